Source: an optimization exercise on an open RTL-to-GDS flow (aim: small area). Production flows keep margins and buffers that such runs may drop. RTL that was checked went through simulation tests only; none was proved equivalent to the original. The runs stand in the order in which they began. Some may have run side by side, so a run need not build on the results above it, and the first need not be the original design. Some runs may be left out. An edit can pass the tests and still lose a function that they never use. Function not checked in runs 3, 4 and 6: the RTL went through the layout flow alone. In runs 9 to 17 the design's own scripts or RTL, not TritonCTS, make the clock network. The flow treats the clock pin as an ideal source. Dropping or thinning the clock tree relies on that and would not hold on a real chip. Power and IR drop assume default switching activity.

### flow/config.mk
export PLATFORM = sky130hd
export DESIGN_NAME = uy
export DESIGN_NICKNAME = uy
export VERILOG_FILES = /design/flow/design.v
export SDC_FILE = /design/flow/constraint.sdc
export NUM_CORES = 4
export LEC_CHECK = 0
export CAP_MARGIN = 20
export CORE_MARGIN = 2
export CORE_UTILIZATION = 40
export SLEW_MARGIN = 20
### flow/constraint.sdc
create_clock -name core_clock -period 10.0 [get_ports {clk}]
set_input_delay 2.0000 -clock core_clock [delete_from_list [all_inputs] [get_ports {clk}]]
set_output_delay 2.0000 -clock core_clock [all_outputs]
set_load 0.01 [all_outputs]
### flow/design.v
module uy(counter1,counter2,counter3,counter4,counter5,counter6,counter7,counter8,control,control2,control3,control4,display,display2,display3,display4,clk,reset,s1,s2,s3,s4,s5,s6,s7,s8,s9);
input clk,reset,s1,s2,s3,s4,s5,s6,s7,s8,s9;
output reg [3:0]control;
output reg [3:0]control2;
output reg [3:0]control3;
output reg [3:0]control4;
output reg [7:0]display;
output reg [7:0]display2;
output reg [7:0]display3;
output reg [7:0]display4;
output reg [3:0]counter1;
output reg [3:0]counter2;
output reg [3:0]counter3;
output reg [3:0]counter4;
output reg [3:0]counter5;
output reg [4:0]counter6;
output reg [4:0]counter7;
output reg [4:0]counter8;
localparam integer DIV = 10;
reg clkms,flag1,flag2,flag3,flag4;
integer temp1;
wire tick;
assign tick = (temp1 == DIV-1) && (clkms == 1'b0);
always@(posedge clk)
begin
if(reset==1'b1)
begin
temp1<=0;
clkms<=1'b0;
end
else if(temp1 == DIV-1)
begin
clkms<=~clkms;
temp1<=0;
end
else
temp1<=temp1+1;
end
always@(posedge clk)
begin
if(reset==1'b1)
begin
counter1=4'd0;
counter2=4'd0;
counter3=4'd0;
counter4=4'd0;
counter5=4'd0;
counter6=5'd0;
counter7=5'd0;
counter8=5'd0;
flag1=1'b0;
flag2=1'b0;
flag3=1'b0;
flag4=1'b0;
control=4'b1111;
control2=4'b1111;
control3=4'b1111;
control4=4'b1111;
display=8'b00000000;
display2=8'b00000000;
display3=8'b00000000;
display4=8'b00000000;
end
else if(tick)
begin
if(s1==1'b1)
begin
begin
counter1=counter1+1;
counter2=counter2+1;
counter3=counter3+1;
counter4=counter4+1;
counter5=counter5+1;
counter6=counter6+1;
counter7=counter7+1;
counter8=counter8+1;
end
if(counter1==4'b0001 && s2==1'b1)
begin
flag1=1'b1;
flag2=1'b0;
flag3=1'b0;
flag4=1'b0;
counter2=4'b0000;
counter3=4'b0000;
counter4=4'b0000;
end
else if(counter2==4'b0001 && s3==1'b1)
begin
flag1=1'b0;
flag2=1'b1;
flag3=1'b0;
flag4=1'b0;
counter3=4'b0000;
counter1=4'b0000;
counter4=4'b0000;
end
else if(counter3==4'b0001 && s4==1'b1)
begin
counter1=4'b0000;
counter4=4'b0000;
counter2=4'b0000;
flag1=1'b0;
flag2=1'b0;
flag3=1'b1;
flag4=1'b0;
end
else if(counter4==4'b0001 && s5==1'b1)
begin
counter1=4'b0000;
counter2=4'b0000;
counter3=4'b0000;
flag1=1'b0;
flag2=1'b0;
flag3=1'b0;
flag4=1'b1;
end
else if(counter1 > 4'b0100)
begin
flag1=1'b0;
flag2=1'b0;
flag3=1'b0;
flag4=1'b0;
counter1=4'b0000;
counter2=4'b0000;
counter3=4'b0000;
counter4=4'b0000;
end
else if(s6==1'b1 && counter5 < 4'b1010)
begin
case(counter5)
4'd0: begin
control=4'b0111;
display=8'b11111100;
end
4'd1:begin
control=4'b0111;
display=8'b01100000;
end
4'd2:begin
control=4'b1011;
display=8'b11011010;
end
4'd3:begin
control=4'b1101;
display=8'b11110010;
end
4'd4:begin
control=4'b1110;
display=8'b01100110;
end
4'd5: begin
control=4'b1110;
display=8'b01100110;
end
4'd6:begin
control=4'b1101;
display=8'b11110010;
end
4'd7:begin
control=4'b1011;
display=8'b11011010;
end
4'd8:begin
control=4'b0111;
display=8'b01100000;
end
endcase
end
else if(s7==1'b1 && counter6 < 5'b10010)
begin
case(counter6)
5'd0:begin
control=4'b0111;
display=8'b00000010;
end
5'd1:begin
control=4'b0111;
display=8'b00000010;
end
5'd2:begin
control=4'b1011;
display=8'b00000010;
end
5'd3:begin
control=4'b1101;
display=8'b00000010;
end
5'd4:begin
control=4'b1110;
display=8'b00000010;
end
5'd5:begin
control=4'b1111;
control2=4'b0111;
display2=8'b00000010;
end
5'd6:begin
control=4'b1111;
control2=4'b1011;
display2=8'b00000010;
end
5'd7:begin
control=4'b1111;
control2=4'b1101;
display2=8'b00000010;
end
5'd8:begin
control=4'b1111;
control2=4'b1110;
display2=8'b00000010;
end
5'd9:begin
control=4'b1111;
control2=4'b1111;
control3=4'b0111;
display3=8'b00000010;
end
5'd10:begin
control=4'b1111;
control2=4'b1111;
control3=4'b1011;
display3=8'b00000010;
end
5'd11:begin
control=4'b1111;
control2=4'b1111;
control3=4'b1101;
display3=8'b00000010;
end
5'd12:begin
control=4'b1111;
control2=4'b1111;
control3=4'b1110;
display3=8'b00000010;
end
5'd13:begin
control=4'b1111;
control2=4'b1111;
control3=4'b1111;
control4=4'b0111;
display4=8'b00000010;
end
5'd14:begin
control=4'b1111;
control2=4'b1111;
control3=4'b1111;
control4=4'b1011;
display4=8'b00000010;
end
5'd15:begin
control=4'b1111;
control2=4'b1111;
control3=4'b1111;
control4=4'b1101;
display4=8'b00000010;
end
5'd16:begin
control=4'b1111;
control2=4'b1111;
control3=4'b1111;
control4=4'b1110;
display4=8'b00000010;
end
5'd17:begin
control=4'b1111;
control2=4'b1111;
control3=4'b1111;
control4=4'b1111;
display4=8'b00000010;
counter6=5'd0;
end
endcase
end
else if(s8==1'b1 && counter7 < 5'b10010)
begin
case(counter7)
5'd0:begin
control=4'b0111;
display=8'b11000110;
end
5'd1:begin
control=4'b0111;
display=8'b11000110;
end
5'd2:begin
control=4'b1011;
display=8'b00111010;
end
5'd3:begin
control=4'b1101;
display=8'b11000110;
end
5'd4:begin
control=4'b1110;
display=8'b00111010;
end
5'd5:begin
control=4'b1111;
control2=4'b0111;
display2=8'b11000110;
end
5'd6:begin
control=4'b1111;
control2=4'b1011;
display2=8'b00111010;
end
5'd7:begin
control=4'b1111;
control2=4'b1101;
display2=8'b11000110;
end
5'd8:begin
control=4'b1111;
control2=4'b1110;
display2=8'b00111010;
end
5'd9:begin
control=4'b1111;
control2=4'b1111;
control3=4'b0111;
display3=8'b11000110;
end
5'd10:begin
control=4'b1111;
control2=4'b1111;
control3=4'b1011;
display3=8'b00111010;
end
5'd11:begin
control=4'b1111;
control2=4'b1111;
control3=4'b1101;
display3=8'b11000110;
end
5'd12:begin
control=4'b1111;
control2=4'b1111;
control3=4'b1110;
display3=8'b00111010;
end
5'd13:begin
control=4'b1111;
control2=4'b1111;
control3=4'b1111;
control4=4'b0111;
display4=8'b11000110;
end
5'd14:begin
control=4'b1111;
control2=4'b1111;
control3=4'b1111;
control4=4'b1011;
display4=8'b00111010;
end
5'd15:begin
control=4'b1111;
control2=4'b1111;
control3=4'b1111;
control4=4'b1101;
display4=8'b11000110;
end
5'd16:begin
control=4'b1111;
control2=4'b1111;
control3=4'b1111;
control4=4'b1110;
display4=8'b00111010;
end
5'd17:begin
control=4'b1111;
control2=4'b1111;
control3=4'b1111;
control4=4'b1111;
display4=8'b00000010;
counter6=5'd0;
end
endcase
end
else if(s9==1'b1 && counter8 < 5'b10011)
begin
case(counter7)
5'd0:begin
control=4'b0111;
display=8'b00001000;
end
5'd1:begin
control=4'b0111;
display=8'b00001000;
end
5'd2:begin
control=4'b0111;
display=8'b00000100;
end
5'd3:begin
control=4'b0111;
display=8'b10000000;
end
5'd4:begin
control=4'b0111;
display=8'b01000000;
end
5'd5:begin
control=4'b0111;
display=8'b00100000;
end
5'd6:begin
control=4'b1011;
display=8'b00000100;
end
5'd7:begin
control=4'b1011;
display=8'b10000000;
end
5'd8:begin
control=4'b1011;
display=8'b01000000;
end
5'd9:begin
control=4'b1101;
display=8'b00100000;
end
5'd10:begin
control=4'b1101;
display=8'b00000100;
end
5'd11:begin
control=4'b1101;
display=8'b10000000;
end
5'd12:begin
control=4'b1101;
display=8'b01000000;
end
5'd13:begin
control=4'b1101;
display=8'b00100000;
end
5'd14:begin
control=4'b1110;
display=8'b00100000;
end
5'd15:begin
control=4'b1110;
display=8'b00000100;
end
5'd16:begin
control=4'b1110;
display=8'b10000000;
end
5'd17:begin
control=4'b1110;
display=8'b01000000;
end
5'd18:begin
control=4'b1110;
display=8'b00100000;
counter8=4'd0;
end
endcase
end
if(flag1==1'b1 && s1==1'b1 && flag2==1'b0)
begin
control=4'b0111;
case(counter1)
4'd0:display=8'b11101110;
4'd1:display=8'b11111110;
4'd2:display=8'b10011100;
4'd3:display=8'b10011100;
4'd4:display=8'b11111100;
4'd5:display=8'b10011100;
4'd6:display=8'b10001110;
4'd7:display=8'b01101110;
4'd8:display=8'b01100000;
4'd9:display=8'b11111010;
endcase
end
else if(flag2==1'b1 && s1==1'b1 && flag1==1'b0)
begin
control=4'b1011;
case(counter2)
4'd0:display=8'b11101110;
4'd1:display=8'b11111110;
4'd2:display=8'b10011100;
4'd3:display=8'b10011100;
4'd4:display=8'b11111100;
4'd5:display=8'b10011100;
4'd6:display=8'b10001110;
4'd7:display=8'b01101110;
4'd8:display=8'b01100000;
4'd9:display=8'b11111010;
endcase
end
else if(flag3==1'b1 && s1==1'b1 && flag2==1'b0 )
begin
control=4'b1101;
case(counter3)
4'd0:display=8'b11101110;
4'd1:display=8'b11111110;
4'd2:display=8'b10011100;
4'd3:display=8'b10011100;
4'd4:display=8'b11111100;
4'd5:display=8'b10011100;
4'd6:display=8'b10001110;
4'd7:display=8'b01101110;
4'd8:display=8'b01100000;
4'd9:display=8'b11111010;
endcase
end
else if(flag4==1'b1 && s1==1'b1 && flag3==1'b0 )
begin
control=4'b1110;
case(counter4)
4'd0:display=8'b11101110;
4'd1:display=8'b11111110;
4'd2:display=8'b10011100;
4'd3:display=8'b10011100;
4'd4:display=8'b11111100;
4'd5:display=8'b10011100;
4'd6:display=8'b10001110;
4'd7:display=8'b01101110;
4'd8:display=8'b01100000;
4'd9:display=8'b11111010;
endcase
end
end
end
end
endmodule
### flow/run.sh
#!/bin/bash
# synth_recipe.tcl (not shown) runs the flow's synth.tcl, then flattens the netlist and writes it again
# the make line also repeats each setting of config.mk as NAME=value (left out here)
make -C /OpenROAD-flow-scripts/flow DESIGN_CONFIG=/design/flow/config.mk WORK_HOME=/design/flow/orfs CLKGATE_MAP_FILE= SYNTH_SCRIPT=/design/flow/synth_recipe.tcl finish
==> results_dict.tcl, run 1 <==
set metrics [dict create \
    criticalPathCategory "in2reg" \
    critPathLaunchType "input port" \
    die_w_um 148 \
    clock-skew-final_ps 14.2 \
    final_common_cell "nor2_1" \
    tritoncts "yes" \
    grt_pass1_wl_um 41500 \
    ys_seq_area_frac 0.254 \
    outcome "timing/DRC/antenna clean" \
    area_growth_pct 14.7 \
    fin_area_um2 9510 \
    avgSynthCellArea_um2 7.37 \
    hold_start "display2[1]" \
    final_cell_mix "nor2_1 (132), dfxtp_1 (105), nand2_1 (98)" \
    power_density_nw_per_um2 89.0 \
    drc 0 \
    setup_tns_ps 0 \
    grt_max_degree 44 \
    cp_max_fo 14 \
    r2r-start "counter4[0]" \
    place_area_um2 9200 \
    nets 1193 \
    cts_buffers 9 \
    start_util 0.408 \
    min_path_cells 2 \
    required_ps 10260 \
    final_max_slew_viol_count 0 \
    first_pass_iters 5 \
    ir_drop_v 0.0000805 \
    vias 8483 \
    netlist_instances 1125 \
    synthDistinctLibCells 96 \
    dp_hpwl_um 18600 \
    cts_sinks 105 \
    cp.arrival_ps 5420 \
    grt_pass1_vias 7620 \
    antenna_found_initial 0 \
    core_um2 20300 \
    cts_setup_buffers 0 \
    cpPeakStageDelay_ps 610 \
    fin_crit_sh 0.517 \
    stdcell_count 1431 \
    clock_latency_ps 370 \
    track_usage 0.232 \
    initialDrtViolationCount 852 \
    p_leak_uw 0.00317 \
    yosys_warnings 1 \
    critPathSlowestCell "nand4_1" \
    r2r_cells 10 \
    synth_seq_cells 105 \
    path_clk_slew_ps 70 \
    gr-usage-met3 0.0358 \
    rows 52 \
    cts-resized-gates 0 \
    multi_input_area_um2 5680 \
    rsz0062_at_grt "false" \
    grt_use_met2 0.376 \
    drt-total-wl_um 25400 \
    cp_cell_sequence "clkdlybuf4s50_1, and2_1, a22oi_4, nand4_1, nor2_1, nand3_1, nor3b_2, nor2b_1, a211o_1" \
    hold_viol_final 0 \
    worst_pin_slew_ps 984 \
    fin_crit_ps 5170 \
    clk_path_buf_depth 2 \
    grt.overflow.total 0 \
    fillerInstances 2085 \
    r2r_end "control4[1]" \
    critPathTopFamily "simple AND/OR/NAND/NOR gates" \
    syn_area_um2 8290 \
    synth-main-ff-cell "dfxtp_1" \
    top_usage_layer "met2" \
    drive_gt1_frac 0.0603 \
    port_buffers 90 \
    die_h_um 148 \
    min_to "display2[1]" \
    ctsHoldBuffers 0 \
    r2r_slack_ps 5620 \
    vias_per_cell 5.93 \
    crit_buf_inv 1 \
    use_met1 0.323 \
    n_antenna_cell 0 \
    max-slew-margin-rel 0.339 \
    ios 94 \
    dp_cells 1415 \
    worst_setup_path_end_kind "register" \
    drtAntennaViolNets 0 \
    fmax_ghz 0.194 \
    setup_violations 0 \
    root_buffer "clkbuf_16" \
    routedWlPerCell_um 17.8 \
    min_path_type "reg2reg" \
    async_reset_ff_frac 0 \
    synth_edf_count 0 \
    h-tree-depth 3 \
    seqCellArea_um2 2100 \
    cap_violations 0 \
    gp_congestion 0.900 \
    dieArea_um2 21900 \
]
-- logic make-up after synthesis --
logic type      Yosys count  synth area share
other cells               1          0.000452
flops                   105             0.254
compound gates          333             0.279
mux                      16            0.0220
fa+ha+maj                26            0.0393
buf+inv                 116            0.0637
simple gates            481             0.291
xor+xnor                 47            0.0515
-- synthesized netlist by cell type (all sizes together), types with 6 or more instances --
master	instances	share of area
a211o	12	0.013
or3	23	0.017
o211ai	9	0.0082
nor2	133	0.061
o21ai	62	0.038
a31oi	16	0.013
o221ai	6	0.0063
nor2b	21	0.016
clkbuf	40	0.018
buf	39	0.029
mux2i	10	0.013
a22oi	13	0.013
nand2b	11	0.0083
nor3	47	0.031
nor4b	6	0.0063
and3	16	0.012
nand4	18	0.014
a211oi	8	0.0078
and2	16	0.012
ha	26	0.039
o21bai	6	0.0054
xnor2	25	0.027
nand2	101	0.047
xor2	22	0.024
dfxtp	105	0.25
nor3b	6	0.0054
or2	9	0.0071
nor4	11	0.0091
a21oi	96	0.058
inv	37	0.017
nand3	47	0.028
o32ai	10	0.011
o31a	6	0.0063
o22ai	6	0.0045
-- worst register-to-register path, cell delays in order (launching register included) --
cell,delay [ps]
dfxtp_1,630
ha_1,460
nor3_1,100
a41o_4,290
a22oi_4,410
nand4_1,620
nor2_1,550
nand3_1,270
nor3b_2,560
nor2b_1,110
a211o_1,280
-- worst max-delay path by stage --
stage,from,endpoint,slack [ps],depth (start not counted)
6_report,s5,control4[1],4830,9
3_5_place_dp,s5,control4[3],4180,9
5_1_grt,s5,control4[0],4680,9
4_1_cts,s5,control4[3],4560,9
2_1_floorplan,s2,control[0],5850,11
3_3_place_gp,s5,control4[0],4280,9
-- power breakdown --
part / switching (µW) / internal (µW)
sequential: 1.61 / 419
combinational: 42.6 / 19.9
clock: 186 / 177
-- layout make-up --
| class | count | area share |
|---|---|---|
| multi-input cells | 906 | 0.598 |
| clock inverters | 7 | 0.00737 |
| flip-flops and latches | 105 | 0.221 |
| inverters | 37 | 0.0146 |
| repair buffers | 97 | 0.0998 |
| clock buffers | 9 | 0.0237 |
| well taps | 270 | 0.0355 |
-- metal layers --
layer,share of wire,routed length [µm],vias up
met5,0,0,-
met4,0.019,486,0
met3,0.056,1420,25
met2,0.46,11700,282
met1,0.46,11800,3988
li1,-,-,4188
-- through the flow --
step / setup slack (ps) / power, µW / hold WS [ps] / utilization
3_3_place_gp: 4280 / 491 / 439 / 0.453
4_1_cts: 4560 / 856 / 448 / 0.468
5_1_grt: 4680 / 882 / 487 / 0.468
6_report: 4830 / 846 / 445 / 0.468
2_1_floorplan: 5850 / 474 / 432 / -
3_5_place_dp: 4180 / 491 / 437 / 0.453
-- flip-flops by register name, indices dropped and copies added, names as in the netlist --
signal	flops
display3	3
counter4	4
flag3	1
counter2	4
display	8
flag4	1
control2	4
counter6	5
counter3	4
display4	3
control	4
counter5	4
control4	4
counter8	5
flag1	1
temp1	32
clkms	1
control3	4
flag2	1
display2	3
counter1	4
counter7	5
==> inputs of run 2 (changes only) <==
==> flow/design.v (replaced) <==
module uy(counter1,counter2,counter3,counter4,counter5,counter6,counter7,counter8,control,control2,control3,control4,display,display2,display3,display4,clk,reset,s1,s2,s3,s4,s5,s6,s7,s8,s9);
input clk,reset,s1,s2,s3,s4,s5,s6,s7,s8,s9;
output [3:0] control;
output [3:0] control2;
output [3:0] control3;
output [3:0] control4;
output [7:0] display;
output [7:0] display2;
output [7:0] display3;
output [7:0] display4;
output [3:0] counter1;
output [3:0] counter2;
output [3:0] counter3;
output [3:0] counter4;
output [3:0] counter5;
output [4:0] counter6;
output [4:0] counter7;
output [4:0] counter8;
reg [4:0] t;
wire tick = (t == 5'd9);
always @(posedge clk)
  if (reset || t == 5'd19) t <= 5'd0;
  else t <= t + 5'd1;
reg [2:0] k;
reg [2:0] f;
reg [4:0] c6, c7, c8;
reg [3:0] ctl1, ctl2, ctl3, ctl4;
reg [7:0] d1;
reg [7:0] d2, d3, d4;
wire [2:0] k1 = k + 3'd1;
assign counter1 = {1'b0, (f == 3'd1) ? k1 : k};
assign counter2 = {1'b0, (f == 3'd2) ? k1 : k};
assign counter3 = {1'b0, (f == 3'd3) ? k1 : k};
assign counter4 = {1'b0, (f == 3'd4) ? k1 : k};
assign counter5 = c7[3:0];
assign counter6 = c6;
assign counter7 = c7;
assign counter8 = c8;
assign control = ctl1;
assign control2 = ctl2;
assign control3 = ctl3;
assign control4 = ctl4;
assign display = d1;
assign display2 = d2;
assign display3 = d3;
assign display4 = d4;
wire en = tick & s1;
wire [4:0] n6 = c6 + 5'd1;
wire [4:0] n7 = c7 + 5'd1;
wire [4:0] n8 = c8 + 5'd1;
wire kz = (k == 3'd0);
reg [2:0] nk, nf;
reg [4:0] m6, m8;
reg [3:0] nc1, nc2, nc3, nc4;
reg [7:0] nd1, nd2, nd3, nd4;
reg rest;
always @* begin
  nk = k1; nf = f; m6 = n6; m8 = n8;
  nc1 = ctl1; nc2 = ctl2; nc3 = ctl3; nc4 = ctl4;
  nd1 = d1; nd2 = d2; nd3 = d3; nd4 = d4;
  rest = 1'b0;
  if (kz && f != 3'd1 && s2) begin nk = 3'd0; nf = 3'd1; end
  else if (kz && f != 3'd2 && s3) begin nk = 3'd0; nf = 3'd2; end
  else if (kz && f != 3'd3 && s4) begin nk = 3'd0; nf = 3'd3; end
  else if (kz && f != 3'd4 && s5) begin nk = 3'd0; nf = 3'd4; end
  else if (k == 3'd4 || (k == 3'd3 && f == 3'd1)) begin nk = 3'd0; nf = 3'd0; end
  else if (s6 && n7[3:0] < 4'd10) begin
    case (n7[3:0])
      4'd0: begin nc1 = 4'b0111; nd1 = 8'b11111100; end
      4'd1: begin nc1 = 4'b0111; nd1 = 8'b01100000; end
      4'd2: begin nc1 = 4'b1011; nd1 = 8'b11011010; end
      4'd3: begin nc1 = 4'b1101; nd1 = 8'b11110010; end
      4'd4: begin nc1 = 4'b1110; nd1 = 8'b01100110; end
      4'd5: begin nc1 = 4'b1110; nd1 = 8'b01100110; end
      4'd6: begin nc1 = 4'b1101; nd1 = 8'b11110010; end
      4'd7: begin nc1 = 4'b1011; nd1 = 8'b11011010; end
      4'd8: begin nc1 = 4'b0111; nd1 = 8'b01100000; end
      default: ;
    endcase
  end
  else if (s7 && n6 < 5'd18) begin
    if (n6 < 5'd5) begin
      nd1 = 8'b00000010;
      case (n6[2:0])
        3'd0, 3'd1: nc1 = 4'b0111;
        3'd2: nc1 = 4'b1011;
        3'd3: nc1 = 4'b1101;
        default: nc1 = 4'b1110;
      endcase
    end else begin
      nc1 = 4'b1111;
      if (n6 < 5'd9) begin
        nd2 = 8'b00000010;
        case (n6)
          5'd5: nc2 = 4'b0111;
          5'd6: nc2 = 4'b1011;
          5'd7: nc2 = 4'b1101;
          default: nc2 = 4'b1110;
        endcase
      end else begin
        nc2 = 4'b1111;
        if (n6 < 5'd13) begin
          nd3 = 8'b00000010;
          case (n6)
            5'd9: nc3 = 4'b0111;
            5'd10: nc3 = 4'b1011;
            5'd11: nc3 = 4'b1101;
            default: nc3 = 4'b1110;
          endcase
        end else begin
          nc3 = 4'b1111;
          nd4 = 8'b00000010;
          case (n6)
            5'd13: nc4 = 4'b0111;
            5'd14: nc4 = 4'b1011;
            5'd15: nc4 = 4'b1101;
            5'd16: nc4 = 4'b1110;
            default: begin nc4 = 4'b1111; m6 = 5'd0; end
          endcase
        end
      end
    end
  end
  else if (s8 && n7 < 5'd18) begin
    if (n7 < 5'd5) begin
      nd1 = (n7 == 5'd2 || n7 == 5'd4) ? 8'b00111010 : 8'b11000110;
      case (n7[2:0])
        3'd0, 3'd1: nc1 = 4'b0111;
        3'd2: nc1 = 4'b1011;
        3'd3: nc1 = 4'b1101;
        default: nc1 = 4'b1110;
      endcase
    end else begin
      nc1 = 4'b1111;
      if (n7 < 5'd9) begin
        nd2 = n7[0] ? 8'b11000110 : 8'b00111010;
        case (n7)
          5'd5: nc2 = 4'b0111;
          5'd6: nc2 = 4'b1011;
          5'd7: nc2 = 4'b1101;
          default: nc2 = 4'b1110;
        endcase
      end else begin
        nc2 = 4'b1111;
        if (n7 < 5'd13) begin
          nd3 = n7[0] ? 8'b11000110 : 8'b00111010;
          case (n7)
            5'd9: nc3 = 4'b0111;
            5'd10: nc3 = 4'b1011;
            5'd11: nc3 = 4'b1101;
            default: nc3 = 4'b1110;
          endcase
        end else begin
          nc3 = 4'b1111;
          case (n7)
            5'd13: begin nc4 = 4'b0111; nd4 = 8'b11000110; end
            5'd14: begin nc4 = 4'b1011; nd4 = 8'b00111010; end
            5'd15: begin nc4 = 4'b1101; nd4 = 8'b11000110; end
            5'd16: begin nc4 = 4'b1110; nd4 = 8'b00111010; end
            default: begin nc4 = 4'b1111; nd4 = 8'b00000010; m6 = 5'd0; end
          endcase
        end
      end
    end
  end
  else if (s9 && n8 < 5'd19) begin
    case (n7)
      5'd0: begin nc1 = 4'b0111; nd1 = 8'b00001000; end
      5'd1: begin nc1 = 4'b0111; nd1 = 8'b00001000; end
      5'd2: begin nc1 = 4'b0111; nd1 = 8'b00000100; end
      5'd3: begin nc1 = 4'b0111; nd1 = 8'b10000000; end
      5'd4: begin nc1 = 4'b0111; nd1 = 8'b01000000; end
      5'd5: begin nc1 = 4'b0111; nd1 = 8'b00100000; end
      5'd6: begin nc1 = 4'b1011; nd1 = 8'b00000100; end
      5'd7: begin nc1 = 4'b1011; nd1 = 8'b10000000; end
      5'd8: begin nc1 = 4'b1011; nd1 = 8'b01000000; end
      5'd9: begin nc1 = 4'b1101; nd1 = 8'b00100000; end
      5'd10: begin nc1 = 4'b1101; nd1 = 8'b00000100; end
      5'd11: begin nc1 = 4'b1101; nd1 = 8'b10000000; end
      5'd12: begin nc1 = 4'b1101; nd1 = 8'b01000000; end
      5'd13: begin nc1 = 4'b1101; nd1 = 8'b00100000; end
      5'd14: begin nc1 = 4'b1110; nd1 = 8'b00100000; end
      5'd15: begin nc1 = 4'b1110; nd1 = 8'b00000100; end
      5'd16: begin nc1 = 4'b1110; nd1 = 8'b10000000; end
      5'd17: begin nc1 = 4'b1110; nd1 = 8'b01000000; end
      5'd18: begin nc1 = 4'b1110; nd1 = 8'b00100000; m8 = 5'd0; end
      default: ;
    endcase
  end
  case (nf)
    3'd1: nc1 = 4'b0111;
    3'd2: nc1 = 4'b1011;
    3'd3: nc1 = 4'b1101;
    3'd4: nc1 = 4'b1110;
    default: ;
  endcase
  if (nf != 3'd0)
    case (nk)
      3'd0: nd1 = 8'b11111110;
      3'd1, 3'd2, 3'd4: nd1 = 8'b10011100;
      default: nd1 = 8'b11111100;
    endcase
end
always @(posedge clk) begin
  if (reset) begin
    k <= 3'd0; f <= 3'd0; c6 <= 5'd0; c7 <= 5'd0; c8 <= 5'd0;
    ctl1 <= 4'b1111; ctl2 <= 4'b1111; ctl3 <= 4'b1111; ctl4 <= 4'b1111;
    d1 <= 8'd0; d2 <= 8'd0; d3 <= 8'd0; d4 <= 8'd0;
  end else if (en) begin
    k <= nk; f <= nf; c6 <= m6; c7 <= n7; c8 <= m8;
    ctl1 <= nc1; ctl2 <= nc2; ctl3 <= nc3; ctl4 <= nc4;
    d1 <= nd1; d2 <= nd2; d3 <= nd3; d4 <= nd4;
  end
end
endmodule
==> run 2 against run 1 <==
Against the previous run: design area down 34%; non-clock buffer count down 1; sequential power down 45%; die area down 37%; worst setup slack better by 560 ps; synthesized cell count down 36%; global-route usage up 2.2 points; combinational power down 33%; core utilization up 2.8 points; sequential cell count down 47; wire length down 30%; largest cell class unchanged; highest routed layer is now met5.
==> results_dict.tcl, run 2 <==
set metrics [dict create \
    fin_crit_ps 4610 \
    vias 5637 \
    drc 0 \
    cp_max_fo 12 \
    grt.overflow.total 0 \
    tritoncts "yes" \
    hold_viol_final 0 \
    critPathLaunchType "input port" \
    h-tree-depth 3 \
    fin_crit_sh 0.461 \
    grt_max_degree 49 \
    syn_area_um2 5170 \
    synth_top_area_frac 0.224 \
    grt_pass1_vias 5327 \
    power_density_nw_per_um2 97.8 \
    final_common_cell "clkdlybuf4s50_1" \
    setup_violations 0 \
    cts_buffers 9 \
    worst_hold_slack_ps 453 \
    path_clk_slew_ps 50 \
    netlist_instances 718 \
    largest-register "d1" \
    start_util 0.410 \
    yosys_warnings 1 \
    first_pass_iters 6 \
    port_buffers 85 \
    cts_sinks 58 \
    p_leak_uw 0.00241 \
    clock_latency_ps 330 \
    cts-resized-gates 0 \
    ios 94 \
    required_ps 10280 \
    largest_reg_flops 7 \
    yosysMostFrequentCell "nand2_1" \
    clk_path_buf_depth 2 \
    max-slew-margin-rel 0.338 \
    dp_hpwl_um 12900 \
    dieArea_um2 13900 \
    rows 41 \
    outcome "timing/DRC/antenna clean" \
    final_core_util 0.497 \
    gp_congestion 0.989 \
    die_h_um 118 \
    drive_gt1_frac 0.0631 \
    antenna_found_initial 0 \
    ys_top_cells_by_count "nand2_1 (73), nor2_1 (72), dfxtp_1 (58)" \
    synth-main-ff-cell "dfxtp_1" \
    avgSynthCellArea_um2 7.21 \
    track_usage 0.254 \
    cp.arrival_ps 4890 \
    cts_setup_buffers 0 \
    p_total_uw 613 \
    ys_seq_area_frac 0.224 \
    n_antenna_cell 0 \
    initialDrtViolationCount 611 \
    clock-skew-final_ps 4.85 \
    critPathSlowestCell "a222oi_1" \
    drt-total-wl_um 17700 \
    critPathTopFamily "compound AO/OA/AOI/OAI gates" \
    ir_drop_v 0.0000814 \
    synthDistinctLibCells 79 \
    ctsHoldBuffers 0 \
    final.setup.worst_slack_ps 5390 \
    final_cell_mix "clkdlybuf4s50_1 (84), nand2_1 (73), nor2_1 (72)" \
    synth_edf_count 0 \
    nets 783 \
    area_growth_pct 21.1 \
    grt_pass1_wl_um 28500 \
    drtAntennaViolNets 0 \
    rsz0062_at_grt "false" \
    criticalPathCategory "in2reg" \
    fmax_ghz 0.217 \
    setup_tns_ps 0 \
    crit_buf_inv 1 \
    synth_seq_cells 58 \
    yosys-top-cells-area "dfxtp_1 (22%), nand2_1 (5.3%), nor2_1 (5.2%), a21oi_1 (4.6%), o21ai_0 (4.3%)" \
    root_buffer "clkbuf_16" \
    r2r_slack_ps 5980 \
    final_max_slew_viol_count 0 \
    core_um2 12600 \
    routedWlPerCell_um 19.0 \
    die_w_um 118 \
    cpPeakStageDelay_ps 760 \
    min_path_type "reg2reg" \
    worst_pin_slew_ps 989 \
    worst_setup_path_end_kind "register" \
    cap_violations 0 \
    async_reset_ff_frac 0 \
    dpl_worst_slack_ps 5110 \
    synth_top_area_cell "dfxtp_1" \
    cp_cell_sequence "clkdlybuf4s50_1, and3b_1, a222oi_1, o211ai_2, nor3_4, nand4b_4, or2_4, a311oi_1, a211o_1" \
    vias_per_cell 6.04 \
]
-- run 2: cell count changes after synthesis, sizes merged, moves of 13 or more --
cell / delta
xor2: -15
o21ai: -15
inv: -14
nor2: -61
nand3: -19
dfxtp: -47
nor3: -26
nand2: -28
xnor2: -13
a21oi: -48
nor2b: -15
or3: -19
-- run 2: kinds of logic after synthesis --
logic type | synth area share
DFF | 0.224
and+or+nand+nor | 0.279
other | 0.000725
buffers and inverters | 0.0936
adders and majority gates | 0.0387
muxes | 0.0355
xor gates and xnor gates | 0.0322
AOI/OAI and AO/OA | 0.296
-- run 2: cell type report --
| class | instances | area [µm²] |
|---|---|---|
| Clock buffer | 11 | 243 |
| Multi-Input combinational cell | 568 | 3560 |
| Timing Repair Buffer | 96 | 928 |
| Tap cell | 172 | 215 |
| Fill cell | 1289 | 6350 |
| Sequential cell | 58 | 1160 |
| Inverter | 23 | 86.3 |
| Clock inverter | 5 | 77.6 |
-- run 2: where the power goes --
group | internal, µW | switching [µW]
clock network | 224 | 114
logic | 13.7 | 27.9
registers | 232 | 1.04
-- run 2: final timing paths --
kind | to | start | cells after the start
max | ctl4[0] | s4 | 9
max reg2reg | ctl1[2] | c7[1] | 10
min | d2[1] | d2[1] | 2
min reg2reg | d2[1] | d2[1] | 2
-- run 2: layer usage --
| metal | up-vias | wire [µm] | GRT usage |
|---|---|---|---|
| met5 | - | 40 | 0.0221 |
| met4 | 2 | 542 | 0.0919 |
| met3 | 38 | 1140 | 0.0562 |
| met2 | 218 | 8320 | 0.418 |
| met1 | 2683 | 7680 | 0.323 |
| li1 | 2696 | - | - |
-- run 2: metrics by stage --
| stage | cell area (µm²) | instances |
|---|---|---|
| global placement | 5950 | 917 |
| CTS | 6270 | 933 |
| finish | 6270 | 933 |
| floorplan | 5200 | 725 |
| global route | 6270 | 933 |
| detailed placement | 5950 | 917 |
-- run 2: tightest hold or removal path: cells and delay by family (launching register included) --
family,cells,cell delay (ps)
compound gates,1,50
buf+inv,1,50
flops,1,300
==> inputs of run 3 (changes only) <==
==> flow/design.v (replaced) <==
module uy(counter1,counter2,counter3,counter4,counter5,counter6,counter7,counter8,control,control2,control3,control4,display,display2,display3,display4,clk,reset,s1,s2,s3,s4,s5,s6,s7,s8,s9);
input clk,reset,s1,s2,s3,s4,s5,s6,s7,s8,s9;
output [3:0] control;
output [3:0] control2;
output [3:0] control3;
output [3:0] control4;
output [7:0] display;
output [7:0] display2;
output [7:0] display3;
output [7:0] display4;
output [3:0] counter1;
output [3:0] counter2;
output [3:0] counter3;
output [3:0] counter4;
output [3:0] counter5;
output [4:0] counter6;
output [4:0] counter7;
output [4:0] counter8;
function [4:0] inc5(input [4:0] x);
  inc5 = x ^ {&x[3:0], &x[2:0], &x[1:0], x[0], 1'b1};
endfunction
reg [4:0] t;
wire tick = (t == 5'd9);
always @(posedge clk)
  if (reset || t == 5'd19) t <= 5'd0;
  else t <= inc5(t);
reg [2:0] k, f;
reg [4:0] c6, c7, c8;
wire [2:0] k1 = {k[2]^(k[1]&k[0]), k[1]^k[0], ~k[0]};
assign counter1 = {1'b0, (f == 3'd1) ? k1 : k};
assign counter2 = {1'b0, (f == 3'd2) ? k1 : k};
assign counter3 = {1'b0, (f == 3'd3) ? k1 : k};
assign counter4 = {1'b0, (f == 3'd4) ? k1 : k};
assign counter5 = c7[3:0];
assign counter6 = c6;
assign counter7 = c7;
assign counter8 = c8;
reg [2:0] ctl1, nc1;
reg [2:0] ctl2, ctl3, ctl4, nc2, nc3, nc4;
reg [3:0] d1, nd1;
reg [1:0] d2, d3, d4, nd2, nd3, nd4;
assign control[0] = (ctl1 == 3'd0) | (ctl1 == 3'd1) | (ctl1 == 3'd2) | (ctl1 == 3'd3);
assign control[1] = (ctl1 == 3'd0) | (ctl1 == 3'd1) | (ctl1 == 3'd2) | (ctl1 == 3'd4);
assign control[2] = (ctl1 == 3'd0) | (ctl1 == 3'd1) | (ctl1 == 3'd3) | (ctl1 == 3'd4);
assign control[3] = (ctl1 == 3'd0) | (ctl1 == 3'd2) | (ctl1 == 3'd3) | (ctl1 == 3'd4);
assign display[0] = 1'b0;
assign display[1] = (d1 == 4'd3) | (d1 == 4'd4) | (d1 == 4'd5) | (d1 == 4'd6) | (d1 == 4'd7) | (d1 == 4'd8) | (d1 == 4'd14);
assign display[2] = (d1 == 4'd1) | (d1 == 4'd5) | (d1 == 4'd7) | (d1 == 4'd10) | (d1 == 4'd14) | (d1 == 4'd15);
assign display[3] = (d1 == 4'd1) | (d1 == 4'd3) | (d1 == 4'd8) | (d1 == 4'd9) | (d1 == 4'd14) | (d1 == 4'd15);
assign display[4] = (d1 == 4'd1) | (d1 == 4'd3) | (d1 == 4'd4) | (d1 == 4'd8) | (d1 == 4'd14) | (d1 == 4'd15);
assign display[5] = (d1 == 4'd1) | (d1 == 4'd2) | (d1 == 4'd4) | (d1 == 4'd5) | (d1 == 4'd8) | (d1 == 4'd13) | (d1 == 4'd14);
assign display[6] = (d1 == 4'd1) | (d1 == 4'd2) | (d1 == 4'd3) | (d1 == 4'd4) | (d1 == 4'd5) | (d1 == 4'd7) | (d1 == 4'd12) | (d1 == 4'd14);
assign display[7] = (d1 == 4'd1) | (d1 == 4'd3) | (d1 == 4'd4) | (d1 == 4'd7) | (d1 == 4'd11) | (d1 == 4'd14) | (d1 == 4'd15);
assign control2[0] = (ctl2 == 3'd0) | (ctl2 == 3'd1) | (ctl2 == 3'd2) | (ctl2 == 3'd3);
assign control2[1] = (ctl2 == 3'd0) | (ctl2 == 3'd1) | (ctl2 == 3'd2) | (ctl2 == 3'd4);
assign control2[2] = (ctl2 == 3'd0) | (ctl2 == 3'd1) | (ctl2 == 3'd3) | (ctl2 == 3'd4);
assign control2[3] = (ctl2 == 3'd0) | (ctl2 == 3'd2) | (ctl2 == 3'd3) | (ctl2 == 3'd4);
assign display2[0] = 1'b0;
assign display2[1] = (d2 == 2'd1) | (d2 == 2'd2) | (d2 == 2'd3);
assign display2[2] = (d2 == 2'd2);
assign display2[3] = (d2 == 2'd3);
assign display2[4] = (d2 == 2'd3);
assign display2[5] = (d2 == 2'd3);
assign display2[6] = (d2 == 2'd2);
assign display2[7] = (d2 == 2'd2);
assign control3[0] = (ctl3 == 3'd0) | (ctl3 == 3'd1) | (ctl3 == 3'd2) | (ctl3 == 3'd3);
assign control3[1] = (ctl3 == 3'd0) | (ctl3 == 3'd1) | (ctl3 == 3'd2) | (ctl3 == 3'd4);
assign control3[2] = (ctl3 == 3'd0) | (ctl3 == 3'd1) | (ctl3 == 3'd3) | (ctl3 == 3'd4);
assign control3[3] = (ctl3 == 3'd0) | (ctl3 == 3'd2) | (ctl3 == 3'd3) | (ctl3 == 3'd4);
assign display3[0] = 1'b0;
assign display3[1] = (d3 == 2'd1) | (d3 == 2'd2) | (d3 == 2'd3);
assign display3[2] = (d3 == 2'd2);
assign display3[3] = (d3 == 2'd3);
assign display3[4] = (d3 == 2'd3);
assign display3[5] = (d3 == 2'd3);
assign display3[6] = (d3 == 2'd2);
assign display3[7] = (d3 == 2'd2);
assign control4[0] = (ctl4 == 3'd0) | (ctl4 == 3'd1) | (ctl4 == 3'd2) | (ctl4 == 3'd3);
assign control4[1] = (ctl4 == 3'd0) | (ctl4 == 3'd1) | (ctl4 == 3'd2) | (ctl4 == 3'd4);
assign control4[2] = (ctl4 == 3'd0) | (ctl4 == 3'd1) | (ctl4 == 3'd3) | (ctl4 == 3'd4);
assign control4[3] = (ctl4 == 3'd0) | (ctl4 == 3'd2) | (ctl4 == 3'd3) | (ctl4 == 3'd4);
assign display4[0] = 1'b0;
assign display4[1] = (d4 == 2'd1) | (d4 == 2'd2) | (d4 == 2'd3);
assign display4[2] = (d4 == 2'd2);
assign display4[3] = (d4 == 2'd3);
assign display4[4] = (d4 == 2'd3);
assign display4[5] = (d4 == 2'd3);
assign display4[6] = (d4 == 2'd2);
assign display4[7] = (d4 == 2'd2);
wire en = tick & s1;
wire kz = (k == 3'd0);
reg [2:0] nk, nf;
reg [4:0] m6, m8;
always @* begin
  nk = k1; nf = f; m6 = inc5(c6); m8 = inc5(c8);
  nc1 = ctl1; nc2 = ctl2; nc3 = ctl3; nc4 = ctl4;
  nd1 = d1; nd2 = d2; nd3 = d3; nd4 = d4;
  if (kz && f != 3'd1 && s2) begin nk = 3'd0; nf = 3'd1; end
  else if (kz && f != 3'd2 && s3) begin nk = 3'd0; nf = 3'd2; end
  else if (kz && f != 3'd3 && s4) begin nk = 3'd0; nf = 3'd3; end
  else if (kz && f != 3'd4 && s5) begin nk = 3'd0; nf = 3'd4; end
  else if (k == 3'd4 || (k == 3'd3 && f == 3'd1)) begin nk = 3'd0; nf = 3'd0; end
  else if (s6 && (c7[3:0] <= 4'd8 || c7[3:0] == 4'd15)) begin
    case (c7[3:0])
      4'd15: begin nc1 = 3'd1; nd1 = 4'd1; end
      4'd0: begin nc1 = 3'd1; nd1 = 4'd2; end
      4'd1: begin nc1 = 3'd2; nd1 = 4'd3; end
      4'd2: begin nc1 = 3'd3; nd1 = 4'd4; end
      4'd3: begin nc1 = 3'd4; nd1 = 4'd5; end
      4'd4: begin nc1 = 3'd4; nd1 = 4'd5; end
      4'd5: begin nc1 = 3'd3; nd1 = 4'd4; end
      4'd6: begin nc1 = 3'd2; nd1 = 4'd3; end
      4'd7: begin nc1 = 3'd1; nd1 = 4'd2; end
      default: ;
    endcase
  end
  else if (s7 && (c6 <= 5'd16 || c6 == 5'd31)) begin
    if (c6 <= 5'd3 || c6 == 5'd31) begin
      nd1 = 4'd6;
      case (c6[1:0])
        2'd3, 2'd0: nc1 = 3'd1;
        2'd1: nc1 = 3'd2;
        2'd2: nc1 = 3'd3;
        default: nc1 = 3'd4;
      endcase
      if (c6 == 5'd3) nc1 = 3'd4;
    end else begin
      nc1 = 3'd0;
      if (c6 <= 5'd7) begin
        nd2 = 2'd1;
        case (c6[1:0])
          2'd0: nc2 = 3'd1;
          2'd1: nc2 = 3'd2;
          2'd2: nc2 = 3'd3;
          default: nc2 = 3'd4;
        endcase
      end else begin
        nc2 = 3'd0;
        if (c6 <= 5'd11) begin
          nd3 = 2'd1;
          case (c6[1:0])
            2'd0: nc3 = 3'd1;
            2'd1: nc3 = 3'd2;
            2'd2: nc3 = 3'd3;
            default: nc3 = 3'd4;
          endcase
        end else begin
          nc3 = 3'd0;
          nd4 = 2'd1;
          if (c6 == 5'd16) begin nc4 = 3'd0; m6 = 5'd0; end
          else case (c6[1:0])
            2'd0: nc4 = 3'd1;
            2'd1: nc4 = 3'd2;
            2'd2: nc4 = 3'd3;
            default: nc4 = 3'd4;
          endcase
        end
      end
    end
  end
  else if (s8 && (c7 <= 5'd16 || c7 == 5'd31)) begin
    if (c7 <= 5'd3 || c7 == 5'd31) begin
      nd1 = (c7 == 5'd1 || c7 == 5'd3) ? 4'd8 : 4'd7;
      case (c7[1:0])
        2'd3, 2'd0: nc1 = 3'd1;
        2'd1: nc1 = 3'd2;
        2'd2: nc1 = 3'd3;
        default: nc1 = 3'd4;
      endcase
      if (c7 == 5'd3) nc1 = 3'd4;
    end else begin
      nc1 = 3'd0;
      if (c7 <= 5'd7) begin
        nd2 = c7[0] ? 2'd3 : 2'd2;
        case (c7[1:0])
          2'd0: nc2 = 3'd1;
          2'd1: nc2 = 3'd2;
          2'd2: nc2 = 3'd3;
          default: nc2 = 3'd4;
        endcase
      end else begin
        nc2 = 3'd0;
        if (c7 <= 5'd11) begin
          nd3 = c7[0] ? 2'd3 : 2'd2;
          case (c7[1:0])
            2'd0: nc3 = 3'd1;
            2'd1: nc3 = 3'd2;
            2'd2: nc3 = 3'd3;
            default: nc3 = 3'd4;
          endcase
        end else begin
          nc3 = 3'd0;
          if (c7 == 5'd16) begin nc4 = 3'd0; nd4 = 2'd1; m6 = 5'd0; end
          else begin
            nd4 = c7[0] ? 2'd3 : 2'd2;
            case (c7[1:0])
              2'd0: nc4 = 3'd1;
              2'd1: nc4 = 3'd2;
              2'd2: nc4 = 3'd3;
              default: nc4 = 3'd4;
            endcase
          end
        end
      end
    end
  end
  else if (s9 && (c8 <= 5'd17 || c8 == 5'd31)) begin
    case (c7)
      5'd31: begin nc1 = 3'd1; nd1 = 4'd9; end
      5'd0: begin nc1 = 3'd1; nd1 = 4'd9; end
      5'd1: begin nc1 = 3'd1; nd1 = 4'd10; end
      5'd2: begin nc1 = 3'd1; nd1 = 4'd11; end
      5'd3: begin nc1 = 3'd1; nd1 = 4'd12; end
      5'd4: begin nc1 = 3'd1; nd1 = 4'd13; end
      5'd5: begin nc1 = 3'd2; nd1 = 4'd10; end
      5'd6: begin nc1 = 3'd2; nd1 = 4'd11; end
      5'd7: begin nc1 = 3'd2; nd1 = 4'd12; end
      5'd8: begin nc1 = 3'd3; nd1 = 4'd13; end
      5'd9: begin nc1 = 3'd3; nd1 = 4'd10; end
      5'd10: begin nc1 = 3'd3; nd1 = 4'd11; end
      5'd11: begin nc1 = 3'd3; nd1 = 4'd12; end
      5'd12: begin nc1 = 3'd3; nd1 = 4'd13; end
      5'd13: begin nc1 = 3'd4; nd1 = 4'd13; end
      5'd14: begin nc1 = 3'd4; nd1 = 4'd10; end
      5'd15: begin nc1 = 3'd4; nd1 = 4'd11; end
      5'd16: begin nc1 = 3'd4; nd1 = 4'd12; end
      5'd17: begin nc1 = 3'd4; nd1 = 4'd13; m8 = 5'd0; end
      default: ;
    endcase
  end
  case (nf)
    3'd1: nc1 = 3'd1;
    3'd2: nc1 = 3'd2;
    3'd3: nc1 = 3'd3;
    3'd4: nc1 = 3'd4;
    default: ;
  endcase
  if (nf != 3'd0)
    case (nk)
      3'd0: nd1 = 4'd14;
      3'd1, 3'd2, 3'd4: nd1 = 4'd15;
      default: nd1 = 4'd1;
    endcase
end
always @(posedge clk) begin
  if (reset) begin
    k <= 3'd0; f <= 3'd0; c6 <= 5'd0; c7 <= 5'd0; c8 <= 5'd0;
    ctl1 <= 3'd0; ctl2 <= 3'd0; ctl3 <= 3'd0; ctl4 <= 3'd0;
    d1 <= 4'd0; d2 <= 2'd0; d3 <= 2'd0; d4 <= 2'd0;
  end else if (en) begin
    k <= nk; f <= nf; c6 <= m6; c7 <= inc5(c7); c8 <= m8;
    ctl1 <= nc1; ctl2 <= nc2; ctl3 <= nc3; ctl4 <= nc4;
    d1 <= nd1; d2 <= nd2; d3 <= nd3; d4 <= nd4;
  end
end
endmodule
==> flow/flow/run.sh (new file) <==
#!/bin/bash
# Standard ORFS layout, with small port buffers and a small clock tree.
set -euo pipefail
export BUFFER_PORTS_ARGS="-buffer_cell sky130_fd_sc_hd__buf_1"
export CTS_ARGS="-sink_clustering_enable -repair_clock_nets -dont_use_dummy_load -sink_clustering_size 8 -buf_list sky130_fd_sc_hd__clkbuf_4 -root_buf sky130_fd_sc_hd__clkbuf_8"
bash standard.sh > make_flow.log 2>&1
==> flow/standard.sh (new file) <==
#!/bin/bash
# synth_recipe.tcl (not shown) runs the flow's synth.tcl, then flattens the netlist and writes it again
# the make line also repeats each setting of config.mk as NAME=value (left out here)
make -C /OpenROAD-flow-scripts/flow DESIGN_CONFIG=/design/flow/config.mk WORK_HOME=/design/flow/orfs CLKGATE_MAP_FILE= SYNTH_SCRIPT=/design/flow/synth_recipe.tcl "${@:-finish}"
removed: flow/run.sh
==> run 3 against run 2 <==
Against the previous run: still clean on timing, DRC and antenna; wire length shrank 39%; via count shrank 26%; clock power shrank 68%; core utilization shrank 5.7 points; critical path depth shrank 1; hold slack gained 4.9 ps; sequential power shrank 17%; total power shrank 46%; first-iteration DRC count shrank 54%.
==> results_dict.tcl, run 3 <==
set metrics [dict create \
    worst_setup_path_end_kind "register" \
    synth.area.mux_share 0.0466 \
    ys_top_cells_by_count "nor2_1 (57), a21oi_1 (48), dfxtp_1 (48)" \
    port_buffers 85 \
    cts_setup_buffers 0 \
    required_ps 10210 \
    tritoncts "yes" \
    synth_edf_count 0 \
    clk_path_buf_depth 2 \
    cap_violations 0 \
    cts-resized-gates 0 \
    worst_pin_slew_ps 978 \
    yosys.area_share.simple 0.270 \
    synth_compound_area_frac 0.261 \
    synth_top_family_by_area "simple AND/OR/NAND/NOR gates" \
    clock-skew-final_ps 24.8 \
    r2r-start "c7[0]" \
    dieArea_um2 11300 \
    n_antenna_cell 0 \
    final_max_slew_viol_count 0 \
    routedWlPerCell_um 14.4 \
    drt-total-wl_um 10800 \
    cts_buffers 5 \
    async_reset_ff_frac 0 \
    antenna_found_initial 0 \
    track_usage 0.183 \
    synth_top_area_cell "dfxtp_1" \
    min_path_type "reg2reg" \
    fin_crit_ps 3950 \
    first_pass_iters 4 \
    r2r_cells 10 \
    synth-main-ff-cell "dfxtp_1" \
    fmax_ghz 0.253 \
    grt_max_degree 47 \
    synth_seq_cells 48 \
    root_buffer "clkbuf_8" \
    h-tree-depth 2 \
    dp_hpwl_um 7970 \
    critPathSlowestCell "or3_1" \
    syn_area_um2 4190 \
    start_util 0.410 \
    die_w_um 106 \
    nets 652 \
    grt_pass1_wl_um 17400 \
    initialDrtViolationCount 284 \
    hold_viol_final 0 \
    r2r_slack_ps 6360 \
    rows 37 \
    netlist_instances 568 \
    r2r_end "c6[4]" \
    hold_start "t[0]" \
    vias_per_cell 5.54 \
    drive_gt1_frac 0.0522 \
    final_common_cell "buf_1" \
    fillerInstances 1069 \
    rsz0062_at_grt "false" \
    max-slew-margin-rel 0.348 \
    outcome "timing/DRC/antenna clean" \
    synthDistinctLibCells 62 \
    p_leak_uw 0.00153 \
    yosys-top-cells-area "dfxtp_1 (23%), ha_1 (7.8%), a21oi_1 (5.7%), nor2_1 (5.1%), buf_4 (4.3%)" \
    setup_tns_ps 0 \
    cp.arrival_ps 4160 \
    grt.overflow.total 0 \
    power_density_nw_per_um2 73.4 \
    core_um2 10200 \
    min_path_cells 1 \
    fin_crit_sh 0.395 \
    cts_sinks 48 \
    ir_drop_v 0.0000465 \
    min_to "t[0]" \
    vias 4150 \
    clock_latency_ps 310 \
    final_cell_mix "buf_1 (84), nor2_1 (57), a21oi_1 (48), dfxtp_1 (48), nand2_1 (47)" \
    ys_seq_area_frac 0.229 \
    ios 94 \
    cp_cell_sequence "buf_1, and3b_1, a32o_2, or3_1, a2111o_4, nor3_4, nor2_1, a311oi_1" \
    yosysMostFrequentCell "nor2_1" \
    synth_fa_ha_area_frac 0.0776 \
    critPathLaunchType "input port" \
    area_growth_pct 7.35 \
    gp_congestion 0.869 \
    synth_top_area_frac 0.229 \
    ctsHoldBuffers 0 \
    criticalPathCategory "in2reg" \
    grt_pass1_vias 3549 \
    synth_xor_area_frac 0.0167 \
    avgSynthCellArea_um2 7.38 \
    cp_max_fo 10 \
    drtAntennaViolNets 0 \
    setup_violations 0 \
    yosys_warnings 1 \
    drc 0 \
    cpPeakStageDelay_ps 500 \
    path_clk_slew_ps 100 \
    die_h_um 106 \
    worst_hold_slack_ps 458 \
]
[run 3: cell families (layout without fill, tap and decap cells)]
logic type               Yosys count  in the layout
AO/OA/AOI/OAI                    168            168
XOR/XNOR                           8              8
adder cells (fa/ha/maj)           26             26
buffers and inverters             82            120
flip-flops                        48             48
multiplexers                      19             19
other                              1              8
AND/OR/NAND/NOR                  216            216
[run 3: worst max path at each step]
stage / startpoint / end / depth (start not counted)
floorplan: s3 / d4[0] / 8
global placement: s3 / d4[0] / 8
detailed placement: s3 / ctl4[2] / 8
CTS: s3 / ctl4[2] / 8
global route: f[2] / counter4[2] / 4
finish: s3 / ctl4[2] / 8
[run 3: cell type report]
type,instances,area [µm²],share of cell area
Multi-Input combinational cell,445,2850,0.633
Tap cell,136,170,0.0378
Inverter,25,93.8,0.0209
Sequential cell,48,961,0.214
Clock buffer,5,68.8,0.0153
Timing Repair Buffer,90,358,0.0796
[run 3: worst max-delay path: cells and delay by family]
kind / cells / cell delay (ps)
buf+inv: 1 / 70
simple gates: 4 / 1140
compound gates: 3 / 970
[run 3: report_power, final]
part | leakage (µW) | internal (µW) | switching, µW
registers | 0.000387 | 192 | 0.967
clock network | 0.0000359 | 45.4 | 63.7
logic | 0.00110 | 8.54 | 19.4
[run 3: per-layer routing]
| layer | vias up | track usage | wire (µm) |
|---|---|---|---|
| met3 | 12 | 0.0233 | 497 |
| met2 | 120 | 0.296 | 4960 |
| met5 | - | 0 | 0 |
| met4 | 0 | 0.0376 | 81 |
| met1 | 1915 | 0.261 | 5250 |
| li1 | 2103 | - | - |
[run 3: through the flow]
step                std cells  utilization  setup WS (ps)  total power [µW]  area (µm²)
floorplan                 575            -           6020               220        4220
global placement          744        0.433           5810               225        4430
detailed placement        744        0.433           5740               225        4430
CTS                       749        0.440           6060               334        4500
global route              749        0.440           5910               344        4500
finish                    749        0.440           6050               330        4500
==> inputs of run 4 (changes only) <==
==> flow/flow/run.sh (replaced) <==
#!/bin/bash
# Standard ORFS layout, with small port buffers and a small clock tree.
set -euo pipefail
export BUFFER_PORTS_ARGS="-buffer_cell sky130_fd_sc_hd__buf_1"
export CTS_ARGS="-sink_clustering_enable -repair_clock_nets -dont_use_dummy_load -buf_list sky130_fd_sc_hd__clkbuf_8 -root_buf sky130_fd_sc_hd__clkbuf_8"
bash standard.sh > make_flow.log 2>&1
==> run 4 against run 3 <==
Against the previous run: core utilization unchanged; die area unchanged; cell count unchanged; via count unchanged; hold slack unchanged; register-to-register slack about the same; maximum frequency unchanged; wire length unchanged; count of clock-buffer cells in the layout unchanged.
==> results_dict.tcl, run 4 <==
set metrics [dict create \
    outcome "timing/DRC/antenna clean" \
    fin_crit_sh 0.395 \
    clock_latency_ps 310 \
    routedWlPerCell_um 14.4 \
    grt_pass1_vias 3549 \
    ctsHoldBuffers 0 \
    cts_buffers 5 \
    criticalPathCategory "in2reg" \
    worst_setup_path_end_kind "register" \
    fin_crit_ps 3950 \
    grt.overflow.total 0 \
    ys_seq_area_frac 0.229 \
    r2r_cells 10 \
    setup_tns_ps 0 \
    syn_area_um2 4190 \
    seqCellArea_um2 961 \
    dp_hpwl_um 7970 \
    swShare 0.255 \
    cp.arrival_ps 4160 \
    critPathLaunchType "input port" \
    rsz0062_at_grt "false" \
    rows 37 \
    area_growth_pct 7.35 \
    grt_pass1_wl_um 17400 \
    h-tree-depth 2 \
    synth_fa_ha_area_frac 0.0776 \
    start_util 0.410 \
    fmax_ghz 0.253 \
    yosysMostFrequentCell "nor2_1" \
    r2r_slack_ps 6360 \
    cap_violations 0 \
    core_um2 10200 \
    port_buffers 85 \
    multi_input_area_um2 2850 \
    hold_start "t[0]" \
    vias 4150 \
    p_sw_uw 84.1 \
    synth_edf_count 0 \
    final_common_cell "buf_1" \
    ir_drop_v 0.0000465 \
    drtAntennaViolNets 0 \
    min_path_type "reg2reg" \
    synth_top_area_frac 0.229 \
    drc 0 \
    power_density_nw_per_um2 73.4 \
    cts_setup_buffers 0 \
    p_int_uw 246 \
    gp_congestion 0.869 \
    power_frac_seq 0.585 \
    synth_seq_cells 48 \
    dieArea_um2 11300 \
    initialDrtViolationCount 284 \
    drt-total-wl_um 10800 \
    async_reset_ff_frac 0 \
    synth_compound_area_frac 0.261 \
    yosys.area_share.simple 0.270 \
    die_h_um 106 \
    drive_gt1_frac 0.0522 \
    r2r-start "c7[0]" \
    clk_path_buf_depth 2 \
    n_antenna_cell 0 \
    vias_per_cell 5.54 \
    track_usage 0.183 \
    nets 652 \
    yosys-top-cells-area "dfxtp_1 (23%), ha_1 (7.8%), a21oi_1 (5.7%), nor2_1 (5.1%), buf_4 (4.3%)" \
    required_ps 10210 \
    worst_pin_slew_ps 978 \
    final_max_slew_viol_count 0 \
    ios 94 \
    avgSynthCellArea_um2 7.38 \
    r2r_end "c6[4]" \
    power_frac_clock 0.330 \
    min_path_cells 1 \
    synth_top_area_cell "dfxtp_1" \
    synthDistinctLibCells 62 \
    fillerInstances 1069 \
    cp_max_fo 10 \
    grt_max_degree 47 \
    first_pass_iters 4 \
    tritoncts "yes" \
    synth.area.mux_share 0.0466 \
    cts-resized-gates 0 \
    place_area_um2 4430 \
    power_frac_comb 0.085 \
    hold_viol_final 0 \
    final_cell_mix "buf_1 (84), nor2_1 (57), a21oi_1 (48), dfxtp_1 (48), nand2_1 (47)" \
    path_clk_slew_ps 100 \
    yosys_warnings 1 \
    ys_top_cells_by_count "nor2_1 (57), a21oi_1 (48), dfxtp_1 (48)" \
    setup_violations 0 \
    fin_area_um2 4500 \
    crit_path_start "s3" \
    p_leak_uw 0.00153 \
    synth-main-ff-cell "dfxtp_1" \
    cts_sinks 48 \
    max-slew-margin-rel 0.348 \
    synth_top_family_by_area "simple AND/OR/NAND/NOR gates" \
    antenna_found_initial 0 \
    netlist_instances 568 \
    die_w_um 106 \
    synth_xor_area_frac 0.0167 \
    root_buffer "clkbuf_8" \
    min_to "t[0]" \
    clock-skew-final_ps 24.8 \
]
run 4: layout make-up:
class,instances,area share
multi-input combinational,445,0.633
tap,136,0.0378
timing repair buffer,90,0.0796
inverter,25,0.0209
clock buffer,5,0.0153
sequential,48,0.214
run 4: how the worst max path moves through the flow:
stage	end	slack, ps	depth (start not counted)
after global routing	counter4[2]	5910	4
after detailed placement	ctl4[2]	5740	8
final	ctl4[2]	6050	8
after global placement	d4[0]	5810	8
after CTS	ctl4[2]	6060	8
after floorplan	d4[0]	6020	8
run 4: cells by family after synthesis:
kind of cell / after synthesis
mux: 19
other cells: 1
buf+inv: 82
xor+xnor: 8
flops: 48
compound gates: 168
fa+ha+maj: 26
simple gates: 216
run 4: worst max-delay path: stages:
cell      delay, ps
buf_1            70
and3b_1         180
a32o_2          280
or3_1           500
a2111o_4        450
nor3_4          380
nor2_1           80
a311oi_1        240
run 4: through the flow:
step / total power (µW) / cells / setup slack [ps] / hold WS, ps / utilization
2_1_floorplan: 220 / 575 / 6020 / 421 / -
3_3_place_gp: 225 / 744 / 5810 / 432 / 0.433
3_5_place_dp: 225 / 744 / 5740 / 443 / 0.433
4_1_cts: 334 / 749 / 6060 / 464 / 0.440
5_1_grt: 344 / 749 / 5910 / 494 / 0.440
6_report: 330 / 749 / 6050 / 458 / 0.440
run 4: layer usage:
layer | wire length (µm) | GRT usage | up-vias
li1 | - | - | 2103
met5 | 0 | 0 | -
met1 | 5250 | 0.261 | 1915
met2 | 4960 | 0.296 | 120
met4 | 81 | 0.0376 | 0
met3 | 497 | 0.0233 | 12
run 4: power by group through the flow:
stage	clock, µW	combinational, µW	sequential, µW
final	109	27.9	193
after CTS	113	27.8	193
after detailed placement	0	27.7	198
after global routing	120	31.4	193
after floorplan	0	22.5	197
after global placement	0	27.3	197
==> inputs of run 5 (changes only) <==
==> flow/design.v (replaced) <==
module uy(counter1,counter2,counter3,counter4,counter5,counter6,counter7,counter8,control,control2,control3,control4,display,display2,display3,display4,clk,reset,s1,s2,s3,s4,s5,s6,s7,s8,s9);
input clk,reset,s1,s2,s3,s4,s5,s6,s7,s8,s9;
output [3:0] control;
output [3:0] control2;
output [3:0] control3;
output [3:0] control4;
output [7:0] display;
output [7:0] display2;
output [7:0] display3;
output [7:0] display4;
output [3:0] counter1;
output [3:0] counter2;
output [3:0] counter3;
output [3:0] counter4;
output [3:0] counter5;
output [4:0] counter6;
output [4:0] counter7;
output [4:0] counter8;
reg [4:0] t;
wire tick = (t == 5'd9);
always @(posedge clk)
  if (reset || t == 5'd19) t <= 5'd0;
  else t <= t + 5'd1;
wire en = tick & s1;
reg [2:0] k, f;
reg [4:0] c6, c7, c8;
wire f1 = (f == 3'd1), f2 = (f == 3'd2), f3 = (f == 3'd3), f4 = (f == 3'd4);
wire k01 = k[0] & k[1];
assign counter1 = {1'b0, k[2] ^ (f1 & k01), k[1] ^ (f1 & k[0]), k[0] ^ f1};
assign counter2 = {1'b0, k[2] ^ (f2 & k01), k[1] ^ (f2 & k[0]), k[0] ^ f2};
assign counter3 = {1'b0, k[2] ^ (f3 & k01), k[1] ^ (f3 & k[0]), k[0] ^ f3};
assign counter4 = {1'b0, k[2] ^ (f4 & k01), k[1] ^ (f4 & k[0]), k[0] ^ f4};
assign counter5 = c7[3:0];
assign counter6 = c6;
assign counter7 = c7;
assign counter8 = c8;
reg [2:0] ctl1, nc1;
reg [2:0] ctl2, ctl3, ctl4, nc2, nc3, nc4;
reg [3:0] d1, nd1;
reg [1:0] d2, d3, d4, nd2, nd3, nd4;
assign control[0] = (ctl1 == 3'd4) | (ctl1 == 3'd0) | (ctl1 == 3'd1) | (ctl1 == 3'd2);
assign control[1] = (ctl1 == 3'd4) | (ctl1 == 3'd0) | (ctl1 == 3'd1) | (ctl1 == 3'd3);
assign control[2] = (ctl1 == 3'd4) | (ctl1 == 3'd0) | (ctl1 == 3'd2) | (ctl1 == 3'd3);
assign control[3] = (ctl1 == 3'd4) | (ctl1 == 3'd1) | (ctl1 == 3'd2) | (ctl1 == 3'd3);
assign display[0] = 1'b0;
assign display[1] = (d1 == 4'd3) | (d1 == 4'd4) | (d1 == 4'd5) | (d1 == 4'd6) | (d1 == 4'd7) | (d1 == 4'd8) | (d1 == 4'd14);
assign display[2] = (d1 == 4'd1) | (d1 == 4'd5) | (d1 == 4'd7) | (d1 == 4'd10) | (d1 == 4'd14) | (d1 == 4'd15);
assign display[3] = (d1 == 4'd1) | (d1 == 4'd3) | (d1 == 4'd8) | (d1 == 4'd9) | (d1 == 4'd14) | (d1 == 4'd15);
assign display[4] = (d1 == 4'd1) | (d1 == 4'd3) | (d1 == 4'd4) | (d1 == 4'd8) | (d1 == 4'd14) | (d1 == 4'd15);
assign display[5] = (d1 == 4'd1) | (d1 == 4'd2) | (d1 == 4'd4) | (d1 == 4'd5) | (d1 == 4'd8) | (d1 == 4'd13) | (d1 == 4'd14);
assign display[6] = (d1 == 4'd1) | (d1 == 4'd2) | (d1 == 4'd3) | (d1 == 4'd4) | (d1 == 4'd5) | (d1 == 4'd7) | (d1 == 4'd12) | (d1 == 4'd14);
assign display[7] = (d1 == 4'd1) | (d1 == 4'd3) | (d1 == 4'd4) | (d1 == 4'd7) | (d1 == 4'd11) | (d1 == 4'd14) | (d1 == 4'd15);
assign control2[0] = (ctl2 == 3'd4) | (ctl2 == 3'd0) | (ctl2 == 3'd1) | (ctl2 == 3'd2);
assign control2[1] = (ctl2 == 3'd4) | (ctl2 == 3'd0) | (ctl2 == 3'd1) | (ctl2 == 3'd3);
assign control2[2] = (ctl2 == 3'd4) | (ctl2 == 3'd0) | (ctl2 == 3'd2) | (ctl2 == 3'd3);
assign control2[3] = (ctl2 == 3'd4) | (ctl2 == 3'd1) | (ctl2 == 3'd2) | (ctl2 == 3'd3);
assign display2[0] = 1'b0;
assign display2[1] = (d2 == 2'd1) | (d2 == 2'd2) | (d2 == 2'd3);
assign display2[2] = (d2 == 2'd2);
assign display2[3] = (d2 == 2'd3);
assign display2[4] = (d2 == 2'd3);
assign display2[5] = (d2 == 2'd3);
assign display2[6] = (d2 == 2'd2);
assign display2[7] = (d2 == 2'd2);
assign control3[0] = (ctl3 == 3'd4) | (ctl3 == 3'd0) | (ctl3 == 3'd1) | (ctl3 == 3'd2);
assign control3[1] = (ctl3 == 3'd4) | (ctl3 == 3'd0) | (ctl3 == 3'd1) | (ctl3 == 3'd3);
assign control3[2] = (ctl3 == 3'd4) | (ctl3 == 3'd0) | (ctl3 == 3'd2) | (ctl3 == 3'd3);
assign control3[3] = (ctl3 == 3'd4) | (ctl3 == 3'd1) | (ctl3 == 3'd2) | (ctl3 == 3'd3);
assign display3[0] = 1'b0;
assign display3[1] = (d3 == 2'd1) | (d3 == 2'd2) | (d3 == 2'd3);
assign display3[2] = (d3 == 2'd2);
assign display3[3] = (d3 == 2'd3);
assign display3[4] = (d3 == 2'd3);
assign display3[5] = (d3 == 2'd3);
assign display3[6] = (d3 == 2'd2);
assign display3[7] = (d3 == 2'd2);
assign control4[0] = (ctl4 == 3'd4) | (ctl4 == 3'd0) | (ctl4 == 3'd1) | (ctl4 == 3'd2);
assign control4[1] = (ctl4 == 3'd4) | (ctl4 == 3'd0) | (ctl4 == 3'd1) | (ctl4 == 3'd3);
assign control4[2] = (ctl4 == 3'd4) | (ctl4 == 3'd0) | (ctl4 == 3'd2) | (ctl4 == 3'd3);
assign control4[3] = (ctl4 == 3'd4) | (ctl4 == 3'd1) | (ctl4 == 3'd2) | (ctl4 == 3'd3);
assign display4[0] = 1'b0;
assign display4[1] = (d4 == 2'd1) | (d4 == 2'd2) | (d4 == 2'd3);
assign display4[2] = (d4 == 2'd2);
assign display4[3] = (d4 == 2'd3);
assign display4[4] = (d4 == 2'd3);
assign display4[5] = (d4 == 2'd3);
assign display4[6] = (d4 == 2'd2);
assign display4[7] = (d4 == 2'd2);
wire kz = (k == 3'd0);
wire fa = kz & s2 & !f1;
wire fb = kz & s3 & !f2 & !fa;
wire fc = kz & s4 & !f3 & !fa & !fb;
wire fd = kz & s5 & !f4 & !fa & !fb & !fc;
wire fe = k[2] | (k01 & f1);
wire fl = fa | fb | fc | fd | fe;
function [4:0] carry5(input [4:0] q, input e);
  carry5 = {e & q[3] & q[2] & q[1] & q[0], e & q[2] & q[1] & q[0], e & q[1] & q[0], e & q[0], e};
endfunction
wire [4:0] ca7 = carry5(c7, en);
wire [4:0] ca6 = carry5(c6, en);
wire [4:0] ca8 = carry5(c8, en);
wire [2:0] cak = {en & k[1] & k[0], en & k[0], en};
reg clr6, clr8;
always @(posedge clk) begin
  if (reset) c7 <= 5'd0; else c7 <= c7 ^ ca7[4:0];
  if (reset || clr6) c6 <= 5'd0; else c6 <= c6 ^ ca6[4:0];
  if (reset || clr8) c8 <= 5'd0; else c8 <= c8 ^ ca8[4:0];
  if (reset || (en && fl)) k <= 3'd0; else k <= k ^ cak[2:0];
  if (reset) f <= 3'd0;
  else if (en && fl) f <= fa ? 3'd1 : fb ? 3'd2 : fc ? 3'd3 : fd ? 3'd4 : 3'd0;
end
wire [2:0] nk = fl ? 3'd0 : k + 3'd1;
wire [2:0] nf = fa ? 3'd1 : fb ? 3'd2 : fc ? 3'd3 : fd ? 3'd4 : fe ? 3'd0 : f;
always @* begin
  clr6 = 1'b0; clr8 = 1'b0;
  nc1 = ctl1; nc2 = ctl2; nc3 = ctl3; nc4 = ctl4;
  nd1 = d1; nd2 = d2; nd3 = d3; nd4 = d4;
  if (fl) ;
  else if (s6 && (c7[3:0] <= 4'd8 || c7[3:0] == 4'd15)) begin
    case (c7[3:0])
      4'd15: begin nc1 = 3'd0; nd1 = 4'd1; end
      4'd0: begin nc1 = 3'd0; nd1 = 4'd2; end
      4'd1: begin nc1 = 3'd1; nd1 = 4'd3; end
      4'd2: begin nc1 = 3'd2; nd1 = 4'd4; end
      4'd3: begin nc1 = 3'd3; nd1 = 4'd5; end
      4'd4: begin nc1 = 3'd3; nd1 = 4'd5; end
      4'd5: begin nc1 = 3'd2; nd1 = 4'd4; end
      4'd6: begin nc1 = 3'd1; nd1 = 4'd3; end
      4'd7: begin nc1 = 3'd0; nd1 = 4'd2; end
      default: ;
    endcase
  end
  else if (s7 && (c6 <= 5'd16 || c6 == 5'd31)) begin
    if (c6 <= 5'd3 || c6 == 5'd31) begin
      nd1 = 4'd6;
      case (c6[1:0])
        2'd3, 2'd0: nc1 = 3'd0;
        2'd1: nc1 = 3'd1;
        2'd2: nc1 = 3'd2;
        default: nc1 = 3'd3;
      endcase
      if (c6 == 5'd3) nc1 = 3'd3;
    end else begin
      nc1 = 3'd4;
      if (c6 <= 5'd7) begin
        nd2 = 2'd1;
        case (c6[1:0])
          2'd0: nc2 = 3'd0;
          2'd1: nc2 = 3'd1;
          2'd2: nc2 = 3'd2;
          default: nc2 = 3'd3;
        endcase
      end else begin
        nc2 = 3'd4;
        if (c6 <= 5'd11) begin
          nd3 = 2'd1;
          case (c6[1:0])
            2'd0: nc3 = 3'd0;
            2'd1: nc3 = 3'd1;
            2'd2: nc3 = 3'd2;
            default: nc3 = 3'd3;
          endcase
        end else begin
          nc3 = 3'd4;
          nd4 = 2'd1;
          if (c6 == 5'd16) begin nc4 = 3'd4; clr6 = en; end
          else case (c6[1:0])
            2'd0: nc4 = 3'd0;
            2'd1: nc4 = 3'd1;
            2'd2: nc4 = 3'd2;
            default: nc4 = 3'd3;
          endcase
        end
      end
    end
  end
  else if (s8 && (c7 <= 5'd16 || c7 == 5'd31)) begin
    if (c7 <= 5'd3 || c7 == 5'd31) begin
      nd1 = (c7 == 5'd1 || c7 == 5'd3) ? 4'd8 : 4'd7;
      case (c7[1:0])
        2'd3, 2'd0: nc1 = 3'd0;
        2'd1: nc1 = 3'd1;
        2'd2: nc1 = 3'd2;
        default: nc1 = 3'd3;
      endcase
      if (c7 == 5'd3) nc1 = 3'd3;
    end else begin
      nc1 = 3'd4;
      if (c7 <= 5'd7) begin
        nd2 = c7[0] ? 2'd3 : 2'd2;
        case (c7[1:0])
          2'd0: nc2 = 3'd0;
          2'd1: nc2 = 3'd1;
          2'd2: nc2 = 3'd2;
          default: nc2 = 3'd3;
        endcase
      end else begin
        nc2 = 3'd4;
        if (c7 <= 5'd11) begin
          nd3 = c7[0] ? 2'd3 : 2'd2;
          case (c7[1:0])
            2'd0: nc3 = 3'd0;
            2'd1: nc3 = 3'd1;
            2'd2: nc3 = 3'd2;
            default: nc3 = 3'd3;
          endcase
        end else begin
          nc3 = 3'd4;
          if (c7 == 5'd16) begin nc4 = 3'd4; nd4 = 2'd1; clr6 = en; end
          else begin
            nd4 = c7[0] ? 2'd3 : 2'd2;
            case (c7[1:0])
              2'd0: nc4 = 3'd0;
              2'd1: nc4 = 3'd1;
              2'd2: nc4 = 3'd2;
              default: nc4 = 3'd3;
            endcase
          end
        end
      end
    end
  end
  else if (s9 && (c8 <= 5'd17 || c8 == 5'd31)) begin
    case (c7)
      5'd31: begin nc1 = 3'd0; nd1 = 4'd9; end
      5'd0: begin nc1 = 3'd0; nd1 = 4'd9; end
      5'd1: begin nc1 = 3'd0; nd1 = 4'd10; end
      5'd2: begin nc1 = 3'd0; nd1 = 4'd11; end
      5'd3: begin nc1 = 3'd0; nd1 = 4'd12; end
      5'd4: begin nc1 = 3'd0; nd1 = 4'd13; end
      5'd5: begin nc1 = 3'd1; nd1 = 4'd10; end
      5'd6: begin nc1 = 3'd1; nd1 = 4'd11; end
      5'd7: begin nc1 = 3'd1; nd1 = 4'd12; end
      5'd8: begin nc1 = 3'd2; nd1 = 4'd13; end
      5'd9: begin nc1 = 3'd2; nd1 = 4'd10; end
      5'd10: begin nc1 = 3'd2; nd1 = 4'd11; end
      5'd11: begin nc1 = 3'd2; nd1 = 4'd12; end
      5'd12: begin nc1 = 3'd2; nd1 = 4'd13; end
      5'd13: begin nc1 = 3'd3; nd1 = 4'd13; end
      5'd14: begin nc1 = 3'd3; nd1 = 4'd10; end
      5'd15: begin nc1 = 3'd3; nd1 = 4'd11; end
      5'd16: begin nc1 = 3'd3; nd1 = 4'd12; end
      5'd17: begin nc1 = 3'd3; nd1 = 4'd13; clr8 = en; end
      default: ;
    endcase
  end
  case (nf)
    3'd1: nc1 = 3'd0;
    3'd2: nc1 = 3'd1;
    3'd3: nc1 = 3'd2;
    3'd4: nc1 = 3'd3;
    default: ;
  endcase
  if (nf != 3'd0)
    case (nk)
      3'd0: nd1 = 4'd14;
      3'd1, 3'd2, 3'd4: nd1 = 4'd15;
      default: nd1 = 4'd1;
    endcase
end
always @(posedge clk) begin
  if (reset) begin
    ctl1 <= 3'd4; ctl2 <= 3'd4; ctl3 <= 3'd4; ctl4 <= 3'd4;
    d1 <= 4'd0; d2 <= 2'd0; d3 <= 2'd0; d4 <= 2'd0;
  end else if (en) begin
    ctl1 <= nc1; ctl2 <= nc2; ctl3 <= nc3; ctl4 <= nc4;
    d1 <= nd1; d2 <= nd2; d3 <= nd3; d4 <= nd4;
  end
end
endmodule
==> flow/flow/run.sh (replaced) <==
#!/bin/bash
# The standard ORFS layout (standard.sh) with:
#  - synthesis mapped by an area-oriented ABC script (flow/synth.tcl, flow/area.abc),
#  - port buffers of the smallest buffer cell,
#  - a clock tree of small buffers and no dummy loads.
set -euo pipefail
W=$PWD
export FLOW_ABC_SCRIPT=$W/flow/area.abc
export FLOW_SYNTH_TCL=$W/synth_recipe.tcl
export BUFFER_PORTS_ARGS="-buffer_cell sky130_fd_sc_hd__buf_1"
export CTS_ARGS="-sink_clustering_enable -repair_clock_nets -dont_use_dummy_load -buf_list sky130_fd_sc_hd__clkbuf_8 -root_buf sky130_fd_sc_hd__clkbuf_8"
sed "s#SYNTH_SCRIPT=[^ ]*#SYNTH_SCRIPT=$W/flow/synth.tcl#" standard.sh > standard_own.sh
bash standard_own.sh > make_flow.log 2>&1
==> flow/flow/area.abc (new file) <==
strash
&get -n
&deepsyn -T 20
&put
amap
topo
==> flow/flow/synth.tcl (new file) <==
# The standard synthesis (synth_recipe.tcl), with two changes to the technology mapping:
# no half/full adder extraction, and an area-oriented ABC script (area.abc).
proc extract_fa {args} { puts "extract_fa skipped" }
proc abc {args} {
  set i [lsearch -exact $args -script]
  if {$i >= 0} { lset args [expr {$i + 1}] $::env(FLOW_ABC_SCRIPT) }
  yosys abc {*}$args
}
source $::env(FLOW_SYNTH_TCL)
==> run 5 against run 4 <==
Against the previous run: still clean on timing, DRC and antenna; clock skew is 4.0 ps higher; synthesized cell count is 26% lower; total power is 3.5% lower; die area is 30% lower; non-clock buffer count is 4 lower; maximum frequency is 21% lower; hold slack better by 2.4 ps; sequential power hardly changed; wire length is 30% lower; sequential cell count stayed put; count of clock-buffer cells in the layout stayed put; clock power is 4% lower; critical path type unchanged; largest cell class unchanged.
==> results_dict.tcl, run 5 <==
set metrics [dict create \
    nets 508 \
    drive_gt1_frac 0.0121 \
    top_usage_layer "met2" \
    max-slew-margin-rel 0.498 \
    root_buffer "clkbuf_8" \
    hold_start "t[4]" \
    min_path_type "reg2reg" \
    start_util 0.407 \
    r2r-start "c7[2]" \
    vias_per_cell 5.20 \
    first_pass_iters 5 \
    syn_area_um2 2900 \
    cts_setup_buffers 0 \
    gp_congestion 0.890 \
    grt_use_met2 0.325 \
    ios 94 \
    critPathSlowestCell "nor3_1" \
    netlist_instances 421 \
    cp_cell_sequence "buf_1, clkinv_1, a31oi_1, clkinv_1, nor2_1, o221a_1, a31oi_1, nor3_1, clkinv_1, nor2_1, clkinv_1, nor2_1, clkinv_1, nor2_1, clkinv_1, o22ai_1" \
    synthDistinctLibCells 38 \
    place_area_um2 3200 \
    port_buffers 85 \
    cap_violations 0 \
    rows 31 \
    die_h_um 89.2 \
    r2r_cells 16 \
    min_path_cells 2 \
    area_growth_pct 12.6 \
    core_um2 7140 \
    grt_pass1_wl_um 11700 \
    fin_crit_ps 5020 \
    drt-total-wl_um 7530 \
    setup_violations 0 \
    r2r_end "ctl4[0]" \
    drc 0 \
    cts-resized-gates 0 \
    crit_path_frequent_cell "clkinv_1" \
    ys_top_cells_by_count "nor2_1 (74), clkinv_1 (72), dfxtp_1 (48)" \
    final_cell_mix "buf_1 (85), nor2_1 (74), clkinv_1 (72)" \
    fin_area_um2 3270 \
    path_clk_slew_ps 100 \
    min_to "t[4]" \
    worst_pin_slew_ps 748 \
    synth_seq_cells 48 \
    die_w_um 89.2 \
    n_antenna_cell 0 \
    required_ps 10240 \
    track_usage 0.186 \
    routedWlPerCell_um 12.7 \
    grt_pass1_vias 2589 \
    outcome "timing/DRC/antenna clean" \
    synth_edf_count 0 \
    cts_sinks 48 \
    rsz0062_at_grt "false" \
    setup_tns_ps 0 \
    critPathLaunchType "input port" \
    vias 3088 \
    final_common_cell "buf_1" \
    ctsHoldBuffers 0 \
    gr-usage-met3 0.0360 \
    synth_top_area_frac 0.331 \
    dieArea_um2 7950 \
    avgSynthCellArea_um2 6.89 \
    drtAntennaViolNets 0 \
    r2r_slack_ps 6000 \
    grt.overflow.total 0 \
    yosys_warnings 1 \
    criticalPathCategory "in2reg" \
    tritoncts "yes" \
    synth_top_area_cell "dfxtp_1" \
    async_reset_ff_frac 0 \
    initialDrtViolationCount 139 \
    cpPeakStageDelay_ps 590 \
    power_density_nw_per_um2 97.5 \
    cp_max_fo 7 \
    yosys-top-cells-area "dfxtp_1 (33%), nor2_1 (9.6%), clkinv_1 (9.3%), buf_4 (6.2%), nand2_1 (5.8%)" \
    p_leak_uw 0.00117 \
    hold_viol_final 0 \
    ir_drop_v 0.0000639 \
    dp_hpwl_um 5890 \
    fin_crit_sh 0.502 \
    worst_setup_path_end_kind "register" \
    final_core_util 0.458 \
    antenna_found_initial 0 \
    grt_max_degree 18 \
    clk_path_buf_depth 2 \
    clock-skew-final_ps 28.8 \
    h-tree-depth 2 \
    final_max_slew_viol_count 0 \
    fmax_ghz 0.199 \
    use_met1 0.234 \
    cp.arrival_ps 5260 \
    synth-main-ff-cell "dfxtp_1" \
    ys_seq_area_frac 0.331 \
    yosysMostFrequentCell "nor2_1" \
    cts_buffers 5 \
    clock_latency_ps 310 \
]
## run 5: cell count changes in the layout (fill, tap and decap cells not counted), sizes merged, moves of 14 or more
cell / change
clkinv: +72
a21oi: -37
ha: -26
inv: -25
nor2: +16
o21a: +16
mux2i: -15
nand2b: -14
## run 5: worst max-delay path: cells and delay by family
kind	cells	cell delay, ps
AND/OR/NAND/NOR	5	1330
buffers and inverters	7	1090
AO/OA/AOI/OAI	4	820
## run 5: worst max-delay path by stage
stage          start  slack, ps       to  depth (start not counted)
2_1_floorplan     s7       5540  ctl4[0]                         15
4_1_cts           s7       5040  ctl4[0]                         16
5_1_grt           s7       4390  ctl4[0]                         16
3_3_place_gp      s7       4990  ctl4[0]                         16
3_5_place_dp      s7       4740  ctl4[0]                         16
6_report          s7       4980  ctl4[0]                         16
## run 5: layout make-up
type / count / area, µm²
flip-flops and latches: 48 / 961
repair buffers: 86 / 327
inverters: 72 / 270
well taps: 99 / 124
multi-input cells: 284 / 1520
clock buffers: 5 / 68.8
fillers: 765 / 3870
## run 5: power by group
group / total [µW] / leakage [µW] / internal, µW / switching [µW]
combinational: 20.6 / 0.000743 / 5.73 / 14.8
clock: 105 / 0.0000359 / 45.2 / 60.0
sequential: 193 / 0.000387 / 192 / 0.727
total: 319 / 0.00117 / 243 / 75.6
## run 5: cells by family (layout without fill, tap and decap cells)
logic type | count (synthesis) | in the layout | share of synthesized area
AOI/OAI and AO/OA | 122 | 122 | 0.290
buffers and inverters | 96 | 163 | 0.155
DFF | 48 | 48 | 0.331
other | 1 | 8 | 0.00129
and+or+nand+nor | 154 | 154 | 0.223
## run 5: per-stage QoR
stage	hold slack (ps)	power (µW)	std cells	worst slack [ps]
floorplan	430	212	428	5540
global placement	444	217	589	4990
detailed placement	452	217	589	4740
CTS	465	321	594	5040
global route	490	331	594	4390
finish	461	319	594	4980
## run 5: per-layer routing
layer	up-vias	wire (µm)
met3	10	478
met2	98	3520
met5	-	0
met4	0	82
li1	1593	-
met1	1387	3450
==> inputs of run 6 (changes only) <==
==> flow/design.v (replaced) <==
module uy(counter1,counter2,counter3,counter4,counter5,counter6,counter7,counter8,control,control2,control3,control4,display,display2,display3,display4,clk,reset,s1,s2,s3,s4,s5,s6,s7,s8,s9);
input clk,reset,s1,s2,s3,s4,s5,s6,s7,s8,s9;
output [3:0] control;
output [3:0] control2;
output [3:0] control3;
output [3:0] control4;
output [7:0] display;
output [7:0] display2;
output [7:0] display3;
output [7:0] display4;
output [3:0] counter1;
output [3:0] counter2;
output [3:0] counter3;
output [3:0] counter4;
output [3:0] counter5;
output [4:0] counter6;
output [4:0] counter7;
output [4:0] counter8;
reg [4:0] t;
wire tick = (t == 5'd9);
always @(posedge clk)
  if (reset || t == 5'd19) t <= 5'd0;
  else t <= t + 5'd1;
wire en = tick & s1;
reg [2:0] k;
reg [3:0] g;
reg [4:0] c6, c7, c8;
wire k01 = k[0] & k[1];
assign counter1 = {1'b0, k[2] ^ (g[0] & k01), k[1] ^ (g[0] & k[0]), k[0] ^ g[0]};
assign counter2 = {1'b0, k[2] ^ (g[1] & k01), k[1] ^ (g[1] & k[0]), k[0] ^ g[1]};
assign counter3 = {1'b0, k[2] ^ (g[2] & k01), k[1] ^ (g[2] & k[0]), k[0] ^ g[2]};
assign counter4 = {1'b0, k[2] ^ (g[3] & k01), k[1] ^ (g[3] & k[0]), k[0] ^ g[3]};
assign counter5 = c7[3:0];
assign counter6 = c6;
assign counter7 = c7;
assign counter8 = c8;
reg [2:0] ctl1, ctl2, ctl3, ctl4;
assign control  = ctl1[2] ? 4'b1111 : ~(4'b1000 >> ctl1[1:0]);
assign control2 = ctl2[2] ? 4'b1111 : ~(4'b1000 >> ctl2[1:0]);
assign control3 = ctl3[2] ? 4'b1111 : ~(4'b1000 >> ctl3[1:0]);
assign control4 = ctl4[2] ? 4'b1111 : ~(4'b1000 >> ctl4[1:0]);
reg [1:0] d2, d3, d4;
assign display2 = {{2{d2 == 2'd2}}, {3{d2 == 2'd3}}, d2 == 2'd2, d2 != 2'd0, 1'b0};
assign display3 = {{2{d3 == 2'd2}}, {3{d3 == 2'd3}}, d3 == 2'd2, d3 != 2'd0, 1'b0};
assign display4 = {{2{d4 == 2'd2}}, {3{d4 == 2'd3}}, d4 == 2'd2, d4 != 2'd0, 1'b0};
reg [3:0] d1;
assign display[0] = 1'b0;
assign display[1] = (d1 == 4'd1) | (d1 == 4'd2) | (d1 == 4'd3) | (d1 == 4'd9) | (d1 == 4'd10) | (d1 == 4'd11) | (d1 == 4'd12);
assign display[2] = (d1 == 4'd2) | (d1 == 4'd4) | (d1 == 4'd11) | (d1 == 4'd12) | (d1 == 4'd13) | (d1 == 4'd14);
assign display[3] = (d1 == 4'd3) | (d1 == 4'd9) | (d1 == 4'd12) | (d1 == 4'd13) | (d1 == 4'd14) | (d1 == 4'd15);
assign display[4] = (d1 == 4'd3) | (d1 == 4'd9) | (d1 == 4'd10) | (d1 == 4'd12) | (d1 == 4'd13) | (d1 == 4'd14);
assign display[5] = (d1 == 4'd3) | (d1 == 4'd7) | (d1 == 4'd8) | (d1 == 4'd10) | (d1 == 4'd11) | (d1 == 4'd12) | (d1 == 4'd14);
assign display[6] = (d1 == 4'd2) | (d1 == 4'd6) | (d1 == 4'd8) | (d1 == 4'd9) | (d1 == 4'd10) | (d1 == 4'd11) | (d1 == 4'd12) | (d1 == 4'd14);
assign display[7] = (d1 == 4'd2) | (d1 == 4'd5) | (d1 == 4'd9) | (d1 == 4'd10) | (d1 == 4'd12) | (d1 == 4'd13) | (d1 == 4'd14);
wire kz = (k == 3'd0);
wire fa = kz & s2 & !g[0];
wire fb = kz & s3 & !g[1] & !fa;
wire fc = kz & s4 & !g[2] & !fa & !fb;
wire fd = kz & s5 & !g[3] & !fa & !fb & !fc;
wire fe = k[2] | (k01 & g[0]);
wire fl = fa | fb | fc | fd | fe;
wire fsel = !fl & s6 & (c7[3:0] <= 4'd8 || c7[3:0] == 4'd15);
wire gsel = !fl & !fsel & s7 & (c6 <= 5'd16 || c6 == 5'd31);
wire hsel = !fl & !fsel & !gsel & s8 & (c7 <= 5'd16 || c7 == 5'd31);
wire isel = !fl & !fsel & !gsel & !hsel & s9 & (c8 <= 5'd17 || c8 == 5'd31);
wire gh = gsel | hsel;
wire [4:0] cs = gsel ? c6 : c7;
wire r1 = (cs[4:2] == 3'd0) || (cs == 5'd31);
wire r2 = (cs[4:2] == 3'd1);
wire r3 = (cs[4:2] == 3'd2);
wire r4 = (cs[4:2] == 3'd3);
wire r5 = (cs == 5'd16);
wire [1:0] ghd = gsel ? 2'd1 : {1'b1, c7[0]};
wire [1:0] ghpos = cs[4] ? 2'd0 : cs[1:0];
wire [1:0] fidx = c7[1:0] ^ {2{c7[2]}};
wire fwr = fsel & (c7[3:0] != 4'd8);
wire iwr = isel & (c7 <= 5'd17 || c7 == 5'd31);
wire [1:0] ipos = (c7 <= 5'd4 || c7 == 5'd31) ? 2'd0 : (c7 <= 5'd7) ? 2'd1 : (c7 <= 5'd12) ? 2'd2 : 2'd3;
wire [1:0] iidx = (c7 >= 5'd13 && c7 != 5'd31) ? {~c7[1], c7[0]} : c7[1:0] - 2'd1;
wire i08 = (c7 == 5'd31) || (c7 == 5'd0);
wire [3:0] ng = fl ? {fd, fc, fb, fa} : g;
wire gon = |ng;
wire [1:0] gpos = {ng[3] | ng[2], ng[3] | ng[1]};
reg [2:0] nc1;
reg [3:0] nd1;
always @* begin
  nc1 = ctl1; nd1 = d1;
  if (fwr) begin
    if (c7[3:0] == 4'd15) begin nc1 = 3'd0; nd1 = 4'd14; end
    else begin nc1 = {1'b0, fidx}; nd1 = {2'b10, fidx}; end
  end
  if (gh) begin
    if (r1) begin
      nc1 = {1'b0, ghpos};
      nd1 = gsel ? 4'd1 : (c7[0] & !c7[4]) ? 4'd3 : 4'd2;
    end else nc1 = 3'b100;
  end
  if (iwr) begin
    nc1 = {1'b0, ipos};
    nd1 = i08 ? 4'd15 : {2'b01, iidx};
  end
  if (gon) begin
    nc1 = {1'b0, gpos};
    nd1 = fl ? 4'd12 : (k == 3'd2) ? 4'd14 : 4'd13;
  end
end
always @(posedge clk) begin
  if (reset) begin
    k <= 3'd0; g <= 4'd0; c6 <= 5'd0; c7 <= 5'd0; c8 <= 5'd0;
    ctl1 <= 3'b100; ctl2 <= 3'b100; ctl3 <= 3'b100; ctl4 <= 3'b100;
    d1 <= 4'd0; d2 <= 2'd0; d3 <= 2'd0; d4 <= 2'd0;
  end else if (en) begin
    if (fl) begin k <= 3'd0; g <= {fd, fc, fb, fa}; end
    else k <= k + 3'd1;
    c7 <= c7 + 5'd1;
    c6 <= (gh && r5) ? 5'd0 : c6 + 5'd1;
    c8 <= (iwr && c7 == 5'd17) ? 5'd0 : c8 + 5'd1;
    ctl1 <= nc1; d1 <= nd1;
    if (gh && r2) begin ctl2 <= {1'b0, cs[1:0]}; d2 <= ghd; end
    else if (gh && (r3 || r4 || r5)) ctl2 <= 3'b100;
    if (gh && r3) begin ctl3 <= {1'b0, cs[1:0]}; d3 <= ghd; end
    else if (gh && (r4 || r5)) ctl3 <= 3'b100;
    if (gh && r4) begin ctl4 <= {1'b0, cs[1:0]}; d4 <= ghd; end
    else if (gh && r5) begin ctl4 <= 3'b100; d4 <= 2'd1; end
  end
end
endmodule
==> flow/flow/run.sh (replaced) <==
#!/bin/bash
# The standard ORFS layout (standard.sh) with:
#  - synthesis mapped by an area-oriented ABC script (flow/synth.tcl, flow/area.abc),
#  - port buffers of the smallest buffer cell,
#  - a clock tree of small buffers and no dummy loads,
#  - one tie cell for all constant outputs.
set -euo pipefail
W=$PWD
export FLOW_ABC_SCRIPT=$W/flow/area.abc
export FLOW_SYNTH_TCL=$W/synth_recipe.tcl
export BUFFER_PORTS_ARGS="-buffer_cell sky130_fd_sc_hd__buf_1"
export SKIP_REPAIR_TIE_FANOUT=1
export CTS_ARGS="-sink_clustering_enable -repair_clock_nets -dont_use_dummy_load -buf_list sky130_fd_sc_hd__clkbuf_8 -root_buf sky130_fd_sc_hd__clkbuf_8"
sed "s#SYNTH_SCRIPT=[^ ]*#SYNTH_SCRIPT=$W/flow/synth.tcl#" standard.sh > standard_own.sh
bash standard_own.sh > make_flow.log 2>&1
==> run 6 against run 5 <==
Against the previous run: die area fell by 0.82%; via count decreased by 1.9%; critical endpoint is now ctl3[1]; critical path depth grew 4; still clean; largest cell class unchanged; largest power group unchanged; cell count shrank 0.51%.
==> results_dict.tcl, run 6 <==
set metrics [dict create \
    outcome "timing/DRC/antenna clean" \
    ir_drop_v 0.0000520 \
    clk_path_buf_depth 2 \
    r2r-start "k[1]" \
    p_leak_uw 0.00106 \
    final_max_slew_viol_count 0 \
    yosysMostFrequentCell "nor2_1" \
    tritoncts "yes" \
    worst_pin_slew_ps 889 \
    grt_max_degree 19 \
    synth_top_area_cell "dfxtp_1" \
    h-tree-depth 2 \
    root_buffer "clkbuf_8" \
    avgSynthCellArea_um2 6.72 \
    gp_congestion 0.879 \
    hold_start "t[4]" \
    ctsHoldBuffers 0 \
    crit_path_start "s2" \
    synthDistinctLibCells 36 \
    seqCellArea_um2 981 \
    n_antenna_cell 0 \
    r2r_slack_ps 5600 \
    rows 30 \
    clock-skew-final_ps 26.5 \
    multi_input_area_um2 1450 \
    gr-usage-met3 0.0364 \
    required_ps 10200 \
    vias 3029 \
    cp_max_fo 8 \
    ys_top_cells_by_count "nor2_1 (94), clkinv_1 (72), dfxtp_1 (49)" \
    setup_tns_ps 0 \
    synth-main-ff-cell "dfxtp_1" \
    top_usage_layer "met2" \
    worst_setup_path_end_kind "register" \
    fin_crit_ps 5720 \
    critPathLaunchType "input port" \
    crit_path_frequent_cell "clkinv_1" \
    netlist_instances 428 \
    stdcell_count 591 \
    syn_area_um2 2880 \
    yosys-top-cells-area "dfxtp_1 (34%), nor2_1 (12%), clkinv_1 (9.4%), buf_4 (6.3%), o21ai_0 (4.7%)" \
    nets 508 \
    cts_buffers 5 \
    fmax_ghz 0.175 \
    cap_violations 0 \
    fillerInstances 751 \
    grt.overflow.total 0 \
    worst_hold_slack_ps 464 \
    fin_crit_sh 0.572 \
    ys_seq_area_frac 0.341 \
    final_common_cell "nor2_1" \
    criticalPathCategory "in2reg" \
    port_buffers 85 \
    synth_top_area_frac 0.341 \
    drt-total-wl_um 7520 \
    rsz0062_at_grt "false" \
    grt_use_met2 0.296 \
    drive_gt1_frac 0.0121 \
    dp_hpwl_um 6010 \
    ios 94 \
    path_clk_slew_ps 100 \
    cts-resized-gates 0 \
    max-slew-margin-rel 0.407 \
    cts_sinks 49 \
    die_h_um 88.8 \
    area_growth_pct 11.7 \
    min_path_type "reg2reg" \
    cp_cell_sequence "buf_1, clkinv_1, o21ai_0, nand3b_1, nand2_1, nor3_1, nand2_1, nor2_1, clkinv_1, a31oi_1, a21oi_1, nand3_1, clkinv_1, nand2_1, nor2_1, nor2_1, clkinv_1, nor2_1, clkinv_1, a221oi_1" \
    cts_setup_buffers 0 \
    core_um2 6870 \
    drtAntennaViolNets 0 \
    start_util 0.419 \
    final_core_util 0.468 \
    die_w_um 88.8 \
    routedWlPerCell_um 12.7 \
    initialDrtViolationCount 159 \
    cp.arrival_ps 5920 \
    hold_viol_final 0 \
    critPathSlowestCell "nor3_1" \
    dp_cells 586 \
    grt_pass1_vias 2510 \
    track_usage 0.193 \
    power_density_nw_per_um2 105 \
    antenna_found_initial 0 \
    clock_latency_ps 310 \
    yosys_warnings 1 \
    async_reset_ff_frac 0 \
    vias_per_cell 5.13 \
    final_cell_mix "nor2_1 (94), buf_1 (85), clkinv_1 (72)" \
    first_pass_iters 6 \
    use_met1 0.280 \
    dieArea_um2 7890 \
    drc 0 \
    cpPeakStageDelay_ps 450 \
    synth_edf_count 0 \
    setup_violations 0 \
    synth_seq_cells 49 \
    grt_pass1_wl_um 12000 \
]
-- run 6: changes by cell type in the layout (fill, tap and decap cells not counted), sizes merged, moves of 4 or more --
cell / change
a211oi: +4
conb: -7
o21a: -16
nor2: +20
nand2: -10
o22ai: -4
nand3: +16
-- run 6: metal layers --
| metal | share of wire | vias to the layer above |
|---|---|---|
| met5 | 0 | - |
| li1 | - | 1588 |
| met2 | 0.43 | 91 |
| met1 | 0.50 | 1342 |
| met3 | 0.054 | 8 |
| met4 | 0.011 | 0 |
-- run 6: through the flow --
stage / setup WS (ps) / total power, µW / area (µm²)
2_1_floorplan: 4820 / 228 / 2880
3_3_place_gp: 4250 / 237 / 3140
3_5_place_dp: 4030 / 237 / 3140
4_1_cts: 4320 / 340 / 3210
5_1_grt: 3720 / 352 / 3210
6_report: 4280 / 337 / 3210
-- run 6: cells by family after synthesis --
| group | share of synthesized area |
|---|---|
| buffers and inverters | 0.157 |
| and+or+nand+nor | 0.263 |
| DFF | 0.341 |
| AOI/OAI and AO/OA | 0.239 |
| other | 0.00130 |
-- run 6: path summary, 6_finish.rpt --
kind | end | cells past startpoint
worst max register to register | ctl3[1] | 19
worst min-delay path | t[4] | 2
worst min register to register | t[4] | 2
worst max-delay path | ctl3[1] | 20
-- run 6: final cells by class --
cell class	instances	share of cell area
sequential	49	0.305
clock buffer	5	0.0214
timing repair buffer	86	0.102
inverter	72	0.0841
tap	96	0.0374
multi-input combinational	283	0.450
-- run 6: report_power, final --
group	total [µW]	internal, µW	switching [µW]
clock	105	45.2	59.4
combinational	34.0	10.0	23.9
sequential	198	197	1.66
-- run 6: worst max-delay path: cells and delay by family --
kind            cells  cell delay [ps]
simple gates       10             2150
compound gates      4              990
buf+inv             6              780
==> inputs of run 7 (changes only) <==
--- a/flow/design.v
+++ b/flow/design.v
@@ -17,19 +17,21 @@
 output [4:0] counter7;
 output [4:0] counter8;
 reg [4:0] t;
-wire tick = (t == 5'd9);
+wire tick = t[3] & !t[2] & !t[1] & t[0];    
 always @(posedge clk)
-  if (reset || t == 5'd19) t <= 5'd0;
+  if (reset || (t[4] & t[1] & t[0])) t <= 5'd0;    
   else t <= t + 5'd1;
 wire en = tick & s1;
 reg [2:0] k;
-reg [3:0] g;
+reg fon;           
+reg [1:0] fpos;    
+wire [3:0] g = fon ? (4'b0001 << fpos) : 4'b0000;
 reg [4:0] c6, c7, c8;
 wire k01 = k[0] & k[1];
-assign counter1 = {1'b0, k[2] ^ (g[0] & k01), k[1] ^ (g[0] & k[0]), k[0] ^ g[0]};
-assign counter2 = {1'b0, k[2] ^ (g[1] & k01), k[1] ^ (g[1] & k[0]), k[0] ^ g[1]};
-assign counter3 = {1'b0, k[2] ^ (g[2] & k01), k[1] ^ (g[2] & k[0]), k[0] ^ g[2]};
-assign counter4 = {1'b0, k[2] ^ (g[3] & k01), k[1] ^ (g[3] & k[0]), k[0] ^ g[3]};
+assign counter1 = {1'b0, k[2] | (g[0] & k01), k[1] ^ (g[0] & k[0]), k[0] ^ g[0]};
+assign counter2 = {1'b0, k[2] | (g[1] & k01), k[1] ^ (g[1] & k[0]), k[0] ^ g[1]};
+assign counter3 = {1'b0, k[2] | (g[2] & k01), k[1] ^ (g[2] & k[0]), k[0] ^ g[2]};
+assign counter4 = {1'b0, k[2] | (g[3] & k01), k[1] ^ (g[3] & k[0]), k[0] ^ g[3]};
 assign counter5 = c7[3:0];
 assign counter6 = c6;
 assign counter7 = c7;
@@ -78,9 +80,9 @@
 wire [1:0] ipos = (c7 <= 5'd4 || c7 == 5'd31) ? 2'd0 : (c7 <= 5'd7) ? 2'd1 : (c7 <= 5'd12) ? 2'd2 : 2'd3;
 wire [1:0] iidx = (c7 >= 5'd13 && c7 != 5'd31) ? {~c7[1], c7[0]} : c7[1:0] - 2'd1;
 wire i08 = (c7 == 5'd31) || (c7 == 5'd0);
-wire [3:0] ng = fl ? {fd, fc, fb, fa} : g;
-wire gon = |ng;
-wire [1:0] gpos = {ng[3] | ng[2], ng[3] | ng[1]};
+wire [1:0] npos = {fc | fd, fb | fd};
+wire gon = fl ? (fa | fb | fc | fd) : fon;
+wire [1:0] gpos = fl ? npos : fpos;
 reg [2:0] nc1;
 reg [3:0] nd1;
 always @* begin
@@ -101,17 +103,17 @@
   end
   if (gon) begin
     nc1 = {1'b0, gpos};
-    nd1 = fl ? 4'd12 : (k == 3'd2) ? 4'd14 : 4'd13;
+    nd1 = fl ? 4'd12 : (k[1] & !k[0]) ? 4'd14 : 4'd13;
   end
 end
 always @(posedge clk) begin
   if (reset) begin
-    k <= 3'd0; g <= 4'd0; c6 <= 5'd0; c7 <= 5'd0; c8 <= 5'd0;
+    k <= 3'd0; fon <= 1'b0; fpos <= 2'd0; c6 <= 5'd0; c7 <= 5'd0; c8 <= 5'd0;
     ctl1 <= 3'b100; ctl2 <= 3'b100; ctl3 <= 3'b100; ctl4 <= 3'b100;
     d1 <= 4'd0; d2 <= 2'd0; d3 <= 2'd0; d4 <= 2'd0;
   end else if (en) begin
-    if (fl) begin k <= 3'd0; g <= {fd, fc, fb, fa}; end
-    else k <= k + 3'd1;
+    if (fl) begin k <= 3'd0; fon <= fa | fb | fc | fd; fpos <= npos; end
+    else k <= {k01, k[1] ^ k[0], !k[0]};    
     c7 <= c7 + 5'd1;
     c6 <= (gh && r5) ? 5'd0 : c6 + 5'd1;
     c8 <= (iwr && c7 == 5'd17) ? 5'd0 : c8 + 5'd1;
--- a/flow/flow/run.sh
+++ b/flow/flow/run.sh
@@ -1,12 +1,16 @@
 #!/bin/bash
 # The standard ORFS layout (standard.sh) with:
-#  - synthesis mapped by an area-oriented ABC script (flow/synth.tcl, flow/area.abc),
+#  - synthesis mapped by an area-oriented ABC script, best of several seeds
+#    (flow/synth.tcl, flow/area.abc),
 #  - port buffers of the smallest buffer cell,
 #  - a clock tree of small buffers and no dummy loads,
 #  - one tie cell for all constant outputs.
 set -euo pipefail
 W=$PWD
+mkdir -p $W/abc
 export FLOW_ABC_SCRIPT=$W/flow/area.abc
+export FLOW_ABC_DIR=$W/abc
+export FLOW_ABC_SEEDS="0 1 2"
 export FLOW_SYNTH_TCL=$W/synth_recipe.tcl
 export BUFFER_PORTS_ARGS="-buffer_cell sky130_fd_sc_hd__buf_1"
 export SKIP_REPAIR_TIE_FANOUT=1
==> flow/flow/area.abc (replaced) <==
strash
&get -n
&deepsyn -T 20 -S @SEED@
&put
amap
topo
==> flow/flow/synth.tcl (replaced) <==
# The standard synthesis (synth_recipe.tcl), with two changes to the technology mapping:
# no half/full adder extraction, and an area-oriented ABC script (area.abc: &deepsyn, then
# amap), run with several random seeds, keeping the smallest result.
proc extract_fa {args} { puts "extract_fa skipped" }
proc abc {args} {
  set i [lsearch -exact $args -script]
  set template [read [open $::env(FLOW_ABC_SCRIPT)]]
  yosys design -save pre_abc
  set best_area 1e30
  set best_seed -1
  foreach seed $::env(FLOW_ABC_SEEDS) {
    yosys design -load pre_abc
    set script $::env(FLOW_ABC_DIR)/area_seed$seed.abc
    set f [open $script w]
    puts -nonewline $f [string map [list @SEED@ $seed] $template]
    close $f
    set a $args
    lset a [expr {$i + 1}] $script
    yosys abc {*}$a
    yosys tee -q -o $::env(FLOW_ABC_DIR)/area_seed$seed.txt stat -liberty [lindex $::env(LIB_FILES) 0]
    set f [open $::env(FLOW_ABC_DIR)/area_seed$seed.txt r]
    set txt [read $f]
    close $f
    regexp {Chip area for module[^:]*:\s*([0-9.]+)} $txt -> area
    puts "ABC seed $seed: area $area"
    if {$area < $best_area} {
      set best_area $area
      set best_seed $seed
      yosys design -save best_abc
    }
  }
  puts "ABC best seed $best_seed: area $best_area"
  yosys design -load best_abc
}
source $::env(FLOW_SYNTH_TCL)
==> run 7 against run 6 <==
Against the previous run: still clean on timing, DRC and antenna; clock power about the same; maximum frequency up 12%; cell count down 7.4%; sequential power about the same; synthesized cell count down 6.5%; non-clock buffer count up 1; wire length down 7.2%; clock skew down 9.5 ps; hold slack better by 9.0 ps; largest cell class unchanged.
==> results_dict.tcl, run 7 <==
set metrics [dict create \
    grt.overflow.total 0 \
    clock-skew-final_ps 17.0 \
    final_cell_mix "buf_1 (85), nor2_1 (79), clkinv_1 (62)" \
    rsz0062_at_grt "false" \
    crit_path_frequent_cell "nor2_1" \
    nets 480 \
    cts_buffers 5 \
    max-slew-margin-rel 0.553 \
    track_usage 0.186 \
    antenna_found_initial 0 \
    r2r-start "fon" \
    tritoncts "yes" \
    final_max_slew_viol_count 0 \
    vias_per_cell 5.24 \
    n_antenna_cell 0 \
    synth_seq_cells 48 \
    synthDistinctLibCells 32 \
    cts-resized-gates 0 \
    r2r_cells 17 \
    avgSynthCellArea_um2 6.86 \
    ys_top_cells_by_count "nor2_1 (79), clkinv_1 (62), dfxtp_1 (48)" \
    r2r_end "d1[0]" \
    h-tree-depth 2 \
    dp_hpwl_um 5500 \
    final_common_cell "buf_1" \
    ys_seq_area_frac 0.350 \
    synth.area.mux_share 0 \
    start_util 0.408 \
    core_um2 6720 \
    fin_crit_ps 5100 \
    power_density_nw_per_um2 111 \
    grt_max_degree 17 \
    crit_path_end "d1[0]" \
    grt_pass1_vias 2504 \
    critPathLaunchType "input port" \
    fin_crit_sh 0.510 \
    yosysMostFrequentCell "nor2_1" \
    port_buffers 85 \
    ctsHoldBuffers 0 \
    initialDrtViolationCount 153 \
    drt-total-wl_um 6980 \
    ios 94 \
    grt_pass1_wl_um 11300 \
    synth_top_area_frac 0.350 \
    area_growth_pct 11.5 \
    vias 2866 \
    root_buffer "clkbuf_8" \
    cpPeakStageDelay_ps 440 \
    cts_setup_buffers 0 \
    criticalPathCategory "in2reg" \
    hold_viol_final 0 \
    min_path_type "reg2reg" \
    setup_tns_ps 0 \
    yosys-top-cells-area "dfxtp_1 (35%), nor2_1 (11%), clkinv_1 (8.5%), buf_4 (6.8%), o21ai_0 (5.7%)" \
    drive_gt1_frac 0.0150 \
    gp_congestion 0.933 \
    yosys.area_share.simple 0.257 \
    synth_fa_ha_area_frac 0 \
    worst_setup_path_end_kind "register" \
    crit_buf_inv 3 \
    drc 0 \
    dieArea_um2 7540 \
    setup_violations 0 \
    critPathSlowestCell "nor2_1" \
    cp_max_fo 8 \
    clock_latency_ps 310 \
    worst_pin_slew_ps 665 \
    fmax_ghz 0.196 \
    critPathTopFamily "simple AND/OR/NAND/NOR gates" \
    synth_top_area_cell "dfxtp_1" \
    ir_drop_v 0.0000798 \
    routedWlPerCell_um 12.8 \
    cts_sinks 48 \
    r2r_slack_ps 5820 \
    clk_path_buf_depth 2 \
    die_w_um 86.8 \
    crit_path_start "s5" \
    synth-main-ff-cell "dfxtp_1" \
    syn_area_um2 2740 \
    first_pass_iters 4 \
    rows 30 \
    p_leak_uw 0.000936 \
    cp.depth 17 \
    synth_xor_area_frac 0 \
    synth_top_family_by_area "simple AND/OR/NAND/NOR gates" \
    outcome "timing/DRC/antenna clean" \
    async_reset_ff_frac 0 \
    drtAntennaViolNets 0 \
    path_clk_slew_ps 80 \
    cp.arrival_ps 5330 \
    synth_edf_count 0 \
    yosys_warnings 1 \
    synth_compound_area_frac 0.238 \
    required_ps 10230 \
    cap_violations 0 \
    cp_cell_sequence "buf_1, a21oi_1, nor2_1, o21a_1, or2_0, nor2_1, o21ai_0, nor2_1, clkinv_1, o22ai_1, clkinv_1, o22ai_1, nor2_1, nor2_1, nor3_1, or4_1, o21ai_0" \
    final_core_util 0.455 \
    die_h_um 86.8 \
    netlist_instances 400 \
    fillerInstances 725 \
]
==> run 7: cell types whose count changed after synthesis, moves of 6 or more <==
| cell | previous run | this run |
|---|---|---|
| or3_1 | 4 | 10 |
| o22ai_1 | 9 | 22 |
| a21oi_1 | 14 | 20 |
| clkinv_1 | 72 | 62 |
| nand2_1 | 35 | 18 |
| nor2_1 | 94 | 79 |
| nor3_1 | 13 | 19 |
| nand3_1 | 20 | 14 |
==> run 7: power by group <==
| group | switching [µW] | internal (µW) | total [µW] | leakage [µW] |
|---|---|---|---|---|
| Clock | 58.7 | 45.2 | 104 | 0.0000359 |
| Sequential | 4.95 | 196 | 201 | 0.000388 |
| Combinational | 22.0 | 10.8 | 32.8 | 0.000512 |
| Total | 85.6 | 252 | 338 | 0.000936 |
==> run 7: per-stage QoR <==
stage	hold WS [ps]	worst slack [ps]	total power [µW]	instances	cell area, µm²
global route	489	4520	352	547	3060
global placement	438	4880	238	542	2990
floorplan	423	5320	229	400	2740
CTS	470	4950	341	547	3060
detailed placement	451	4670	238	542	2990
finish	474	4900	338	547	3060
==> run 7: worst min-delay path by stage <==
stage | from | endpoint | slack [ps] | depth (start not counted)
6_report | t[0] | t[0] | 470 | 1
5_1_grt | t[0] | t[0] | 490 | 1
4_1_cts | t[0] | t[0] | 470 | 1
3_5_place_dp | t[0] | t[0] | 450 | 1
3_3_place_gp | t[0] | t[0] | 440 | 1
2_1_floorplan | t[0] | t[0] | 420 | 1
==> run 7: worst reg2reg max path, cell delays in order (launching register included) <==
cell      delay (ps)
dfxtp_1          360
clkinv_1         130
nor3_1           300
clkinv_1         200
o21a_1           190
or2_0            330
nor2_1           250
o21ai_0          190
nor2_1           440
clkinv_1         280
o22ai_1          280
clkinv_1         130
o22ai_1          300
nor2_1           110
nor2_1           130
nor3_1            50
or4_1            390
o21ai_0           80
==> run 7: logic make-up (layout without fill, tap and decap cells) <==
family / Yosys count / after routing
and+or+nand+nor: 158 / 158
buffers and inverters: 87 / 154
DFF: 48 / 48
AOI/OAI and AO/OA: 106 / 106
other: 1 / 1
==> run 7: cell type report <==
class	instances	area, µm²	area share
repair buffers	87	334	0.109
multi-input cells	265	1360	0.445
inverters	62	233	0.0761
clock buffers	5	68.8	0.0225
well taps	80	100	0.0327
flip-flops and latches	48	961	0.314
==> run 7: routing by layer <==
metal	vias to the layer above	track usage	routed length (µm)	share of wire
li1	1510	-	-	-
met1	1266	0.248	3350	0.48
met2	82	0.305	3130	0.45
met3	8	0.0381	409	0.059
met4	0	0.0469	88	0.013
met5	-	0	0	0
==> inputs of run 8 (changes only) <==
==> flow/flow/run.sh (replaced) <==
#!/bin/bash
# The standard ORFS layout (standard.sh) with:
#  - synthesis mapped by an area-oriented ABC script, best of several seeds
#    (flow/synth.tcl, flow/area.abc),
#  - port buffers of the smallest buffer cell,
#  - in place of clock tree synthesis, the clock port drives three clock buffers directly,
#    each feeding one cluster of the flip-flops (flow/manual_cts.tcl),
#  - one tie cell for all constant outputs.
set -euo pipefail
W=$PWD
mkdir -p $W/abc
export FLOW_ABC_SCRIPT=$W/flow/area.abc
export FLOW_ABC_DIR=$W/abc
export FLOW_ABC_SEEDS="0 1 2"
export FLOW_SYNTH_TCL=$W/synth_recipe.tcl
export BUFFER_PORTS_ARGS="-buffer_cell sky130_fd_sc_hd__buf_1"
export SKIP_REPAIR_TIE_FANOUT=1
export PRE_CTS_TCL=$W/flow/manual_cts.tcl
export FLOW_CTS_N=3
export FLOW_CTS_BUF=sky130_fd_sc_hd__clkbuf_8
export FLOW_CTS_CLOCK=clk
sed "s#SYNTH_SCRIPT=[^ ]*#SYNTH_SCRIPT=$W/flow/synth.tcl#" standard.sh > standard_own.sh
bash standard_own.sh > make_flow.log 2>&1
==> flow/flow/manual_cts.tcl (new file) <==
# Clock buffering in place of clock_tree_synthesis: the clock port drives FLOW_CTS_N buffers
# (FLOW_CTS_BUF) directly, each feeding one cluster of the clock sinks (k-means on location).
proc clock_tree_synthesis {args} {
  set block [ord::get_db_block]
  set db [ord::get_db]
  set n $::env(FLOW_CTS_N)
  set master [$db findMaster $::env(FLOW_CTS_BUF)]
  set clk_net [$block findNet $::env(FLOW_CTS_CLOCK)]
  set sinks {}
  foreach it [$clk_net getITerms] {
    {
      set inst [$it getInst]
      set bb [$inst getBBox]
      lappend sinks [list $it [expr {([$bb xMin] + [$bb xMax]) / 2.0}] [expr {([$bb yMin] + [$bb yMax]) / 2.0}]]
    }
  }
  set m [llength $sinks]
  # k-means, seeded by sinks spread along the sorted x order
  set sorted [lsort -real -index 1 $sinks]
  set cent {}
  for {set c 0} {$c < $n} {incr c} {
    set s [lindex $sorted [expr {int(($c + 0.5) * $m / $n)}]]
    lappend cent [list [lindex $s 1] [lindex $s 2]]
  }
  for {set iter 0} {$iter < 50} {incr iter} {
    set assign {}
    foreach s $sinks {
      set best 0; set bd 1e30
      for {set c 0} {$c < $n} {incr c} {
        set dx [expr {[lindex $s 1] - [lindex $cent $c 0]}]
        set dy [expr {[lindex $s 2] - [lindex $cent $c 1]}]
        set d [expr {abs($dx) + abs($dy)}]
        if {$d < $bd} { set bd $d; set best $c }
      }
      lappend assign $best
    }
    set newc {}
    for {set c 0} {$c < $n} {incr c} {
      set sx 0.0; set sy 0.0; set k 0
      foreach s $sinks a $assign { if {$a == $c} { set sx [expr {$sx + [lindex $s 1]}]; set sy [expr {$sy + [lindex $s 2]}]; incr k } }
      if {$k > 0} { lappend newc [list [expr {$sx / $k}] [expr {$sy / $k}]] } else { lappend newc [lindex $cent $c] }
    }
    set cent $newc
  }
  for {set c 0} {$c < $n} {incr c} {
    set inst [odb::dbInst_create $block $master "clkbuf_manual_$c"]
    set net [odb::dbNet_create $block "clknet_manual_$c"]
    $net setSigType CLOCK
    [$inst findITerm A] connect $clk_net
    [$inst findITerm X] connect $net
    set k 0
    foreach s $sinks a $assign {
      if {$a == $c} { set it [lindex $s 0]; $it disconnect; $it connect $net; incr k }
    }
    $inst setLocation [expr {int([lindex $cent $c 0])}] [expr {int([lindex $cent $c 1])}]
    $inst setPlacementStatus PLACED
    puts "manual clock buffer $c: $k sinks at [lindex $cent $c]"
  }
  set_propagated_clock [all_clocks]
}
==> run 8 against run 7 <==
Against the previous run: the run now fails in clock tree synthesis (4_1_cts); area after synthesis did not move; synthesized cell count did not move.
==> results_dict.tcl, run 8 <==
set metrics [dict create \
    outcome "stopped before the end" \
    stop_stage "clock tree synthesis (4_1_cts)" \
    tool.error "Error: cts.tcl, 36 invalid command name \"" \
    synth_top_area_cell "dfxtp_1" \
    start_util 0.408 \
    ys_seq_area_frac 0.350 \
    port_buffers 85 \
    ys_top_cells_by_count "nor2_1 (79), clkinv_1 (62), dfxtp_1 (48)" \
    synth-main-ff-cell "dfxtp_1" \
    avgSynthCellArea_um2 6.86 \
    die_w_um 86.8 \
    gp_congestion 0.933 \
    yosysMostFrequentCell "nor2_1" \
    rows 30 \
    async_reset_ff_frac 0 \
    netlist_instances 400 \
    dpl_worst_slack_ps 4670 \
    synthDistinctLibCells 32 \
    synth_top_area_frac 0.350 \
    ios 94 \
    syn_area_um2 2740 \
    synth_edf_count 0 \
    yosys_warnings 1 \
    yosys-top-cells-area "dfxtp_1 (35%), nor2_1 (11%), clkinv_1 (8.5%), buf_4 (6.8%), o21ai_0 (5.7%)" \
    synth_seq_cells 48 \
    die_h_um 86.8 \
    dp_hpwl_um 5500 \
]
-- run 8: cell counts after synthesis --
No cell type changed its count.
-- run 8: worst max-delay path by stage --
stage                     endpoint  slack [ps]  cells after the start
after floorplan              d1[0]        5320                     16
after global placement       d1[0]        4880                     17
after detailed placement     d1[0]        4670                     17
-- run 8: power groups by stage --
| stage | Clock, µW | Sequential (µW) | Combinational (µW) |
|---|---|---|---|
| after detailed placement | 0 | 206 | 32.4 |
| after global placement | 0 | 206 | 32.2 |
| after floorplan | 0 | 205 | 24.3 |
-- run 8: cells by family after synthesis --
group | synth area share
AO/OA/AOI/OAI | 0.238
buffers and inverters | 0.153
flip-flops | 0.350
other | 0.00137
AND/OR/NAND/NOR | 0.257
-- run 8: stage by stage --
stage	power (µW)	area (µm²)	utilization	instances	hold slack, ps
2_1_floorplan	229	2740	-	400	423
3_3_place_gp	238	2990	0.445	542	438
3_5_place_dp	238	2990	0.445	542	451
==> inputs of run 9 (changes only) <==
--- a/flow/flow/manual_cts.tcl
+++ b/flow/flow/manual_cts.tcl
@@ -8,11 +8,8 @@
   set clk_net [$block findNet $::env(FLOW_CTS_CLOCK)]
   set sinks {}
   foreach it [$clk_net getITerms] {
-    {
-      set inst [$it getInst]
-      set bb [$inst getBBox]
-      lappend sinks [list $it [expr {([$bb xMin] + [$bb xMax]) / 2.0}] [expr {([$bb yMin] + [$bb yMax]) / 2.0}]]
-    }
+    set bb [[$it getInst] getBBox]
+    lappend sinks [list $it [expr {([$bb xMin] + [$bb xMax]) / 2.0}] [expr {([$bb yMin] + [$bb yMax]) / 2.0}]]
   }
   set m [llength $sinks]
   # k-means, seeded by sinks spread along the sorted x order
==> run 9 against run 8 <==
Against the previous run: now clean on timing, DRC and antenna; synthesized cell count is the same; area after synthesis stayed put.
==> results_dict.tcl, run 9 <==
set metrics [dict create \
    rsz0062_at_grt "false" \
    drc 0 \
    min_to "t[0]" \
    synth_edf_count 0 \
    core_um2 6720 \
    final_cell_mix "buf_1 (85), nor2_1 (79), clkinv_1 (62)" \
    synthDistinctLibCells 32 \
    yosysMostFrequentCell "nor2_1" \
    yosys-top-cells-area "dfxtp_1 (35%), nor2_1 (11%), clkinv_1 (8.5%), buf_4 (6.8%), o21ai_0 (5.7%)" \
    die_w_um 86.8 \
    power_density_nw_per_um2 102 \
    critPathLaunchType "input port" \
    r2r_slack_ps 5780 \
    async_reset_ff_frac 0 \
    r2r_cells 17 \
    routedWlPerCell_um 12.7 \
    cpPeakStageDelay_ps 440 \
    port_buffers 85 \
    drtAntennaViolNets 0 \
    n_antenna_cell 0 \
    synth_top_family_by_area "simple AND/OR/NAND/NOR gates" \
    cap_violations 0 \
    track_usage 0.175 \
    ys_seq_area_frac 0.350 \
    synth.area.mux_share 0 \
    critPathSlowestCell "nor2_1" \
    grt_pass1_vias 2493 \
    crit_path_frequent_cell "nor2_1" \
    yosys.area_share.simple 0.257 \
    synth_xor_area_frac 0 \
    ios 94 \
    ctsHoldBuffers 0 \
    max-slew-margin-rel 0.555 \
    synth_compound_area_frac 0.238 \
    netlist_instances 400 \
    grt_max_degree 19 \
    clock-skew-final_ps 11.9 \
    grt_pass1_wl_um 11200 \
    synth_fa_ha_area_frac 0 \
    p_leak_uw 0.000922 \
    setup_tns_ps 0 \
    min_path_cells 1 \
    drt-total-wl_um 6900 \
    drive_gt1_frac 0.0108 \
    nets 478 \
    dp_hpwl_um 5500 \
    fin_crit_ps 5270 \
    area_growth_pct 10.5 \
    place_area_um2 2990 \
    synth_seq_cells 48 \
    gp_congestion 0.933 \
    cp.arrival_ps 5360 \
    grt.overflow.total 0 \
    path_clk_slew_ps 90 \
    outcome "timing/DRC/antenna clean" \
    fmax_ghz 0.190 \
    yosys_warnings 1 \
    initialDrtViolationCount 147 \
    final_common_cell "buf_1" \
    r2r-start "fon" \
    required_ps 10090 \
    cts_setup_buffers 0 \
    rows 30 \
    worst_setup_path_end_kind "register" \
    criticalPathCategory "in2reg" \
    clock_latency_ps 160 \
    ys_top_cells_by_count "nor2_1 (79), clkinv_1 (62), dfxtp_1 (48)" \
    die_h_um 86.8 \
    first_pass_iters 5 \
    cp_max_fo 8 \
    cts-resized-gates 0 \
    setup_violations 0 \
    hold_start "t[0]" \
    worst_pin_slew_ps 660 \
    syn_area_um2 2740 \
    antenna_found_initial 0 \
    dieArea_um2 7540 \
    synth-main-ff-cell "dfxtp_1" \
    synth_top_area_frac 0.350 \
    ir_drop_v 0.0000639 \
    r2r_end "d1[0]" \
    cp_cell_sequence "buf_1, a21oi_1, nor2_1, o21a_1, or2_0, nor2_1, o21ai_0, nor2_1, clkinv_1, o22ai_1, clkinv_1, o22ai_1, nor2_1, nor2_1, nor3_1, or4_1, o21ai_0" \
    min_path_type "reg2reg" \
    avgSynthCellArea_um2 6.86 \
    final_max_slew_viol_count 0 \
    fin_area_um2 3030 \
    vias 2852 \
    hold_viol_final 0 \
    start_util 0.408 \
    vias_per_cell 5.23 \
    synth_top_area_cell "dfxtp_1" \
    fillerInstances 723 \
    fin_crit_sh 0.527 \
]
==> run 9: cell counts after synthesis <==
Identical to the previous run, type by type.
==> run 9: worst max path at each step <==
| stage | from | end | slack (ps) | cells past startpoint |
|---|---|---|---|---|
| 2_1_floorplan | s5 | d1[0] | 5320 | 16 |
| 3_3_place_gp | s5 | d1[0] | 4880 | 17 |
| 3_5_place_dp | s5 | d1[0] | 4670 | 17 |
| 4_1_cts | s5 | d1[0] | 4810 | 17 |
| 5_1_grt | s5 | d1[0] | 4370 | 17 |
| 6_report | s5 | d1[0] | 4730 | 17 |
==> run 9: where the power goes <==
part	total, µW	switching [µW]	internal [µW]
Clock	74.9	47.1	27.8
Combinational	32.7	21.9	10.8
Sequential	201	4.99	196
Total	309	73.9	235
==> run 9: cells by family (layout without fill, tap and decap cells) <==
group                  Yosys count  in the layout
other                            1              1
buffers and inverters           87            152
AOI/OAI and AO/OA              106            106
DFF                             48             48
and+or+nand+nor                158            158
==> run 9: worst max-delay path, delay by kind of cell <==
kind,cells,cell delay (ps)
compound gates,6,1070
buf+inv,3,500
simple gates,8,1790
==> run 9: metrics by stage <==
stage	cells	power (µW)	setup slack, ps	hold slack [ps]	util
final	545	309	4730	477	0.451
after global placement	542	238	4880	438	0.445
after floorplan	400	229	5320	423	-
after global routing	545	324	4370	492	0.451
after CTS	545	312	4810	475	0.451
after detailed placement	542	238	4670	451	0.445
==> run 9: final cells by class <==
| type | instances | area (µm²) | area share |
|---|---|---|---|
| plain buffers | 3 | 41.3 | 0.0136 |
| inverters | 62 | 233 | 0.0768 |
| multi-input cells | 265 | 1360 | 0.449 |
| flip-flops and latches | 48 | 961 | 0.317 |
| well taps | 80 | 100 | 0.0330 |
| repair buffers | 87 | 334 | 0.110 |
==> run 9: per-layer routing <==
metal	vias up	GRT usage	share of wire
met4	0	0.0142	0.0067
li1	1507	-	-
met1	1265	0.249	0.49
met2	76	0.301	0.45
met3	4	0.0162	0.055
met5	-	0	0
==> inputs of run 10 (changes only) <==
--- a/flow/design.v
+++ b/flow/design.v
@@ -26,7 +26,9 @@
 reg fon;           
 reg [1:0] fpos;    
 wire [3:0] g = fon ? (4'b0001 << fpos) : 4'b0000;
-reg [4:0] c6, c7, c8;
+reg [4:0] c6, c7;
+reg c8b;
+wire [4:0] c8 = c8b ? c7 + 5'd14 : c7;
 wire k01 = k[0] & k[1];
 assign counter1 = {1'b0, k[2] | (g[0] & k01), k[1] ^ (g[0] & k[0]), k[0] ^ g[0]};
 assign counter2 = {1'b0, k[2] | (g[1] & k01), k[1] ^ (g[1] & k[0]), k[0] ^ g[1]};
@@ -108,7 +110,7 @@
 end
 always @(posedge clk) begin
   if (reset) begin
-    k <= 3'd0; fon <= 1'b0; fpos <= 2'd0; c6 <= 5'd0; c7 <= 5'd0; c8 <= 5'd0;
+    k <= 3'd0; fon <= 1'b0; fpos <= 2'd0; c6 <= 5'd0; c7 <= 5'd0; c8b <= 1'b0;
     ctl1 <= 3'b100; ctl2 <= 3'b100; ctl3 <= 3'b100; ctl4 <= 3'b100;
     d1 <= 4'd0; d2 <= 2'd0; d3 <= 2'd0; d4 <= 2'd0;
   end else if (en) begin
@@ -116,7 +118,7 @@
     else k <= {k01, k[1] ^ k[0], !k[0]};    
     c7 <= c7 + 5'd1;
     c6 <= (gh && r5) ? 5'd0 : c6 + 5'd1;
-    c8 <= (iwr && c7 == 5'd17) ? 5'd0 : c8 + 5'd1;
+    if (iwr && c7 == 5'd17) c8b <= 1'b1;
     ctl1 <= nc1; d1 <= nd1;
     if (gh && r2) begin ctl2 <= {1'b0, cs[1:0]}; d2 <= ghd; end
     else if (gh && (r3 || r4 || r5)) ctl2 <= 3'b100;
==> run 10 against run 9 <==
Against the previous run: total power rose by 2.2%; first-iteration DRC count fell by 18%; clock power fell by 5.7%; sequential share of layout area fell by 1.5 points; die area fell by 3.4%; sequential power fell by 6%; cell count fell by 3.5%; critical path depth rose by 1; wire length fell by 5.9%; area after synthesis fell by 3.6%; clock skew rose by 5.6 ps; combinational power rose by 75%; critical path type unchanged; largest cell class unchanged; highest routed layer unchanged.
==> results_dict.tcl, run 10 <==
set metrics [dict create \
    grt_pass1_wl_um 10600 \
    min_to "t[1]" \
    outcome "timing/DRC/antenna clean" \
    fin_crit_ps 5410 \
    final_common_cell "buf_1" \
    hold_start "t[1]" \
    setup_tns_ps 0 \
    dp_hpwl_um 5100 \
    first_pass_iters 4 \
    yosysMostFrequentCell "nor2_1" \
    clock_latency_ps 150 \
    cp.arrival_ps 5490 \
    place_area_um2 2870 \
    max-slew-margin-rel 0.517 \
    vias_per_cell 5.19 \
    synth_top_area_cell "dfxtp_1" \
    ios 94 \
    drt-total-wl_um 6490 \
    start_util 0.414 \
    r2r_cells 19 \
    synth-main-ff-cell "dfxtp_1" \
    drtAntennaViolNets 0 \
    gp_congestion 0.942 \
    routedWlPerCell_um 12.3 \
    fin_area_um2 2910 \
    nets 462 \
    rsz0062_at_grt "false" \
    drive_gt1_frac 0.00891 \
    p_leak_uw 0.000917 \
    area_growth_pct 10.2 \
    path_clk_slew_ps 100 \
    port_buffers 85 \
    initialDrtViolationCount 121 \
    criticalPathCategory "in2reg" \
    min_path_cells 1 \
    r2r_slack_ps 5650 \
    fin_crit_sh 0.541 \
    synthDistinctLibCells 33 \
    critPathLaunchType "input port" \
    async_reset_ff_frac 0 \
    min_path_type "reg2reg" \
    fmax_ghz 0.185 \
    final_cell_mix "buf_1 (85), nor2_1 (71), clkinv_1 (60)" \
    synth_edf_count 0 \
    yosys_warnings 1 \
    grt.overflow.total 0 \
    cap_violations 0 \
    n_antenna_cell 0 \
    grt_pass1_vias 2256 \
    avgSynthCellArea_um2 6.85 \
    rows 29 \
    setup_violations 0 \
    ys_seq_area_frac 0.333 \
    cts_setup_buffers 0 \
    die_h_um 85.3 \
    r2r_end "ctl1[0]" \
    power_density_nw_per_um2 108 \
    grt_max_degree 25 \
    hold_viol_final 0 \
    netlist_instances 386 \
    cp_max_fo 10 \
    core_um2 6390 \
    synth_seq_cells 44 \
    ys_top_cells_by_count "nor2_1 (71), clkinv_1 (60), dfxtp_1 (44)" \
    worst_setup_path_end_kind "register" \
    r2r-start "fpos[0]" \
    die_w_um 85.3 \
    antenna_found_initial 0 \
    clock-skew-final_ps 17.5 \
    cts-resized-gates 0 \
    yosys-top-cells-area "dfxtp_1 (33%), nor2_1 (10%), clkinv_1 (8.5%), buf_4 (7.4%), o21ai_0 (7.0%)" \
    ir_drop_v 0.0000775 \
    ctsHoldBuffers 0 \
    drc 0 \
    worst_pin_slew_ps 719 \
    syn_area_um2 2650 \
    synth_top_area_frac 0.333 \
    required_ps 10070 \
    worst_hold_slack_ps 460 \
    dieArea_um2 7280 \
    track_usage 0.168 \
    final_max_slew_viol_count 0 \
    vias 2730 \
    fillerInstances 683 \
]
[run 10: cell types whose count changed in the layout (fill, tap and decap cells not counted), moves of 4 or more]
| cell | change |
|---|---|
| nor3_1 | -9 |
| o21ai_0 | +6 |
| a221oi_1 | +4 |
| dfxtp_1 | -4 |
| a2111oi_0 | +4 |
| o22ai_1 | -9 |
| nor2_1 | -8 |
[run 10: worst max path at each step]
stage	slack, ps	end	start
global route	4160	ctl1[0]	s2
floorplan	5130	ctl1[0]	s2
CTS	4630	ctl1[0]	s2
detailed placement	4480	ctl1[0]	s2
global placement	4720	ctl1[0]	s2
finish	4590	ctl1[0]	s2
[run 10: power breakdown]
part           leakage [µW]  internal [µW]  total, µW  switching [µW]
sequential         0.000356            182        188            5.91
clock             0.0000216           27.7       70.6            43.0
combinational      0.000540           18.8       57.3            38.6
total              0.000917            228        316            87.4
[run 10: logic make-up (layout without fill, tap and decap cells)]
group / count (synthesis) / after routing / share of synthesized area
buffers and inverters: 86 / 149 / 0.159
AND/OR/NAND/NOR: 142 / 142 / 0.238
other: 1 / 1 / 0.00142
AO/OA/AOI/OAI: 113 / 113 / 0.269
flip-flops: 44 / 44 / 0.333
[run 10: metal layers]
layer	vias up	GRT usage	part of all wire
li1	1458	-	-
met1	1193	0.271	0.51
met2	72	0.252	0.42
met3	7	0.00973	0.056
met4	0	0.0202	0.012
met5	-	0	0
[run 10: area by class of cell]
type | instances | area [µm²] | area share
Multi-Input combinational cell | 256 | 1340 | 0.461
Sequential cell | 44 | 881 | 0.302
Timing Repair Buffer | 86 | 327 | 0.112
Inverter | 60 | 225 | 0.0773
Tap cell | 77 | 96.3 | 0.0331
Buffer | 3 | 41.3 | 0.0142
[run 10: critical path, cell delays in order]
cell and delay [ps]:
buf_1 70, nor2b_1 130, nor2_1 160, nor2_1 60, nor2_1 190, nand3_1 180, o21bai_1 230, nor2_1 490
clkinv_1 240, or2_0 260, o21ai_0 130, o21ai_0 160, o21ai_0 380, clkinv_1 110, o21ai_0 250, o221a_1 240
nor2_1 40, a211oi_1 170
[run 10: stage by stage]
stage / setup slack [ps] / util / power (µW) / std cells
6_report: 4590 / 0.456 / 316 / 526
3_3_place_gp: 4720 / 0.450 / 248 / 523
5_1_grt: 4160 / 0.456 / 334 / 526
2_1_floorplan: 5130 / - / 234 / 386
3_5_place_dp: 4480 / 0.450 / 249 / 523
4_1_cts: 4630 / 0.456 / 318 / 526
==> inputs of run 11 (changes only) <==
--- a/flow/flow/run.sh
+++ b/flow/flow/run.sh
@@ -11,7 +11,7 @@
 mkdir -p $W/abc
 export FLOW_ABC_SCRIPT=$W/flow/area.abc
 export FLOW_ABC_DIR=$W/abc
-export FLOW_ABC_SEEDS="0 1 2"
+export FLOW_ABC_SEEDS="1 0"
 export FLOW_SYNTH_TCL=$W/synth_recipe.tcl
 export BUFFER_PORTS_ARGS="-buffer_cell sky130_fd_sc_hd__buf_1"
 export SKIP_REPAIR_TIE_FANOUT=1
==> flow/flow/area.abc (replaced) <==
strash
&get -n
&deepsyn -T 20 -S @SEED@
&eslim -T 180 -D 10
&put
amap
topo
--- a/flow/flow/synth.tcl
+++ b/flow/flow/synth.tcl
@@ -1,5 +1,6 @@
 # The standard synthesis (synth_recipe.tcl), with two changes to the technology mapping:
-# no half/full adder extraction, and an area-oriented ABC script (area.abc: &deepsyn, then
+# no half/full adder extraction, and an area-oriented ABC script (area.abc: &deepsyn and
+# &eslim, then
 # amap), run with several random seeds, keeping the smallest result.
 proc extract_fa {args} { puts "extract_fa skipped" }
 proc abc {args} {
==> run 11 against run 10 <==
Against the previous run: die area shrank 1.5%; core utilization shrank 0.15 points; design area shrank 1.5%; worst setup slack lost 960 ps; via count grew 1.7%; maximum frequency shrank 15%; global-route usage grew 1.0 points; still clean; critical path depth grew 7; combinational power grew 52%; total power grew 14%; first-iteration DRC count grew 57%.
==> results_dict.tcl, run 11 <==
set metrics [dict create \
    outcome "timing/DRC/antenna clean" \
    fin_crit_ps 6380 \
    grt_pass1_vias 2424 \
    area_growth_pct 10.3 \
    fin_area_um2 2870 \
    final_core_util 0.455 \
    fin_crit_sh 0.638 \
    power_frac_seq 0.559 \
    clock_latency_ps 160 \
    vias 2776 \
    p_int_uw 240 \
    power_density_nw_per_um2 125 \
    power_frac_comb 0.243 \
    cpPeakStageDelay_ps 380 \
    vias_per_cell 5.40 \
    crit_path_frequent_cell "nor2_1" \
    p_sw_uw 118 \
    dp_hpwl_um 5290 \
    rsz0062_at_grt "false" \
    final_common_cell "buf_1" \
    setup_tns_ps 0 \
    gp_congestion 0.862 \
    criticalPathCategory "in2reg" \
    drtAntennaViolNets 0 \
    hold_viol_final 0 \
    core_um2 6310 \
    worst_setup_path_end_kind "register" \
    min_path_type "reg2reg" \
    dieArea_um2 7170 \
    synthDistinctLibCells 34 \
    track_usage 0.179 \
    start_util 0.412 \
    routedWlPerCell_um 12.9 \
    nets 450 \
    die_w_um 84.7 \
    cap_violations 0 \
    p_leak_uw 0.000933 \
    ys_seq_area_frac 0.338 \
    initialDrtViolationCount 190 \
    port_buffers 85 \
    yosys-top-cells-area "dfxtp_1 (34%), clkinv_1 (10%), nor2_1 (9.1%), buf_4 (7.5%), o21ai_0 (4.4%)" \
    rows 29 \
    ctsHoldBuffers 0 \
    synth_seq_cells 44 \
    synth_top_area_frac 0.338 \
    yosysMostFrequentCell "clkinv_1" \
    async_reset_ff_frac 0 \
    yosys_warnings 1 \
    synth_edf_count 0 \
    synth_top_area_cell "dfxtp_1" \
    ir_drop_v 0.0000964 \
    final_max_slew_viol_count 0 \
    ios 94 \
    critPathLaunchType "input port" \
    syn_area_um2 2600 \
    grt_pass1_wl_um 11100 \
    r2r_slack_ps 5570 \
    path_clk_slew_ps 90 \
    required_ps 10030 \
    max-slew-margin-rel 0.661 \
    clock-skew-final_ps 26.7 \
    netlist_instances 374 \
    cp.arrival_ps 6400 \
    die_h_um 84.7 \
    drive_gt1_frac 0.00915 \
    cts-resized-gates 0 \
    drc 0 \
    final_cell_mix "buf_1 (85), clkinv_1 (70), nor2_1 (63)" \
    grt_max_degree 18 \
    cts_setup_buffers 0 \
    antenna_found_initial 0 \
    setup_violations 0 \
    cp_max_fo 16 \
    synth-main-ff-cell "dfxtp_1" \
    place_area_um2 2830 \
    worst_pin_slew_ps 509 \
    power_frac_clock 0.198 \
    n_antenna_cell 0 \
    grt.overflow.total 0 \
    fmax_ghz 0.157 \
    p_total_uw 359 \
    critPathSlowestCell "nand4_1" \
    drt-total-wl_um 6650 \
    swShare 0.330 \
    avgSynthCellArea_um2 6.96 \
    ys_top_cells_by_count "clkinv_1 (70), nor2_1 (63), dfxtp_1 (44)" \
    first_pass_iters 4 \
]
==> run 11: stage by stage <==
| stage | hold WS, ps | setup WS [ps] | std cells |
|---|---|---|---|
| 3_5_place_dp | 449 | 3490 | 511 |
| 6_report | 465 | 3620 | 514 |
| 2_1_floorplan | 427 | 4630 | 374 |
| 5_1_grt | 524 | 2880 | 514 |
| 3_3_place_gp | 458 | 3750 | 511 |
| 4_1_cts | 472 | 3640 | 514 |
==> run 11: power groups by stage <==
stage               combinational (µW)  clock, µW  sequential [µW]
CTS                               86.3       72.8              200
global route                      97.9       78.7              202
global placement                  86.8          0              205
floorplan                         66.8          0              201
finish                            87.0       71.1              201
detailed placement                85.8          0              204
==> run 11: layout make-up <==
class	instances	area (µm²)
plain buffers	3	41.3
fillers	684	3440
inverters	70	263
multi-input cells	234	1260
flip-flops and latches	44	881
well taps	77	96.3
repair buffers	86	327
==> run 11: logic make-up (layout without fill, tap and decap cells) <==
family / count (synthesis) / after routing / synth area share
buf+inv: 96 / 159 / 0.176
flops: 44 / 44 / 0.338
simple gates: 128 / 128 / 0.218
other cells: 1 / 1 / 0.00144
compound gates: 105 / 105 / 0.266
==> run 11: worst max-delay path: cells and delay by family <==
family / cells / cell delay [ps]
AOI/OAI and AO/OA: 6 / 1280
and+or+nand+nor: 13 / 2260
buffers and inverters: 6 / 840
==> run 11: path summary, 6_finish.rpt <==
path / to / startpoint / depth (start not counted)
worst min-delay path: t[0] / t[0] / 1
worst max register to register: d1[1] / t[0] / 23
worst max-delay path: d1[1] / reset / 25
worst min register to register: t[0] / t[0] / 1
==> run 11: layer usage <==
layer	part of all wire	GRT usage	routed length (µm)	up-vias
li1	-	-	-	1420
met1	0.47	0.258	3150	1240
met2	0.44	0.289	2920	105
met3	0.071	0.0236	473	11
met4	0.015	0.0317	103	0
met5	0	0	0	-
==> inputs of run 12 (changes only) <==
==> flow/flow/run.sh (replaced) <==
#!/bin/bash
# The standard ORFS layout (standard.sh) with:
#  - synthesis mapped by an area-oriented ABC script (flow/synth.tcl, flow/area.abc); the
#    synthesis runs once per ABC random seed, in parallel, and the layout continues from
#    the smallest result,
#  - port buffers of the smallest buffer cell,
#  - in place of clock tree synthesis, the clock port drives three clock buffers directly,
#    each feeding one cluster of the flip-flops (flow/manual_cts.tcl),
#  - one tie cell for all constant outputs.
set -euo pipefail
W=$PWD
export FLOW_ABC_SCRIPT=$W/flow/area.abc
export FLOW_SYNTH_TCL=$W/synth_recipe.tcl
export BUFFER_PORTS_ARGS="-buffer_cell sky130_fd_sc_hd__buf_1"
export SKIP_REPAIR_TIE_FANOUT=1
export PRE_CTS_TCL=$W/flow/manual_cts.tcl
export FLOW_CTS_N=3
export FLOW_CTS_BUF=sky130_fd_sc_hd__clkbuf_8
export FLOW_CTS_CLOCK=clk
SEEDS="1 2 3 4"
for s in $SEEDS; do
  mkdir -p $W/abc_s$s
  sed -e "s#SYNTH_SCRIPT=[^ ]*#SYNTH_SCRIPT=$W/flow/synth.tcl#" -e "s#WORK_HOME=[^ ]*#WORK_HOME=$W/orfs_s$s#" standard.sh > standard_s$s.sh
  (FLOW_ABC_SEEDS=$s FLOW_ABC_DIR=$W/abc_s$s bash standard_s$s.sh synth > synth_s$s.log 2>&1) &
done
wait
best=""
best_area=""
for s in $SEEDS; do
  a=$(sed -n 's/^ABC best seed [0-9]*: area \([0-9.]*\)$/\1/p' synth_s$s.log | tail -1)
  echo "seed $s: area ${a:-none}" >> seeds.log
  if [[ -n "$a" ]] && { [[ -z "$best" ]] || awk -v a="$a" -v b="$best_area" 'BEGIN { exit !(a < b) }'; }; then
    best=$s; best_area=$a
  fi
done
echo "best seed $best: area $best_area" >> seeds.log
mv $W/orfs_s$best $W/orfs
sed "s#SYNTH_SCRIPT=[^ ]*#SYNTH_SCRIPT=$W/flow/synth.tcl#" standard.sh > standard_own.sh
bash standard_own.sh > make_flow.log 2>&1
==> flow/flow/area.abc (replaced) <==
strash
&get -n
&deepsyn -T 60 -S @SEED@
&eslim -T 300 -D 30
&put
amap
topo
--- a/flow/flow/synth.tcl
+++ b/flow/flow/synth.tcl
@@ -1,7 +1,7 @@
 # The standard synthesis (synth_recipe.tcl), with two changes to the technology mapping:
 # no half/full adder extraction, and an area-oriented ABC script (area.abc: &deepsyn and
 # &eslim, then
-# amap), run with several random seeds, keeping the smallest result.
+# amap), run with each random seed in FLOW_ABC_SEEDS, keeping the smallest result.
 proc extract_fa {args} { puts "extract_fa skipped" }
 proc abc {args} {
   set i [lsearch -exact $args -script]
==> run 12 against run 11 <==
Against the previous run: maximum frequency decreased by 6.5%; clock skew down 5.2 ps; global-route usage decreased by 0.29 points; sequential power about the same; first-iteration DRC count shrank 6.8%; critical path depth shrank 6; design area fell by 0.83%; sequential cell count unchanged; area after synthesis fell by 0.63%; clock power is essentially flat; worst setup slack lost 440 ps; sequential share of layout area grew 0.26 points; critical endpoint is now d4[0].
==> results_dict.tcl, run 12 <==
set metrics [dict create \
    drc 0 \
    grt_pass1_vias 2300 \
    critPathLaunchType "input port" \
    cts-resized-gates 0 \
    die_w_um 84.4 \
    synth_fa_ha_area_frac 0 \
    vias 2752 \
    grt_use_met2 0.271 \
    cap_violations 0 \
    place_area_um2 2810 \
    worst_pin_slew_ps 717 \
    grt.overflow.total 0 \
    setup_tns_ps 0 \
    clock_latency_ps 160 \
    final_max_slew_viol_count 0 \
    synth-main-ff-cell "dfxtp_1" \
    ys_seq_area_frac 0.341 \
    vias_per_cell 5.30 \
    ys_top_cells_by_count "clkinv_1 (69), nor2_1 (68), dfxtp_1 (44)" \
    hold_viol_final 0 \
    setup_violations 0 \
    async_reset_ff_frac 0 \
    fin_crit_ps 6820 \
    path_clk_slew_ps 80 \
    grt_max_degree 19 \
    worst_setup_path_end_kind "register" \
    cts_setup_buffers 0 \
    ctsHoldBuffers 0 \
    port_buffers 85 \
    synth_edf_count 0 \
    p_int_uw 244 \
    power_density_nw_per_um2 126 \
    synth_top_family_by_area "compound AO/OA/AOI/OAI gates" \
    rsz0062_at_grt "false" \
    p_leak_uw 0.000951 \
    fmax_ghz 0.147 \
    yosys_warnings 1 \
    grt_pass1_wl_um 10800 \
    synth_seq_cells 44 \
    final_cell_mix "buf_1 (85), clkinv_1 (69), nor2_1 (68)" \
    power_frac_seq 0.558 \
    area_growth_pct 10.1 \
    yosys.area_share.simple 0.223 \
    start_util 0.410 \
    clock-skew-final_ps 21.5 \
    top_usage_layer "met1" \
    ios 94 \
    track_usage 0.176 \
    required_ps 10060 \
    swShare 0.320 \
    cp_max_fo 13 \
    gp_congestion 0.875 \
    dp_hpwl_um 5350 \
    yosysMostFrequentCell "clkinv_1" \
    power_frac_comb 0.245 \
    cp.arrival_ps 6880 \
    ir_drop_v 0.0000812 \
    use_met1 0.273 \
    drtAntennaViolNets 0 \
    synthDistinctLibCells 32 \
    gr-usage-met3 0.0157 \
    drt-total-wl_um 6650 \
    antenna_found_initial 0 \
    drive_gt1_frac 0.00679 \
    fin_crit_sh 0.682 \
    r2r_cells 18 \
    synth_compound_area_frac 0.260 \
    power_frac_clock 0.198 \
    min_path_type "reg2reg" \
    avgSynthCellArea_um2 6.81 \
    final_common_cell "buf_1" \
    rows 29 \
    netlist_instances 380 \
    dieArea_um2 7130 \
    synth.area.mux_share 0 \
    first_pass_iters 4 \
    yosys-top-cells-area "dfxtp_1 (34%), clkinv_1 (10%), nor2_1 (9.9%), buf_4 (7.5%), o21ai_0 (5.2%)" \
    nets 455 \
    fin_area_um2 2850 \
    syn_area_um2 2590 \
    synth_top_area_frac 0.341 \
    initialDrtViolationCount 177 \
    die_h_um 84.4 \
    synth_top_area_cell "dfxtp_1" \
    n_antenna_cell 0 \
    min_path_cells 2 \
    p_sw_uw 115 \
    criticalPathCategory "in2reg" \
    max-slew-margin-rel 0.517 \
    routedWlPerCell_um 12.8 \
    synth_xor_area_frac 0 \
    outcome "timing/DRC/antenna clean" \
    core_um2 6310 \
]
## run 12: changes by cell type after synthesis, sizes merged, moves of 2 or more
cell    before  now
nor3        12   10
a22oi        9    3
nor2        63   68
a31oi        3    6
nand2       17   26
a21oi       19   21
nand4        4    1
a221oi       4    2
o211ai       1    3
o21ai       23   27
or3          8    5
## run 12: critical path, stage by stage
cell and delay (ps):
buf_1 360, clkinv_1 460, nand2_1 250, nor2_1 70, nand4_1 210, nor2_1 110
nand2_1 90, nor2_1 100, o31ai_1 350, nand3_1 140, a31oi_1 520, clkinv_1 290
o22ai_1 420, clkinv_1 160, o21ai_0 610, clkinv_1 310, nand2_1 200, nor2_1 50
a211oi_1 160
## run 12: logic make-up (layout without fill, tap and decap cells)
kind of cell	after synthesis	in the layout
flip-flops	44	44
AND/OR/NAND/NOR	134	134
AO/OA/AOI/OAI	106	106
other	1	1
buffers and inverters	95	157
## run 12: worst paths after layout
| path | startpoint | endpoint | slack [ps] |
|---|---|---|---|
| worst min-delay path | t[1] | t[1] | 480 |
| worst max-delay path | reset | d4[0] | 3180 |
| worst max register to register | fon | d4[0] | 4880 |
| worst min register to register | t[1] | t[1] | 480 |
## run 12: layer usage
layer  routed length (µm)  part of all wire
met1                 3370              0.51
met2                 2800              0.42
met3                  400             0.060
met4                   73             0.011
met5                    0                 0
## run 12: power groups by stage
stage	sequential, µW	combinational [µW]	clock, µW
global placement	204	87.8	0
finish	200	87.7	71.0
CTS	200	88.0	72.9
floorplan	201	68.0	0
global route	202	100	80.6
detailed placement	204	87.7	0
## run 12: area by class of cell
class	count	area [µm²]
Buffer	3	41.3
Fill cell	715	3470
Inverter	69	259
Multi-Input combinational cell	241	1250
Sequential cell	44	881
Tap cell	77	96.3
Timing Repair Buffer	85	319
## run 12: per-stage QoR
step / power [µW] / hold WS (ps) / setup WS [ps] / instances / utilization
finish: 359 / 476 / 3180 / 519 / 0.451
global route: 383 / 504 / 2340 / 519 / 0.451
CTS: 361 / 481 / 3240 / 519 / 0.451
detailed placement: 292 / 462 / 3100 / 516 / 0.445
global placement: 292 / 465 / 3300 / 516 / 0.445
floorplan: 269 / 427 / 4460 / 380 / -
==> inputs of run 13 (changes only) <==
--- a/flow/design.v
+++ b/flow/design.v
@@ -38,12 +38,15 @@
 assign counter6 = c6;
 assign counter7 = c7;
 assign counter8 = c8;
-reg [2:0] ctl1, ctl2, ctl3, ctl4;
+reg [2:0] ctl1;
 assign control  = ctl1[2] ? 4'b1111 : ~(4'b1000 >> ctl1[1:0]);
-assign control2 = ctl2[2] ? 4'b1111 : ~(4'b1000 >> ctl2[1:0]);
-assign control3 = ctl3[2] ? 4'b1111 : ~(4'b1000 >> ctl3[1:0]);
-assign control4 = ctl4[2] ? 4'b1111 : ~(4'b1000 >> ctl4[1:0]);
-reg [1:0] d2, d3, d4;
+reg [3:0] e2, e3, e4;
+wire [1:0] d2 = !e2[3] ? e2[2:1] : e2[0] ? 2'd1 : {1'b1, e2[1]};
+wire [1:0] d3 = !e3[3] ? e3[2:1] : e3[0] ? 2'd1 : {1'b1, e3[1]};
+wire [1:0] d4 = !e4[3] ? e4[2:1] : e4[0] ? 2'd1 : {1'b1, e4[1]};
+assign control2 = e2[3] ? ~(4'b1000 >> e2[2:1]) : 4'b1111;
+assign control3 = e3[3] ? ~(4'b1000 >> e3[2:1]) : 4'b1111;
+assign control4 = e4[3] ? ~(4'b1000 >> e4[2:1]) : 4'b1111;
 assign display2 = {{2{d2 == 2'd2}}, {3{d2 == 2'd3}}, d2 == 2'd2, d2 != 2'd0, 1'b0};
 assign display3 = {{2{d3 == 2'd2}}, {3{d3 == 2'd3}}, d3 == 2'd2, d3 != 2'd0, 1'b0};
 assign display4 = {{2{d4 == 2'd2}}, {3{d4 == 2'd3}}, d4 == 2'd2, d4 != 2'd0, 1'b0};
@@ -74,7 +77,6 @@
 wire r3 = (cs[4:2] == 3'd2);
 wire r4 = (cs[4:2] == 3'd3);
 wire r5 = (cs == 5'd16);
-wire [1:0] ghd = gsel ? 2'd1 : {1'b1, c7[0]};
 wire [1:0] ghpos = cs[4] ? 2'd0 : cs[1:0];
 wire [1:0] fidx = c7[1:0] ^ {2{c7[2]}};
 wire fwr = fsel & (c7[3:0] != 4'd8);
@@ -111,8 +113,8 @@
 always @(posedge clk) begin
   if (reset) begin
     k <= 3'd0; fon <= 1'b0; fpos <= 2'd0; c6 <= 5'd0; c7 <= 5'd0; c8b <= 1'b0;
-    ctl1 <= 3'b100; ctl2 <= 3'b100; ctl3 <= 3'b100; ctl4 <= 3'b100;
-    d1 <= 4'd0; d2 <= 2'd0; d3 <= 2'd0; d4 <= 2'd0;
+    ctl1 <= 3'b100; e2 <= 4'd0; e3 <= 4'd0; e4 <= 4'd0;
+    d1 <= 4'd0;
   end else if (en) begin
     if (fl) begin k <= 3'd0; fon <= fa | fb | fc | fd; fpos <= npos; end
     else k <= {k01, k[1] ^ k[0], !k[0]};    
@@ -120,12 +122,12 @@
     c6 <= (gh && r5) ? 5'd0 : c6 + 5'd1;
     if (iwr && c7 == 5'd17) c8b <= 1'b1;
     ctl1 <= nc1; d1 <= nd1;
-    if (gh && r2) begin ctl2 <= {1'b0, cs[1:0]}; d2 <= ghd; end
-    else if (gh && (r3 || r4 || r5)) ctl2 <= 3'b100;
-    if (gh && r3) begin ctl3 <= {1'b0, cs[1:0]}; d3 <= ghd; end
-    else if (gh && (r4 || r5)) ctl3 <= 3'b100;
-    if (gh && r4) begin ctl4 <= {1'b0, cs[1:0]}; d4 <= ghd; end
-    else if (gh && r5) begin ctl4 <= 3'b100; d4 <= 2'd1; end
+    if (gh && r2) e2 <= {1'b1, cs[1:0], gsel};
+    else if (gh && (r3 || r4 || r5)) e2 <= {1'b0, d2, 1'b0};
+    if (gh && r3) e3 <= {1'b1, cs[1:0], gsel};
+    else if (gh && (r4 || r5)) e3 <= {1'b0, d3, 1'b0};
+    if (gh && r4) e4 <= {1'b1, cs[1:0], gsel};
+    else if (gh && r5) e4 <= {1'b0, 2'd1, 1'b0};
   end
 end
 endmodule
==> run 13 against run 12 <==
Against the previous run: sequential share of layout area is 1.5 points lower; critical path depth is 8 higher; wire length is 2.3% lower; cell count is 0.77% lower; sequential power is 7% lower; clock power is 4.1% lower; highest routed layer unchanged.
==> results_dict.tcl, run 13 <==
set metrics [dict create \
    min_path_cells 1 \
    cts-resized-gates 0 \
    p_int_uw 226 \
    setup_tns_ps 0 \
    fin_crit_ps 6980 \
    core_um2 5990 \
    grt_pass1_vias 2301 \
    rows 28 \
    die_w_um 83.4 \
    grt_max_degree 18 \
    drtAntennaViolNets 0 \
    drc 0 \
    cp_max_fo 14 \
    synth_edf_count 0 \
    yosys_warnings 1 \
    antenna_found_initial 0 \
    nets 453 \
    initialDrtViolationCount 232 \
    async_reset_ff_frac 0 \
    worst_setup_path_end_kind "register" \
    synth-main-ff-cell "dfxtp_1" \
    power_density_nw_per_um2 117 \
    path_clk_slew_ps 100 \
    die_h_um 83.4 \
    final_max_slew_viol_count 0 \
    crit_buf_inv 7 \
    cpPeakStageDelay_ps 430 \
    min_to "t[0]" \
    ys_seq_area_frac 0.326 \
    synth_top_area_cell "dfxtp_1" \
    routedWlPerCell_um 12.6 \
    yosysMostFrequentCell "nor2_1" \
    drive_gt1_frac 0.00909 \
    ir_drop_v 0.0000872 \
    clock-skew-final_ps 16.4 \
    vias_per_cell 5.26 \
    synth_seq_cells 41 \
    cts_setup_buffers 0 \
    synthDistinctLibCells 33 \
    cap_violations 0 \
    p_sw_uw 100 \
    synth_top_family_by_area "compound AO/OA/AOI/OAI gates" \
    area_growth_pct 10.6 \
    synth.area.mux_share 0 \
    ys_top_cells_by_count "nor2_1 (71), clkinv_1 (65), dfxtp_1 (41)" \
    r2r_slack_ps 4950 \
    netlist_instances 377 \
    ios 94 \
    r2r_end "d1[0]" \
    critPathLaunchType "input port" \
    power_frac_seq 0.574 \
    vias 2711 \
    max-slew-margin-rel 0.624 \
    final_common_cell "buf_1" \
    start_util 0.420 \
    synth_fa_ha_area_frac 0 \
    track_usage 0.180 \
    grt.overflow.total 0 \
    gp_congestion 0.943 \
    required_ps 10070 \
    final_core_util 0.465 \
    yosys-top-cells-area "dfxtp_1 (33%), nor2_1 (11%), clkinv_1 (9.7%), buf_4 (7.7%), o21ai_0 (7.2%)" \
    n_antenna_cell 0 \
    power_frac_comb 0.217 \
    r2r_cells 28 \
    hold_start "t[0]" \
    cp.arrival_ps 7060 \
    yosys.area_share.simple 0.236 \
    first_pass_iters 6 \
    grt_pass1_wl_um 10800 \
    hold_viol_final 0 \
    dp_cells 512 \
    p_leak_uw 0.000959 \
    outcome "timing/DRC/antenna clean" \
    criticalPathCategory "in2reg" \
    power_frac_clock 0.209 \
    stdcell_count 515 \
    setup_violations 0 \
    critPathSlowestCell "o21ai_0" \
    ctsHoldBuffers 0 \
    swShare 0.308 \
    port_buffers 85 \
    fin_crit_sh 0.698 \
    worst_pin_slew_ps 559 \
    fmax_ghz 0.143 \
    dieArea_um2 6950 \
    avgSynthCellArea_um2 6.68 \
    min_path_type "reg2reg" \
    dp_hpwl_um 5170 \
    r2r-start "t[0]" \
    synth_top_area_frac 0.326 \
    syn_area_um2 2520 \
    clock_latency_ps 150 \
    rsz0062_at_grt "false" \
    synth_xor_area_frac 0 \
    synth_compound_area_frac 0.262 \
    critPathTopFamily "compound AO/OA/AOI/OAI gates" \
    drt-total-wl_um 6500 \
    final_cell_mix "buf_1 (85), nor2_1 (71), clkinv_1 (65)" \
]
[run 13: changes by cell type after synthesis, sizes merged, moves of 5 or more]
cell / before / now
a22oi: 3 / 8
o22ai: 18 / 11
o21ai: 27 / 36
nand3: 15 / 27
nand2: 26 / 19
[run 13: final cells by class]
type / instances / area (µm²)
buffer: 3 / 41.3
fill: 621 / 3210
timing repair buffer: 86 / 327
inverter: 65 / 244
multi-input combinational: 245 / 1260
tap: 75 / 93.8
sequential: 41 / 821
[run 13: kinds of logic after synthesis]
| family | Yosys count |
|---|---|
| other | 1 |
| buffers and inverters | 91 |
| AND/OR/NAND/NOR | 138 |
| AO/OA/AOI/OAI | 106 |
| flip-flops | 41 |
[run 13: power groups by stage]
stage / logic (µW) / clock network (µW) / registers, µW
after floorplan: 53.6 / 0 / 188
after global placement: 70.7 / 0 / 191
after detailed placement: 70.4 / 0 / 191
after CTS: 70.8 / 70.6 / 187
after global routing: 79.9 / 75.3 / 189
final: 70.8 / 68.1 / 187
[run 13: worst max-delay path by stage]
stage                     start    end  slack, ps  cells after the start
after floorplan           reset  d1[0]       4040                     28
after global placement    reset  e2[1]       3180                     26
after detailed placement  reset  d1[0]       2960                     27
after CTS                 reset  d1[0]       3080                     27
after global routing      reset  d1[0]       2240                     27
final                     reset  d1[0]       3020                     27
[run 13: layer usage]
layer / global-route usage / part of all wire / up-vias
met5: 0 / 0 / -
met4: 0.0224 / 0.017 / 0
met3: 0.0119 / 0.070 / 11
met2: 0.271 / 0.41 / 101
met1: 0.286 / 0.50 / 1187
li1: - / - / 1412
[run 13: worst reg2reg max path, delay by kind of cell (launching register included)]
family / cells / cell delay [ps]
buffers and inverters: 7 / 1020
flip-flops: 1 / 350
AND/OR/NAND/NOR: 14 / 2210
AO/OA/AOI/OAI: 7 / 1420
[run 13: stage by stage]
| step | total power (µW) | hold WS (ps) | setup slack, ps | area (µm²) |
|---|---|---|---|---|
| final | 326 | 483 | 3020 | 2790 |
| after global routing | 344 | 510 | 2240 | 2790 |
| after CTS | 328 | 482 | 3080 | 2790 |
| after detailed placement | 261 | 447 | 2960 | 2740 |
| after global placement | 262 | 458 | 3180 | 2740 |
| after floorplan | 241 | 426 | 4040 | 2520 |
==> inputs of run 14 (changes only) <==
--- a/flow/flow/run.sh
+++ b/flow/flow/run.sh
@@ -14,10 +14,10 @@
 export BUFFER_PORTS_ARGS="-buffer_cell sky130_fd_sc_hd__buf_1"
 export SKIP_REPAIR_TIE_FANOUT=1
 export PRE_CTS_TCL=$W/flow/manual_cts.tcl
-export FLOW_CTS_N=3
+export FLOW_CTS_N=2
 export FLOW_CTS_BUF=sky130_fd_sc_hd__clkbuf_8
 export FLOW_CTS_CLOCK=clk
-SEEDS="1 2 3 4"
+SEEDS="1"
 for s in $SEEDS; do
   mkdir -p $W/abc_s$s
   sed -e "s#SYNTH_SCRIPT=[^ ]*#SYNTH_SCRIPT=$W/flow/synth.tcl#" -e "s#WORK_HOME=[^ ]*#WORK_HOME=$W/orfs_s$s#" standard.sh > standard_s$s.sh
--- a/flow/config.mk
+++ b/flow/config.mk
@@ -8,4 +8,5 @@
 export CAP_MARGIN = 20
 export CORE_MARGIN = 2
 export CORE_UTILIZATION = 40
+export PLACE_DENSITY = 0.85
 export SLEW_MARGIN = 20
==> run 14 against run 13 <==
Against the previous run: still clean; largest power group unchanged; register-to-register slack better by 130 ps; synthesized cell count down 2.9%; critical path type unchanged; critical path depth stayed put; worst setup slack got worse by 86 ps; wire length is 0.17% lower.
==> results_dict.tcl, run 14 <==
set metrics [dict create \
    required_ps 10050 \
    final_max_slew_viol_count 0 \
    synth-main-ff-cell "dfxtp_1" \
    async_reset_ff_frac 0 \
    r2r_cells 25 \
    first_pass_iters 5 \
    syn_area_um2 2480 \
    synth_edf_count 0 \
    synth_top_area_cell "dfxtp_1" \
    final_common_cell "buf_1" \
    yosysMostFrequentCell "nor2_1" \
    min_path_type "reg2reg" \
    die_h_um 82.8 \
    clock-skew-final_ps 4.38 \
    grt_pass1_vias 2300 \
    cap_violations 0 \
    core_um2 5960 \
    min_path_cells 2 \
    p_sw_uw 101 \
    drt-total-wl_um 6490 \
    synth_top_area_frac 0.330 \
    cp_max_fo 19 \
    grt_pass1_wl_um 10400 \
    grt_max_degree 22 \
    setup_violations 0 \
    ios 94 \
    cp.arrival_ps 7120 \
    start_util 0.417 \
    final_core_util 0.460 \
    dp_hpwl_um 5080 \
    drive_gt1_frac 0.00701 \
    rsz0062_at_grt "false" \
    nets 441 \
    cts_setup_buffers 0 \
    cts-resized-gates 0 \
    dpl_worst_slack_ps 2950 \
    p_int_uw 212 \
    ys_seq_area_frac 0.330 \
    place_area_um2 2710 \
    synth_seq_cells 41 \
    initialDrtViolationCount 283 \
    fin_area_um2 2740 \
    n_antenna_cell 0 \
    ir_drop_v 0.0000846 \
    p_leak_uw 0.000929 \
    power_frac_comb 0.222 \
    r2r_end "e3[2]" \
    setup_tns_ps 0 \
    ctsHoldBuffers 0 \
    fillerInstances 585 \
    r2r-start "t[0]" \
    dieArea_um2 6860 \
    synthDistinctLibCells 36 \
    avgSynthCellArea_um2 6.79 \
    fmax_ghz 0.141 \
    ys_top_cells_by_count "nor2_1 (68), clkinv_1 (59), dfxtp_1 (41)" \
    critPathLaunchType "input port" \
    final.setup.worst_slack_ps 2930 \
    min_to "e4[0]" \
    routedWlPerCell_um 12.9 \
    final_cell_mix "buf_1 (85), nor2_1 (68), clkinv_1 (59)" \
    max-slew-margin-rel 0.462 \
    rows 28 \
    power_frac_clock 0.189 \
    vias_per_cell 5.44 \
    yosys_warnings 1 \
    antenna_found_initial 0 \
    hold_viol_final 0 \
    worst_setup_path_end_kind "register" \
    fin_crit_ps 7070 \
    vias 2737 \
    swShare 0.322 \
    grt.overflow.total 0 \
    gp_congestion 0.969 \
    area_growth_pct 10.2 \
    power_frac_seq 0.589 \
    r2r_slack_ps 5080 \
    yosys-top-cells-area "dfxtp_1 (33%), nor2_1 (10%), clkinv_1 (8.9%), buf_4 (7.9%), o21ai_0 (5.4%)" \
    track_usage 0.172 \
    die_w_um 82.8 \
    path_clk_slew_ps 120 \
    criticalPathCategory "in2reg" \
    clock_latency_ps 170 \
    outcome "timing/DRC/antenna clean" \
    drtAntennaViolNets 0 \
    netlist_instances 366 \
    port_buffers 85 \
    fin_crit_sh 0.707 \
    hold_start "e4[0]" \
    drc 0 \
    power_density_nw_per_um2 114 \
    worst_pin_slew_ps 798 \
    crit_path_start "reset" \
]
run 14: cell types whose count changed after synthesis, moves of 4 or more:
cell      delta
a21oi_1      -4
o21a_1       -4
a22oi_1      -4
o22ai_1      +9
clkinv_1     -6
o21ai_0      -9
run 14: area by class of cell:
cell class	instances	area [µm²]	share of cell area
Sequential cell	41	821	0.300
Inverter	59	221	0.0809
Tap cell	75	93.8	0.0343
Buffer	2	27.5	0.0101
Timing Repair Buffer	86	327	0.119
Multi-Input combinational cell	240	1250	0.456
run 14: kinds of logic (layout without fill, tap and decap cells):
logic type	count (synthesis)	in the layout	synth area share
compound gates	104	104	0.267
other cells	1	1	0.00151
simple gates	135	135	0.233
buf+inv	85	147	0.168
flops	41	41	0.330
run 14: how the worst max path moves through the flow:
stage	end	slack, ps	cells after the start
global route	e3[2]	2280	27
global placement	e3[2]	3300	27
floorplan	e3[2]	4210	25
CTS	e3[2]	3100	27
finish	e3[2]	2930	27
detailed placement	e3[2]	2950	27
run 14: routing by layer:
layer | GRT usage | vias up | part of all wire | wire length, µm
li1 | - | 1388 | - | -
met1 | 0.242 | 1223 | 0.46 | 2990
met2 | 0.285 | 109 | 0.45 | 2910
met3 | 0.0129 | 17 | 0.061 | 397
met4 | 0.0432 | 0 | 0.028 | 184
met5 | 0 | - | 0 | 0
run 14: critical path, cell delays in order:
cell	delay [ps]
buf_1	70
buf_4	230
clkinv_1	340
nand2_1	240
nor2_1	80
nand4_1	150
clkinv_1	130
nand2_1	140
nor2_1	80
and3_1	200
o21ai_0	450
clkinv_1	280
a21oi_1	230
nor2_1	120
nand3_1	160
nor2_1	130
a31oi_1	480
nor2_1	140
o21ai_0	230
clkinv_1	220
o21ai_0	200
a21oi_1	120
nor2_1	180
nor2_1	80
nor2_1	90
nor2_1	50
a2111oi_0	300
run 14: per-stage QoR:
| step | hold slack, ps | power (µW) | cells |
|---|---|---|---|
| floorplan | 426 | 239 | 366 |
| CTS | 475 | 312 | 503 |
| detailed placement | 452 | 255 | 501 |
| global route | 508 | 328 | 503 |
| finish | 473 | 312 | 503 |
| global placement | 463 | 254 | 501 |
run 14: power by group through the flow:
stage | clock network, µW | registers, µW | logic (µW)
3_3_place_gp | 0 | 187 | 66.8
6_report | 59.1 | 184 | 69.2
3_5_place_dp | 0 | 188 | 67.4
4_1_cts | 60.0 | 184 | 67.7
5_1_grt | 67.1 | 186 | 75.2
2_1_floorplan | 0 | 186 | 53.6
==> inputs of run 15 (changes only) <==
--- a/flow/flow/run.sh
+++ b/flow/flow/run.sh
@@ -4,8 +4,9 @@
 #    synthesis runs once per ABC random seed, in parallel, and the layout continues from
 #    the smallest result,
 #  - port buffers of the smallest buffer cell,
-#  - in place of clock tree synthesis, the clock port drives three clock buffers directly,
-#    each feeding one cluster of the flip-flops (flow/manual_cts.tcl),
+#  - in place of clock tree synthesis, the clock port drives a few clock buffers directly,
+#    each feeding one cluster of the flip-flops; two, or more if the estimated clock-pin
+#    slew would exceed 122 ps (flow/manual_cts.tcl),
 #  - one tie cell for all constant outputs.
 set -euo pipefail
 W=$PWD
@@ -15,9 +16,10 @@
 export SKIP_REPAIR_TIE_FANOUT=1
 export PRE_CTS_TCL=$W/flow/manual_cts.tcl
 export FLOW_CTS_N=2
+export FLOW_CTS_SLEW_PS=122
 export FLOW_CTS_BUF=sky130_fd_sc_hd__clkbuf_8
 export FLOW_CTS_CLOCK=clk
-SEEDS="1"
+SEEDS="1 2 3 4"
 for s in $SEEDS; do
   mkdir -p $W/abc_s$s
   sed -e "s#SYNTH_SCRIPT=[^ ]*#SYNTH_SCRIPT=$W/flow/synth.tcl#" -e "s#WORK_HOME=[^ ]*#WORK_HOME=$W/orfs_s$s#" standard.sh > standard_s$s.sh
==> flow/flow/area.abc (replaced) <==
strash
&get -n
&deepsyn -T 60 -S @SEED@
&eslim -T 400 -D 30
&put
amap
topo
--- a/flow/flow/manual_cts.tcl
+++ b/flow/flow/manual_cts.tcl
@@ -1,9 +1,47 @@
-# Clock buffering in place of clock_tree_synthesis: the clock port drives FLOW_CTS_N buffers
+# Clock buffering in place of clock_tree_synthesis: the clock port drives n buffers
 # (FLOW_CTS_BUF) directly, each feeding one cluster of the clock sinks (k-means on location).
+# n starts at FLOW_CTS_N and grows while the estimated worst clock-pin slew of the sinks
+# exceeds FLOW_CTS_SLEW_PS.
 proc clock_tree_synthesis {args} {
+  for {set n $::env(FLOW_CTS_N)} {$n <= 8} {incr n} {
+    set bufs [manual_clock_buffers $n]
+    detailed_placement
+    set_propagated_clock [all_clocks]
+    estimate_parasitics -placement
+    set worst 0.0
+    foreach pin [get_pins -of_objects [get_nets -of_objects [get_pins [lmap b $bufs {string cat $b /X}]]] -filter "direction == input"] {
+      foreach e {rise fall} {
+        set s [get_property $pin slew_max_$e]
+        if {$s > $worst} { set worst $s }
+      }
+    }
+    puts "manual clock tree: $n buffers, estimated worst sink slew $worst"
+    # slews are in ns
+    if {$worst <= $::env(FLOW_CTS_SLEW_PS) * 1e-3 || $n == 8} { break }
+    undo_manual_clock_buffers $bufs
+  }
+  set_propagated_clock [all_clocks]
+}
+
+proc undo_manual_clock_buffers {bufs} {
+  set block [ord::get_db_block]
+  set clk_net [$block findNet $::env(FLOW_CTS_CLOCK)]
+  foreach b $bufs {
+    set inst [$block findInst $b]
+    set net [[$inst findITerm X] getNet]
+    foreach it [$net getITerms] {
+      if {[$it getInst] ne $inst} { $it disconnect; $it connect $clk_net }
+    }
+    [$inst findITerm A] disconnect
+    [$inst findITerm X] disconnect
+    odb::dbInst_destroy $inst
+    odb::dbNet_destroy $net
+  }
+}
+
+proc manual_clock_buffers {n} {
   set block [ord::get_db_block]
   set db [ord::get_db]
-  set n $::env(FLOW_CTS_N)
   set master [$db findMaster $::env(FLOW_CTS_BUF)]
   set clk_net [$block findNet $::env(FLOW_CTS_CLOCK)]
   set sinks {}
@@ -39,9 +77,11 @@
     }
     set cent $newc
   }
+  set bufs {}
   for {set c 0} {$c < $n} {incr c} {
-    set inst [odb::dbInst_create $block $master "clkbuf_manual_$c"]
-    set net [odb::dbNet_create $block "clknet_manual_$c"]
+    set inst [odb::dbInst_create $block $master "clkbuf_manual_${n}_$c"]
+    set net [odb::dbNet_create $block "clknet_manual_${n}_$c"]
+    lappend bufs "clkbuf_manual_${n}_$c"
     $net setSigType CLOCK
     [$inst findITerm A] connect $clk_net
     [$inst findITerm X] connect $net
@@ -51,7 +91,7 @@
     }
     $inst setLocation [expr {int([lindex $cent $c 0])}] [expr {int([lindex $cent $c 1])}]
     $inst setPlacementStatus PLACED
-    puts "manual clock buffer $c: $k sinks at [lindex $cent $c]"
+    puts "manual clock buffer $c of $n: $k sinks at [lindex $cent $c]"
   }
-  set_propagated_clock [all_clocks]
+  return $bufs
 }
==> run 15 against run 14 <==
Against the previous run: first-iteration DRC count shrank 53%; critical endpoint is now d1[0]; clock skew grew 16 ps; synthesized cell count grew 1.4%.
==> results_dict.tcl, run 15 <==
set metrics [dict create \
    outcome "timing/DRC/antenna clean" \
    ctsHoldBuffers 0 \
    hold_start "t[1]" \
    fillerInstances 607 \
    final_common_cell "buf_1" \
    dp_hpwl_um 5250 \
    power_density_nw_per_um2 99.4 \
    cp_max_fo 12 \
    netlist_instances 371 \
    core_um2 5990 \
    ir_drop_v 0.0000621 \
    worst_setup_path_end_kind "register" \
    yosysMostFrequentCell "clkinv_1" \
    min_to "t[1]" \
    synthDistinctLibCells 33 \
    vias_per_cell 5.42 \
    track_usage 0.179 \
    hold_viol_final 0 \
    synth-main-ff-cell "dfxtp_1" \
    yosys-top-cells-area "dfxtp_1 (33%), clkinv_1 (11%), nor2_1 (9.6%), buf_4 (7.8%), nand3_1 (5.8%)" \
    critPathLaunchType "input port" \
    cap_violations 0 \
    required_ps 10050 \
    dieArea_um2 6930 \
    die_w_um 83.3 \
    port_buffers 85 \
    area_growth_pct 10.3 \
    dp_cells 505 \
    synth_edf_count 0 \
    vias 2752 \
    syn_area_um2 2510 \
    die_h_um 83.3 \
    n_antenna_cell 0 \
    drive_gt1_frac 0.00693 \
    synth_top_area_frac 0.327 \
    final_cell_mix "buf_1 (85), clkinv_1 (72), nor2_1 (64)" \
    dpl_worst_slack_ps 2800 \
    synth_top_area_cell "dfxtp_1" \
    r2r_end "d1[0]" \
    start_util 0.420 \
    cpPeakStageDelay_ps 590 \
    initialDrtViolationCount 134 \
    fin_crit_sh 0.715 \
    cts-resized-gates 0 \
    antenna_found_initial 0 \
    async_reset_ff_frac 0 \
    clock_latency_ps 150 \
    fin_area_um2 2770 \
    grt_pass1_wl_um 11000 \
    stdcell_count 508 \
    cp.arrival_ps 7210 \
    ys_top_cells_by_count "clkinv_1 (72), nor2_1 (64), dfxtp_1 (41)" \
    p_leak_uw 0.000877 \
    grt.overflow.total 0 \
    max-slew-margin-rel 0.480 \
    setup_violations 0 \
    routedWlPerCell_um 13.0 \
    min_path_cells 2 \
    drtAntennaViolNets 0 \
    cts_setup_buffers 0 \
    cp.depth 20 \
    fmax_ghz 0.140 \
    clock-skew-final_ps 20.4 \
    cp_cell_sequence "buf_1, clkinv_1, o21ai_0, nor2_1, nand4_1, or2_0, nor4_1, nor2_1, clkinv_1, a21oi_1, nand3_1, clkinv_1, a31oi_1, o2111ai_1, nor2_1, o32ai_1, o22ai_1, o21a_1, or4_1, o2111a_1" \
    rsz0062_at_grt "false" \
    grt_pass1_vias 2500 \
    synth_seq_cells 41 \
    nets 446 \
    ys_seq_area_frac 0.327 \
    setup_tns_ps 0 \
    place_area_um2 2730 \
    drc 0 \
    ios 94 \
    avgSynthCellArea_um2 6.78 \
    drt-total-wl_um 6590 \
    crit_buf_inv 4 \
    r2r_slack_ps 4200 \
    final.setup.worst_slack_ps 2850 \
    final_core_util 0.463 \
    path_clk_slew_ps 90 \
    final_max_slew_viol_count 0 \
    yosys_warnings 1 \
    worst_pin_slew_ps 774 \
    critPathSlowestCell "o32ai_1" \
    gp_congestion 0.936 \
    rows 28 \
    r2r-start "k[0]" \
    grt_max_degree 16 \
    criticalPathCategory "in2reg" \
    critPathTopFamily "compound AO/OA/AOI/OAI gates" \
    min_path_type "reg2reg" \
    fin_crit_ps 7150 \
    first_pass_iters 4 \
    r2r_cells 19 \
]
==> run 15: worst reg2reg max path, stage by stage, from the launching register on <==
cell	delay [ps]
dfxtp_1	570
clkinv_1	320
nor2_1	530
clkinv_1	250
o21ai_0	280
or2_0	300
nor4_1	130
nor2_1	180
clkinv_1	130
a21oi_1	320
nand3_1	370
clkinv_1	260
a31oi_1	140
o2111ai_1	280
nor2_1	100
o32ai_1	590
o22ai_1	240
o21a_1	210
or4_1	400
o2111a_1	130
==> run 15: report_power, final <==
part | total [µW] | internal, µW | switching (µW)
Sequential | 171 | 166 | 4.82
Clock | 68.4 | 27.6 | 40.8
Combinational | 36.4 | 12.9 | 23.6
==> run 15: cell type report <==
class                      count  area [µm²]  area share
buffer                         3        41.3      0.0149
inverter                      72         270      0.0975
multi-input combinational    232        1230       0.443
sequential                    41         821       0.296
tap                           75        93.8      0.0338
timing repair buffer          85         319       0.115
==> run 15: stage by stage <==
stage          hold slack (ps)  total power [µW]
2_1_floorplan              430               200
3_3_place_gp               445               210
3_5_place_dp               455               211
4_1_cts                    469               277
5_1_grt                    485               287
6_report                   464               276
==> run 15: metal layers <==
layer  routed length (µm)  global-route usage
met5                    0                   0
met4                  118              0.0343
met3                  354              0.0149
met2                 3280               0.332
met1                 2830               0.226
==> run 15: kinds of logic after synthesis <==
group | count (synthesis) | synth area share
simple gates | 131 | 0.227
compound gates | 100 | 0.260
buf+inv | 98 | 0.185
flops | 41 | 0.327
other cells | 1 | 0.00149
==> run 15: worst max path at each step <==
stage | from | endpoint | slack [ps]
3_3_place_gp | reset | d1[0] | 3100
2_1_floorplan | reset | d1[0] | 4170
5_1_grt | reset | d1[0] | 2330
3_5_place_dp | reset | d1[0] | 2800
6_report | reset | d1[0] | 2850
4_1_cts | reset | d1[0] | 2940
==> inputs of run 16 (changes only) <==
--- a/flow/flow/run.sh
+++ b/flow/flow/run.sh
@@ -5,7 +5,7 @@
 #    the smallest result,
 #  - port buffers of the smallest buffer cell,
 #  - in place of clock tree synthesis, the clock port drives a few clock buffers directly,
-#    each feeding one cluster of the flip-flops; two, or more if the estimated clock-pin
+#    each feeding an equal share of the flip-flops; two, or more if the estimated clock-pin
 #    slew would exceed 122 ps (flow/manual_cts.tcl),
 #  - one tie cell for all constant outputs.
 set -euo pipefail
--- a/flow/flow/manual_cts.tcl
+++ b/flow/flow/manual_cts.tcl
@@ -1,5 +1,5 @@
 # Clock buffering in place of clock_tree_synthesis: the clock port drives n buffers
-# (FLOW_CTS_BUF) directly, each feeding one cluster of the clock sinks (k-means on location).
+# (FLOW_CTS_BUF) directly, each feeding one cluster of the clock sinks (balanced strips along the wider axis).
 # n starts at FLOW_CTS_N and grows while the estimated worst clock-pin slew of the sinks
 # exceeds FLOW_CTS_SLEW_PS.
 proc clock_tree_synthesis {args} {
@@ -50,32 +50,23 @@
     lappend sinks [list $it [expr {([$bb xMin] + [$bb xMax]) / 2.0}] [expr {([$bb yMin] + [$bb yMax]) / 2.0}]]
   }
   set m [llength $sinks]
-  # k-means, seeded by sinks spread along the sorted x order
-  set sorted [lsort -real -index 1 $sinks]
+  # balanced strips: sort the sinks along the axis of larger spread and cut them into n
+  # groups of equal size
+  set xs [lmap s $sinks {lindex $s 1}]
+  set ys [lmap s $sinks {lindex $s 2}]
+  set xspan [expr {[tcl::mathfunc::max {*}$xs] - [tcl::mathfunc::min {*}$xs]}]
+  set yspan [expr {[tcl::mathfunc::max {*}$ys] - [tcl::mathfunc::min {*}$ys]}]
+  set axis [expr {$xspan >= $yspan ? 1 : 2}]
+  set sorted [lsort -real -index $axis $sinks]
+  set groups {}
+  for {set c 0} {$c < $n} {incr c} {
+    lappend groups [lrange $sorted [expr {$c * $m / $n}] [expr {($c + 1) * $m / $n - 1}]]
+  }
   set cent {}
-  for {set c 0} {$c < $n} {incr c} {
-    set s [lindex $sorted [expr {int(($c + 0.5) * $m / $n)}]]
-    lappend cent [list [lindex $s 1] [lindex $s 2]]
-  }
-  for {set iter 0} {$iter < 50} {incr iter} {
-    set assign {}
-    foreach s $sinks {
-      set best 0; set bd 1e30
-      for {set c 0} {$c < $n} {incr c} {
-        set dx [expr {[lindex $s 1] - [lindex $cent $c 0]}]
-        set dy [expr {[lindex $s 2] - [lindex $cent $c 1]}]
-        set d [expr {abs($dx) + abs($dy)}]
-        if {$d < $bd} { set bd $d; set best $c }
-      }
-      lappend assign $best
-    }
-    set newc {}
-    for {set c 0} {$c < $n} {incr c} {
-      set sx 0.0; set sy 0.0; set k 0
-      foreach s $sinks a $assign { if {$a == $c} { set sx [expr {$sx + [lindex $s 1]}]; set sy [expr {$sy + [lindex $s 2]}]; incr k } }
-      if {$k > 0} { lappend newc [list [expr {$sx / $k}] [expr {$sy / $k}]] } else { lappend newc [lindex $cent $c] }
-    }
-    set cent $newc
+  foreach g $groups {
+    set sx 0.0; set sy 0.0
+    foreach s $g { set sx [expr {$sx + [lindex $s 1]}]; set sy [expr {$sy + [lindex $s 2]}] }
+    lappend cent [list [expr {$sx / [llength $g]}] [expr {$sy / [llength $g]}]]
   }
   set bufs {}
   for {set c 0} {$c < $n} {incr c} {
@@ -86,9 +77,7 @@
     [$inst findITerm A] connect $clk_net
     [$inst findITerm X] connect $net
     set k 0
-    foreach s $sinks a $assign {
-      if {$a == $c} { set it [lindex $s 0]; $it disconnect; $it connect $net; incr k }
-    }
+    foreach s [lindex $groups $c] { set it [lindex $s 0]; $it disconnect; $it connect $net; incr k }
     $inst setLocation [expr {int([lindex $cent $c 0])}] [expr {int([lindex $cent $c 1])}]
     $inst setPlacementStatus PLACED
     puts "manual clock buffer $c of $n: $k sinks at [lindex $cent $c]"
==> run 16 against run 15 <==
Against the previous run: clock skew shrank 16 ps; sequential power grew 4%; design area shrank 1.4%; via count grew 0.98%; still clean; sequential share of layout area grew 0.42 points; combinational power shrank 5.8%; synthesized cell count shrank 1.1%; clock power shrank 11%.
==> results_dict.tcl, run 16 <==
set metrics [dict create \
    worst_pin_slew_ps 663 \
    setup_violations 0 \
    async_reset_ff_frac 0 \
    final_common_cell "buf_1" \
    min_path_type "reg2reg" \
    ios 94 \
    die_w_um 82.9 \
    swShare 0.263 \
    area_growth_pct 9.85 \
    n_antenna_cell 0 \
    crit_path_frequent_cell "nor2_1" \
    grt_max_degree 22 \
    required_ps 10020 \
    outcome "timing/DRC/antenna clean" \
    final_max_slew_viol_count 0 \
    stdcell_count 503 \
    criticalPathCategory "in2reg" \
    drt-total-wl_um 6680 \
    grt_pass1_vias 2374 \
    critPathSlowestCell "o21ai_0" \
    cpPeakStageDelay_ps 510 \
    setup_tns_ps 0 \
    fmax_ghz 0.143 \
    power_frac_comb 0.126 \
    ctsHoldBuffers 0 \
    max-slew-margin-rel 0.553 \
    nets 441 \
    p_leak_uw 0.000929 \
    vias 2779 \
    cp.arrival_ps 7030 \
    dp_cells 501 \
    grt.overflow.total 0 \
    clock-skew-final_ps 4.72 \
    vias_per_cell 5.52 \
    netlist_instances 367 \
    fin_crit_ps 7000 \
    p_int_uw 201 \
    yosys-top-cells-area "dfxtp_1 (33%), nor2_1 (11%), clkinv_1 (8.9%), buf_4 (7.8%), o21ai_0 (5.8%)" \
    drive_gt1_frac 0.00467 \
    final_cell_mix "buf_1 (85), nor2_1 (75), clkinv_1 (59)" \
    routedWlPerCell_um 13.3 \
    ys_top_cells_by_count "nor2_1 (75), clkinv_1 (59), dfxtp_1 (41)" \
    track_usage 0.178 \
    wl_met1_um 2960 \
    synth_top_area_frac 0.330 \
    port_buffers 85 \
    synth_seq_cells 41 \
    met3WireLength_um 504 \
    synth_edf_count 0 \
    p_sw_uw 71.8 \
    highest_layer "met4" \
    critPathLaunchType "input port" \
    worst_setup_path_end_kind "register" \
    cp_max_fo 12 \
    synthDistinctLibCells 37 \
    synth-main-ff-cell "dfxtp_1" \
    first_pass_iters 5 \
    fin_crit_sh 0.700 \
    power_frac_seq 0.652 \
    gp_congestion 0.919 \
    cp_cell_sequence "buf_1, clkinv_1, nand2_1, nor2_1, nand4_1, nor2_1, clkinv_1, nor2_1, clkinv_1, nor2_1, clkinv_1, nor2_1, clkinv_1, a31oi_1, a31oi_1, or3_1, o21ai_0, o21ai_0, a21oi_1, clkinv_1, nor2_1, nor2_1, a2111oi_0" \
    ir_drop_v 0.0000703 \
    ys_seq_area_frac 0.330 \
    yosysMostFrequentCell "nor2_1" \
    dp_hpwl_um 5290 \
    drtAntennaViolNets 0 \
    drc 0 \
    power_frac_clock 0.223 \
    cap_violations 0 \
    core_um2 5960 \
    syn_area_um2 2490 \
    dieArea_um2 6870 \
    die_h_um 82.9 \
    met2WireLength_um 3140 \
    start_util 0.418 \
    avgSynthCellArea_um2 6.78 \
    initialDrtViolationCount 201 \
    hold_viol_final 0 \
    path_clk_slew_ps 120 \
    rows 28 \
    antenna_found_initial 0 \
    rsz0062_at_grt "false" \
    grt_pass1_wl_um 10800 \
    synth_top_area_cell "dfxtp_1" \
    cts_setup_buffers 0 \
    power_density_nw_per_um2 99.7 \
    clock_latency_ps 170 \
    cts-resized-gates 0 \
    yosys_warnings 1 \
]
-- run 16: changes by cell type after synthesis, moves of 10 or more --
cell,change
a21oi_1,-11
clkinv_1,-13
nand2_1,+12
nand3_1,-11
nor2_1,+11
o21ai_0,+10
-- run 16: per-stage QoR --
step / power [µW] / setup slack, ps / util / hold WS [ps] / instance area (µm²)
5_1_grt: 285 / 2630 / 0.459 / 503 / 2730
6_report: 273 / 3000 / 0.459 / 487 / 2730
2_1_floorplan: 206 / 4320 / - / 426 / 2490
4_1_cts: 272 / 3170 / 0.459 / 484 / 2730
3_3_place_gp: 213 / 3460 / 0.454 / 460 / 2710
3_5_place_dp: 215 / 2960 / 0.454 / 455 / 2710
-- run 16: metal layers --
| layer | vias up | global-route usage |
|---|---|---|
| li1 | 1377 | - |
| met1 | 1262 | 0.248 |
| met2 | 129 | 0.310 |
| met3 | 11 | 0.00994 |
| met4 | 0 | 0.0238 |
| met5 | - | 0 |
-- run 16: worst max-delay path: cells and delay by family --
family / cells / cell delay (ps)
compound gates: 6 / 1970
simple gates: 10 / 1890
buf+inv: 7 / 1180
-- run 16: path summary, 6_finish.rpt --
| path | from | to | slack [ps] | cells after the start |
|---|---|---|---|---|
| setup reg to reg | t[0] | e3[2] | 5030 | 22 |
| setup / recovery | reset | e3[2] | 3000 | 23 |
| hold / removal | e4[0] | e4[0] | 490 | 2 |
| hold reg to reg | e4[0] | e4[0] | 490 | 2 |
-- run 16: kinds of logic (layout without fill, tap and decap cells) --
group,Yosys count,count (layout),share of synthesized area
AOI/OAI and AO/OA,98,98,0.260
buffers and inverters,85,146,0.167
DFF,41,41,0.330
other,1,1,0.00151
and+or+nand+nor,142,142,0.241
-- run 16: cell type report --
cell class / count / area (µm²)
fillers: 629 / 3220
multi-input cells: 241 / 1250
flip-flops and latches: 41 / 821
repair buffers: 85 / 319
inverters: 59 / 221
well taps: 75 / 93.8
plain buffers: 2 / 27.5
-- run 16: power by group through the flow --
| stage | logic (µW) | clock network (µW) | registers [µW] |
|---|---|---|---|
| global placement | 32.7 | 0 | 181 |
| finish | 34.3 | 60.6 | 178 |
| floorplan | 26.4 | 0 | 179 |
| CTS | 33.9 | 60.7 | 177 |
| global route | 38.8 | 67.1 | 179 |
| detailed placement | 33.7 | 0 | 181 |
==> inputs of run 17 (changes only) <==
--- a/flow/flow/run.sh
+++ b/flow/flow/run.sh
@@ -19,7 +19,7 @@
 export FLOW_CTS_SLEW_PS=122
 export FLOW_CTS_BUF=sky130_fd_sc_hd__clkbuf_8
 export FLOW_CTS_CLOCK=clk
-SEEDS="1 2 3 4"
+SEEDS="1 2 3 4 5 6"
 for s in $SEEDS; do
   mkdir -p $W/abc_s$s
   sed -e "s#SYNTH_SCRIPT=[^ ]*#SYNTH_SCRIPT=$W/flow/synth.tcl#" -e "s#WORK_HOME=[^ ]*#WORK_HOME=$W/orfs_s$s#" standard.sh > standard_s$s.sh
==> run 17 against run 16 <==
Against the previous run: wire length down 1.6%; critical path type unchanged; clock power increased by 18%; total power grew 21%; sequential share of layout area down 0.055 points.
==> results_dict.tcl, run 17 <==
set metrics [dict create \
    p_leak_uw 0.000960 \
    ys_top_cells_by_count "nor2_1 (64), clkinv_1 (63), dfxtp_1 (41)" \
    use_met1 0.270 \
    cts-resized-gates 0 \
    port_buffers 85 \
    cp_max_fo 17 \
    fmax_ghz 0.154 \
    p_int_uw 225 \
    cpPeakStageDelay_ps 390 \
    worst_pin_slew_ps 655 \
    dieArea_um2 6810 \
    core_um2 5960 \
    top_usage_layer "met2" \
    die_w_um 82.5 \
    critPathLaunchType "input port" \
    grt_max_degree 18 \
    yosysMostFrequentCell "nor2_1" \
    clock_latency_ps 160 \
    final_core_util 0.460 \
    fin_crit_sh 0.650 \
    swShare 0.315 \
    dp_cells 495 \
    power_frac_comb 0.213 \
    routedWlPerCell_um 13.2 \
    path_clk_slew_ps 100 \
    worst_hold_slack_ps 465 \
    cp_cell_sequence "buf_1, buf_4, a21oi_1, clkinv_1, nor2_1, nand4_1, nor2_1, clkinv_1, nor3_1, nor2_1, clkinv_1, a21oi_1, o311ai_0, buf_4, clkinv_1, a31oi_1, clkinv_1, a31oi_1, clkinv_1, nor2_1, o31ai_1, nor2_1, o311ai_0, a31oi_1" \
    async_reset_ff_frac 0 \
    yosys-top-cells-area "dfxtp_1 (33%), nor2_1 (9.7%), clkinv_1 (9.6%), buf_4 (7.9%), o21ai_0 (6.5%)" \
    synth-main-ff-cell "dfxtp_1" \
    yosys_warnings 1 \
    required_ps 10100 \
    rows 28 \
    first_pass_iters 5 \
    drtAntennaViolNets 0 \
    die_h_um 82.5 \
    crit_path_frequent_cell "clkinv_1" \
    area_growth_pct 11.1 \
    drc 0 \
    power_frac_seq 0.570 \
    synth_top_area_frac 0.333 \
    start_util 0.414 \
    gr-usage-met3 0.0141 \
    critPathSlowestCell "nor3_1" \
    setup_tns_ps 0 \
    worst_setup_path_end_kind "register" \
    grt_pass1_vias 2286 \
    grt.overflow.total 0 \
    final_max_slew_viol_count 0 \
    stdcell_count 498 \
    drive_gt1_frac 0.0118 \
    max-slew-margin-rel 0.559 \
    netlist_instances 359 \
    syn_area_um2 2460 \
    rsz0062_at_grt "false" \
    dp_hpwl_um 5140 \
    vias_per_cell 5.47 \
    nets 436 \
    setup_violations 0 \
    n_antenna_cell 0 \
    final_common_cell "buf_1" \
    gp_congestion 0.952 \
    track_usage 0.188 \
    synth_edf_count 0 \
    antenna_found_initial 0 \
    vias 2723 \
    r2r_cells 22 \
    outcome "timing/DRC/antenna clean" \
    initialDrtViolationCount 294 \
    drt-total-wl_um 6570 \
    power_density_nw_per_um2 120 \
    min_path_cells 1 \
    synth_top_area_cell "dfxtp_1" \
    ios 94 \
    clock-skew-final_ps 16.8 \
    ys_seq_area_frac 0.333 \
    fin_crit_ps 6500 \
    hold_viol_final 0 \
    p_sw_uw 103 \
    avgSynthCellArea_um2 6.87 \
    criticalPathCategory "in2reg" \
    cts_setup_buffers 0 \
    final_cell_mix "buf_1 (85), nor2_1 (64), clkinv_1 (63)" \
    cap_violations 0 \
    ir_drop_v 0.0000687 \
    synth_seq_cells 41 \
    ctsHoldBuffers 0 \
    cp.arrival_ps 6600 \
    grt_use_met2 0.317 \
    power_frac_clock 0.218 \
    grt_pass1_wl_um 10400 \
    min_path_type "reg2reg" \
    synthDistinctLibCells 29 \
]
run 17: metal layers:
metal | up-vias | share of wire
met5 | - | 0
met2 | 123 | 0.46
met3 | 10 | 0.078
met4 | 0 | 0.014
li1 | 1362 | -
met1 | 1228 | 0.45
run 17: cell type report:
type | instances | area [µm²]
plain buffers | 3 | 41.3
inverters | 63 | 236
repair buffers | 87 | 334
flip-flops and latches | 41 | 821
multi-input cells | 229 | 1210
fillers | 621 | 3220
well taps | 75 | 93.8
run 17: power groups by stage:
stage	Sequential, µW	Combinational, µW	Clock [µW]
2_1_floorplan	188	51.1	0
3_3_place_gp	191	67.6	0
3_5_place_dp	191	69.5	0
4_1_cts	187	69.7	70.6
5_1_grt	189	78.4	77.3
6_report	187	69.9	71.6
run 17: final timing paths:
path | startpoint | endpoint | slack, ps
worst max-delay path | reset | d1[1] | 3500
worst min-delay path | t[0] | t[0] | 460
worst max register to register | t[0] | d1[1] | 5250
worst min register to register | t[0] | t[0] | 460
run 17: stage by stage:
| stage | setup slack [ps] | total power, µW | cell area, µm² |
|---|---|---|---|
| after global routing | 2960 | 345 | 2740 |
| after detailed placement | 3470 | 260 | 2700 |
| after global placement | 3770 | 258 | 2700 |
| after floorplan | 3910 | 239 | 2460 |
| after CTS | 3600 | 327 | 2740 |
| final | 3500 | 329 | 2740 |
run 17: cells by family after synthesis:
family                 after synthesis  synth area share
buffers and inverters               89             0.175
AND/OR/NAND/NOR                    127             0.222
flip-flops                          41             0.333
other                                1           0.00152
AO/OA/AOI/OAI                      101             0.268
run 17: worst max-delay path, delay by kind of cell:
kind,cells,cell delay [ps]
compound gates,8,1540
buf+inv,9,1530
simple gates,7,1530

-- what the ideal ports hide --
In the flow no input, the clock included, has a driving cell. The finished layouts below were timed again as built, in two steps.
Step 1, drivers: a clkbuf_16 drives clk and a buf_2 each remaining input, both assumed.
Step 2 times the ports against the registers' clock, not the clock port: input delays grow and output delays shrink by t, the midpoint of the rising clock arrivals with the driver on.
Slacks: ideal / step 1 / step 2; pairs: ideal / step 1.
run	shift t [ns]	setup slack, ns	worst slew at a driven data input, ns
run 1	0.409	4.834 / 4.853 / 4.444	0.04
run 2	0.372	5.394 / 5.405 / 5.033	0.04
run 3	0.324	6.051 / 6.023 / 5.739	0.03
run 4	0.324	6.051 / 6.023 / 5.739	0.03
run 5	0.321	4.982 / 4.986 / 4.666	0.03
run 6	0.326	4.285 / 4.291 / 3.966	0.03
run 7	0.327	4.901 / 4.908 / 4.581	0.04
run 9	0.204	4.730 / 4.759 / 4.555	0.04
run 10	0.196	4.586 / 4.617 / 4.421	0.04
run 11	0.200	3.624 / 3.657 / 3.458	0.04
run 12	0.200	3.183 / 3.208 / 3.008	0.04
run 13	0.197	3.018 / 3.045 / 2.848	0.03
run 14	0.213	2.932 / 2.950 / 2.737	0.04
run 15	0.190	2.848 / 2.873 / 2.683	0.03
run 16	0.210	2.997 / 3.015 / 2.805	0.03
run 17	0.194	3.496 / 3.520 / 3.327	0.04
After both steps every run listed still meets setup and hold. For run 1, which loses most, drivers alone change the setup slack by +0.019 ns; drivers and shift together by -0.390 ns.
